From an optimization exercise on the open Yosys and OpenROAD flow, aimed at small area; shortcuts taken in it are not production practice.
RTL that was checked went through simulation tests only; none was proved equivalent to the original.
Runs are listed by start time; runs that overlapped did not see each other's results, and the first one shown may already differ from the original design.
Some runs may be left out. An edit can pass the tests and still lose a function that they never use.
The RTL of runs 1, 3 and 5 was laid out without a check of its function.
Power figures rest on the tool's default switching activity, not on a simulated workload.

File: flow/design.v
module mult_gen_0(A, B, P);
input signed [32:0] A;
input signed [13:0] B;
output signed [53:0] P;
assign P = A * B;
endmodule
module mult_gen_1(A, B, P);
input signed [11:0] A;
input signed [13:0] B;
output signed [32:0] P;
assign P = A * B;
endmodule
`timescale 1ns / 1ps
module myidct_less_lut(clk, rst, start, dct_2d, idct_2d, rdy);
output [7:0] idct_2d; 
output rdy;
input clk, rst, start; 
input[11:0] dct_2d; 
wire[7:0] idct_2d; 
wire rdy;
integer i;
function signed [13:0] coef;
    input [2:0] k;
    input [2:0] n;
    begin
        case ({k, n})
            6'd0: coef = 14'd5793;
            6'd1: coef = 14'd5793;
            6'd2: coef = 14'd5793;
            6'd3: coef = 14'd5793;
            6'd4: coef = 14'd5793;
            6'd5: coef = 14'd5793;
            6'd6: coef = 14'd5793;
            6'd7: coef = 14'd5793;
            6'd8: coef = 14'd8035;
            6'd9: coef = 14'd6811;
            6'd10: coef = 14'd4551;
            6'd11: coef = 14'd1598;
            6'd12: coef = -14'd1598;
            6'd13: coef = -14'd4551;
            6'd14: coef = -14'd6811;
            6'd15: coef = -14'd8035;
            6'd16: coef = 14'd7568;
            6'd17: coef = 14'd3135;
            6'd18: coef = -14'd3135;
            6'd19: coef = -14'd7568;
            6'd20: coef = -14'd7568;
            6'd21: coef = -14'd3135;
            6'd22: coef = 14'd3135;
            6'd23: coef = 14'd7568;
            6'd24: coef = 14'd6811;
            6'd25: coef = -14'd1598;
            6'd26: coef = -14'd8035;
            6'd27: coef = -14'd4551;
            6'd28: coef = 14'd4551;
            6'd29: coef = 14'd8035;
            6'd30: coef = 14'd1598;
            6'd31: coef = -14'd6811;
            6'd32: coef = 14'd5793;
            6'd33: coef = -14'd5793;
            6'd34: coef = -14'd5793;
            6'd35: coef = 14'd5793;
            6'd36: coef = 14'd5793;
            6'd37: coef = -14'd5793;
            6'd38: coef = -14'd5793;
            6'd39: coef = 14'd5793;
            6'd40: coef = 14'd4551;
            6'd41: coef = -14'd8035;
            6'd42: coef = 14'd1598;
            6'd43: coef = 14'd6811;
            6'd44: coef = -14'd6811;
            6'd45: coef = -14'd1598;
            6'd46: coef = 14'd8035;
            6'd47: coef = -14'd4551;
            6'd48: coef = 14'd3135;
            6'd49: coef = -14'd7568;
            6'd50: coef = 14'd7568;
            6'd51: coef = -14'd3135;
            6'd52: coef = -14'd3135;
            6'd53: coef = 14'd7568;
            6'd54: coef = -14'd7568;
            6'd55: coef = 14'd3135;
            6'd56: coef = 14'd1598;
            6'd57: coef = -14'd4551;
            6'd58: coef = 14'd6811;
            6'd59: coef = -14'd8035;
            6'd60: coef = 14'd8035;
            6'd61: coef = -14'd6811;
            6'd62: coef = 14'd4551;
            6'd63: coef = -14'd1598;
            default: coef = 14'd0;
        endcase
    end
endfunction
reg [32:0] mem [0:63];
reg [32:0] dup_mem [0:63];
reg [5:0] mem_index;
reg [5:0] mem_index_2;
reg [5:0] mem_index_2_initial;
wire mem_rdy;
assign mem_rdy = (stage_1_cnt == 3'd0 & stage_1_cnt_valid == 1'b1) & (mem_index == 6'd56);
reg [2:0] stage_1_cnt;
reg [2:0] stage_1_cnt_i;
reg stage_1_cnt_valid; 
reg stage_1_i_valid; 
reg signed [11:0] dct_2d_signed;
reg signed [32:0] stage_1 [0:7];
reg signed [32:0] stage_1_i [0:7];
reg stage_1_rdy;
reg signed [32:0] stage_2_in;
reg signed [53:0] stage_2_i [0:7];
reg signed [53:0] stage_2 [0:7];
reg [2:0] stage_2_cnt;
reg [2:0] stage_2_cnt_i;
reg stage2_cnt_valid;
reg stage_2_rdy_i;
reg stage_2_rdy;
reg [53:0] output_buffer [0:7];
reg [53:0] output_i_0;
reg [25:0] output_i_1;
reg [25:0] output_i_2;
reg [7:0] output_i_3;
reg [8:0] output_i_4;
reg [7:0] output_final;
always @(posedge clk) begin
    if (rst) begin
        stage_1_cnt <= 3'd0;
        stage_1_cnt_valid <= 1'b0;
        stage_1_i_valid <= 1'b0;
        stage_1_cnt_i <= 3'd0;
    end
    else begin
        if (start) begin
            stage_1_cnt_i <= stage_1_cnt_i + 1;
            stage_1_i_valid <= 1'b1;
            if (stage_1_i_valid) begin
                stage_1_cnt <= stage_1_cnt + 1;
                stage_1_cnt_valid <= 1'b1;
            end
        end
    end
end
always @(*) begin
    if (rst) begin
        dct_2d_signed <= 0;
    end
    else begin
        dct_2d_signed <= dct_2d;
    end
end
reg signed [13:0] cin_0 [0:7];
wire signed [32:0] mult_out_0 [0:7];
always @(*) begin
   for (i = 0; i < 8; i = i + 1) begin
       cin_0[i] = coef(stage_1_cnt_i, i[2:0]);   
  end
end
mult_gen_1 mult_8(.P(mult_out_0[0]), .A(dct_2d_signed), .B(cin_0[0]));
mult_gen_1 mult_9(.P(mult_out_0[1]), .A(dct_2d_signed), .B(cin_0[1]));
mult_gen_1 mult_10(.P(mult_out_0[2]), .A(dct_2d_signed), .B(cin_0[2]));
mult_gen_1 mult_11(.P(mult_out_0[3]), .A(dct_2d_signed), .B(cin_0[3]));
mult_gen_1 mult_12(.P(mult_out_0[4]), .A(dct_2d_signed), .B(cin_0[4]));
mult_gen_1 mult_13(.P(mult_out_0[5]), .A(dct_2d_signed), .B(cin_0[5]));
mult_gen_1 mult_14(.P(mult_out_0[6]), .A(dct_2d_signed), .B(cin_0[6]));
mult_gen_1 mult_15(.P(mult_out_0[7]), .A(dct_2d_signed), .B(cin_0[7]));
always @(posedge clk) begin
   for (i = 0; i < 8; i = i + 1) begin
       if (rst) begin
            stage_1_i[i] <= 0;
        end
        else if (start) begin
            stage_1_i[i] <= mult_out_0[i];
        end
    end
end
always @(posedge clk) begin
   for (i = 0; i < 8; i = i + 1) begin
       if (rst) begin
            stage_1[i] <= 0;
        end
        else if (start && stage_1_i_valid) begin
            case(stage_1_cnt)
                0: stage_1[i] <= stage_1_i[i];
                1: stage_1[i] <= stage_1_i[i] + stage_1[i];
                2: stage_1[i] <= stage_1_i[i] + stage_1[i];
                3: stage_1[i] <= stage_1_i[i] + stage_1[i];
                4: stage_1[i] <= stage_1_i[i] + stage_1[i];
                5: stage_1[i] <= stage_1_i[i] + stage_1[i];
                6: stage_1[i] <= stage_1_i[i] + stage_1[i];
                7: stage_1[i] <= stage_1_i[i] + stage_1[i];
              endcase
        end
    end
end
always @(posedge clk) begin
    if (rst) begin
        mem_index <= 6'd0;
        stage_1_rdy <= 0;
    end
    else begin
        if (start) begin
            if (stage_1_cnt == 3'd0 && stage_1_cnt_valid == 1'b1) begin
                for (i = 0; i < 8; i = i + 1) begin
                    mem[mem_index + i] <= stage_1[i];
                end
                mem_index <= mem_index + 8;
                if (mem_rdy) begin
                    mem_index <= 6'd0;
                    stage_1_rdy <= 1'b1;
                end
              end
         end
    end
end
reg mem_rdy_d;
always @(posedge clk) begin
    if (rst) begin
        mem_rdy_d <= 1'b0;
    end else begin
        if (start) begin
            mem_rdy_d <= mem_rdy;
        end
    end
end
always @(posedge clk) begin
    if (start && mem_rdy_d) begin
        for (i = 0; i < 64; i = i + 1) begin
            dup_mem[i] <= mem[i];
        end
    end
end
always @(posedge clk) begin
    if (rst) begin
        stage_2_in <= 0;
        mem_index_2 <= 0;
        mem_index_2_initial <= 1;
    end else begin
        if (start && mem_rdy) begin
            stage_2_in <= mem[0];    
            mem_index_2 <= 8;
            mem_index_2_initial <= 1;
        end else begin
            if (start && stage_1_rdy) begin
                if (mem_index_2 == 8) begin
                    stage_2_in <= mem[mem_index_2];
                end else begin
                    stage_2_in <= dup_mem[mem_index_2];
                end
                if (mem_index_2[5:3] == 3'b111) begin
                    mem_index_2 <= mem_index_2_initial;
                    mem_index_2_initial <= mem_index_2_initial + 1;
                end else begin
                    mem_index_2 <= mem_index_2 + 8;
                end
            end
        end
    end
end
always @(posedge clk) begin
    if (rst) begin
        stage_2_cnt <= 3'd0;
        stage_2_rdy <= 1'b0;
        stage2_cnt_valid <= 1'b0;
        stage_2_rdy_i <= 1'b0;
        stage_2_cnt_i <= 3'd0;
    end
    else begin
        if (start && stage_1_rdy) begin
            stage_2_rdy_i <= 1'b1;
            stage_2_cnt_i <= stage_2_cnt_i + 1;
        end
        if (start && stage_2_rdy_i) begin
            stage_2_cnt <= stage_2_cnt + 1;
            stage2_cnt_valid <= 1'b1;
            if (stage_2_cnt == 3'd0 && stage2_cnt_valid == 1'b1) begin
                stage_2_rdy <= 1'b1;
            end
        end
    end
end
reg signed [13:0] cin [0:7];
wire signed [53:0] mult_out [0:7];
always @(*) begin
   for (i = 0; i < 8; i = i + 1) begin
       cin[i] = coef(stage_2_cnt_i, i[2:0]);   
  end
end
mult_gen_0 mult_0(.P(mult_out[0]), .A(stage_2_in), .B(cin[0]));
mult_gen_0 mult_1(.P(mult_out[1]), .A(stage_2_in), .B(cin[1]));
mult_gen_0 mult_2(.P(mult_out[2]), .A(stage_2_in), .B(cin[2]));
mult_gen_0 mult_3(.P(mult_out[3]), .A(stage_2_in), .B(cin[3]));
mult_gen_0 mult_4(.P(mult_out[4]), .A(stage_2_in), .B(cin[4]));
mult_gen_0 mult_5(.P(mult_out[5]), .A(stage_2_in), .B(cin[5]));
mult_gen_0 mult_6(.P(mult_out[6]), .A(stage_2_in), .B(cin[6]));
mult_gen_0 mult_7(.P(mult_out[7]), .A(stage_2_in), .B(cin[7]));
always @(posedge clk) begin
   for (i = 0; i < 8; i = i + 1) begin
       if (rst) begin
            stage_2_i[i] <= 0;
        end
        else if (start && stage_1_rdy) begin
            stage_2_i[i] <= mult_out[i];
        end
    end
end
always @(posedge clk) begin
   for (i = 0; i < 8; i = i + 1) begin
       if (rst) begin
            stage_2[i] <= 0;
        end
        else if (start && stage_2_rdy_i) begin
            case(stage_2_cnt)
                0: stage_2[i] <= stage_2_i[i];
                1: stage_2[i] <= stage_2_i[i] + stage_2[i];
                2: stage_2[i] <= stage_2_i[i] + stage_2[i];
                3: stage_2[i] <= stage_2_i[i] + stage_2[i];
                4: stage_2[i] <= stage_2_i[i] + stage_2[i];
                5: stage_2[i] <= stage_2_i[i] + stage_2[i];
                6: stage_2[i] <= stage_2_i[i] + stage_2[i];
                7: stage_2[i] <= stage_2_i[i] + stage_2[i];
              endcase
        end
    end
end
always @(posedge clk) begin
    for (i = 0; i < 8; i = i + 1) begin
        if (rst) begin
            output_buffer[i] <= 0;
        end
        else begin
            if (start && stage_2_cnt == 3'd0 && stage2_cnt_valid == 1'b1)  begin
                output_buffer[i] <= stage_2[i];
            end
        end
    end
end
always @(*) begin
    if (rst) begin
        output_final <= 0;
        output_i_0 <= 0;
        output_i_1 <= 0;
        output_i_2 <= 0;
        output_i_3 <= 0;
        output_i_4 <= 0;
    end
    else begin
        begin
            output_i_0 = output_buffer[stage_2_cnt-3'b1];
            output_i_1 = (output_i_0[53] == 1) ? ~((~output_i_0+1)>>28)+1 : output_i_0>>28;
            output_i_2 = (output_i_1[25] == 1) ? ~output_i_1+1 : output_i_1;
            output_i_3 = (|(output_i_2[25:7]) ? (output_i_1[25] == 1 ? -8'd128 : 8'd127) : output_i_1[7:0]);
            output_i_4 = {output_i_3[7], output_i_3} + 9'd128;
            output_final = output_i_4[7:0];
        end
    end
end
assign rdy = stage_2_rdy & start;
assign idct_2d =  output_final &  {8{rdy}};
endmodule
File: flow/constraint.sdc
create_clock -name core_clock -period 15.0 [get_ports {clk}]
set_input_delay 3.0000 -clock core_clock [delete_from_list [all_inputs] [get_ports {clk}]]
set_output_delay 3.0000 -clock core_clock [all_outputs]
set_load 0.01 [all_outputs]
File: flow/run.sh
#!/bin/bash
# synth_recipe.tcl (not shown) runs the flow's synth.tcl, then flattens the netlist and writes it again
# the make line also repeats each setting of config.mk as NAME=value (left out here)
make -C /OpenROAD-flow-scripts/flow DESIGN_CONFIG=/design/flow/config.mk WORK_HOME=/design/flow/orfs CLKGATE_MAP_FILE= SYNTH_SCRIPT=/design/flow/synth_recipe.tcl finish
File: flow/config.mk
export PLATFORM = sky130hd
export DESIGN_NAME = myidct_less_lut
export DESIGN_NICKNAME = myidct_less_lut
export VERILOG_FILES = /design/flow/design.v
export SDC_FILE = /design/flow/constraint.sdc
export NUM_CORES = 8
export LEC_CHECK = 0
export CAP_MARGIN = 20
export CORE_MARGIN = 2
export CORE_UTILIZATION = 28
export PLACE_DENSITY = 0.4
export SLEW_MARGIN = 20
==> results of run 1 <==
how the worst max path moves through the flow:
| stage | to | depth (start not counted) |
|---|---|---|
| floorplan | dup_mem[0][0]$_DFFE_PP_ | 5 |
| detailed placement | stage_2_i[2][45]$_SDFFE_PP0P_ | 36 |
| global route | idct_2d[1] | 26 |
| finish | idct_2d[1] | 26 |
| global placement | idct_2d[1] | 27 |
| CTS | idct_2d[1] | 26 |
where the power goes:
group	switching, mW	total [mW]	internal (mW)
combinational	7.15	10.9	3.78
clock	7.84	18.3	10.4
sequential	0.674	18.4	17.7
total	15.7	47.6	31.9
area by class of cell:
class	count	area share, %
multi-input combinational	28151	49.3
sequential	5962	34.0
tap	20158	5.31
antenna	100	0.0527
timing repair buffer	1126	1.95
inverter	5500	4.36
clock buffer	938	4.12
clock inverter	384	0.945
flip-flops by register name, summed over array words and instances, names as in the netlist, 3 cells and up:
name / cells
dup_mem: 2079
mem: 2112
mem_index: 3
mem_index_2: 6
mem_index_2_initial: 6
output_buffer: 432
stage_1: 264
stage_1_cnt: 3
stage_1_cnt_i: 3
stage_1_i: 204
stage_2: 432
stage_2_cnt: 3
stage_2_cnt_i: 3
stage_2_i: 372
stage_2_in: 33
through the flow:
stage	area (sq um)	instances	setup WS, ns
3_5_place_dp	450000	60896	2.18
5_1_grt	475000	62230	0.577
6_report	475000	62319	1.07
3_3_place_gp	450000	60882	1.16
2_1_floorplan	423000	42051	-3.26
4_1_cts	475000	62218	1.05
worst max-delay path: cells and delay by family (launching register included):
family                     cells  cell delay (ns)
buffers and inverters          4             1.22
muxes                          1             0.16
and+or+nand+nor               10             2.92
AOI/OAI and AO/OA              7             3.66
adders and majority gates      3             1.01
xor gates and xnor gates       1             0.17
DFF                            1             0.55
cells by family after synthesis:
family | share of synthesized area [%]
DFF | 38.1
xor gates and xnor gates | 2.17
muxes | 0.363
and+or+nand+nor | 13.6
buffers and inverters | 7.06
AOI/OAI and AO/OA | 11.1
adders and majority gates | 27.5
routing by layer:
layer	vias up	routed length, um	global-route usage (%)	share of wire [%]
met5	-	462	0	0.023
met4	64	94500	10.5	4.6
met3	2738	155000	4.14	7.6
met2	14158	925000	41.7	45
met1	171087	873000	36.2	43
li1	137919	-	-	-
cell usage in the layout, fill, tap and decap left out, drive strengths merged, types with 940 or more instances in the layout:
cell type     n
dfxtp      1771
fa         4536
nor2       2681
and2        971
nand2      6981
a21oi      2145
o21ai      1162
clkbuf      940
edfxtp     4191
ha         2061
inv        5521
a21o       1022
buf        1103
==> run summary, run 1 <==
- Status: complete, no violations
- Final nets: approximately 48000
- Fin util: 31.5%
- Post-synth top area share: about 30%
- Mean Syn Cell Area: around 10 sq um
- Routability congestion estimate: ~0.94
- Area of the multi-input gates: around 230000 sq um
- Starting Density: between 20% and 30%
- RSZ-0062 raised after global routing: false
- Die Area: ~1500000 sq um
- Post-detailed-route count of antenna-violating nets: 0
- Initial antenna violation count: around 220
- Peak supply drop: between 0.1 and 0.15 mV
- Count leader, synth: nand2_1
- DRT Pass-1 Iters: 7
- Fin crit period: around 14 ns
- Largest net degree at the start of global routing: ~170
- CP max stage cell: a211oi_1
- Hold Slack: ~0.32 ns
- Routed vias/inst: 5.23
- Max FO, Critical Path: 23
- R2r endpoint: stage_2_i[2][45]$_SDFFE_PP0P_
- Post-Syn Nets: 48663
- Clock tree buffer depth: 5
- I/O Pins: 24
- Pleak: about 210 nW
- Number of max-cap violations: 0
- Layout fillers: 155594
- Skew final: between 0.15 and 0.2 ns
- Crit Path Class: flop to output pin
- Synth Flop Type: edfxtp_1
- Setup Fix Bufs, Post-CTS: 0
- CP Launch Type: flop
- Pwr per Cell Area: about 100 nW/um^2
- Hold_buf cts: 0
- DR DRC count: 0
- Fmax: between 70 and 80 MHz
- Worst skew pair latency: between 1 and 1.5 ns
- DR iter-0 viols: just under 40000
- Sequential cell area fraction in the yosys report: roughly two fifths
- DR vias: ~330k
- Hold depth: 0
- Port buffer count: 23
- CTS sink count: between 5000 and 6000
- Slew HR: approximately an eighth
- Mapped Area: between 400000 and 500000 sq um
- Endpoints failing setup: 0
- Final hold violation count: 0
- Leading area contributor after synthesis: edfxtp_1
- Total Power: between 40 and 50 mW
- Launching point of the worst reg2reg path: stage_2_cnt_i[1]$_SDFFE_PP0P_
- Reg-to-reg slack, setup: 1.77 ns
- Worst-path clk slew: about 0.060 ns
- Post-synthesis cell count: ~42000
- First-pass GRT wire length: between 2000000 and 3000000 um
- Total track usage: a little over a quarter
- CTS tree: done
- Final Cycle Share: approximately 93%
- Routed WL: ~2000000 um
- Layout cells sized above 1: ~6.5%
- CORE AREA: between 1500000 and 2000000 sq um
- Commonest cells in the synthesized netlist: nand2_1, inv_1, fa_1
- Synth top area cells: edfxtp_1, fa_1, dfxtp_1
- Vias in the first global route: roughly 320k
- Number of synthesized flops with an enable pin: between 4000 and 5000
- Crit end category: output pin
- Critical path required time: between 10 and 15 ns
- CTS buffer count: about 730
- Worst-Margin Slew: about 1.3 ns
- Drt wl/cell: ~33 um
- Setup crit start: stage_2_cnt[0]$_SDFFE_PP0P_
- Hold Path Origin: mem[15][30]$_DFFE_PP_
- Worst reg-to-reg path cell count: 36
- Warnings from Yosys: 17
- Root Buffer: clkbuf_16
- Register area: about 160000 sq um
- Hold Path End: dup_mem[15][30]$_DFFE_PP_
- Worst hold path class: flop to flop
- Synth cell types: 96
- Die H: between 1000 and 1500 um
- Die width: around 1200 um
- # rows: about 450
- Post-CTS Resized: 0
- HPWL after DPL: 1490000 um
- TNS Setup: 0 ns
- #FFs+latches synth: about 6000
- Layout area overhead: 12.2%
- Slowest stage delay, CP: roughly 0.86 ns
- CTS H-tree lvls: 6
- Final slew viol count: 0
- Arr. time, crit path: 10.93 ns
- Synth async-reset ratio: 0%
- Gr ovfl total: 0
==> run 2, diff against run 1 <==
==> flow/design.v (replaced) <==
module idct_dot_col(sel, x0, x1, x2, x3, x4, x5, x6, x7, out);
input [2:0] sel;
input [27:0] x0, x1, x2, x3, x4, x5, x6, x7;
output [42:0] out;
wire s4 = (sel == 3'd1) | (sel == 3'd2) | (sel == 3'd5) | (sel == 3'd6);
wire [28:0] x4n = {29{s4}} ^ {x4[27], x4};
wire [28:0] sv = {x0[27], x0} + x4n + {28'd0, s4};
wire [28:0] sv_u = {~sv[28], sv[27:0]};
reg [27:0] m7568;
always @(*) begin
    case (sel)
        3'd0: m7568 = x2;
        3'd1: m7568 = ~x6;
        3'd2: m7568 = x6;
        3'd3: m7568 = ~x2;
        3'd4: m7568 = ~x2;
        3'd5: m7568 = x6;
        3'd6: m7568 = ~x6;
        3'd7: m7568 = x2;
        default: m7568 = 28'd0;
    endcase
end
wire [27:0] m7568_u = {~m7568[27], m7568[26:0]};
reg [27:0] m3135;
always @(*) begin
    case (sel)
        3'd0: m3135 = x6;
        3'd1: m3135 = x2;
        3'd2: m3135 = ~x2;
        3'd3: m3135 = ~x6;
        3'd4: m3135 = ~x6;
        3'd5: m3135 = ~x2;
        3'd6: m3135 = x2;
        3'd7: m3135 = x6;
        default: m3135 = 28'd0;
    endcase
end
wire [27:0] m3135_u = {~m3135[27], m3135[26:0]};
reg [27:0] m8035;
always @(*) begin
    case (sel)
        3'd0: m8035 = x1;
        3'd1: m8035 = ~x5;
        3'd2: m8035 = ~x3;
        3'd3: m8035 = ~x7;
        3'd4: m8035 = x7;
        3'd5: m8035 = x3;
        3'd6: m8035 = x5;
        3'd7: m8035 = ~x1;
        default: m8035 = 28'd0;
    endcase
end
wire [27:0] m8035_u = {~m8035[27], m8035[26:0]};
reg [27:0] m6811;
always @(*) begin
    case (sel)
        3'd0: m6811 = x3;
        3'd1: m6811 = x1;
        3'd2: m6811 = x7;
        3'd3: m6811 = x5;
        3'd4: m6811 = ~x5;
        3'd5: m6811 = ~x7;
        3'd6: m6811 = ~x1;
        3'd7: m6811 = ~x3;
        default: m6811 = 28'd0;
    endcase
end
wire [27:0] m6811_u = {~m6811[27], m6811[26:0]};
reg [27:0] m4551;
always @(*) begin
    case (sel)
        3'd0: m4551 = x5;
        3'd1: m4551 = ~x7;
        3'd2: m4551 = x1;
        3'd3: m4551 = ~x3;
        3'd4: m4551 = x3;
        3'd5: m4551 = ~x1;
        3'd6: m4551 = x7;
        3'd7: m4551 = ~x5;
        default: m4551 = 28'd0;
    endcase
end
wire [27:0] m4551_u = {~m4551[27], m4551[26:0]};
reg [27:0] m1598;
always @(*) begin
    case (sel)
        3'd0: m1598 = x7;
        3'd1: m1598 = ~x3;
        3'd2: m1598 = x5;
        3'd3: m1598 = x1;
        3'd4: m1598 = ~x1;
        3'd5: m1598 = ~x5;
        3'd6: m1598 = x3;
        3'd7: m1598 = ~x7;
        default: m1598 = 28'd0;
    endcase
end
wire [27:0] m1598_u = {~m1598[27], m1598[26:0]};
reg [42:0] kc;
always @(*) begin
    case (sel)
        3'd0: kc = 43'd415538092906;
        3'd1: kc = 43'd415538114658;
        3'd2: kc = 43'd415538104076;
        3'd3: kc = 43'd415538116195;
        3'd4: kc = 43'd415538112018;
        3'd5: kc = 43'd415538109001;
        3'd6: kc = 43'd415538107285;
        3'd7: kc = 43'd415538113901;
        default: kc = 43'd0;
    endcase
end
wire [42:0] pp0 = {14'd0, sv_u} << 0;
wire [42:0] pp1 = {14'd0, sv_u} << 5;
wire [42:0] pp2 = {14'd0, sv_u} << 7;
wire [42:0] pp3 = {14'd0, ~sv_u} << 9;
wire [42:0] pp4 = {14'd0, ~sv_u} << 11;
wire [42:0] pp5 = {14'd0, sv_u} << 13;
wire [42:0] pp6 = {15'd0, m7568_u} << 4;
wire [42:0] pp7 = {15'd0, ~m7568_u} << 7;
wire [42:0] pp8 = {15'd0, ~m7568_u} << 9;
wire [42:0] pp9 = {15'd0, m7568_u} << 13;
wire [42:0] pp10 = {15'd0, ~m3135_u} << 0;
wire [42:0] pp11 = {15'd0, m3135_u} << 6;
wire [42:0] pp12 = {15'd0, ~m3135_u} << 10;
wire [42:0] pp13 = {15'd0, m3135_u} << 12;
wire [42:0] pp14 = {15'd0, ~m8035_u} << 0;
wire [42:0] pp15 = {15'd0, m8035_u} << 2;
wire [42:0] pp16 = {15'd0, ~m8035_u} << 5;
wire [42:0] pp17 = {15'd0, ~m8035_u} << 7;
wire [42:0] pp18 = {15'd0, m8035_u} << 13;
wire [42:0] pp19 = {15'd0, ~m6811_u} << 0;
wire [42:0] pp20 = {15'd0, ~m6811_u} << 2;
wire [42:0] pp21 = {15'd0, m6811_u} << 5;
wire [42:0] pp22 = {15'd0, m6811_u} << 7;
wire [42:0] pp23 = {15'd0, m6811_u} << 9;
wire [42:0] pp24 = {15'd0, ~m6811_u} << 11;
wire [42:0] pp25 = {15'd0, m6811_u} << 13;
wire [42:0] pp26 = {15'd0, ~m4551_u} << 0;
wire [42:0] pp27 = {15'd0, m4551_u} << 3;
wire [42:0] pp28 = {15'd0, ~m4551_u} << 6;
wire [42:0] pp29 = {15'd0, m4551_u} << 9;
wire [42:0] pp30 = {15'd0, m4551_u} << 12;
wire [42:0] pp31 = {15'd0, ~m1598_u} << 1;
wire [42:0] pp32 = {15'd0, m1598_u} << 6;
wire [42:0] pp33 = {15'd0, ~m1598_u} << 9;
wire [42:0] pp34 = {15'd0, m1598_u} << 11;
assign out = pp0 + pp1 + pp2 + pp3 + pp4 + pp5 + pp6 + pp7 + pp8 + pp9 + pp10 + pp11 + pp12 + pp13 + pp14 + pp15 + pp16 + pp17 + pp18 + pp19 + pp20 + pp21 + pp22 + pp23 + pp24 + pp25 + pp26 + pp27 + pp28 + pp29 + pp30 + pp31 + pp32 + pp33 + pp34 + kc;
endmodule
module idct_dot_row(sel, x0, x1, x2, x3, x4, x5, x6, x7, out);
input [2:0] sel;
input [11:0] x0, x1, x2, x3, x4, x5, x6, x7;
output [27:0] out;
wire s4 = (sel == 3'd1) | (sel == 3'd2) | (sel == 3'd5) | (sel == 3'd6);
wire [12:0] x4n = {13{s4}} ^ {x4[11], x4};
wire [12:0] sv = {x0[11], x0} + x4n + {12'd0, s4};
wire [12:0] sv_u = {~sv[12], sv[11:0]};
reg [11:0] m7568;
always @(*) begin
    case (sel)
        3'd0: m7568 = x2;
        3'd1: m7568 = ~x6;
        3'd2: m7568 = x6;
        3'd3: m7568 = ~x2;
        3'd4: m7568 = ~x2;
        3'd5: m7568 = x6;
        3'd6: m7568 = ~x6;
        3'd7: m7568 = x2;
        default: m7568 = 12'd0;
    endcase
end
wire [11:0] m7568_u = {~m7568[11], m7568[10:0]};
reg [11:0] m3135;
always @(*) begin
    case (sel)
        3'd0: m3135 = x6;
        3'd1: m3135 = x2;
        3'd2: m3135 = ~x2;
        3'd3: m3135 = ~x6;
        3'd4: m3135 = ~x6;
        3'd5: m3135 = ~x2;
        3'd6: m3135 = x2;
        3'd7: m3135 = x6;
        default: m3135 = 12'd0;
    endcase
end
wire [11:0] m3135_u = {~m3135[11], m3135[10:0]};
reg [11:0] m8035;
always @(*) begin
    case (sel)
        3'd0: m8035 = x1;
        3'd1: m8035 = ~x5;
        3'd2: m8035 = ~x3;
        3'd3: m8035 = ~x7;
        3'd4: m8035 = x7;
        3'd5: m8035 = x3;
        3'd6: m8035 = x5;
        3'd7: m8035 = ~x1;
        default: m8035 = 12'd0;
    endcase
end
wire [11:0] m8035_u = {~m8035[11], m8035[10:0]};
reg [11:0] m6811;
always @(*) begin
    case (sel)
        3'd0: m6811 = x3;
        3'd1: m6811 = x1;
        3'd2: m6811 = x7;
        3'd3: m6811 = x5;
        3'd4: m6811 = ~x5;
        3'd5: m6811 = ~x7;
        3'd6: m6811 = ~x1;
        3'd7: m6811 = ~x3;
        default: m6811 = 12'd0;
    endcase
end
wire [11:0] m6811_u = {~m6811[11], m6811[10:0]};
reg [11:0] m4551;
always @(*) begin
    case (sel)
        3'd0: m4551 = x5;
        3'd1: m4551 = ~x7;
        3'd2: m4551 = x1;
        3'd3: m4551 = ~x3;
        3'd4: m4551 = x3;
        3'd5: m4551 = ~x1;
        3'd6: m4551 = x7;
        3'd7: m4551 = ~x5;
        default: m4551 = 12'd0;
    endcase
end
wire [11:0] m4551_u = {~m4551[11], m4551[10:0]};
reg [11:0] m1598;
always @(*) begin
    case (sel)
        3'd0: m1598 = x7;
        3'd1: m1598 = ~x3;
        3'd2: m1598 = x5;
        3'd3: m1598 = x1;
        3'd4: m1598 = ~x1;
        3'd5: m1598 = ~x5;
        3'd6: m1598 = x3;
        3'd7: m1598 = ~x7;
        default: m1598 = 12'd0;
    endcase
end
wire [11:0] m1598_u = {~m1598[11], m1598[10:0]};
reg [27:0] kc;
always @(*) begin
    case (sel)
        3'd0: kc = 28'd140565354;
        3'd1: kc = 28'd140587106;
        3'd2: kc = 28'd140576524;
        3'd3: kc = 28'd140588643;
        3'd4: kc = 28'd140584466;
        3'd5: kc = 28'd140581449;
        3'd6: kc = 28'd140579733;
        3'd7: kc = 28'd140586349;
        default: kc = 28'd0;
    endcase
end
wire [27:0] pp0 = {15'd0, sv_u} << 0;
wire [27:0] pp1 = {15'd0, sv_u} << 5;
wire [27:0] pp2 = {15'd0, sv_u} << 7;
wire [27:0] pp3 = {15'd0, ~sv_u} << 9;
wire [27:0] pp4 = {15'd0, ~sv_u} << 11;
wire [27:0] pp5 = {15'd0, sv_u} << 13;
wire [27:0] pp6 = {16'd0, m7568_u} << 4;
wire [27:0] pp7 = {16'd0, ~m7568_u} << 7;
wire [27:0] pp8 = {16'd0, ~m7568_u} << 9;
wire [27:0] pp9 = {16'd0, m7568_u} << 13;
wire [27:0] pp10 = {16'd0, ~m3135_u} << 0;
wire [27:0] pp11 = {16'd0, m3135_u} << 6;
wire [27:0] pp12 = {16'd0, ~m3135_u} << 10;
wire [27:0] pp13 = {16'd0, m3135_u} << 12;
wire [27:0] pp14 = {16'd0, ~m8035_u} << 0;
wire [27:0] pp15 = {16'd0, m8035_u} << 2;
wire [27:0] pp16 = {16'd0, ~m8035_u} << 5;
wire [27:0] pp17 = {16'd0, ~m8035_u} << 7;
wire [27:0] pp18 = {16'd0, m8035_u} << 13;
wire [27:0] pp19 = {16'd0, ~m6811_u} << 0;
wire [27:0] pp20 = {16'd0, ~m6811_u} << 2;
wire [27:0] pp21 = {16'd0, m6811_u} << 5;
wire [27:0] pp22 = {16'd0, m6811_u} << 7;
wire [27:0] pp23 = {16'd0, m6811_u} << 9;
wire [27:0] pp24 = {16'd0, ~m6811_u} << 11;
wire [27:0] pp25 = {16'd0, m6811_u} << 13;
wire [27:0] pp26 = {16'd0, ~m4551_u} << 0;
wire [27:0] pp27 = {16'd0, m4551_u} << 3;
wire [27:0] pp28 = {16'd0, ~m4551_u} << 6;
wire [27:0] pp29 = {16'd0, m4551_u} << 9;
wire [27:0] pp30 = {16'd0, m4551_u} << 12;
wire [27:0] pp31 = {16'd0, ~m1598_u} << 1;
wire [27:0] pp32 = {16'd0, m1598_u} << 6;
wire [27:0] pp33 = {16'd0, ~m1598_u} << 9;
wire [27:0] pp34 = {16'd0, m1598_u} << 11;
assign out = pp0 + pp1 + pp2 + pp3 + pp4 + pp5 + pp6 + pp7 + pp8 + pp9 + pp10 + pp11 + pp12 + pp13 + pp14 + pp15 + pp16 + pp17 + pp18 + pp19 + pp20 + pp21 + pp22 + pp23 + pp24 + pp25 + pp26 + pp27 + pp28 + pp29 + pp30 + pp31 + pp32 + pp33 + pp34 + kc;
endmodule
module myidct_less_lut(clk, rst, start, dct_2d, idct_2d, rdy);
output [7:0] idct_2d;
output rdy;
input clk, rst, start;
input [11:0] dct_2d;
integer n;
wire en = start & ~rst;
reg [5:0] pos;
reg wrapped;
reg rdy_q;
always @(posedge clk) begin
    if (rst) begin
        pos <= 6'd0;
        wrapped <= 1'b0;
        rdy_q <= 1'b0;
    end else if (start) begin
        pos <= pos + 6'd1;
        if (pos == 6'd63) wrapped <= 1'b1;
        if (wrapped && pos == 6'd11) rdy_q <= 1'b1;
    end
end
reg [11:0] xin [0:65];
always @(posedge clk) begin
    if (start) begin
        xin[0] <= dct_2d;
        for (n = 1; n < 66; n = n + 1) xin[n] <= xin[n-1];
    end
end
reg [11:0] xs [0:63];
always @(posedge clk) begin
    if (en && pos == 6'd2) begin
        for (n = 0; n < 64; n = n + 1) xs[n] <= xin[65-n];
    end
end
wire [5:0] t = pos - 6'd3;
wire [2:0] cj = t[5:3];
wire [2:0] cs = t[2:0];
wire [11:0] xr [0:7];
genvar g;
generate
    for (g = 0; g < 8; g = g + 1) begin : rowsel
        assign xr[g] = xs[{cs, g[2:0]}];
    end
endgenerate
wire [27:0] y;
idct_dot_row rowpass(.sel(cj), .x0(xr[0]), .x1(xr[1]), .x2(xr[2]), .x3(xr[3]),
                     .x4(xr[4]), .x5(xr[5]), .x6(xr[6]), .x7(xr[7]), .out(y));
reg signed [27:0] ysr [0:6];
reg signed [27:0] ycol [0:7];
always @(posedge clk) begin
    if (start) begin
        ysr[0] <= y;
        for (n = 1; n < 7; n = n + 1) ysr[n] <= ysr[n-1];
    end
    if (en && cs == 3'd7) begin
        ycol[7] <= y;
        for (n = 0; n < 7; n = n + 1) ycol[n] <= ysr[6-n];
    end
end
wire [42:0] z;
idct_dot_col colpass(.sel(cs), .x0(ycol[0]), .x1(ycol[1]), .x2(ycol[2]), .x3(ycol[3]),
                     .x4(ycol[4]), .x5(ycol[5]), .x6(ycol[6]), .x7(ycol[7]), .out(z));
wire zneg = z[42];
wire [14:0] zq = z[42:28];
wire zfrac = |z[27:0];
wire [14:0] zt = zq + {14'd0, zneg & zfrac};
wire [7:0] pix = (zt[14] ? (zt[14:7] != 8'hff) : (zt[14:7] != 8'h00)) ?
                 (zt[14] ? 8'h00 : 8'hff) : {~zt[7], zt[6:0]};
reg [7:0] pixel;
always @(posedge clk) begin
    if (start) pixel <= pix;
end
assign rdy = rdy_q & start;
assign idct_2d = (rdy & ~rst) ? pixel : 8'd0;
endmodule
==> run 2 against run 1 <==
Still clean on timing, DRC and antenna. Cell count shrank 77%. Hold slack gained 0.059 ns. First-iteration DRC count shrank 81%. Final area shrank 72%. Synthesized cell count shrank 79%. Critical path depth grew 26. Wire length shrank 81%. Critical endpoint is now pixel[3]$_DFFE_PP_. Largest cell class is now sequential cells.
==> run summary, run 2 <==
- Routability congestion estimate: 0.925 (-1.3%)
- Largest net degree at the start of global routing: 154 (-9.9%)
- Final nets: 10440 (-78%)
- Die Area: 423000 sq um (-72%)
- Arr. time, crit path: 14.89 ns (+3.96 ns)
- Mean Syn Cell Area: 13.4 sq um (+33%)
- Max reg flops: 792 (-63%)
- DR iter-0 viols: 7284 (-81%)
- TNS Setup: 0 ns (unchanged)
- Post-detailed-route count of antenna-violating nets: 0 (unchanged)
- Synth top area cells: edfxtp_1, fa_1, inv_1
- Total track usage: 18.1% (-8.3 points)
- Met2 Use GR: 30.0% (-12 points)
- Hold_buf cts: 0 (unchanged)
- Number of synthesized flops with an enable pin: 1988 (-53%)
- Sequential cell area fraction in the yosys report: 51.2% (+13 points)
- I/O Pins: 24 (unchanged)
- Max FO, Critical Path: 7 (-70%)
- Layout area overhead: 13.3%
- Top Registers: xin (792), xs (768), ycol (224)
- Routed WL: 390000 um (-81%)
- Endpoints failing setup: 0 (unchanged)
- Count leader, synth: edfxtp_1
- Worst skew pair latency: 0.95 ns (-0.30 ns)
- Root Buffer: clkbuf_16
- Commonest non-fill, non-tap cells in the layout: edfxtp_1, inv_1, fa_1
- Warnings from Yosys: 11 (-6)
- Die width: 650 um (-47%)
- GR Util met3: 1.85% (-2.3 points)
- #FFs+latches synth: 1996 (-67%)
- First-pass GRT wire length: 555000 um (-80%)
- Reg-to-reg slack, setup: 0.70 ns (-1.07 ns)
- Initial antenna violation count: 16 (-93%)
- Layout fillers: 41250 (-73%)
- Clock tree buffer depth: 4 (-1)
- CP max stage cell: fa_1
- Worst hold path class: flop to flop
- CTS H-tree lvls: 4 (-2)
- Critical path required time: 15.58 ns (+3.58 ns)
- CTS buffer count: 221 (-70%)
- Synth Flop Type: edfxtp_1
- Gr ovfl total: 0 (unchanged)
- Drt wl/cell: 26.8 um (-18%)
- CTS tree: done
- Setup ws final: 0.696 ns (-0.373 ns)
- Die H: 650 um (-47%)
- Post-synth top area share: 51.1% (+21 points)
- Worst-Margin Slew: 1.17 ns (-0.142 ns)
- Fin util: 31.8% (+0.32 points)
- Commonest cells in the synthesized netlist: edfxtp_1, inv_1, fa_1
- Skew final: 0.156 ns (-0.00637 ns)
- Routed vias/inst: 4.88 (-6.7%)
- CORE AREA: 416000 sq um (-72%)
- Fin crit period: 14.30 ns (+0.373 ns)
- Final Cycle Share: 95.4% (+2.5 points)
- Slowest stage delay, CP: 0.57 ns (-0.29 ns)
- Slew HR: 21.7% (+9.5 points)
- RSZ-0062 raised after global routing: false
- Hold Slack: 0.374 ns (+0.0587 ns)
- Layout cells sized above 1: 7.77% (+1.3 points)
- Setup slack at placement: -0.414 ns (-2.59 ns)
- M1 GR Usage: 25.2% (-11 points)
- Synth cell types: 101 (+5.2%)
- Final slew viol count: 0 (unchanged)
- Fmax: 69.9 MHz (-2.6%)
- Crit end category: flop
- Port buffer count: 23 (unchanged)
- HPWL after DPL: 296000 um (-80%)
- Most Crowded Layer GR: met2
- Post-synthesis cell count: 8709 (-79%)
- Synth async-reset ratio: 0% (unchanged)
- DRT Pass-1 Iters: 6 (-1)
- CP Launch Type: flop
- Final hold violation count: 0 (unchanged)
- Number of max-cap violations: 0 (unchanged)
- Mapped Area: 117000 sq um (-72%)
- DR DRC count: 0 (unchanged)
- Status: complete, no violations
- Starting Density: 28.1% (about the same)
- Biggest register: xin
- DR vias: 70846 (-78%)
- # rows: 237 (-47%)
- Most used cell, CP: fa_1
- Vias in the first global route: 74264 (-77%)
- Crit Path Class: flop to flop
- Post-Syn Nets: 10327 (-79%)
- Leading area contributor after synthesis: edfxtp_1
- CTS sink count: 1996 (-67%)
- Worst-path clk slew: 0.06 ns (about the same)
- Most common cell after layout, fill and taps aside: edfxtp_1
-- run 2: cell types whose count changed in the layout (fill, tap and decap cells not counted), sizes merged, moves of 965 or more --
cell,change
nor2,-2175
ha,-1735
edfxtp,-2203
nand2,-6549
fa,-3259
inv,-4138
a21o,-965
a21oi,-1788
dfxtp,-1763
-- run 2: area by class of cell --
type | count | area (sq um) | share of cell area (%)
diodes | 5 | 12.5 | 0.00945
flip-flops and latches | 1996 | 59900 | 45.2
inverters | 1378 | 5190 | 3.92
clock inverters | 146 | 1520 | 1.15
multi-input cells | 4954 | 50900 | 38.4
well taps | 5497 | 6880 | 5.19
repair buffers | 271 | 2410 | 1.82
clock buffers | 264 | 5710 | 4.31
-- run 2: logic make-up after synthesis --
family                   count (synthesis)  share of synthesized area [%]
adder cells (fa/ha/maj)               1607                           25.4
flip-flops                            1996                           51.2
AO/OA/AOI/OAI                         1683                           9.95
buffers and inverters                 1759                           5.67
multiplexers                           129                           1.11
XOR/XNOR                               219                           1.71
AND/OR/NAND/NOR                       1316                           4.97
-- run 2: through the flow --
step | area (sq um) | std cells
5_1_grt | 132000 | 14508
3_5_place_dp | 125000 | 14083
3_3_place_gp | 125000 | 14082
4_1_cts | 132000 | 14496
6_report | 132000 | 14511
2_1_floorplan | 117000 | 8709
-- run 2: worst paths after layout --
path / startpoint / end / cells after the start
min reg2reg: xin[26][7]$_DFFE_PP_ / xin[27][7]$_DFFE_PP_ / 0
max reg2reg: pos[1]$_SDFFE_PP0P_ / pixel[3]$_DFFE_PP_ / 52
min: xin[26][7]$_DFFE_PP_ / xin[27][7]$_DFFE_PP_ / 0
max: pos[1]$_SDFFE_PP0P_ / pixel[3]$_DFFE_PP_ / 52
-- run 2: worst max-delay path, delay by kind of cell, from the launching register on --
kind | cells | cell delay [ns]
buf+inv | 8 | 1.11
flops | 1 | 0.42
compound gates | 18 | 4.58
fa+ha+maj | 14 | 5.61
simple gates | 8 | 1.69
xor+xnor | 4 | 0.57
-- run 2: what timing repair did --
action                                  in CTS  in global routing
resized for setup                            2                 29
pin swaps                                    0                  3
setup buffers                                3                  7
endpoints found under the setup margin       7                  8
-- run 2: metal layers --
layer	share of wire, %	vias to the layer above
met5	0	-
met4	3.0	0
met3	4.4	505
met2	47	2225
met1	45	37387
li1	-	30729
Power of run 2 is left out: the tool's default activity adds up to more than one toggle a clock period on the data nets, which glitch-free logic cannot reach.
--- run 3: outline of the changes from run 2 ---
flow/design.v: 373 -> 3037 lines; modules unchanged: 1
  idct_dot_col: edited, 149 -> 2005 lines, shown in part
  idct_fa: new, 6 lines
  idct_ha: new, 6 lines
  idct_dot_row: edited, 149 -> 945 lines, not shown
==> module idct_dot_col, changes in run 3, first 71 of 1982 lines <==
@@ -6,6 +6,7 @@
 wire [28:0] x4n = {29{s4}} ^ {x4[27], x4};
 wire [28:0] sv = {x0[27], x0} + x4n + {28'd0, s4};
 wire [28:0] sv_u = {~sv[28], sv[27:0]};
+wire [28:0] sv_n = ~sv_u;
 reg [27:0] m7568;
 always @(*) begin
     case (sel)
@@ -21,6 +22,7 @@
     endcase
 end
 wire [27:0] m7568_u = {~m7568[27], m7568[26:0]};
+wire [27:0] m7568_n = ~m7568_u;
 reg [27:0] m3135;
 always @(*) begin
     case (sel)
@@ -36,6 +38,7 @@
     endcase
 end
 wire [27:0] m3135_u = {~m3135[27], m3135[26:0]};
+wire [27:0] m3135_n = ~m3135_u;
 reg [27:0] m8035;
 always @(*) begin
     case (sel)
@@ -51,6 +54,7 @@
     endcase
 end
 wire [27:0] m8035_u = {~m8035[27], m8035[26:0]};
+wire [27:0] m8035_n = ~m8035_u;
 reg [27:0] m6811;
 always @(*) begin
     case (sel)
@@ -66,6 +70,7 @@
     endcase
 end
 wire [27:0] m6811_u = {~m6811[27], m6811[26:0]};
+wire [27:0] m6811_n = ~m6811_u;
 reg [27:0] m4551;
 always @(*) begin
     case (sel)
@@ -81,6 +86,7 @@
     endcase
 end
 wire [27:0] m4551_u = {~m4551[27], m4551[26:0]};
+wire [27:0] m4551_n = ~m4551_u;
 reg [27:0] m1598;
 always @(*) begin
     case (sel)
@@ -96,6 +102,7 @@
     endcase
 end
 wire [27:0] m1598_u = {~m1598[27], m1598[26:0]};
+wire [27:0] m1598_n = ~m1598_u;
 reg [42:0] kc;
 always @(*) begin
     case (sel)
@@ -110,40 +117,1889 @@
         default: kc = 43'd0;
     endcase
 end
-wire [42:0] pp0 = {14'd0, sv_u} << 0;
-wire [42:0] pp1 = {14'd0, sv_u} << 5;
-wire [42:0] pp2 = {14'd0, sv_u} << 7;
-wire [42:0] pp3 = {14'd0, ~sv_u} << 9;
-wire [42:0] pp4 = {14'd0, ~sv_u} << 11;
-wire [42:0] pp5 = {14'd0, sv_u} << 13;
-wire [42:0] pp6 = {15'd0, m7568_u} << 4;
-wire [42:0] pp7 = {15'd0, ~m7568_u} << 7;
-wire [42:0] pp8 = {15'd0, ~m7568_u} << 9;
-wire [42:0] pp9 = {15'd0, m7568_u} << 13;
-wire [42:0] pp10 = {15'd0, ~m3135_u} << 0;
==> module idct_fa as of run 3 <==
module idct_fa(a, b, c, s, co);
input a, b, c;
output s, co;
assign s = a ^ b ^ c;
assign co = (a & b) | (a & c) | (b & c);
endmodule
==> module idct_ha as of run 3 <==
module idct_ha(a, b, s, co);
input a, b;
output s, co;
assign s = a ^ b;
assign co = a & b;
endmodule
--- a/flow/config.mk
+++ b/flow/config.mk
@@ -5,8 +5,11 @@
 export SDC_FILE = /design/flow/constraint.sdc
 export NUM_CORES = 8
 export LEC_CHECK = 0
+export ABC_AREA = 1
 export CAP_MARGIN = 20
 export CORE_MARGIN = 2
-export CORE_UTILIZATION = 28
-export PLACE_DENSITY = 0.4
+export CORE_UTILIZATION = 65
+export PLACE_DENSITY = 0.72
 export SLEW_MARGIN = 20
+export SYNTH_HIERARCHICAL = 1
+export SYNTH_MINIMUM_KEEP_SIZE = 0
==> run 3 against run 2 <==
Clock skew is 0.080 ns lower. Critical path depth is 5 lower. Wire length is 13% lower. Largest cell class unchanged. Synthesized area is 3.9% lower. Sequential cell count stayed put. Fmax is 8.3% higher. Hold slack better by 0.018 ns. Highest routed layer is now met5. Register-to-register slack better by 1.1 ns. Sequential share of layout area is 4.0 points higher. Still clean. Setup slack better by 1.1 ns.
==> run summary, run 3 <==
- Sequential cell area fraction in the yosys report: 53.3% (+2.1 points)
- #FFs+latches synth: 1996 (unchanged)
- Most used cell, CP: nand2_1
- CTS tree: done
- Mean Syn Cell Area: 13.3 sq um (-0.90%)
- Hold Slack: 0.392 ns (+0.0181 ns)
- Root Buffer: clkbuf_16
- Setup slack at placement: 1.30 ns (+1.71 ns)
- Post-Syn Nets: 9947 (-3.7%)
- CP Launch Type: flop
- Synth Flop Type: edfxtp_1
- Fmax: 75.7 MHz (+8.3%)
- Reg-to-reg slack, setup: 1.80 ns (+1.10 ns)
- Hold_buf cts: 0 (unchanged)
- CTS sink count: 1996 (unchanged)
- DP Cell Count: 10613 (-25%)
- Final hold violation count: 0 (unchanged)
- Non-Filler Instances: 10958 (-24%)
- Post-CTS Resized: 0 (-2)
- Biggest register: xin
- Die Area: 176000 sq um (-58%)
- Largest net degree at the start of global routing: 178 (+16%)
- Skew final: 0.0762 ns (-0.0795 ns)
- Synth top area cells: edfxtp_1, fa_1, nand2_1
- Mapped Area: 112000 sq um (-3.9%)
- HPWL after DPL: 253000 um (-15%)
- TNS Setup: 0 ns (unchanged)
- Synth cell types: 52 (-49%)
- Post-detailed-route count of antenna-violating nets: 0 (unchanged)
- Initial antenna violation count: 3 (-13)
- Crit Path Class: flop to flop
- Slew HR: 8.66% (-13 points)
- Endpoints failing setup: 0 (unchanged)
- CTS H-tree lvls: 4 (unchanged)
- Gr ovfl total: 0 (unchanged)
- Port buffer count: 23 (unchanged)
- Worst hold path class: flop to flop
- Layout area overhead: 8.32%
- Layout cells sized above 1: 5.71% (-2.1 points)
- Buf/Inv on CP: 5 (-3)
- Critical path required time: 15.60 ns (+0.02 ns)
- Status: complete, no violations
- Critical path's top delay family: adder cells
- Setup Fix Bufs, Post-CTS: 0 (-3)
- Final nets: 9993 (-4.3%)
- Routability congestion estimate: 1.09 (+18%)
- Max reg flops: 792 (unchanged)
- Vias in the first global route: 73019 (-1.7%)
- Drt wl/cell: 30.8 um (+15%)
- Die H: 420 um (-35%)
- Max FO, Critical Path: 19 (+12)
- CTS buffer count: 185 (-16%)
- CORE AREA: 172000 sq um (-59%)
- Worst skew pair latency: 0.86 ns (-0.09 ns)
- Commonest cells in the synthesized netlist: edfxtp_1, fa_1, nand2_1
- Routed WL: 338000 um (-13%)
- # rows: 152 (-36%)
- Total track usage: 39.0% (+21 points)
- Leading area contributor after synthesis: edfxtp_1
- Warnings from Yosys: 17 (+6)
- I/O Pins: 24 (unchanged)
- Arr. time, crit path: 13.81 ns (-1.08 ns)
- Synth async-reset ratio: 0% (unchanged)
- Slowest stage delay, CP: 0.83 ns (+0.26 ns)
- DR vias: 72332 (+2.1%)
- Fin crit period: 13.20 ns (-1.10 ns)
- CP max stage cell: xor2_1
- DR iter-0 viols: 10456 (+44%)
- Post-synth top area share: 53.1% (+2.1 points)
- Starting Density: 65.4% (+37 points)
- Most common cell after layout, fill and taps aside: edfxtp_1
- Final slew viol count: 0 (unchanged)
- Die width: 420 um (-35%)
- DRT Pass-1 Iters: 8 (+2)
- Routed vias/inst: 6.60 (+35%)
- Commonest non-fill, non-tap cells in the layout: edfxtp_1, fa_1, nand2_1
- Post-synthesis cell count: 8446 (-3.0%)
- Worst-Margin Slew: 1.36 ns (+0.189 ns)
- Antenna diodes: 0 (-5)
- Clock tree buffer depth: 3 (-1)
- Setup ws final: 1.80 ns (+1.10 ns)
- Top Registers: xin (792), xs (768), ycol (224)
- Worst-path clk slew: 0.06 ns (about the same)
- Final Cycle Share: 88.0% (-7.3 points)
- Number of synthesized flops with an enable pin: 1988 (unchanged)
- Crit end category: flop
- First-pass GRT wire length: 487000 um (-12%)
- RSZ-0062 raised after global routing: false
- DR DRC count: 0 (unchanged)
- Count leader, synth: edfxtp_1
- Number of max-cap violations: 0 (unchanged)
[run 3: cell types whose count changed after synthesis, sizes merged, moves of 82 or more]
| cell | before | now |
|---|---|---|
| ha | 326 | 178 |
| nand3 | 97 | 586 |
| o21ai | 370 | 197 |
| inv | 1375 | 914 |
| a222oi | 123 | 0 |
| o22ai | 86 | 375 |
| a22oi | 168 | 56 |
| nor2 | 506 | 346 |
| a21oi | 357 | 458 |
| nand2 | 432 | 1180 |
| xnor2 | 162 | 53 |
| o2111a | 6 | 88 |
| clkbuf | 297 | 168 |
| mux2i | 120 | 0 |
[run 3: path summary, 6_finish.rpt]
path	endpoint	from	cells after the start
setup / recovery	pixel[1]$_DFFE_PP_	pos[0]$_SDFFE_PP0P_	47
hold / removal	xin[55][11]$_DFFE_PP_	xin[54][11]$_DFFE_PP_	0
setup reg to reg	pixel[1]$_DFFE_PP_	pos[0]$_SDFFE_PP0P_	47
hold reg to reg	xin[55][11]$_DFFE_PP_	xin[54][11]$_DFFE_PP_	0
[run 3: Yosys stat by module, one instance, submodules excluded]
| module | area (sq um) | flops+latches | times used |
|---|---|---|---|
| myidct_less_lut | 66500 | 1996 | 1 |
| idct_dot_col | 12900 | 0 | 1 |
| idct_dot_row | 6310 | 0 | 1 |
| idct_fa | 20.0 | 0 | 1304 |
| idct_ha | 12.5 | 0 | 42 |
[run 3: stage by stage]
stage,util [%],instance area (sq um)
floorplan,-,112000
detailed placement,67.2,115000
CTS,70.8,122000
finish,70.9,122000
global route,70.9,122000
global placement,67.2,115000
[run 3: cell families after synthesis]
group	share of synthesized area, %
AOI/OAI and AO/OA	7.70
buffers and inverters	4.29
DFF	53.3
and+or+nand+nor	8.59
adders and majority gates	25.3
xor gates and xnor gates	0.857
[run 3: layout make-up]
class	count	area, sq um
multi-input combinational	5223	47900
sequential	1996	59900
clock inverter	127	1380
clock buffer	216	4780
timing repair buffer	168	1510
tap	2310	2890
fill	11210	50000
inverter	918	3450
[run 3: metal layers]
metal | part of all wire [%] | GRT usage [%] | vias up
met2 | 45 | 58.6 | 5250
met3 | 13 | 12.0 | 1067
met5 | 0.0027 | 0 | -
li1 | - | - | 29713
met4 | 5.4 | 17.5 | 2
met1 | 37 | 53.2 | 36300
Power of run 3 is left out for the same reason.
--- run 4: outline of the changes from run 3 ---
flow/design.v: 3037 -> 3263 lines; modules unchanged: 2
  idct_dot_col: edited, 2005 -> 2057 lines, shown in part
  idct_dot_row: edited, 945 -> 1066 lines, not shown
  myidct_less_lut: edited, 75 -> 128 lines
==> module idct_dot_col as of run 4, first 52 of 2057 lines <==
module idct_dot_col(ph, sa, pa, pb, o0, o1, o2, o3, pix);
input [2:0] ph;
input [28:0] sa;
input [27:0] pa, pb, o0, o1, o2, o3;
output [7:0] pix;
wire [28:0] sa_u = {~sa[28], sa[27:0]};
wire [28:0] sa_n = ~sa_u;
wire [27:0] pa_u = {~pa[27], pa[26:0]};
wire [27:0] pa_n = ~pa_u;
wire [27:0] pb_u = {~pb[27], pb[26:0]};
wire [27:0] pb_n = ~pb_u;
wire [27:0] o0_u = {~o0[27], o0[26:0]};
wire [27:0] o0_n = ~o0_u;
wire [27:0] o1_u = {~o1[27], o1[26:0]};
wire [27:0] o1_n = ~o1_u;
wire [27:0] o2_u = {~o2[27], o2[26:0]};
wire [27:0] o2_n = ~o2_u;
wire [27:0] o3_u = {~o3[27], o3[26:0]};
wire [27:0] o3_n = ~o3_u;
reg [42:0] kc;
always @(*) begin
    case (ph)
        3'd0: kc = 43'd415538092906;
        3'd1: kc = 43'd415538114658;
        3'd2: kc = 43'd415538116195;
        3'd3: kc = 43'd415538104076;
        3'd4: kc = 43'd415538113901;
        3'd5: kc = 43'd415538107285;
        3'd6: kc = 43'd415538112018;
        3'd7: kc = 43'd415538109001;
        default: kc = 43'd0;
    endcase
end
wire s1, c2;
idct_fa fs1 (.a(sa_u[11]), .b(sa_u[6]), .c(sa_u[4]), .s(s1), .co(c2));
wire s3, c4;
idct_fa fs3 (.a(sa_u[12]), .b(sa_u[7]), .c(sa_u[5]), .s(s3), .co(c4));
wire s5, c6;
idct_fa fs5 (.a(sa_n[3]), .b(sa_n[1]), .c(pa_u[8]), .s(s5), .co(c6));
wire s7, c8;
idct_ha hs7 (.a(pa_n[5]), .b(pa_n[3]), .s(s7), .co(c8));
wire s9, c10;
idct_fa fs9 (.a(sa_u[13]), .b(sa_u[8]), .c(sa_u[6]), .s(s9), .co(c10));
wire s11, c12;
idct_fa fs11 (.a(sa_n[4]), .b(sa_n[2]), .c(sa_u[0]), .s(s11), .co(c12));
wire s13, c14;
idct_fa fs13 (.a(pa_u[9]), .b(pa_n[6]), .c(pa_n[4]), .s(s13), .co(c14));
wire s15, c16;
idct_fa fs15 (.a(pa_u[0]), .b(pb_n[13]), .c(pb_u[7]), .s(s15), .co(c16));
wire s17, c18;
idct_fa fs17 (.a(pb_n[3]), .b(pb_u[1]), .c(o0_n[13]), .s(s17), .co(c18));
wire s19, c20;
==> module myidct_less_lut as of run 4 <==
module myidct_less_lut(clk, rst, start, dct_2d, idct_2d, rdy);
output [7:0] idct_2d;
output rdy;
input clk, rst, start;
input [11:0] dct_2d;
integer n;
wire en = start & ~rst;
reg [5:0] pos;
reg wrapped;
reg rdy_q;
always @(posedge clk) begin
    if (rst) begin
        pos <= 6'd0;
        wrapped <= 1'b0;
        rdy_q <= 1'b0;
    end else if (start) begin
        pos <= pos + 6'd1;
        if (pos == 6'd63) wrapped <= 1'b1;
        if (wrapped && pos == 6'd11) rdy_q <= 1'b1;
    end
end
wire [2:0] ph = pos[2:0];
reg [11:0] xin [0:62];
always @(posedge clk) begin
    if (start) begin
        xin[0] <= dct_2d;
        for (n = 1; n < 63; n = n + 1) xin[n] <= xin[n-1];
    end
end
reg [11:0] xs [0:63];
always @(posedge clk) begin
    if (en && pos == 6'd63) begin
        for (n = 0; n < 63; n = n + 1) xs[n] <= xin[62-n];
        xs[63] <= dct_2d;
    end
end
wire [11:0] xr [0:7];
genvar g;
generate
    for (g = 0; g < 8; g = g + 1) begin : rowsel
        assign xr[g] = xs[{ph, g[2:0]}];
    end
endgenerate
wire [27:0] y;
idct_dot_row rowpass(.sel(pos[5:3]), .x0(xr[0]), .x1(xr[1]), .x2(xr[2]), .x3(xr[3]),
                     .x4(xr[4]), .x5(xr[5]), .x6(xr[6]), .x7(xr[7]), .y(y));
reg [27:0] ysr [0:6];
always @(posedge clk) begin
    if (start) begin
        ysr[0] <= y;
        for (n = 1; n < 7; n = n + 1) ysr[n] <= ysr[n-1];
    end
end
wire [28:0] y0e = {ysr[6][27], ysr[6]};
wire [28:0] y4e = {ysr[2][27], ysr[2]};
wire [28:0] splus = y0e + y4e;
wire [28:0] sminus = y0e - y4e;
reg [28:0] sa, sb;
reg [27:0] pa, pb;
reg [27:0] o [0:3];
reg [3:0] fl;
always @(*) begin
    case (ph)
        3'd0: fl = 4'b1101;
        3'd1: fl = 4'b0010;
        3'd2: fl = 4'b0010;
        3'd3: fl = 4'b1101;
        3'd4: fl = 4'b1101;
        3'd5: fl = 4'b0010;
        3'd6: fl = 4'b0010;
        default: fl = 4'b0000;
    endcase
end
always @(posedge clk) begin
    if (start) begin
        if (ph == 3'd7) begin
            sa <= splus;
            sb <= sminus;
            pa <= ysr[4];
            pb <= ysr[0];
            o[0] <= ysr[5];
            o[1] <= ysr[3];
            o[2] <= ysr[1];
            o[3] <= y;
        end else begin
            sa <= sb;
            sb <= sa;
            pa <= ~pb;
            pb <= pa;
            o[0] <= o[2] ^ {28{fl[0]}};
            o[1] <= o[0] ^ {28{fl[1]}};
            o[2] <= o[3] ^ {28{fl[2]}};
            o[3] <= o[1] ^ {28{fl[3]}};
        end
    end
end
wire [7:0] pix;
idct_dot_col colpass(.ph(ph), .sa(sa), .pa(pa), .pb(pb), .o0(o[0]), .o1(o[1]),
                     .o2(o[2]), .o3(o[3]), .pix(pix));
reg [7:0] pbuf [0:3];
reg [1:0] ra;
always @(*) begin
    case (pos[3:0])
        4'd0: ra = 2'd0;
        4'd1: ra = 2'd1;
        4'd2: ra = 2'd2;
        4'd3: ra = 2'd3;
        4'd4: ra = 2'd0;
        4'd5: ra = 2'd1;
        4'd6: ra = 2'd3;
        4'd7: ra = 2'd2;
        4'd8: ra = 2'd3;
        4'd9: ra = 2'd2;
        4'd10: ra = 2'd1;
        4'd11: ra = 2'd0;
        4'd12: ra = 2'd3;
        4'd13: ra = 2'd2;
        4'd14: ra = 2'd0;
        4'd15: ra = 2'd1;
        default: ra = 2'd0;
    endcase
end
always @(posedge clk) begin
    if (start) pbuf[ra] <= pix;
end
assign rdy = rdy_q & start;
assign idct_2d = (rdy & ~rst) ? pbuf[ra] : 8'd0;
endmodule
--- a/flow/config.mk
+++ b/flow/config.mk
@@ -5,7 +5,6 @@
 export SDC_FILE = /design/flow/constraint.sdc
 export NUM_CORES = 8
 export LEC_CHECK = 0
-export ABC_AREA = 1
 export CAP_MARGIN = 20
 export CORE_MARGIN = 2
 export CORE_UTILIZATION = 65
==> run 4 against run 3 <==
The layout now fails its checks (negative setup slack). Global-route usage decreased by 2.5 points. Sequential share of layout area increased by 1.6 points. Utilization increased by 0.13 points. Via count decreased by 18%. Sequential cell count decreased by 8. Highest routed layer unchanged.
==> run summary, run 4 <==
- Port buffer count: 23 (unchanged)
- Max reg flops: 768 (-3.0%)
- Count leader, synth: edfxtp_1
- Area of the multi-input gates: 46300 sq um (-3.3%)
- Commonest cells in the synthesized netlist: edfxtp_1, fa_1, nand2_1
- Worst reg-to-reg path cell count: 46 (-2.1%)
- Status: complete, but fails checks
- Largest net degree at the start of global routing: 193 (+8.4%)
- Arr. time, crit path: 16.09 ns (+2.28 ns)
- HPWL after DPL: 226000 um (-11%)
- Critical path required time: 15.50 ns (-0.10 ns)
- CTS sink count: 1988 (-0.40%)
- #FFs+latches synth: 1988 (-0.40%)
- DP Cell Count: 8639 (-19%)
- Commonest non-fill, non-tap cells in the layout: edfxtp_1, fa_1, nand2_1
- Initial antenna violation count: 4 (+1)
- Routed vias/inst: 6.63 (+0.37%)
- Slew HR: 14.7% (+6.1 points)
- Endpoints failing setup: 6 (+6)
- Post-detailed-route count of antenna-violating nets: 0 (unchanged)
- Synth Flop Type: edfxtp_1
- Worst-Margin Slew: 1.27 ns (-0.0880 ns)
- Drt wl/cell: 33.9 um (+10%)
- DRT Pass-1 Iters: 7 (-1)
- DR DRC count: 0 (unchanged)
- Layout area overhead: 8.32% (about the same)
- Mapped Area: 108000 sq um (-3.5%)
- Root Buffer: clkbuf_16
- CORE AREA: 165000 sq um (-3.7%)
- CP Launch Type: flop
- Post-synthesis cell count: 6610 (-22%)
- Die width: 412 um (-1.8%)
- Crit Path Class: flop to flop
- Most common cell after layout, fill and taps aside: edfxtp_1
- Mean Syn Cell Area: 16.4 sq um (+23%)
- Worst-path clk slew: 0.06 ns (about the same)
- Final nets: 8224 (-18%)
- Number of synthesized flops with an enable pin: 1978 (-0.50%)
- Total track usage: 36.5% (-2.5 points)
- Fmax: 64.1 MHz (-15%)
- Post-Syn Nets: 8193 (-18%)
- DR vias: 59506 (-18%)
- Max FO, Critical Path: 4 (-15)
- CTS tree: done
- Setup ws final: -0.592 ns (-2.39 ns)
- Non-Filler Instances: 8982 (-18%)
- Top Registers: xs (768), xin (756), ysr (196)
- Gr ovfl total: 0 (unchanged)
- Hold_buf cts: 0 (unchanged)
- Clock tree buffer depth: 3 (unchanged)
- First-pass GRT wire length: 435000 um (-11%)
- Final Cycle Share: 104% (+16 points)
- CTS H-tree lvls: 4 (unchanged)
- Worst skew pair latency: 0.87 ns (about the same)
- CTS buffer count: 183 (-1.1%)
- Routability congestion estimate: 1.01 (-7.2%)
- I/O Pins: 24 (unchanged)
- Synth cell types: 90 (+73%)
- Fin crit period: 15.59 ns (+2.39 ns)
- Most used cell, CP: fa_2
- Layout fillers: 9925 (-11%)
- Register area: 59600 sq um (-0.41%)
- Starting Density: 65.6% (+0.12 points)
- Die H: 412 um (-1.8%)
- Biggest register: xs
- Worst hold path class: flop to flop
- Final slew viol count: 0 (unchanged)
- Hold depth: 0 (unchanged)
- Post-synth top area share: 54.8% (+1.7 points)
- Layout cells sized above 1: 11.8% (+6.1 points)
- RSZ-0062 raised after global routing: true
- Crit end category: flop
- Leading area contributor after synthesis: edfxtp_1
- Routed WL: 305000 um (-9.8%)
- Final hold violation count: 0 (unchanged)
- Vias in the first global route: 61937 (-15%)
- Sequential cell area fraction in the yosys report: 55.0% (+1.7 points)
- DR iter-0 viols: 8714 (-17%)
- Warnings from Yosys: 17 (unchanged)
- Synth async-reset ratio: 0% (unchanged)
- Layout Check Fails: negative setup slack
- Die Area: 170000 sq um (-3.5%)
- Skew final: 0.111 ns (+0.0351 ns)
- Slowest stage delay, CP: 0.58 ns (-0.25 ns)
- # rows: 149 (-2.0%)
- Synth top area cells: edfxtp_1, fa_1, mux2_2
- CP max stage cell: fa_2
- Number of max-cap violations: 0 (unchanged)
[run 4: cell types whose count changed after synthesis, sizes merged, moves of 88 or more]
cell / change
a21oi: -282
a222oi: +96
inv: -531
mux2: +239
nand2: -788
nand3: -558
o2111a: -88
o22ai: -372
[run 4: repair_timing]
| item | in CTS | in global routing |
|---|---|---|
| pin swaps | 0 | 1 |
| resized for setup | 9 | 2 |
| setup endpoints to repair | 6 | 8 |
| setup buffers | 4 | 2 |
[run 4: critical path: cells and delay by family (launching register included)]
kind	cells	cell delay, ns
DFF	1	0.38
xor gates and xnor gates	1	0.19
adders and majority gates	35	13.31
buffers and inverters	4	0.22
AOI/OAI and AO/OA	3	0.67
muxes	1	0.27
and+or+nand+nor	2	0.23
[run 4: per-layer routing]
metal | vias up | track usage [%] | wire length (um)
li1 | 23895 | - | -
met1 | 31420 | 48.8 | 114000
met2 | 3525 | 60.6 | 151000
met3 | 660 | 5.71 | 24500
met4 | 6 | 15.5 | 15400
met5 | - | 0 | 29
[run 4: cells by family (layout without fill, tap and decap cells)]
logic type                 after synthesis  count (layout)  share of synthesized area (%)
DFF                                   1988            1988                           55.0
adders and majority gates             1568            1568                           27.7
AOI/OAI and AO/OA                      939             939                           6.13
and+or+nand+nor                        910             910                           3.74
buffers and inverters                  699             878                           2.64
muxes                                  298             298                           3.15
xor gates and xnor gates               208             208                           1.68
other                                    0               4                              0
[run 4: final timing paths]
| check | startpoint | endpoint | slack, ns |
|---|---|---|---|
| hold / removal | xin[56][8]$_DFFE_PP_ | xin[57][8]$_DFFE_PP_ | 0.41 |
| setup reg to reg | pos[0]$_SDFFE_PP0P_ | o[3][26]$_DFFE_PP_ | -0.59 |
| hold reg to reg | xin[56][8]$_DFFE_PP_ | xin[57][8]$_DFFE_PP_ | 0.41 |
| setup / recovery | pos[0]$_SDFFE_PP0P_ | o[3][26]$_DFFE_PP_ | -0.59 |
[run 4: layout make-up]
type                       count  area share, %
multi-input combinational   3923           39.4
sequential                  1988           50.8
tap                         2189           2.33
timing repair buffer         162           1.17
clock inverter               114           1.03
inverter                     383           1.23
clock buffer                 219           4.02
antenna                        4        0.00852
[run 4: stage by stage]
stage	hold WS [ns]	setup WS (ns)	setup TNS, ns	area, sq um	utilization (%)
global placement	0.401	-0.396	-0.774	111000	67.4
CTS	0.396	-0.516	-1.64	117000	71.0
global route	0.411	-0.866	-3.89	117000	71.0
floorplan	0.400	-7.03	-5405.59	109000	-
finish	0.405	-0.592	-2.13	117000	71.0
detailed placement	0.406	-0.491	-1.30	111000	67.4
[run 4: modules after synthesis, one instance, submodules excluded]
module | times used | flops+latches
idct_ha | 45 | 0
idct_dot_col | 1 | 0
myidct_less_lut | 1 | 1988
idct_fa | 1382 | 0
idct_dot_row | 1 | 0
Power of run 4 is left out for the same reason.
==> run 5, diff against run 4 <==
--- a/flow/design.v
+++ b/flow/design.v
@@ -22,11 +22,11 @@
     case (ph)
         3'd0: kc = 43'd415538092906;
         3'd1: kc = 43'd415538114658;
-        3'd2: kc = 43'd415538116195;
+        3'd2: kc = 43'd415538112018;
         3'd3: kc = 43'd415538104076;
         3'd4: kc = 43'd415538113901;
         3'd5: kc = 43'd415538107285;
-        3'd6: kc = 43'd415538112018;
+        3'd6: kc = 43'd415538116195;
         3'd7: kc = 43'd415538109001;
         default: kc = 43'd0;
     endcase
@@ -3121,6 +3121,131 @@
 wire m944 = c876 ? s930 : s903;
 assign y = {m944, m943, m942, m941, m940, m939, m938, m937, m936, m935, m934, m933, m932, m931, s875, s873, s871, s869, s867, s865, s863, s861, s859, s857, s855, s853, s851, s849};
 endmodule
+module idct_addsub(a, b, sum, dif);
+input [27:0] a, b;
+output [28:0] sum, dif;
+wire [28:0] ae = {a[27], a};
+wire [28:0] be = {b[27], b};
+wire [28:0] bn = ~be;
+wire s1, c2;
+idct_ha hs1 (.a(ae[0]), .b(be[0]), .s(s1), .co(c2));
+wire s3, c4;
+idct_fa fs3 (.a(ae[1]), .b(be[1]), .c(c2), .s(s3), .co(c4));
+wire s5, c6;
+idct_fa fs5 (.a(ae[2]), .b(be[2]), .c(c4), .s(s5), .co(c6));
+wire s7, c8;
+idct_fa fs7 (.a(ae[3]), .b(be[3]), .c(c6), .s(s7), .co(c8));
+wire s9, c10;
+idct_fa fs9 (.a(ae[4]), .b(be[4]), .c(c8), .s(s9), .co(c10));
+wire s11, c12;
+idct_fa fs11 (.a(ae[5]), .b(be[5]), .c(c10), .s(s11), .co(c12));
+wire s13, c14;
+idct_fa fs13 (.a(ae[6]), .b(be[6]), .c(c12), .s(s13), .co(c14));
+wire s15, c16;
+idct_fa fs15 (.a(ae[7]), .b(be[7]), .c(c14), .s(s15), .co(c16));
+wire s17, c18;
+idct_fa fs17 (.a(ae[8]), .b(be[8]), .c(c16), .s(s17), .co(c18));
+wire s19, c20;
+idct_fa fs19 (.a(ae[9]), .b(be[9]), .c(c18), .s(s19), .co(c20));
+wire s21, c22;
+idct_fa fs21 (.a(ae[10]), .b(be[10]), .c(c20), .s(s21), .co(c22));
+wire s23, c24;
+idct_fa fs23 (.a(ae[11]), .b(be[11]), .c(c22), .s(s23), .co(c24));
+wire s25, c26;
+idct_fa fs25 (.a(ae[12]), .b(be[12]), .c(c24), .s(s25), .co(c26));
+wire s27, c28;
+idct_fa fs27 (.a(ae[13]), .b(be[13]), .c(c26), .s(s27), .co(c28));
+wire s29, c30;
+idct_fa fs29 (.a(ae[14]), .b(be[14]), .c(c28), .s(s29), .co(c30));
+wire s31, c32;
+idct_fa fs31 (.a(ae[15]), .b(be[15]), .c(c30), .s(s31), .co(c32));
+wire s33, c34;
+idct_fa fs33 (.a(ae[16]), .b(be[16]), .c(c32), .s(s33), .co(c34));
+wire s35, c36;
+idct_fa fs35 (.a(ae[17]), .b(be[17]), .c(c34), .s(s35), .co(c36));
+wire s37, c38;
+idct_fa fs37 (.a(ae[18]), .b(be[18]), .c(c36), .s(s37), .co(c38));
+wire s39, c40;
+idct_fa fs39 (.a(ae[19]), .b(be[19]), .c(c38), .s(s39), .co(c40));
+wire s41, c42;
+idct_fa fs41 (.a(ae[20]), .b(be[20]), .c(c40), .s(s41), .co(c42));
+wire s43, c44;
+idct_fa fs43 (.a(ae[21]), .b(be[21]), .c(c42), .s(s43), .co(c44));
+wire s45, c46;
+idct_fa fs45 (.a(ae[22]), .b(be[22]), .c(c44), .s(s45), .co(c46));
+wire s47, c48;
+idct_fa fs47 (.a(ae[23]), .b(be[23]), .c(c46), .s(s47), .co(c48));
+wire s49, c50;
+idct_fa fs49 (.a(ae[24]), .b(be[24]), .c(c48), .s(s49), .co(c50));
+wire s51, c52;
+idct_fa fs51 (.a(ae[25]), .b(be[25]), .c(c50), .s(s51), .co(c52));
+wire s53, c54;
+idct_fa fs53 (.a(ae[26]), .b(be[26]), .c(c52), .s(s53), .co(c54));
+wire s55, c56;
+idct_fa fs55 (.a(ae[27]), .b(be[27]), .c(c54), .s(s55), .co(c56));
+wire s57, c58;
+idct_fa fs57 (.a(ae[28]), .b(be[28]), .c(c56), .s(s57), .co(c58));
+wire s59 = ~(ae[0] ^ bn[0]);
+wire c60 = ae[0] | bn[0];
+wire s61, c62;
+idct_fa fs61 (.a(ae[1]), .b(bn[1]), .c(c60), .s(s61), .co(c62));
+wire s63, c64;
+idct_fa fs63 (.a(ae[2]), .b(bn[2]), .c(c62), .s(s63), .co(c64));
+wire s65, c66;
+idct_fa fs65 (.a(ae[3]), .b(bn[3]), .c(c64), .s(s65), .co(c66));
+wire s67, c68;
+idct_fa fs67 (.a(ae[4]), .b(bn[4]), .c(c66), .s(s67), .co(c68));
+wire s69, c70;
+idct_fa fs69 (.a(ae[5]), .b(bn[5]), .c(c68), .s(s69), .co(c70));
+wire s71, c72;
+idct_fa fs71 (.a(ae[6]), .b(bn[6]), .c(c70), .s(s71), .co(c72));
+wire s73, c74;
+idct_fa fs73 (.a(ae[7]), .b(bn[7]), .c(c72), .s(s73), .co(c74));
+wire s75, c76;
+idct_fa fs75 (.a(ae[8]), .b(bn[8]), .c(c74), .s(s75), .co(c76));
+wire s77, c78;
+idct_fa fs77 (.a(ae[9]), .b(bn[9]), .c(c76), .s(s77), .co(c78));
+wire s79, c80;
+idct_fa fs79 (.a(ae[10]), .b(bn[10]), .c(c78), .s(s79), .co(c80));
+wire s81, c82;
+idct_fa fs81 (.a(ae[11]), .b(bn[11]), .c(c80), .s(s81), .co(c82));
+wire s83, c84;
+idct_fa fs83 (.a(ae[12]), .b(bn[12]), .c(c82), .s(s83), .co(c84));
+wire s85, c86;
+idct_fa fs85 (.a(ae[13]), .b(bn[13]), .c(c84), .s(s85), .co(c86));
+wire s87, c88;
+idct_fa fs87 (.a(ae[14]), .b(bn[14]), .c(c86), .s(s87), .co(c88));
+wire s89, c90;
+idct_fa fs89 (.a(ae[15]), .b(bn[15]), .c(c88), .s(s89), .co(c90));
+wire s91, c92;
+idct_fa fs91 (.a(ae[16]), .b(bn[16]), .c(c90), .s(s91), .co(c92));
+wire s93, c94;
+idct_fa fs93 (.a(ae[17]), .b(bn[17]), .c(c92), .s(s93), .co(c94));
+wire s95, c96;
+idct_fa fs95 (.a(ae[18]), .b(bn[18]), .c(c94), .s(s95), .co(c96));
+wire s97, c98;
+idct_fa fs97 (.a(ae[19]), .b(bn[19]), .c(c96), .s(s97), .co(c98));
+wire s99, c100;
+idct_fa fs99 (.a(ae[20]), .b(bn[20]), .c(c98), .s(s99), .co(c100));
+wire s101, c102;
+idct_fa fs101 (.a(ae[21]), .b(bn[21]), .c(c100), .s(s101), .co(c102));
+wire s103, c104;
+idct_fa fs103 (.a(ae[22]), .b(bn[22]), .c(c102), .s(s103), .co(c104));
+wire s105, c106;
+idct_fa fs105 (.a(ae[23]), .b(bn[23]), .c(c104), .s(s105), .co(c106));
+wire s107, c108;
+idct_fa fs107 (.a(ae[24]), .b(bn[24]), .c(c106), .s(s107), .co(c108));
+wire s109, c110;
+idct_fa fs109 (.a(ae[25]), .b(bn[25]), .c(c108), .s(s109), .co(c110));
+wire s111, c112;
+idct_fa fs111 (.a(ae[26]), .b(bn[26]), .c(c110), .s(s111), .co(c112));
+wire s113, c114;
+idct_fa fs113 (.a(ae[27]), .b(bn[27]), .c(c112), .s(s113), .co(c114));
+wire s115, c116;
+idct_fa fs115 (.a(ae[28]), .b(bn[28]), .c(c114), .s(s115), .co(c116));
+assign sum = {s57, s55, s53, s51, s49, s47, s45, s43, s41, s39, s37, s35, s33, s31, s29, s27, s25, s23, s21, s19, s17, s15, s13, s11, s9, s7, s5, s3, s1};
+assign dif = {s115, s113, s111, s109, s107, s105, s103, s101, s99, s97, s95, s93, s91, s89, s87, s85, s83, s81, s79, s77, s75, s73, s71, s69, s67, s65, s63, s61, s59};
+endmodule
 module idct_fa(a, b, c, s, co);
 input a, b, c;
 output s, co;
@@ -3186,26 +3311,11 @@
         for (n = 1; n < 7; n = n + 1) ysr[n] <= ysr[n-1];
     end
 end
-wire [28:0] y0e = {ysr[6][27], ysr[6]};
-wire [28:0] y4e = {ysr[2][27], ysr[2]};
-wire [28:0] splus = y0e + y4e;
-wire [28:0] sminus = y0e - y4e;
+wire [28:0] splus, sminus;
+idct_addsub sadd(.a(ysr[6]), .b(ysr[2]), .sum(splus), .dif(sminus));
 reg [28:0] sa, sb;
 reg [27:0] pa, pb;
 reg [27:0] o [0:3];
-reg [3:0] fl;
-always @(*) begin
-    case (ph)
-        3'd0: fl = 4'b1101;
-        3'd1: fl = 4'b0010;
-        3'd2: fl = 4'b0010;
-        3'd3: fl = 4'b1101;
-        3'd4: fl = 4'b1101;
-        3'd5: fl = 4'b0010;
-        3'd6: fl = 4'b0010;
-        default: fl = 4'b0000;
-    endcase
-end
 always @(posedge clk) begin
     if (start) begin
         if (ph == 3'd7) begin
@@ -3222,10 +3332,10 @@
             sb <= sa;
             pa <= ~pb;
             pb <= pa;
-            o[0] <= o[2] ^ {28{fl[0]}};
-            o[1] <= o[0] ^ {28{fl[1]}};
-            o[2] <= o[3] ^ {28{fl[2]}};
-            o[3] <= o[1] ^ {28{fl[3]}};
+            o[0] <= ~o[2];
+            o[1] <= o[0];
+            o[2] <= ~o[3];
+            o[3] <= ~o[1];
         end
     end
 end
@@ -3235,24 +3345,40 @@
 reg [7:0] pbuf [0:3];
 reg [1:0] ra;
 always @(*) begin
-    case (pos[3:0])
-        4'd0: ra = 2'd0;
-        4'd1: ra = 2'd1;
-        4'd2: ra = 2'd2;
-        4'd3: ra = 2'd3;
-        4'd4: ra = 2'd0;
-        4'd5: ra = 2'd1;
-        4'd6: ra = 2'd3;
-        4'd7: ra = 2'd2;
-        4'd8: ra = 2'd3;
-        4'd9: ra = 2'd2;
-        4'd10: ra = 2'd1;
-        4'd11: ra = 2'd0;
-        4'd12: ra = 2'd3;
-        4'd13: ra = 2'd2;
-        4'd14: ra = 2'd0;
-        4'd15: ra = 2'd1;
-        default: ra = 2'd0;
+    case (pos[4:0])
+        5'd0: ra = 2'd0;
+        5'd1: ra = 2'd1;
+        5'd2: ra = 2'd2;
+        5'd3: ra = 2'd3;
+        5'd4: ra = 2'd0;
+        5'd5: ra = 2'd1;
+        5'd6: ra = 2'd3;
+        5'd7: ra = 2'd3;
+        5'd8: ra = 2'd2;
+        5'd9: ra = 2'd3;
+        5'd10: ra = 2'd1;
+        5'd11: ra = 2'd0;
+        5'd12: ra = 2'd2;
+        5'd13: ra = 2'd3;
+        5'd14: ra = 2'd0;
+        5'd15: ra = 2'd0;
+        5'd16: ra = 2'd1;
+        5'd17: ra = 2'd0;
+        5'd18: ra = 2'd3;
+        5'd19: ra = 2'd2;
+        5'd20: ra = 2'd1;
+        5'd21: ra = 2'd0;
+        5'd22: ra = 2'd2;
+        5'd23: ra = 2'd2;
+        5'd24: ra = 2'd3;
+        5'd25: ra = 2'd2;
+        5'd26: ra = 2'd0;
+        5'd27: ra = 2'd1;
+        5'd28: ra = 2'd3;
+        5'd29: ra = 2'd2;
+        5'd30: ra = 2'd1;
+        5'd31: ra = 2'd1;
+        default: ra = 0;
     endcase
 end
 always @(posedge clk) begin
--- a/flow/config.mk
+++ b/flow/config.mk
@@ -8,6 +8,7 @@
 export CAP_MARGIN = 20
 export CORE_MARGIN = 2
 export CORE_UTILIZATION = 65
+export CTS_BUF_LIST = sky130_fd_sc_hd__clkbuf_4 sky130_fd_sc_hd__clkbuf_8
 export PLACE_DENSITY = 0.72
 export SLEW_MARGIN = 20
 export SYNTH_HIERARCHICAL = 1
==> run 5 against run 4 <==
Still fails the layout checks on negative setup slack. Synthesized area down 2.3%. Setup slack better by 0.054 ns. Sequential share of layout area up 1.5 points. Synthesized cell count down 7.1%. Utilization down 0.66 points. Clock-buffer cell count up 185. Wire length down 8.1%. Clock skew down 0.0096 ns. Critical endpoint unchanged. Largest cell class unchanged.
==> run summary, run 5 <==
- Post-Syn Nets: 7726 (-5.7%)
- RSZ-0062 raised after global routing: true
- CTS buffer count: 318 (+74%)
- Most Crowded Layer GR: met2
- DRT Pass-1 Iters: 8 (+1)
- Commonest non-fill, non-tap cells in the layout: edfxtp_1, fa_1, inv_1
- Routed vias/inst: 6.47 (-2.3%)
- GR Util met3: 5.43% (-0.28 points)
- Worst-Margin Slew: 1.22 ns (-0.0549 ns)
- Met2 Use GR: 55.2% (-5.4 points)
- #FFs+latches synth: 1988 (unchanged)
- Worst reg-to-reg path cell count: 48 (+4.3%)
- DR vias: 56002 (-5.9%)
- CORE AREA: 162000 sq um (-1.9%)
- M1 GR Usage: 46.3% (-2.5 points)
- Arr. time, crit path: 16.21 ns (+0.12 ns)
- Final Cycle Share: 104% (-0.36 points)
- CTS H-tree lvls: 5 (+1)
- Die width: 408 um (-1.1%)
- Endpoints failing setup: 6 (unchanged)
- Final slew viol count: 0 (unchanged)
- HPWL after DPL: 214000 um (-5.2%)
- Skew final: 0.102 ns (-0.00963 ns)
- Root Buffer: clkbuf_8
- Most common cell after layout, fill and taps aside: edfxtp_1
- Die H: 408 um (-1.1%)
- Crit end category: flop
- Synth async-reset ratio: 0% (unchanged)
- # rows: 148 (-0.67%)
- Largest net degree at the start of global routing: 205 (+6.2%)
- Number of max-cap violations: 0 (unchanged)
- Post-detailed-route count of antenna-violating nets: 0 (unchanged)
- CP Launch Type: flop
- Synth cell types: 66 (-27%)
- Count leader, synth: edfxtp_1
- Non-Filler Instances: 8650 (-3.7%)
- R2r endpoint: o[3][26]$_DFFE_PP_
- Port buffer count: 23 (unchanged)
- Routability congestion estimate: 1.05 (+4.1%)
- Biggest register: xs
- Fin crit period: 15.54 ns (-0.0538 ns)
- Hold depth: 0 (unchanged)
- Top Registers: xs (768), xin (756), ysr (196)
- Setup ws final: -0.538 ns (+0.0538 ns)
- Commonest cells in the synthesized netlist: edfxtp_1, fa_1, inv_1
- Post-synthesis cell count: 6140 (-7.1%)
- Worst hold path class: flop to flop
- CTS tree: done
- Crit path to: o[3][26]$_DFFE_PP_
- Starting Density: 65.3% (-0.27 points)
- Max reg flops: 768 (unchanged)
- Layout Check Fails: negative setup slack
- Worst skew pair latency: 1.06 ns (+0.19 ns)
- Worst-path clk slew: 0.06 ns (about the same)
- TNS Setup: -1.70 ns (+0.427 ns)
- Setup crit start: pos[1]$_SDFFE_PP0P_
- Critical path required time: 15.68 ns (+0.18 ns)
- Post-synth top area share: 56.1% (+1.3 points)
- First-pass GRT wire length: 401000 um (-7.8%)
- CP max stage cell: fa_2
- Sequential cell area fraction in the yosys report: 56.3% (+1.3 points)
- Crit Path Class: flop to flop
- Gr ovfl total: 0 (unchanged)
- Leading area contributor after synthesis: edfxtp_1
- I/O Pins: 24 (unchanged)
- Synth top area cells: edfxtp_1, fa_1, ha_1
- Layout area overhead: 7.76%
- Mean Syn Cell Area: 17.2 sq um (+5.2%)
- Slew HR: 18.8% (+4.1 points)
- Mapped Area: 106000 sq um (-2.3%)
- Final hold violation count: 0 (unchanged)
- Vias in the first global route: 58590 (-5.4%)
- Routed WL: 280000 um (-8.1%)
- Fmax: 64.4 MHz (+0.35%)
- Final nets: 7850 (-4.5%)
- Launching point of the worst reg2reg path: pos[1]$_SDFFE_PP0P_
- Most used cell, CP: fa_2
- Warnings from Yosys: 17 (unchanged)
- Reg-to-reg slack, setup: -0.54 ns (+0.05 ns)
- Slowest stage delay, CP: 0.61 ns (+0.03 ns)
- Status: complete, but fails checks
- Initial antenna violation count: 6 (+2)
- Number of synthesized flops with an enable pin: 1978 (unchanged)
- Layout cells sized above 1: 13.5% (+1.7 points)
- Die Area: 166000 sq um (-2.3%)
- CTS sink count: 1988 (unchanged)
- Clock tree buffer depth: 4 (+1)
- DP Cell Count: 8114 (-6.1%)
- Max FO, Critical Path: 4 (unchanged)
- DR iter-0 viols: 7892 (-9.4%)
- Drt wl/cell: 32.4 um (-4.6%)
- Synth Flop Type: edfxtp_1
- Total track usage: 34.3% (-2.3 points)
- DR DRC count: 0 (unchanged)
-- run 5: changes by cell type in the layout (fill, tap and decap cells not counted), sizes merged, moves of 38 or more --
cell and delta:
clkbuf +185, nand2 -158, xor2 -118, mux2 -90, o21ai -90, a221oi +79
a41oi -78, a22oi +73, fa +54, a31oi +53, ha -51, o211ai +43
inv -39, nor2 -38
-- run 5: worst min-delay path by stage --
stage	startpoint	to	slack, ns
after global placement	xin[62][8]$_DFFE_PP_	xs[0][8]$_DFFE_PP_	0.40
after detailed placement	xin[62][8]$_DFFE_PP_	xs[0][8]$_DFFE_PP_	0.40
after global routing	ysr[0][23]$_DFFE_PP_	ysr[1][23]$_DFFE_PP_	0.40
after floorplan	xin[62][0]$_DFFE_PP_	xs[0][0]$_DFFE_PP_	0.40
final	ysr[0][23]$_DFFE_PP_	ysr[1][23]$_DFFE_PP_	0.38
after CTS	ysr[0][23]$_DFFE_PP_	ysr[1][23]$_DFFE_PP_	0.37
-- run 5: final cells by class --
class	instances	area (sq um)
well taps	2175	2720
fillers	10178	48100
multi-input cells	3446	43400
inverters	352	1330
repair buffers	158	1350
diodes	4	10.0
flip-flops and latches	1988	59600
clock inverters	123	686
clock buffers	404	5050
-- run 5: worst max-delay path, delay by kind of cell (launching register included) --
| family | cells | cell delay (ns) |
|---|---|---|
| flops | 1 | 0.37 |
| fa+ha+maj | 36 | 13.31 |
| simple gates | 2 | 0.17 |
| compound gates | 4 | 0.53 |
| buf+inv | 4 | 0.36 |
| xor+xnor | 1 | 0.18 |
| mux | 1 | 0.27 |
-- run 5: per-module statistics from Yosys (local to each module, per instance) --
| module | copies in the design | area, sq um |
|---|---|---|
| idct_dot_row | 1 | 5370 |
| idct_fa | 1438 | 20.0 |
| idct_dot_col | 1 | 3050 |
| myidct_less_lut | 1 | 67600 |
| idct_addsub | 1 | 561 |
| idct_ha | 46 | 12.5 |
-- run 5: cell families (layout without fill, tap and decap cells) --
group,count (synthesis),after routing,synth area share (%)
adder cells (fa/ha/maj),1571,1571,28.8
multiplexers,208,208,2.26
buffers and inverters,706,1037,3.05
other,0,4,0
AND/OR/NAND/NOR,671,671,2.87
XOR/XNOR,55,55,0.455
AO/OA/AOI/OAI,941,941,6.33
flip-flops,1988,1988,56.3
-- run 5: layer usage --
metal	share of wire (%)	vias up
met4	5.6	4
met5	0.010	-
li1	-	22639
met1	38	29585
met3	7.9	637
met2	49	3137
-- run 5: what timing repair did --
item	in CTS	in global routing
buffers inserted	4	0
gates resized for setup	11	2
pin swaps	5	0
endpoints found under the setup margin	6	8
hold buffers	0	0
-- run 5: through the flow --
stage               worst slack [ns]  hold slack (ns)  utilization [%]  instance area [sq um]
global route                  -0.916            0.403             70.3                 114000
finish                        -0.538            0.382             70.3                 114000
floorplan                      -7.02            0.400                -                 106000
CTS                           -0.477            0.375             70.3                 114000
detailed placement            -0.510            0.405             66.7                 108000
global placement              -0.434            0.403             66.7                 108000
Power of run 5 is left out for the same reason.
==> run 6: too many edits to list; what changed since run 5 <==
flow/design.v: 3389 -> 3495 lines; modules unchanged: 5
  idct_dot_row: edited, 1066 -> 1172 lines, shown in part
==> module idct_dot_row, changes in run 6, first 48 of 1603 lines <==
@@ -3,37 +3,11 @@
 input [11:0] x0, x1, x2, x3, x4, x5, x6, x7;
 output [27:0] y;
 wire s4 = (sel == 3'd1) | (sel == 3'd2) | (sel == 3'd5) | (sel == 3'd6);
-wire [12:0] x4n = {13{s4}} ^ {x4[11], x4};
-wire [12:0] x0e = {x0[11], x0};
-wire s1, c2;
-idct_fa fs1 (.a(x0e[0]), .b(x4n[0]), .c(s4), .s(s1), .co(c2));
-wire s3, c4;
-idct_fa fs3 (.a(x0e[1]), .b(x4n[1]), .c(c2), .s(s3), .co(c4));
-wire s5, c6;
-idct_fa fs5 (.a(x0e[2]), .b(x4n[2]), .c(c4), .s(s5), .co(c6));
-wire s7, c8;
-idct_fa fs7 (.a(x0e[3]), .b(x4n[3]), .c(c6), .s(s7), .co(c8));
-wire s9, c10;
-idct_fa fs9 (.a(x0e[4]), .b(x4n[4]), .c(c8), .s(s9), .co(c10));
-wire s11, c12;
-idct_fa fs11 (.a(x0e[5]), .b(x4n[5]), .c(c10), .s(s11), .co(c12));
-wire s13, c14;
-idct_fa fs13 (.a(x0e[6]), .b(x4n[6]), .c(c12), .s(s13), .co(c14));
-wire s15, c16;
-idct_fa fs15 (.a(x0e[7]), .b(x4n[7]), .c(c14), .s(s15), .co(c16));
-wire s17, c18;
-idct_fa fs17 (.a(x0e[8]), .b(x4n[8]), .c(c16), .s(s17), .co(c18));
-wire s19, c20;
-idct_fa fs19 (.a(x0e[9]), .b(x4n[9]), .c(c18), .s(s19), .co(c20));
-wire s21, c22;
-idct_fa fs21 (.a(x0e[10]), .b(x4n[10]), .c(c20), .s(s21), .co(c22));
-wire s23, c24;
-idct_fa fs23 (.a(x0e[11]), .b(x4n[11]), .c(c22), .s(s23), .co(c24));
-wire s25, c26;
-idct_fa fs25 (.a(x0e[12]), .b(x4n[12]), .c(c24), .s(s25), .co(c26));
-wire [12:0] sv = {s25, s23, s21, s19, s17, s15, s13, s11, s9, s7, s5, s3, s1};
-wire [12:0] sv_u = {~sv[12], sv[11:0]};
-wire [12:0] sv_n = ~sv_u;
+wire [11:0] x4s = {12{s4}} ^ x4;
+wire [11:0] x0_u = {~x0[11], x0[10:0]};
+wire [11:0] x0_n = ~x0_u;
+wire [11:0] x4s_u = {~x4s[11], x4s[10:0]};
+wire [11:0] x4s_n = ~x4s_u;
 reg [11:0] m7568;
 always @(*) begin
     case (sel)
@@ -133,934 +107,1066 @@
 reg [27:0] kc;
 always @(*) begin
     case (sel)
-        3'd0: kc = 28'd140565354;
--- a/flow/config.mk
+++ b/flow/config.mk
@@ -8,7 +8,6 @@
 export CAP_MARGIN = 20
 export CORE_MARGIN = 2
 export CORE_UTILIZATION = 65
-export CTS_BUF_LIST = sky130_fd_sc_hd__clkbuf_4 sky130_fd_sc_hd__clkbuf_8
 export PLACE_DENSITY = 0.72
 export SLEW_MARGIN = 20
 export SYNTH_HIERARCHICAL = 1
==> run 6 against run 5 <==
The run now finishes clean. Synthesized area up 0.90%. Via count up 1.2%. Fmax up 12%.
==> run summary, run 6 <==
- Max FO, Critical Path: 49 (+45)
- Hold_buf cts: 0 (unchanged)
- Worst-path clk slew: 0.06 ns (about the same)
- CTS H-tree lvls: 4 (-1)
- Die Area: 168000 sq um (+0.89%)
- Most common cell after layout, fill and taps aside: edfxtp_1
- Worst hold path class: flop to flop
- Biggest register: xs
- Worst-Margin Slew: 1.28 ns (+0.0572 ns)
- Vias in the first global route: 59768 (+2.0%)
- Mean Syn Cell Area: 17.4 sq um (+0.94%)
- CP max stage cell: o32ai_1
- Routed vias/inst: 6.69 (+3.4%)
- Drt wl/cell: 35.1 um (+8.5%)
- Commonest cells in the synthesized netlist: edfxtp_1, fa_1, inv_1
- Root Buffer: clkbuf_16
- Largest net degree at the start of global routing: 215 (+4.9%)
- CTS tree: done
- DR DRC count: 0 (unchanged)
- Post-Syn Nets: 7779 (+0.69%)
- Post-detailed-route count of antenna-violating nets: 0 (unchanged)
- First-pass GRT wire length: 426000 um (+6.1%)
- # rows: 148 (unchanged)
- Most used cell, CP: fa_1
- Synth async-reset ratio: 0% (unchanged)
- Number of synthesized flops with an enable pin: 1978 (unchanged)
- Warnings from Yosys: 17 (unchanged)
- Fin crit period: 13.87 ns (-1.67 ns)
- Number of max-cap violations: 0 (unchanged)
- Initial antenna violation count: 5 (-1)
- Final Cycle Share: 92.5% (-11 points)
- CTS sink count: 1988 (unchanged)
- Synth cell types: 79 (+20%)
- Commonest non-fill, non-tap cells in the layout: edfxtp_1, fa_1, inv_1
- Starting Density: 65.6% (+0.29 points)
- Top Registers: xs (768), xin (756), ysr (196)
- Post-synthesis cell count: 6138 (-0.033%)
- CTS buffer count: 186 (-42%)
- Slowest stage delay, CP: 0.94 ns (+0.33 ns)
- Synth Flop Type: edfxtp_1
- Slew HR: 15.0% (-3.8 points)
- Worst skew pair latency: 0.83 ns (-0.23 ns)
- Clock tree buffer depth: 3 (-1)
- Post-synth top area share: 55.6% (-0.50 points)
- Layout area overhead: 7.82% (about the same)
- Die H: 409 um (+0.45%)
- Crit end category: flop
- Max reg flops: 768 (unchanged)
- Routed WL: 297000 um (+6.2%)
- Gr ovfl total: 0 (unchanged)
- DR iter-0 viols: 8136 (+3.1%)
- Final slew viol count: 0 (unchanged)
- Mapped Area: 107000 sq um (+0.90%)
- Die width: 409 um (+0.45%)
- Final nets: 7767 (-1.1%)
- Endpoints failing setup: 0 (-6)
- Post-CTS Resized: 0 (-11)
- Leading area contributor after synthesis: edfxtp_1
- HPWL after DPL: 223000 um (+4.2%)
- Total track usage: 36.4% (+2.1 points)
- Area of placed instances: 109000 sq um (+0.82%)
- Count leader, synth: edfxtp_1
- DRT Pass-1 Iters: 9 (+1)
- DR vias: 56665 (+1.2%)
- Final hold violation count: 0 (unchanged)
- Routability congestion estimate: 1.05 (about the same)
- #FFs+latches synth: 1988 (unchanged)
- Layout cells sized above 1: 9.50% (-4.0 points)
- Setup Fix Bufs, Post-CTS: 0 (-4)
- CORE AREA: 163000 sq um (+0.46%)
- TNS Setup: 0 ns (+1.70 ns)
- Critical path required time: 15.49 ns (-0.19 ns)
- Fmax: 72.1 MHz (+12%)
- Sequential cell area fraction in the yosys report: 55.8% (-0.50 points)
- CP Launch Type: flop
- Status: complete, no violations
- Skew final: 0.0650 ns (-0.0367 ns)
- Synth top area cells: edfxtp_1, fa_1, ha_1
- I/O Pins: 24 (unchanged)
- Port buffer count: 23 (unchanged)
- Arr. time, crit path: 14.36 ns (-1.85 ns)
- RSZ-0062 raised after global routing: false
- Design Area, Final: 115000 sq um (+0.96%)
- Crit Path Class: flop to flop
## run 6: cell types whose count changed after synthesis, moves of 29 or more
| cell | previous run | this run |
|---|---|---|
| a21oi_1 | 156 | 103 |
| a31o_2 | 36 | 0 |
| mux2i_1 | 49 | 18 |
| a221oi_1 | 131 | 96 |
| fa_1 | 1438 | 1491 |
| o32ai_1 | 0 | 35 |
| nand2b_1 | 62 | 33 |
| nor2_1 | 226 | 179 |
| a31oi_1 | 117 | 86 |
## run 6: per-stage QoR
| stage | instances | utilization [%] | hold slack (ns) | setup WS [ns] |
|---|---|---|---|---|
| 2_1_floorplan | 6138 | - | 0.400 | -7.02 |
| 5_1_grt | 8462 | 70.7 | 0.406 | 0.716 |
| 6_report | 8464 | 70.7 | 0.405 | 1.13 |
| 4_1_cts | 8459 | 70.7 | 0.393 | 1.31 |
| 3_5_place_dp | 8113 | 67.0 | 0.405 | 1.38 |
| 3_3_place_gp | 8112 | 67.0 | 0.402 | 1.52 |
## run 6: layer usage
metal  track usage, %  share of wire [%]  vias to the layer above
met3             5.83                8.1                      715
met1             49.3                 37                    30061
met4             15.8                5.3                        4
li1                 -                  -                    22395
met5                0             0.0084                        -
met2             59.7                 49                     3490
## run 6: cell type report
cell class / count / area [sq um]
Tap cell: 2175 / 2720
Clock inverter: 128 / 1230
Inverter: 370 / 1390
Multi-Input combinational cell: 3429 / 44100
Timing Repair Buffer: 151 / 1350
Fill cell: 9909 / 47700
Sequential cell: 1988 / 59600
Antenna cell: 5 / 12.5
Clock buffer: 218 / 4800
## run 6: worst paths after layout
path / start / end / slack, ns / cells after the start
max: pos[1]$_SDFFE_PP0P_ / o[3][26]$_DFFE_PP_ / 1.13 / 34
min: ysr[4][20]$_DFFE_PP_ / ysr[5][20]$_DFFE_PP_ / 0.41 / 0
max reg2reg: pos[1]$_SDFFE_PP0P_ / o[3][26]$_DFFE_PP_ / 1.13 / 34
min reg2reg: ysr[4][20]$_DFFE_PP_ / ysr[5][20]$_DFFE_PP_ / 0.41 / 0
## run 6: worst max-delay path: cells and delay by family (launching register included)
kind	cells	cell delay, ns
AO/OA/AOI/OAI	5	2.41
adder cells (fa/ha/maj)	21	8.97
buffers and inverters	3	0.32
flip-flops	1	0.40
multiplexers	1	0.28
AND/OR/NAND/NOR	4	1.08
## run 6: modules after synthesis (local to each module, per instance)
module | copies in the design | area [sq um] | flops+latches | cells inside
idct_addsub | 1 | 561 | 0 | 89
idct_dot_row | 1 | 5260 | 0 | 805
idct_ha | 46 | 12.5 | 0 | 1
idct_fa | 1491 | 20.0 | 0 | 1
idct_dot_col | 1 | 3050 | 0 | 517
myidct_less_lut | 1 | 67600 | 1988 | 3190
## run 6: logic make-up after synthesis
family,after synthesis,share of synthesized area [%]
simple gates,603,2.52
xor+xnor,80,0.656
fa+ha+maj,1626,29.5
buf+inv,721,3.08
flops,1988,55.8
compound gates,958,6.69
mux,162,1.77
Power of run 6 is left out for the same reason.
==> run 7, diff against run 6 <==
--- a/flow/config.mk
+++ b/flow/config.mk
@@ -8,6 +8,8 @@
 export CAP_MARGIN = 20
 export CORE_MARGIN = 2
 export CORE_UTILIZATION = 65
+export CTS_CLUSTER_DIAMETER = 100
+export CTS_CLUSTER_SIZE = 32
 export PLACE_DENSITY = 0.72
 export SLEW_MARGIN = 20
 export SYNTH_HIERARCHICAL = 1
==> run 7 against run 6 <==
Utilization fell by 2.3 points. Cell count decreased by 2.9%. Fmax up 1.4%. Sequential share of layout area rose by 1.7 points. Sequential cell count did not move. Via count fell by 2.8%. Critical path depth shrank 2. Highest routed layer unchanged. Final area decreased by 3.2%. Non-clock buffer count unchanged. Critical path type unchanged. Hold slack gained 0.011 ns.
==> run summary, run 7 <==
- Most common cell after layout, fill and taps aside: edfxtp_1
- Vias in the first global route: 57785 (-3.3%)
- Worst path depth: 32 (-5.9%)
- CTS tree: done
- Root Buffer: clkbuf_16
- Worst reg-to-reg path cell count: 32 (-5.9%)
- Most used cell, CP: fa_1
- DR DRC count: 0 (unchanged)
- CP Launch Type: flop
- Met2 Use GR: 57.7% (-1.9 points)
- Worst-Margin Slew: 1.24 ns (-0.0398 ns)
- Max FO, Critical Path: 44 (-10%)
- Synth cell types: 79 (unchanged)
- Buf/Inv on CP: 2 (-1)
- Gr ovfl total: 0 (unchanged)
- Non-Filler Instances: 8222 (-2.9%)
- DR vias: 55063 (-2.8%)
- Synth top area cells: edfxtp_1, fa_1, ha_1
- Crit path to: o[3][26]$_DFFE_PP_
- Hold Slack: 0.416 ns (+0.0112 ns)
- Post-Synth Simple-Gate Area: 2.52% (unchanged)
- Post-synthesis mux area share: 1.77% (unchanged)
- Slew HR: 17.2% (+2.3 points)
- Total track usage: 35.1% (-1.3 points)
- Post-CTS Resized: 0 (unchanged)
- First-pass GRT wire length: 411000 um (-3.6%)
- Most Crowded Layer GR: met2
- Top Registers: xs (768), xin (756), ysr (196)
- Max reg flops: 768 (unchanged)
- Final nets: 7658 (-1.4%)
- DRT Pass-1 Iters: 9 (unchanged)
- Number of synthesized flops with an enable pin: 1978 (unchanged)
- Sequential cell area fraction in the yosys report: 55.8% (unchanged)
- Compound-Gate Fraction of Synth Area: 6.69% (unchanged)
- Arr. time, crit path: 14.13 ns (-0.23 ns)
- Initial antenna violation count: 7 (+2)
- CTS sink count: 1988 (unchanged)
- Largest net degree at the start of global routing: 215 (unchanged)
- #FFs+latches synth: 1988 (unchanged)
- CTS H-tree lvls: 3 (-1)
- Post-Syn Nets: 7779 (unchanged)
- Layout area overhead: 4.37%
- Count leader, synth: edfxtp_1
- Hold_buf cts: 0 (unchanged)
- Area of placed instances: 109000 sq um (unchanged)
- Critical path required time: 15.44 ns (-0.05 ns)
- Skew final: 0.0859 ns (+0.0209 ns)
- Launching point of the worst reg2reg path: pos[1]$_SDFFE_PP0P_
- Post-synth top area share: 55.6% (unchanged)
- Setup crit start: pos[1]$_SDFFE_PP0P_
- Design Area, Final: 112000 sq um (-3.2%)
- Die width: 409 um (unchanged)
- Worst hold path class: flop to flop
- RSZ-0062 raised after global routing: false
- Post-synthesis cell count: 6138 (unchanged)
- Final slew viol count: 0 (unchanged)
- Routability congestion estimate: 1.05 (unchanged)
- Register area: 59600 sq um (unchanged)
- DR iter-0 viols: 7412 (-8.9%)
- Slowest stage delay, CP: 0.74 ns (-0.20 ns)
- Crit end category: flop
- Hold Path Origin: ysr[5][7]$_DFFE_PP_
- Routed vias/inst: 6.70 (about the same)
- Routed WL: 287000 um (-3.4%)
- Fmax: 73.1 MHz (+1.4%)
- Starting Density: 65.6% (unchanged)
- Final Cycle Share: 91.2% (-1.3 points)
- Crit Path Class: flop to flop
- Setup slack at placement: 1.38 ns (unchanged)
- CORE AREA: 163000 sq um (unchanged)
- Layout fillers: 10495 (+5.9%)
- Post-detailed-route count of antenna-violating nets: 0 (unchanged)
- Final hold violation count: 0 (unchanged)
- Commonest cells in the synthesized netlist: edfxtp_1, fa_1, inv_1
- Setup ws final: 1.32 ns (+0.191 ns)
- Setup Fix Bufs, Post-CTS: 0 (unchanged)
- HPWL after DPL: 223000 um (unchanged)
- Die H: 409 um (unchanged)
- Mapped Area: 107000 sq um (unchanged)
- Largest family of logic cells by synthesized area: adder cells
- Fin crit period: 13.68 ns (-0.191 ns)
- Synth Flop Type: edfxtp_1
- R2r endpoint: o[3][26]$_DFFE_PP_
- Drt wl/cell: 34.9 um (-0.56%)
- GR Util met3: 4.73% (-1.1 points)
- # rows: 148 (unchanged)
- CTS buffer count: 77 (-59%)
- Area of the multi-input gates: 44100 sq um (unchanged)
- CP max stage cell: xor2_1
- Area share of fa/ha/maj cells after synthesis: 29.5% (unchanged)
- Synth Area in XOR/XNOR: 0.656% (unchanged)
- Worst-path clk slew: 0.12 ns (+0.06 ns)
- Die Area: 168000 sq um (unchanged)
- Clock tree buffer depth: 3 (unchanged)
- Critical path's top delay family: adder cells
- Synth async-reset ratio: 0% (unchanged)
- Mean Syn Cell Area: 17.4 sq um (unchanged)
- I/O Pins: 24 (unchanged)
- M1 GR Usage: 48.2% (-1.2 points)
- Reg-to-reg slack, setup: 1.32 ns (+0.19 ns)
- DP Cell Count: 8113 (unchanged)
- Port buffer count: 23 (unchanged)
- Biggest register: xs
- Commonest non-fill, non-tap cells in the layout: edfxtp_1, fa_1, inv_1
- Layout cells sized above 1: 6.99% (-2.5 points)
- Worst skew pair latency: 0.76 ns (-0.07 ns)
- Status: complete, no violations
- Endpoints failing setup: 0 (unchanged)
- Number of max-cap violations: 0 (unchanged)
- Warnings from Yosys: 17 (unchanged)
- Leading area contributor after synthesis: edfxtp_1
## run 7: cell counts after synthesis
No cell type changed its count.
## run 7: worst register-to-register path: cells and delay by family (launching register included)
kind / cells / cell delay [ns]
fa+ha+maj: 22 / 10.10
flops: 1 / 0.52
xor+xnor: 1 / 0.74
simple gates: 2 / 0.13
buf+inv: 2 / 0.85
compound gates: 4 / 0.83
mux: 1 / 0.28
## run 7: cells by family after synthesis
kind of cell,Yosys count
DFF,1988
buffers and inverters,721
AOI/OAI and AO/OA,958
adders and majority gates,1626
and+or+nand+nor,603
muxes,162
xor gates and xnor gates,80
## run 7: per-module statistics from Yosys (local to each module, per instance)
module	flip-flops and latches	cells inside	times used	cell area, sq um
idct_dot_col	0	517	1	3050
myidct_less_lut	1988	3190	1	67600
idct_dot_row	0	805	1	5260
idct_ha	0	1	46	12.5
idct_addsub	0	89	1	561
idct_fa	0	1	1491	20.0
## run 7: final cells by class
| class | instances | share of cell area [%] |
|---|---|---|
| clock buffers | 86 | 1.78 |
| clock inverters | 16 | 0.312 |
| repair buffers | 151 | 1.21 |
| diodes | 7 | 0.0157 |
| inverters | 370 | 1.25 |
| flip-flops and latches | 1988 | 53.5 |
| well taps | 2175 | 2.44 |
| multi-input cells | 3429 | 39.5 |
## run 7: layer usage
metal	routed length [um]	vias up
met2	142000	2978
met4	14700	2
met3	21800	573
li1	-	22024
met5	6	-
met1	109000	29486
## run 7: per-stage QoR
step	TNS (ns)	util (%)
2_1_floorplan	-5393.63	-
4_1_cts	0	68.4
3_3_place_gp	0	67.0
5_1_grt	0	68.4
6_report	0	68.4
3_5_place_dp	0	67.0
## run 7: worst min-delay path by stage
stage | slack (ns) | endpoint | depth (start not counted)
final | 0.42 | ysr[6][7]$_DFFE_PP_ | 0
after floorplan | 0.40 | xs[0][0]$_DFFE_PP_ | 0
after detailed placement | 0.40 | xs[0][7]$_DFFE_PP_ | 0
after global routing | 0.43 | ysr[6][7]$_DFFE_PP_ | 0
after global placement | 0.40 | xs[0][3]$_DFFE_PP_ | 0
after CTS | 0.41 | ysr[6][7]$_DFFE_PP_ | 0
Power of run 7 is left out for the same reason.
==> run 8, diff against run 7 <==
--- a/flow/config.mk
+++ b/flow/config.mk
@@ -9,7 +9,7 @@
 export CORE_MARGIN = 2
 export CORE_UTILIZATION = 65
 export CTS_CLUSTER_DIAMETER = 100
-export CTS_CLUSTER_SIZE = 32
+export CTS_CLUSTER_SIZE = 24
 export PLACE_DENSITY = 0.72
 export SLEW_MARGIN = 20
 export SYNTH_HIERARCHICAL = 1
==> run 8 against run 7 <==
Via count rose by 0.40%. Sequential share of layout area decreased by 0.19 points. Fmax shrank 0.59%. Critical endpoint unchanged. Final area is 0.36% higher. Sequential cell count did not move. Critical path depth up 3. Still clean on timing, DRC and antenna. Clock skew shrank 0.0038 ns. Global-route usage increased by 0.20 points.
==> run summary, run 8 <==
- CP max stage cell: o32ai_1
- Hold Slack: 0.404 ns (-0.0122 ns)
- Launching point of the worst reg2reg path: pos[1]$_SDFFE_PP0P_
- Routed WL: 288000 um (+0.30%)
- Root Buffer: clkbuf_16
- Mean Syn Cell Area: 17.4 sq um (unchanged)
- Final Cycle Share: 91.8% (+0.54 points)
- Commonest cells in the synthesized netlist: edfxtp_1, fa_1, inv_1
- Post-CTS Resized: 0 (unchanged)
- Critical path's top delay family: adder cells
- Final slew viol count: 0 (unchanged)
- CP Launch Type: flop
- Most common cell after layout, fill and taps aside: edfxtp_1
- Max reg flops: 768 (unchanged)
- Buf/Inv on CP: 3 (+1)
- Hold Path Origin: ysr[0][21]$_DFFE_PP_
- Status: complete, no violations
- Hold_buf cts: 0 (unchanged)
- I/O Pins: 24 (unchanged)
- Commonest non-fill, non-tap cells in the layout: edfxtp_1, fa_1, inv_1
- Layout area overhead: 4.74%
- Die H: 409 um (unchanged)
- Max layer used: met5
- DP Cell Count: 8113 (unchanged)
- Worst-path clk slew: 0.09 ns (-0.03 ns)
- Biggest register: xs
- Largest net degree at the start of global routing: 215 (unchanged)
- Wire length on met2: 142000 um (about the same)
- Worst hold path class: flop to flop
- Die Area: 168000 sq um (unchanged)
- Routed vias/inst: 6.71 (+0.16%)
- Fmax: 72.7 MHz (-0.59%)
- Post-Syn Nets: 7779 (unchanged)
- DRT Pass-1 Iters: 8 (-1)
- Number of max-cap violations: 0 (unchanged)
- Endpoints failing setup: 0 (unchanged)
- Sequential cell area fraction in the yosys report: 55.8% (unchanged)
- DR vias: 55284 (+0.40%)
- DR iter-0 viols: 7673 (+3.5%)
- Routability congestion estimate: 1.05 (unchanged)
- Synth cell types: 79 (unchanged)
- Starting Density: 65.6% (unchanged)
- RSZ-0062 raised after global routing: false
- Design Area, Final: 112000 sq um (+0.36%)
- Synth async-reset ratio: 0% (unchanged)
- HPWL after DPL: 223000 um (unchanged)
- CTS buffer count: 97 (+26%)
- Final hold violation count: 0 (unchanged)
- #FFs+latches synth: 1988 (unchanged)
- Post-synthesis cell count: 6138 (unchanged)
- Slowest stage delay, CP: 0.95 ns (+0.21 ns)
- Max FO, Critical Path: 46 (+4.5%)
- Drt wl/cell: 35.0 um (about the same)
- Worst skew pair latency: 0.78 ns (+0.02 ns)
- Layout cells sized above 1: 7.23% (+0.24 points)
- Port buffer count: 23 (unchanged)
- Reg-to-reg slack, setup: 1.24 ns (-0.08 ns)
- Worst-Margin Slew: 1.22 ns (-0.0199 ns)
- Synth top area cells: edfxtp_1, fa_1, ha_1
- Fin util: 68.7% (+0.24 points)
- Setup Fix Bufs, Post-CTS: 0 (unchanged)
- Total track usage: 35.3% (+0.20 points)
- Number of synthesized flops with an enable pin: 1978 (unchanged)
- CTS H-tree lvls: 3 (unchanged)
- Final nets: 7678 (+0.26%)
- CTS tree: done
- Vias in the first global route: 58071 (+0.49%)
- Area of placed instances: 109000 sq um (unchanged)
- Met3 routed WL: 22100 um (+1.1%)
- Post-synth top area share: 55.6% (unchanged)
- First-pass GRT wire length: 413000 um (+0.48%)
- Setup crit start: pos[1]$_SDFFE_PP0P_
- Gr ovfl total: 0 (unchanged)
- Non-Filler Instances: 8242 (+0.24%)
- Post-detailed-route count of antenna-violating nets: 0 (unchanged)
- Crit end category: flop
- Initial antenna violation count: 6 (-1)
- Crit Path Class: flop to flop
- Die width: 409 um (unchanged)
- Warnings from Yosys: 17 (unchanged)
- Leading area contributor after synthesis: edfxtp_1
- Count leader, synth: edfxtp_1
- Metal-1 WL: 109000 um (about the same)
- Mapped Area: 107000 sq um (unchanged)
- Fin crit period: 13.76 ns (+0.0806 ns)
- Critical path required time: 15.44 ns (about the same)
- Clock tree buffer depth: 3 (unchanged)
- DR DRC count: 0 (unchanged)
- CORE AREA: 163000 sq um (unchanged)
- Arr. time, crit path: 14.21 ns (+0.08 ns)
- Top Registers: xs (768), xin (756), ysr (196)
- # rows: 148 (unchanged)
- Skew final: 0.0821 ns (-0.00377 ns)
- Slew HR: 19.0% (+1.7 points)
- Synth Flop Type: edfxtp_1
- CTS sink count: 1988 (unchanged)
- Most used cell, CP: fa_1
==> run 8: cell counts after synthesis <==
Identical to the previous run, type by type.
==> run 8: path summary, 6_finish.rpt <==
path,endpoint,cells past startpoint
worst min register to register,ysr[1][21]$_DFFE_PP_,0
worst min-delay path,ysr[1][21]$_DFFE_PP_,0
worst max-delay path,o[3][26]$_DFFE_PP_,35
worst max register to register,o[3][26]$_DFFE_PP_,35
==> run 8: layer usage <==
| layer | up-vias | GRT usage (%) |
|---|---|---|
| li1 | 22089 | - |
| met1 | 29424 | 48.5 |
| met2 | 3118 | 57.9 |
| met3 | 651 | 4.51 |
| met4 | 2 | 15.4 |
| met5 | - | 0 |
==> run 8: Yosys stat by module, one instance, submodules excluded <==
module / cells inside / copies in the design
idct_addsub: 89 / 1
idct_dot_col: 517 / 1
idct_dot_row: 805 / 1
idct_fa: 1 / 1491
idct_ha: 1 / 46
myidct_less_lut: 3190 / 1
==> run 8: cell type report <==
| cell class | count | area [sq um] |
|---|---|---|
| Sequential cell | 1988 | 59600 |
| Clock inverter | 13 | 253 |
| Tap cell | 2175 | 2720 |
| Inverter | 370 | 1390 |
| Fill cell | 10438 | 51000 |
| Multi-Input combinational cell | 3429 | 44100 |
| Antenna cell | 5 | 12.5 |
| Clock buffer | 111 | 2480 |
| Timing Repair Buffer | 151 | 1350 |
==> run 8: logic make-up after synthesis <==
group | after synthesis | synth area share (%)
AO/OA/AOI/OAI | 958 | 6.69
XOR/XNOR | 80 | 0.656
adder cells (fa/ha/maj) | 1626 | 29.5
buffers and inverters | 721 | 3.08
flip-flops | 1988 | 55.8
multiplexers | 162 | 1.77
AND/OR/NAND/NOR | 603 | 2.52
==> run 8: stage by stage <==
step | setup TNS (ns) | setup slack [ns]
finish | 0 | 1.24
CTS | 0 | 1.38
floorplan | -5393.63 | -7.02
detailed placement | 0 | 1.38
global placement | 0 | 1.52
global route | 0 | 0.809
Power of run 8 is left out for the same reason.
==> run 9, diff against run 8 <==
==> flow/config.mk (replaced) <==
export PLATFORM = sky130hd
export DESIGN_NAME = myidct_less_lut
export DESIGN_NICKNAME = myidct_less_lut
export VERILOG_FILES = /design/flow/design.v
export SDC_FILE = /design/flow/constraint.sdc
export NUM_CORES = 8
export LEC_CHECK = 0
export CAP_MARGIN = 0
export CORE_MARGIN = 2
export CORE_UTILIZATION = 65
export CTS_CLUSTER_DIAMETER = 100
export CTS_CLUSTER_SIZE = 28
export PLACE_DENSITY = 0.72
export SLEW_MARGIN = 0
export SYNTH_HIERARCHICAL = 1
export SYNTH_MINIMUM_KEEP_SIZE = 0
==> run 9 against run 8 <==
Still clean. Register-to-register slack worse by 0.11 ns. Clock skew is 0.042 ns lower. Die area stayed put. Sequential share of layout area is 0.17 points higher. Sequential cell count stayed put. Final area is 0.33% lower. Critical path depth is 2 lower. Via count stayed put. Critical path type unchanged. Critical endpoint unchanged.
==> run summary, run 9 <==
- Routability congestion estimate: 1.05 (unchanged)
- CTS H-tree lvls: 3 (unchanged)
- DR vias: 55284 (unchanged)
- Area of placed instances: 109000 sq um (about the same)
- HPWL after DPL: 223000 um (about the same)
- Post-synthesis cell count: 6138 (unchanged)
- CP Launch Type: flop
- Layout fillers: 10534 (+0.92%)
- Vias in the first global route: 57783 (-0.50%)
- Port buffer count: 23 (unchanged)
- RSZ-0062 raised after global routing: false
- Worst-path clk slew: 0.10 ns (about the same)
- Number of max-cap violations: 0 (unchanged)
- Synth top area cells: edfxtp_1, fa_1, ha_1
- Largest family of logic cells by synthesized area: adder cells
- Hold_buf cts: 0 (unchanged)
- Worst skew pair latency: 0.76 ns (-0.02 ns)
- Final nets: 7664 (-0.18%)
- Fmax: 72.1 MHz (-0.82%)
- Mapped Area: 107000 sq um (unchanged)
- Biggest register: xs
- Die width: 409 um (unchanged)
- Final Cycle Share: 92.5% (+0.76 points)
- CORE AREA: 163000 sq um (unchanged)
- Starting Density: 65.6% (unchanged)
- Drt wl/cell: 35.0 um (about the same)
- Most Crowded Layer GR: met2
- Worst hold path class: flop to flop
- First-pass GRT wire length: 410000 um (-0.54%)
- Design Area, Final: 112000 sq um (-0.33%)
- Leading area contributor after synthesis: edfxtp_1
- Status: complete, no violations
- Fin crit period: 13.88 ns (+0.114 ns)
- Met2 Use GR: 57.3% (-0.58 points)
- Slowest stage delay, CP: 1.06 ns (+0.11 ns)
- Endpoints failing setup: 0 (unchanged)
- Synth Flop Type: edfxtp_1
- Layout area overhead: 4.40%
- Commonest cells in the synthesized netlist: edfxtp_1, fa_1, inv_1
- Post-Synth Simple-Gate Area: 2.52% (unchanged)
- Post-detailed-route count of antenna-violating nets: 0 (unchanged)
- Compound-Gate Fraction of Synth Area: 6.69% (unchanged)
- Routed vias/inst: 6.72 (+0.17%)
- Warnings from Yosys: 17 (unchanged)
- Layout cells sized above 1: 7.00% (-0.23 points)
- Max FO, Critical Path: 35 (-24%)
- Clock tree buffer depth: 3 (unchanged)
- Skew final: 0.0397 ns (-0.0424 ns)
- Largest net degree at the start of global routing: 215 (unchanged)
- Arr. time, crit path: 14.34 ns (+0.13 ns)
- GR Util met3: 5.02% (+0.51 points)
- M1 GR Usage: 48.0% (-0.55 points)
- Final slew viol count: 0 (unchanged)
- #FFs+latches synth: 1988 (unchanged)
- Die Area: 168000 sq um (unchanged)
- Root Buffer: clkbuf_16
- Post-CTS Resized: 0 (unchanged)
- Synth async-reset ratio: 0% (unchanged)
- Commonest non-fill, non-tap cells in the layout: edfxtp_1, fa_1, inv_1
- Gr ovfl total: 0 (unchanged)
- Setup Fix Bufs, Post-CTS: 0 (unchanged)
- Count leader, synth: edfxtp_1
- Most used cell, CP: fa_1
- I/O Pins: 24 (unchanged)
- Post-Syn Nets: 7779 (unchanged)
- CTS buffer count: 84 (-13%)
- Final hold violation count: 0 (unchanged)
- Die H: 409 um (unchanged)
- Total track usage: 35.1% (-0.18 points)
- CTS tree: done
- DRT Pass-1 Iters: 10 (+2)
- DR iter-0 viols: 7589 (-1.1%)
- Synth cell types: 79 (unchanged)
- CP max stage cell: a41oi_1
- Initial antenna violation count: 3 (-3)
- Number of synthesized flops with an enable pin: 1978 (unchanged)
- Top Registers: xs (768), xin (756), ysr (196)
- Routed WL: 288000 um (about the same)
- Critical path required time: 15.46 ns (+0.02 ns)
- Crit end category: flop
- DR DRC count: 0 (unchanged)
- Post-synthesis mux area share: 1.77% (unchanged)
- Mean Syn Cell Area: 17.4 sq um (unchanged)
- Post-synth top area share: 55.6% (unchanged)
- Sequential cell area fraction in the yosys report: 55.8% (unchanged)
- Max reg flops: 768 (unchanged)
- CTS sink count: 1988 (unchanged)
- # rows: 148 (unchanged)
- Slew HR: 15.9% (-3.1 points)
- Synth Area in XOR/XNOR: 0.656% (unchanged)
- Crit Path Class: flop to flop
- Area share of fa/ha/maj cells after synthesis: 29.5% (unchanged)
- Worst-Margin Slew: 1.26 ns (+0.0466 ns)
- Most common cell after layout, fill and taps aside: edfxtp_1
-- run 9: cells by family (layout without fill, tap and decap cells) --
| logic type | after synthesis | count (layout) |
|---|---|---|
| DFF | 1988 | 1988 |
| adders and majority gates | 1626 | 1626 |
| and+or+nand+nor | 603 | 603 |
| muxes | 162 | 162 |
| buffers and inverters | 721 | 629 |
| other | 0 | 7 |
| xor gates and xnor gates | 80 | 80 |
| AOI/OAI and AO/OA | 958 | 958 |
-- run 9: final timing paths --
check | startpoint | endpoint | slack [ns] | cells after the start
setup / recovery | pos[1]$_SDFFE_PP0P_ | o[3][26]$_DFFE_PP_ | 1.12 | 33
hold / removal | xin[62][6]$_DFFE_PP_ | xs[0][6]$_DFFE_PP_ | 0.42 | 0
setup reg to reg | pos[1]$_SDFFE_PP0P_ | o[3][26]$_DFFE_PP_ | 1.12 | 33
hold reg to reg | xin[62][6]$_DFFE_PP_ | xs[0][6]$_DFFE_PP_ | 0.42 | 0
-- run 9: per-layer routing --
| metal | share of wire [%] | routed length (um) | vias to the layer above |
|---|---|---|---|
| li1 | - | - | 22038 |
| met2 | 49 | 141000 | 3056 |
| met1 | 38 | 109000 | 29547 |
| met4 | 5.4 | 15500 | 2 |
| met3 | 7.7 | 22100 | 641 |
| met5 | 0.0038 | 11 | - |
-- run 9: per-module statistics from Yosys (local to each module, per instance) --
module	flops+latches	cell area, sq um	times used
myidct_less_lut	1988	67600	1
idct_dot_row	0	5260	1
idct_dot_col	0	3050	1
idct_addsub	0	561	1
idct_fa	0	20.0	1491
idct_ha	0	12.5	46
-- run 9: through the flow --
stage / setup TNS [ns] / worst slack [ns] / hold slack [ns] / utilization, % / instances
2_1_floorplan: -5393.63 / -7.02 / 0.400 / - / 6138
3_3_place_gp: 0 / 1.52 / 0.402 / 67.0 / 8112
3_5_place_dp: 0 / 1.31 / 0.405 / 67.0 / 8112
4_1_cts: 0 / 1.34 / 0.420 / 68.4 / 8221
5_1_grt: 0 / 0.823 / 0.416 / 68.4 / 8226
6_report: 0 / 1.12 / 0.424 / 68.5 / 8228
-- run 9: worst max-delay path, delay by kind of cell (launching register included) --
kind | cells | cell delay (ns)
AO/OA/AOI/OAI | 3 | 2.14
adder cells (fa/ha/maj) | 21 | 8.96
buffers and inverters | 3 | 0.30
flip-flops | 1 | 0.53
multiplexers | 2 | 0.52
AND/OR/NAND/NOR | 4 | 1.07
-- run 9: area by class of cell --
class | count | area (sq um) | share of cell area (%)
Antenna cell | 7 | 17.5 | 0.0157
Multi-Input combinational cell | 3429 | 44100 | 39.5
Timing Repair Buffer | 150 | 1340 | 1.20
Sequential cell | 1988 | 59600 | 53.4
Clock inverter | 14 | 248 | 0.222
Inverter | 370 | 1390 | 1.25
Clock buffer | 95 | 2140 | 1.92
Tap cell | 2175 | 2720 | 2.44
Power of run 9 is left out for the same reason.
==> run 10, diff against run 9 <==
--- a/flow/design.v
+++ b/flow/design.v
@@ -3386,25 +3386,25 @@
     end
 end
 wire [2:0] ph = pos[2:0];
-reg [11:0] xin [0:62];
+reg [11:0] xin [0:55];
 always @(posedge clk) begin
-    if (start) begin
+    if (start && pos[5:3] != 3'd7) begin
         xin[0] <= dct_2d;
-        for (n = 1; n < 63; n = n + 1) xin[n] <= xin[n-1];
+        for (n = 1; n < 56; n = n + 1) xin[n] <= xin[n-1];
     end
 end
 reg [11:0] xs [0:63];
 always @(posedge clk) begin
-    if (en && pos == 6'd63) begin
-        for (n = 0; n < 63; n = n + 1) xs[n] <= xin[62-n];
-        xs[63] <= dct_2d;
+    if (start && pos == 6'd63) begin
+        for (n = 0; n < 56; n = n + 1) xs[n] <= xin[55-n];
     end
+    if (start && pos[5:3] == 3'd7) xs[{3'd7, pos[2:0]}] <= dct_2d;
 end
 wire [11:0] xr [0:7];
 genvar g;
 generate
     for (g = 0; g < 8; g = g + 1) begin : rowsel
-        assign xr[g] = xs[{ph, g[2:0]}];
+        assign xr[g] = xs[{ph - 3'd1, g[2:0]}];
     end
 endgenerate
 wire [27:0] y;
@@ -3418,7 +3418,7 @@
     end
 end
 wire [28:0] splus, sminus;
-idct_addsub sadd(.a(ysr[6]), .b(ysr[2]), .sum(splus), .dif(sminus));
+idct_addsub sadd(.a(ysr[5]), .b(ysr[1]), .sum(splus), .dif(sminus));
 reg [28:0] sa, sb;
 reg [27:0] pa, pb;
 reg [27:0] o [0:3];
@@ -3427,12 +3427,12 @@
         if (ph == 3'd7) begin
             sa <= splus;
             sb <= sminus;
-            pa <= ysr[4];
-            pb <= ysr[0];
-            o[0] <= ysr[5];
-            o[1] <= ysr[3];
-            o[2] <= ysr[1];
-            o[3] <= y;
+            pa <= ysr[3];
+            pb <= y;
+            o[0] <= ysr[4];
+            o[1] <= ysr[2];
+            o[2] <= ysr[0];
+            o[3] <= ysr[6];
         end else begin
             sa <= sb;
             sb <= sa;
==> run 10 against run 9 <==
Fmax increased by 1.4%. Critical path depth fell by 1. Utilization is 0.27 points lower. Non-clock buffer count decreased by 45. Sequential share of layout area decreased by 1.2 points. Setup slack improved by 0.19 ns. Critical path type unchanged. Highest routed layer unchanged. Cell count decreased by 6.8%.
==> run summary, run 10 <==
- DP Cell Count: 7565 (-6.7%)
- Number of synthesized flops with an enable pin: 1894 (-4.2%)
- Post-synthesis cell count: 5565 (-9.3%)
- Die Area: 164000 sq um (-2.0%)
- Final hold violation count: 0 (unchanged)
- CTS H-tree lvls: 3 (unchanged)
- Worst skew pair latency: 0.74 ns (-0.02 ns)
- Mean Syn Cell Area: 18.8 sq um (+8.0%)
- Fin util: 68.2% (-0.27 points)
- Clock tree buffer depth: 3 (unchanged)
- CTS buffer count: 80 (-4.8%)
- Post-synth top area share: 54.3% (-1.3 points)
- Buf/Inv on CP: 4 (+1)
- CP Launch Type: flop
- Antenna diodes: 0 (-7)
- Slew HR: 19.8% (+3.9 points)
- Layout area overhead: 4.36% (about the same)
- Commonest cells in the synthesized netlist: edfxtp_1, fa_1, inv_1
- Worst hold path class: flop to flop
- Endpoints failing setup: 0 (unchanged)
- DR DRC count: 0 (unchanged)
- TNS Setup: 0 ns (unchanged)
- Non-Filler Instances: 7672 (-6.8%)
- Critical path's top delay family: adder cells
- Starting Density: 65.3% (-0.23 points)
- Status: complete, no violations
- Die H: 405 um (-1.0%)
- Drt wl/cell: 36.0 um (+3.0%)
- Critical path required time: 15.47 ns (about the same)
- Routed vias/inst: 6.60 (-1.8%)
- First-pass GRT wire length: 391000 um (-4.7%)
- Fmax: 73.1 MHz (+1.4%)
- Warnings from Yosys: 15 (-2)
- Commonest non-fill, non-tap cells in the layout: edfxtp_1, fa_1, inv_1
- CTS sink count: 1904 (-4.2%)
- Synth cell types: 59 (-25%)
- Synth Flop Type: edfxtp_1
- Hold_buf cts: 0 (unchanged)
- Max reg flops: 768 (unchanged)
- Total track usage: 34.8% (-0.33 points)
- Biggest register: xs
- Final slew viol count: 0 (unchanged)
- HPWL after DPL: 212000 um (-5.0%)
- CTS tree: done
- Mapped Area: 105000 sq um (-2.0%)
- Post-detailed-route count of antenna-violating nets: 0 (unchanged)
- Most common cell after layout, fill and taps aside: edfxtp_1
- Setup ws final: 1.31 ns (+0.189 ns)
- # rows: 147 (-0.68%)
- Sequential cell area fraction in the yosys report: 54.5% (-1.2 points)
- CORE AREA: 160000 sq um (-1.7%)
- Synth async-reset ratio: 0% (unchanged)
- Gr ovfl total: 0 (unchanged)
- Metal-1 WL: 104000 um (-4.8%)
- DR vias: 50639 (-8.4%)
- Largest net degree at the start of global routing: 189 (-12%)
- Port buffer count: 23 (unchanged)
- Leading area contributor after synthesis: edfxtp_1
- Met3 routed WL: 20200 um (-8.8%)
- Initial antenna violation count: 3 (unchanged)
- Hold depth: 0 (unchanged)
- Worst-path clk slew: 0.10 ns (about the same)
- Top Registers: xs (768), xin (672), ysr (196)
- Slowest stage delay, CP: 0.83 ns (-0.23 ns)
- Post-CTS Resized: 0 (unchanged)
- Wire length on met2: 138000 um (-2.6%)
- CP max stage cell: a22oi_1
- Crit Path Class: flop to flop
- Routed WL: 276000 um (-4.0%)
- Final Cycle Share: 91.3% (-1.3 points)
- Die width: 405 um (-1.0%)
- Worst path depth: 32 (-3.0%)
- DR iter-0 viols: 6711 (-12%)
- Setup Fix Bufs, Post-CTS: 0 (unchanged)
- Max layer used: met5
- I/O Pins: 24 (unchanged)
- Root Buffer: clkbuf_16
- Layout fillers: 10008 (-5.0%)
- Routability congestion estimate: 1.03 (-2.6%)
- Layout cells sized above 1: 11.7% (+4.7 points)
- Crit end category: flop
- Worst-Margin Slew: 1.20 ns (-0.0587 ns)
- Fin crit period: 13.69 ns (-0.189 ns)
- Number of max-cap violations: 0 (unchanged)
- Synth top area cells: edfxtp_1, fa_1, mux4_2
- Count leader, synth: edfxtp_1
- Max FO, Critical Path: 36 (+2.9%)
- DRT Pass-1 Iters: 9 (-1)
- Arr. time, crit path: 14.16 ns (-0.18 ns)
- #FFs+latches synth: 1904 (-4.2%)
- Setup slack at placement: 1.37 ns (+0.0523 ns)
- Final nets: 7125 (-7.0%)
- RSZ-0062 raised after global routing: false
- Skew final: 0.0429 ns (+0.00314 ns)
- Worst reg-to-reg path cell count: 32 (-3.0%)
- Most used cell, CP: fa_1
- Vias in the first global route: 53797 (-6.9%)
- Post-Syn Nets: 7203 (-7.4%)
==> run 10: cell types whose count changed after synthesis, sizes merged, moves of 37 or more <==
cell    change
mux2       +90
a21oi      -73
o21ai      -41
a222oi     -73
a221oi     -95
clkbuf     -37
buf        -49
edfxtp     -84
mux4      +192
a31oi      -85
nor2      -144
a22o       +43
==> run 10: logic make-up after synthesis <==
logic type / share of synthesized area [%]
DFF: 54.5
adders and majority gates: 30.1
buffers and inverters: 2.89
AOI/OAI and AO/OA: 3.26
muxes: 6.88
and+or+nand+nor: 1.66
xor gates and xnor gates: 0.678
==> run 10: path summary, 6_finish.rpt <==
| path | from | endpoint | slack, ns |
|---|---|---|---|
| worst max register to register | pos[0]$_SDFFE_PP0P_ | pb[26]$_DFFE_PP_ | 1.31 |
| worst max-delay path | pos[0]$_SDFFE_PP0P_ | pb[26]$_DFFE_PP_ | 1.31 |
| worst min register to register | xin[55][4]$_DFFE_PP_ | xs[0][4]$_DFFE_PP_ | 0.43 |
| worst min-delay path | xin[55][4]$_DFFE_PP_ | xs[0][4]$_DFFE_PP_ | 0.43 |
==> run 10: metal layers <==
layer	GRT usage, %	up-vias
met2	57.5	2721
met1	47.2	27481
met3	4.76	601
li1	-	19832
met5	0	-
met4	15.2	4
==> run 10: worst register-to-register path, delay by kind of cell, from the launching register on <==
family | cells | cell delay, ns
AO/OA/AOI/OAI | 3 | 1.39
adder cells (fa/ha/maj) | 21 | 9.23
multiplexers | 4 | 1.26
flip-flops | 1 | 0.72
buffers and inverters | 4 | 0.87
==> run 10: final cells by class <==
cell class	instances	area, sq um	area share [%]
Timing Repair Buffer	105	951	0.871
Clock buffer	94	2080	1.90
Inverter	400	1500	1.37
Multi-Input combinational cell	2996	44700	40.9
Tap cell	2160	2700	2.47
Clock inverter	13	239	0.219
Sequential cell	1904	57100	52.3
==> run 10: per-stage QoR <==
stage	area, sq um	hold WS [ns]
3_5_place_dp	107000	0.405
3_3_place_gp	107000	0.401
6_report	109000	0.428
2_1_floorplan	105000	0.400
5_1_grt	109000	0.432
4_1_cts	109000	0.423
==> run 10: Yosys stat by module (local to each module, per instance) <==
| module | flip-flops and latches | copies in the design | cells | area [sq um] |
|---|---|---|---|---|
| myidct_less_lut | 1904 | 1 | 2718 | 66000 |
| idct_ha | 0 | 46 | 1 | 12.5 |
| idct_dot_row | 0 | 1 | 704 | 4650 |
| idct_addsub | 0 | 1 | 89 | 561 |
| idct_fa | 0 | 1491 | 1 | 20.0 |
| idct_dot_col | 0 | 1 | 517 | 3050 |
Power of run 10 is left out for the same reason.
==> run 11, diff against run 10 <==
--- a/flow/config.mk
+++ b/flow/config.mk
@@ -7,10 +7,10 @@
 export LEC_CHECK = 0
 export CAP_MARGIN = 0
 export CORE_MARGIN = 2
-export CORE_UTILIZATION = 65
+export CORE_UTILIZATION = 55
 export CTS_CLUSTER_DIAMETER = 100
 export CTS_CLUSTER_SIZE = 28
-export PLACE_DENSITY = 0.72
+export PLACE_DENSITY = 0.62
 export SLEW_MARGIN = 0
 export SYNTH_HIERARCHICAL = 1
 export SYNTH_MINIMUM_KEEP_SIZE = 0
==> run 11 against run 10 <==
Final area up 0.52%. Fmax rose by 1.4%. Die area increased by 18%. Still clean on timing, DRC and antenna. Synthesized cell count stayed put. First-iteration DRC count shrank 17%. Largest cell class unchanged. Highest routed layer is now met4.
==> run summary, run 11 <==
- Status: complete, no violations
- CP max stage cell: a221oi_1
- Fmax: 74.1 MHz (+1.4%)
- Most common cell after layout, fill and taps aside: edfxtp_1
- Largest family of logic cells by synthesized area: adder cells
- Layout area overhead: 4.91%
- Commonest non-fill, non-tap cells in the layout: edfxtp_1, fa_1, inv_1
- CP Launch Type: flop
- DR iter-0 viols: 5594 (-17%)
- Final slew viol count: 0 (unchanged)
- Final nets: 7130 (+0.070%)
- Starting Density: 55.2% (-10 points)
- Worst-Margin Slew: 1.14 ns (-0.0628 ns)
- CORE AREA: 190000 sq um (+18%)
- First-pass GRT wire length: 391000 um (about the same)
- DR DRC count: 0 (unchanged)
- CTS tree: done
- Initial antenna violation count: 2 (-1)
- Routability congestion estimate: 1.01 (-1.4%)
- Fin crit period: 13.50 ns (-0.186 ns)
- #FFs+latches synth: 1904 (unchanged)
- Hold_buf cts: 0 (unchanged)
- Synth top area cells: edfxtp_1, fa_1, mux4_2
- Skew final: 0.0615 ns (+0.0186 ns)
- DRT Pass-1 Iters: 8 (-1)
- Sequential cell area fraction in the yosys report: 54.5% (unchanged)
- Gr ovfl total: 0 (unchanged)
- Final hold violation count: 0 (unchanged)
- Area of the multi-input gates: 44700 sq um (about the same)
- Layout cells sized above 1: 11.8% (+0.050 points)
- Vias in the first global route: 52937 (-1.6%)
- Slowest stage delay, CP: 0.95 ns (+0.12 ns)
- Crit end category: flop
- Post-Synth Simple-Gate Area: 1.66% (unchanged)
- GR Util met3: 3.28% (-1.5 points)
- Mapped Area: 105000 sq um (unchanged)
- Die Area: 194000 sq um (+18%)
- Leading area contributor after synthesis: edfxtp_1
- Die H: 440 um (+8.6%)
- Count leader, synth: edfxtp_1
- Worst-path clk slew: 0.11 ns (about the same)
- Port buffer count: 23 (unchanged)
- Endpoints failing setup: 0 (unchanged)
- Routed WL: 276000 um (about the same)
- Drt wl/cell: 34.4 um (-4.4%)
- CTS buffer count: 81 (+1.3%)
- Slew HR: 24.0% (+4.2 points)
- Clock tree buffer depth: 3 (unchanged)
- Post-detailed-route count of antenna-violating nets: 0 (unchanged)
- CTS H-tree lvls: 3 (unchanged)
- Most used cell, CP: fa_1
- Commonest cells in the synthesized netlist: edfxtp_1, fa_1, inv_1
- Worst hold path class: flop to flop
- DR vias: 49248 (-2.7%)
- Crit Path Class: flop to flop
- Warnings from Yosys: 15 (unchanged)
- Mean Syn Cell Area: 18.8 sq um (unchanged)
- Total track usage: 29.2% (-5.6 points)
- Biggest register: xs
- Fin util: 57.9% (-10 points)
- Setup Fix Bufs, Post-CTS: 0 (unchanged)
- Worst skew pair latency: 0.74 ns (about the same)
- Post-synthesis mux area share: 6.88% (unchanged)
- Layout fillers: 14028 (+40%)
- Max FO, Critical Path: 34 (-5.6%)
- RSZ-0062 raised after global routing: false
- Post-synth top area share: 54.3% (unchanged)
- Antenna diodes: 0 (unchanged)
- Root Buffer: clkbuf_16
- # rows: 160 (+8.8%)
- Synth async-reset ratio: 0% (unchanged)
- I/O Pins: 24 (unchanged)
- Top Registers: xs (768), xin (672), ysr (196)
- Post-Syn Nets: 7203 (unchanged)
- Buf/Inv on CP: 3 (-1)
- Die width: 440 um (+8.6%)
- Max reg flops: 768 (unchanged)
- Met2 Use GR: 48.2% (-9.3 points)
- Synth Area in XOR/XNOR: 0.678% (unchanged)
- Largest net degree at the start of global routing: 179 (-5.3%)
- Post-CTS Resized: 0 (unchanged)
- Area share of fa/ha/maj cells after synthesis: 30.1% (unchanged)
- Synth Flop Type: edfxtp_1
- Number of max-cap violations: 0 (unchanged)
- M1 GR Usage: 40.5% (-6.7 points)
- CTS sink count: 1904 (unchanged)
- Most Crowded Layer GR: met2
- Synth cell types: 59 (unchanged)
- HPWL after DPL: 218000 um (+3.1%)
- TNS Setup: 0 ns (unchanged)
- Compound-Gate Fraction of Synth Area: 3.26% (unchanged)
- Critical path required time: 15.48 ns (about the same)
- Final Cycle Share: 90.0% (-1.2 points)
- Arr. time, crit path: 13.98 ns (-0.18 ns)
- Number of synthesized flops with an enable pin: 1894 (unchanged)
- Critical path's top delay family: adder cells
- Routed vias/inst: 6.14 (-7.0%)
- Register area: 57100 sq um (unchanged)
- Post-synthesis cell count: 5565 (unchanged)
## run 11: layout make-up
cell class	instances	area share (%)
Sequential cell	1904	52.0
Tap cell	2511	2.86
Clock buffer	92	1.88
Multi-Input combinational cell	2996	40.7
Clock inverter	13	0.243
Inverter	400	1.37
Timing Repair Buffer	109	0.962
## run 11: logic make-up after synthesis
kind of cell | count (synthesis)
AOI/OAI and AO/OA | 467
xor gates and xnor gates | 81
adders and majority gates | 1623
buffers and inverters | 665
DFF | 1904
muxes | 441
and+or+nand+nor | 384
## run 11: per-module statistics from Yosys, one instance, submodules excluded
module,times used,cells
idct_ha,46,1
myidct_less_lut,1,2718
idct_dot_col,1,517
idct_addsub,1,89
idct_fa,1491,1
idct_dot_row,1,704
## run 11: through the flow
stage	setup slack (ns)	area, sq um	std cells	hold slack [ns]
floorplan	1.01	105000	5565	0.400
global placement	1.64	107000	7920	0.401
detailed placement	1.53	107000	7920	0.405
CTS	1.48	110000	8025	0.406
global route	1.22	110000	8025	0.434
finish	1.50	110000	8025	0.424
## run 11: worst paths after layout
kind	from	endpoint	slack, ns	cells past startpoint
worst max-delay path	pos[0]$_SDFFE_PP0P_	pb[26]$_DFFE_PP_	1.50	30
worst min-delay path	xin[10][2]$_DFFE_PP_	xs[45][2]$_DFFE_PP_	0.42	0
worst max register to register	pos[0]$_SDFFE_PP0P_	pb[26]$_DFFE_PP_	1.50	30
worst min register to register	xin[10][2]$_DFFE_PP_	xs[45][2]$_DFFE_PP_	0.42	0
## run 11: metal layers
layer  wire length, um  part of all wire, %
met5                 0                    0
met4             12200                  4.4
met3             13300                  4.8
met2            136000                   49
met1            115000                   41
Power of run 11 is left out for the same reason.
## Run 12: large edit since run 11, in outline
flow/design.v: 3495 -> 3516 lines; modules unchanged: 2
  myidct_less_lut: edited, 129 -> 3504 lines, shown in part
  removed: idct_dot_col, idct_dot_row, idct_addsub
==> module myidct_less_lut, changes in run 12, first 51 of 3500 lines <==
@@ -34,16 +34,1222 @@
     end
     if (start && pos[5:3] == 3'd7) xs[{3'd7, pos[2:0]}] <= dct_2d;
 end
-wire [11:0] xr [0:7];
-genvar g;
+wire [7:0] rsel;
+assign rsel[7] = (ph == 3'd0);
+genvar g, h;
 generate
-    for (g = 0; g < 8; g = g + 1) begin : rowsel
-        assign xr[g] = xs[{ph - 3'd1, g[2:0]}];
+    for (h = 0; h < 7; h = h + 1) begin : rdec
+        assign rsel[h] = (ph == h + 1);
     end
 endgenerate
-wire [27:0] y;
-idct_dot_row rowpass(.sel(pos[5:3]), .x0(xr[0]), .x1(xr[1]), .x2(xr[2]), .x3(xr[3]),
-                     .x4(xr[4]), .x5(xr[5]), .x6(xr[6]), .x7(xr[7]), .y(y));
+reg [11:0] xr [0:7];
+always @(*) begin
+    for (n = 0; n < 8; n = n + 1)
+        xr[n] = (xs[n] & {12{rsel[0]}}) | (xs[8+n] & {12{rsel[1]}}) |
+                (xs[16+n] & {12{rsel[2]}}) | (xs[24+n] & {12{rsel[3]}}) |
+                (xs[32+n] & {12{rsel[4]}}) | (xs[40+n] & {12{rsel[5]}}) |
+                (xs[48+n] & {12{rsel[6]}}) | (xs[56+n] & {12{rsel[7]}});
+end
+wire [2:0] r_sel;
+wire [11:0] r_x0, r_x1, r_x2, r_x3, r_x4, r_x5, r_x6, r_x7;
+wire [27:0] r_y;
+wire r_s4 = (r_sel == 3'd1) | (r_sel == 3'd2) | (r_sel == 3'd5) | (r_sel == 3'd6);
+wire [11:0] r_x4s = {12{r_s4}} ^ r_x4;
+wire [11:0] r_x0_u = {~r_x0[11], r_x0[10:0]};
+wire [11:0] r_x0_n = ~r_x0_u;
+wire [11:0] r_x4s_u = {~r_x4s[11], r_x4s[10:0]};
+wire [11:0] r_x4s_n = ~r_x4s_u;
+reg [11:0] r_m7568;
+always @(*) begin
+    case (r_sel)
+        3'd0: r_m7568 = r_x2;
+        3'd1: r_m7568 = ~r_x6;
+        3'd2: r_m7568 = r_x6;
+        3'd3: r_m7568 = ~r_x2;
+        3'd4: r_m7568 = ~r_x2;
+        3'd5: r_m7568 = r_x6;
+        3'd6: r_m7568 = ~r_x6;
+        3'd7: r_m7568 = r_x2;
+        default: r_m7568 = 12'd0;
+    endcase
+end
+wire [11:0] r_m7568_u = {~r_m7568[11], r_m7568[10:0]};
--- a/flow/config.mk
+++ b/flow/config.mk
@@ -7,10 +7,10 @@
 export LEC_CHECK = 0
 export CAP_MARGIN = 0
 export CORE_MARGIN = 2
-export CORE_UTILIZATION = 55
+export CORE_UTILIZATION = 65
 export CTS_CLUSTER_DIAMETER = 100
 export CTS_CLUSTER_SIZE = 28
-export PLACE_DENSITY = 0.62
+export PLACE_DENSITY = 0.72
 export SLEW_MARGIN = 0
 export SYNTH_HIERARCHICAL = 1
 export SYNTH_MINIMUM_KEEP_SIZE = 0
==> run 12 against run 11 <==
Still clean. Via count rose by 9.7%. Utilization increased by 11 points. Clock-buffer cell count fell by 8. First-iteration DRC count up 57%. Register-to-register slack lost 0.31 ns.
==> run summary, run 12 <==
- Count leader, synth: edfxtp_1
- Post-CTS Resized: 0 (unchanged)
- Largest family of logic cells by synthesized area: adder cells
- Final hold violation count: 0 (unchanged)
- R2r endpoint: pb[26]$_DFFE_PP_
- Final slew viol count: 0 (unchanged)
- CORE AREA: 156000 sq um (-18%)
- Starting Density: 65.5% (+10 points)
- Critical path's top delay family: adder cells
- Biggest register: xs
- Compound-Gate Fraction of Synth Area: 6.92% (+3.7 points)
- Most common cell after layout, fill and taps aside: edfxtp_1
- Setup Fix Bufs, Post-CTS: 0 (unchanged)
- RSZ-0062 raised after global routing: false
- Launching point of the worst reg2reg path: pos[1]$_SDFFE_PP0P_
- Die width: 401 um (-8.9%)
- Commonest non-fill, non-tap cells in the layout: edfxtp_1, fa_1, nand2_1
- Commonest cells in the synthesized netlist: edfxtp_1, fa_1, nand2_1
- Max FO, Critical Path: 45 (+32%)
- Number of synthesized flops with an enable pin: 1894 (unchanged)
- Warnings from Yosys: 11 (-4)
- Worst skew pair latency: 0.76 ns (+0.02 ns)
- Leading area contributor after synthesis: edfxtp_1
- # rows: 145 (-9.4%)
- Reg-to-reg slack, setup: 1.19 ns (-0.31 ns)
- Final Cycle Share: 92.1% (+2.0 points)
- Routed WL: 288000 um (+4.0%)
- Post-Syn Nets: 7431 (+3.2%)
- Root Buffer: clkbuf_16
- Layout cells sized above 1: 5.85% (-5.9 points)
- Post-synth top area share: 55.5% (+1.2 points)
- Gr ovfl total: 0 (unchanged)
- Die Area: 161000 sq um (-17%)
- Routed vias/inst: 6.86 (+12%)
- Crit end category: flop
- DR vias: 54043 (+9.7%)
- Port buffer count: 23 (unchanged)
- Initial antenna violation count: 8 (+6)
- #FFs+latches synth: 1902 (-0.11%)
- Vias in the first global route: 56196 (+6.2%)
- Total track usage: 36.5% (+7.3 points)
- Post-Synth Simple-Gate Area: 2.29% (+0.63 points)
- Endpoints failing setup: 0 (unchanged)
- Synth top area cells: edfxtp_1, fa_1, a222oi_1
- Max reg flops: 768 (unchanged)
- Clock tree buffer depth: 3 (unchanged)
- Synth Flop Type: edfxtp_1
- Most used cell, CP: fa_1
- Drt wl/cell: 36.5 um (+6.0%)
- Slowest stage delay, CP: 1.02 ns (+0.07 ns)
- DR DRC count: 0 (unchanged)
- First-pass GRT wire length: 408000 um (+4.4%)
- Routability congestion estimate: 1.05 (+3.5%)
- TNS Setup: 0 ns (unchanged)
- DRT Pass-1 Iters: 9 (+1)
- Slew HR: 14.4% (-9.5 points)
- Setup crit start: pos[1]$_SDFFE_PP0P_
- Top Registers: xs (768), xin (672), ysr (196)
- DR iter-0 viols: 8765 (+57%)
- Arr. time, crit path: 14.26 ns (+0.28 ns)
- Area share of fa/ha/maj cells after synthesis: 30.6% (+0.55 points)
- Fin crit period: 13.81 ns (+0.307 ns)
- Fmax: 72.4 MHz (-2.2%)
- Mean Syn Cell Area: 17.7 sq um (-6.1%)
- Status: complete, no violations
- Post-synthesis mux area share: 1.59% (-5.3 points)
- Worst path depth: 34 (+13%)
- Sequential cell area fraction in the yosys report: 55.7% (+1.1 points)
- CTS H-tree lvls: 3 (unchanged)
- Synth cell types: 71 (+20%)
- CTS buffer count: 81 (unchanged)
- Mapped Area: 102000 sq um (-2.1%)
- Synth Area in XOR/XNOR: 0.675% (-0.0026 points)
- Die H: 401 um (-8.9%)
- Final nets: 7430 (+4.2%)
- Worst-path clk slew: 0.11 ns (about the same)
- Hold Slack: 0.426 ns (+0.00133 ns)
- Layout area overhead: 5.42%
- Post-detailed-route count of antenna-violating nets: 0 (unchanged)
- CP Launch Type: flop
- Synth async-reset ratio: 0% (unchanged)
- HPWL after DPL: 223000 um (+2.0%)
- Crit path to: pb[26]$_DFFE_PP_
- I/O Pins: 24 (unchanged)
- Crit Path Class: flop to flop
- CP max stage cell: a222oi_1
- CTS sink count: 1902 (-0.11%)
- CTS tree: done
- Worst reg-to-reg path cell count: 34 (+13%)
- Buf/Inv on CP: 4 (+1)
- Skew final: 0.0452 ns (-0.0163 ns)
- Number of max-cap violations: 0 (unchanged)
- Hold_buf cts: 0 (unchanged)
- Largest net degree at the start of global routing: 196 (+9.5%)
- Post-synthesis cell count: 5801 (+4.2%)
- Worst-Margin Slew: 1.28 ns (+0.143 ns)
- Worst hold path class: flop to flop
- Critical path required time: 15.45 ns (-0.03 ns)
run 12: cell count changes after synthesis, sizes merged, moves of 91 or more:
cell,before,now
mux4,200,9
a222oi,23,198
mux2,226,53
nand2,221,361
buf,193,74
o21ai,133,248
clkbuf,72,163
run 12: per-layer routing:
metal / vias to the layer above / part of all wire (%) / GRT usage [%]
met3: 576 / 9.0 / 5.79
met5: - / 0.016 / 0
li1: 21224 / - / -
met1: 28760 / 38 / 51.6
met2: 3477 / 48 / 57.4
met4: 6 / 5.4 / 16.3
run 12: how the worst min path moves through the flow:
| stage | slack (ns) | endpoint | start | cells past startpoint |
|---|---|---|---|---|
| global placement | 0.40 | xs[0][6]$_DFFE_PP_ | xin[55][6]$_DFFE_PP_ | 0 |
| finish | 0.43 | xs[19][3]$_DFFE_PP_ | xin[36][3]$_DFFE_PP_ | 0 |
| CTS | 0.43 | xs[0][3]$_DFFE_PP_ | xin[55][3]$_DFFE_PP_ | 0 |
| global route | 0.43 | xs[0][0]$_DFFE_PP_ | xin[55][0]$_DFFE_PP_ | 0 |
| floorplan | 0.40 | xs[0][0]$_DFFE_PP_ | xin[55][0]$_DFFE_PP_ | 0 |
| detailed placement | 0.41 | xs[0][9]$_DFFE_PP_ | xin[55][9]$_DFFE_PP_ | 0 |
run 12: Yosys stat by module (local to each module, per instance):
module           flops+latches  cells inside  times used  cell area, sq um
idct_fa                      0             1        1491              20.0
myidct_less_lut           1902          4264           1             72100
idct_ha                      0             1          46              12.5
run 12: metrics by stage:
step                area (sq um)  utilization (%)  std cells  worst slack, ns
detailed placement        106000             67.6       7775             1.40
CTS                       108000             69.1       7874             1.36
global placement          106000             67.6       7775             1.55
finish                    108000             69.1       7875             1.19
floorplan                 102000                -       5801             1.03
global route              108000             69.1       7874            0.663
run 12: final cells by class:
class	instances	area [sq um]
inverter	353	1330
multi-input combinational	3309	43300
timing repair buffer	153	1390
clock inverter	15	320
tap	2058	2570
clock buffer	84	2040
fill	9856	48400
sequential	1902	57000
antenna	1	2.50
run 12: cells by family after synthesis:
| kind of cell | Yosys count |
|---|---|
| simple gates | 556 |
| buf+inv | 590 |
| compound gates | 914 |
| mux | 145 |
| flops | 1902 |
| xor+xnor | 79 |
| fa+ha+maj | 1615 |
Power of run 12 is left out for the same reason.
==> run 13, diff against run 12 <==
--- a/flow/config.mk
+++ b/flow/config.mk
@@ -8,8 +8,8 @@
 export CAP_MARGIN = 0
 export CORE_MARGIN = 2
 export CORE_UTILIZATION = 65
-export CTS_CLUSTER_DIAMETER = 100
-export CTS_CLUSTER_SIZE = 28
+export CTS_CLUSTER_DIAMETER = 70
+export CTS_CLUSTER_SIZE = 30
 export PLACE_DENSITY = 0.72
 export SLEW_MARGIN = 0
 export SYNTH_HIERARCHICAL = 1
==> run 13 against run 12 <==
Critical endpoint unchanged. Still clean. Fmax decreased by 0.45%. Synthesized cell count stayed put. Synthesized area unchanged. Hold slack worse by 0.00087 ns. Die area stayed put. Utilization up 0.35 points. Final area is 0.51% higher. Cell count up 0.53%. Via count barely moved. First-iteration DRC count fell by 1.4%.
==> run summary, run 13 <==
- Status: complete, no violations
- Worst-path clk slew: 0.10 ns (about the same)
- DR iter-0 viols: 8640 (-1.4%)
- Count leader, synth: edfxtp_1
- Post-Syn Nets: 7431 (unchanged)
- Slew HR: 15.7% (+1.3 points)
- Mapped Area: 102000 sq um (unchanged)
- Synth Area in XOR/XNOR: 0.675% (unchanged)
- #FFs+latches synth: 1902 (unchanged)
- Biggest register: xs
- Die width: 401 um (unchanged)
- Skew final: 0.0516 ns (+0.00641 ns)
- Design Area, Final: 109000 sq um (+0.51%)
- Endpoints failing setup: 0 (unchanged)
- CTS buffer count: 87 (+7.4%)
- Critical path required time: 15.46 ns (about the same)
- Final nets: 7436 (+0.081%)
- Total track usage: 36.5% (+0.037 points)
- Hold_buf cts: 0 (unchanged)
- Most common cell after layout, fill and taps aside: edfxtp_1
- Area share of fa/ha/maj cells after synthesis: 30.6% (unchanged)
- Post-Synth Simple-Gate Area: 2.29% (unchanged)
- Vias in the first global route: 56197 (+0.0018%)
- CORE AREA: 156000 sq um (unchanged)
- # rows: 145 (unchanged)
- DR vias: 54035 (-0.015%)
- Fin crit period: 13.87 ns (+0.0625 ns)
- DRT Pass-1 Iters: 10 (+1)
- Worst hold path class: flop to flop
- Synth Flop Type: edfxtp_1
- Worst-Margin Slew: 1.25 ns (-0.0303 ns)
- TNS Setup: 0 ns (unchanged)
- Synth cell types: 71 (unchanged)
- RSZ-0062 raised after global routing: false
- Layout fillers: 9781 (-0.76%)
- Die Area: 161000 sq um (unchanged)
- Largest family of logic cells by synthesized area: adder cells
- Number of synthesized flops with an enable pin: 1894 (unchanged)
- Max reg flops: 768 (unchanged)
- Routed WL: 287000 um (about the same)
- Compound-Gate Fraction of Synth Area: 6.92% (unchanged)
- Layout area overhead: 5.95%
- Setup slack at placement: 1.40 ns (unchanged)
- Port buffer count: 23 (unchanged)
- Synth top area cells: edfxtp_1, fa_1, a222oi_1
- Buf/Inv on CP: 4 (unchanged)
- Initial antenna violation count: 6 (-2)
- CTS sink count: 1902 (unchanged)
- Top Registers: xs (768), xin (672), ysr (196)
- Slowest stage delay, CP: 1.01 ns (about the same)
- Number of max-cap violations: 0 (unchanged)
- Worst skew pair latency: 0.77 ns (about the same)
- CP max stage cell: a222oi_1
- Fmax: 72.1 MHz (-0.45%)
- CP Launch Type: flop
- Synth async-reset ratio: 0% (unchanged)
- First-pass GRT wire length: 408000 um (about the same)
- Setup ws final: 1.13 ns (-0.0625 ns)
- DR DRC count: 0 (unchanged)
- Crit Path Class: flop to flop
- Max FO, Critical Path: 45 (unchanged)
- I/O Pins: 24 (unchanged)
- CTS tree: done
- Most used cell, CP: fa_1
- Crit end category: flop
- Root Buffer: clkbuf_16
- Layout cells sized above 1: 6.42% (+0.58 points)
- Routability congestion estimate: 1.05 (unchanged)
- Post-synth top area share: 55.5% (unchanged)
- Post-detailed-route count of antenna-violating nets: 0 (unchanged)
- Post-CTS Resized: 0 (unchanged)
- Clock tree buffer depth: 3 (unchanged)
- Commonest cells in the synthesized netlist: edfxtp_1, fa_1, nand2_1
- Critical path's top delay family: adder cells
- Warnings from Yosys: 11 (unchanged)
- CTS H-tree lvls: 3 (unchanged)
- Drt wl/cell: 36.3 um (-0.59%)
- Area of placed instances: 106000 sq um (unchanged)
- Leading area contributor after synthesis: edfxtp_1
- Sequential cell area fraction in the yosys report: 55.7% (unchanged)
- Routed vias/inst: 6.83 (-0.55%)
- Arr. time, crit path: 14.33 ns (+0.07 ns)
- Final hold violation count: 0 (unchanged)
- Commonest non-fill, non-tap cells in the layout: edfxtp_1, fa_1, nand2_1
- Fin util: 69.4% (+0.35 points)
- Mean Syn Cell Area: 17.7 sq um (unchanged)
- Starting Density: 65.5% (unchanged)
- Final Cycle Share: 92.5% (+0.42 points)
- Die H: 401 um (unchanged)
- Gr ovfl total: 0 (unchanged)
- Post-synthesis cell count: 5801 (unchanged)
- Post-synthesis mux area share: 1.59% (unchanged)
- Largest net degree at the start of global routing: 196 (unchanged)
- Setup Fix Bufs, Post-CTS: 0 (unchanged)
- HPWL after DPL: 223000 um (unchanged)
- Final slew viol count: 0 (unchanged)
## run 13: worst paths after layout
path,startpoint,end,slack (ns),cells after the start
hold / removal,xin[55][7]$_DFFE_PP_,xs[0][7]$_DFFE_PP_,0.42,0
setup reg to reg,pos[1]$_SDFFE_PP0P_,pb[26]$_DFFE_PP_,1.13,34
hold reg to reg,xin[55][7]$_DFFE_PP_,xs[0][7]$_DFFE_PP_,0.42,0
setup / recovery,pos[1]$_SDFFE_PP0P_,pb[26]$_DFFE_PP_,1.13,34
## run 13: layout make-up
class	count	area (sq um)	share of cell area, %
Sequential cell	1902	57000	52.5
Timing Repair Buffer	153	1390	1.28
Inverter	353	1330	1.23
Clock inverter	48	708	0.652
Clock buffer	90	2190	2.02
Antenna cell	4	10.0	0.00922
Multi-Input combinational cell	3309	43300	39.9
Tap cell	2058	2570	2.37
## run 13: worst register-to-register path, delay by kind of cell (launching register included)
family,cells,cell delay (ns)
and+or+nand+nor,2,0.19
muxes,1,0.30
adders and majority gates,21,8.80
AOI/OAI and AO/OA,6,2.90
DFF,1,0.69
buffers and inverters,4,0.76
## run 13: Yosys stat by module (local to each module, per instance)
module,copies in the design,cells inside,cell area (sq um),flip-flops and latches
myidct_less_lut,1,4264,72100,1902
idct_fa,1491,1,20.0,0
idct_ha,46,1,12.5,0
## run 13: metal layers
| layer | vias to the layer above | global-route usage (%) | share of wire [%] |
|---|---|---|---|
| met3 | 583 | 6.29 | 9.1 |
| met2 | 3451 | 57.4 | 48 |
| met5 | - | 0 | 0.0080 |
| li1 | 21303 | - | - |
| met1 | 28694 | 51.3 | 38 |
| met4 | 4 | 16.4 | 5.4 |
## run 13: kinds of logic (layout without fill, tap and decap cells)
| family | after synthesis | count (layout) |
|---|---|---|
| compound gates | 914 | 914 |
| xor+xnor | 79 | 79 |
| fa+ha+maj | 1615 | 1615 |
| buf+inv | 590 | 644 |
| flops | 1902 | 1902 |
| mux | 145 | 145 |
| other cells | 0 | 4 |
| simple gates | 556 | 556 |
## run 13: stage by stage
stage / cells / hold WS (ns)
5_1_grt: 7913 / 0.434
3_5_place_dp: 7775 / 0.405
4_1_cts: 7913 / 0.429
6_report: 7917 / 0.425
2_1_floorplan: 5801 / 0.400
3_3_place_gp: 7775 / 0.401
Power of run 13 is left out for the same reason.
==> run 14, diff against run 13 <==
--- a/flow/config.mk
+++ b/flow/config.mk
@@ -8,8 +8,9 @@
 export CAP_MARGIN = 0
 export CORE_MARGIN = 2
 export CORE_UTILIZATION = 65
-export CTS_CLUSTER_DIAMETER = 70
-export CTS_CLUSTER_SIZE = 30
+export CTS_BUF_LIST = sky130_fd_sc_hd__clkbuf_8
+export CTS_CLUSTER_DIAMETER = 60
+export CTS_CLUSTER_SIZE = 16
 export PLACE_DENSITY = 0.72
 export SLEW_MARGIN = 0
 export SYNTH_HIERARCHICAL = 1
==> run 14 against run 13 <==
Sequential share of layout area increased by 0.16 points. Final area fell by 0.30%. Critical path depth did not move. First-iteration DRC count down 1.1%. Clock-buffer cell count is 57 higher. Fmax is 0.69% higher. Global-route usage shrank 0.21 points. Via count is 0.13% lower. Still clean on timing, DRC and antenna.
==> run summary, run 14 <==
- Worst-Margin Slew: 1.28 ns (+0.0278 ns)
- Die Area: 161000 sq um (unchanged)
- Routability congestion estimate: 1.05 (unchanged)
- Status: complete, no violations
- Synth cell types: 71 (unchanged)
- DR iter-0 viols: 8542 (-1.1%)
- Count leader, synth: edfxtp_1
- Crit end category: flop
- Die width: 401 um (unchanged)
- Post-synthesis cell count: 5801 (unchanged)
- Post-detailed-route count of antenna-violating nets: 0 (unchanged)
- Largest family of logic cells by synthesized area: adder cells
- TNS Setup: 0 ns (unchanged)
- Final nets: 7496 (+0.81%)
- Mapped Area: 102000 sq um (unchanged)
- Post-Synth Simple-Gate Area: 2.29% (unchanged)
- Commonest non-fill, non-tap cells in the layout: edfxtp_1, fa_1, nand2_1
- First-pass GRT wire length: 406000 um (-0.58%)
- Setup Fix Bufs, Post-CTS: 0 (unchanged)
- CTS sink count: 1902 (unchanged)
- Die H: 401 um (unchanged)
- Max reg flops: 768 (unchanged)
- Clock tree buffer depth: 3 (unchanged)
- Slew HR: 14.6% (-1.2 points)
- Skew final: 0.0747 ns (+0.0231 ns)
- Biggest register: xs
- Gr ovfl total: 0 (unchanged)
- Total track usage: 36.3% (-0.21 points)
- RSZ-0062 raised after global routing: false
- CTS H-tree lvls: 4 (+1)
- Fin crit period: 13.78 ns (-0.0946 ns)
- Leading area contributor after synthesis: edfxtp_1
- #FFs+latches synth: 1902 (unchanged)
- Most used cell, CP: fa_1
- Largest net degree at the start of global routing: 196 (unchanged)
- Area share of fa/ha/maj cells after synthesis: 30.6% (unchanged)
- Post-Syn Nets: 7431 (unchanged)
- Synth Flop Type: edfxtp_1
- Worst-path clk slew: 0.10 ns (about the same)
- Sequential cell area fraction in the yosys report: 55.7% (unchanged)
- Port buffer count: 23 (unchanged)
- Layout cells sized above 1: 7.18% (+0.76 points)
- Final slew viol count: 0 (unchanged)
- DR DRC count: 0 (unchanged)
- CTS tree: done
- Max FO, Critical Path: 45 (unchanged)
- Arr. time, crit path: 14.37 ns (+0.04 ns)
- Critical path required time: 15.59 ns (+0.13 ns)
- Starting Density: 65.5% (unchanged)
- Final Cycle Share: 91.8% (-0.63 points)
- Number of synthesized flops with an enable pin: 1894 (unchanged)
- Worst hold path class: flop to flop
- Layout area overhead: 5.63%
- Synth Area in XOR/XNOR: 0.675% (unchanged)
- Fmax: 72.6 MHz (+0.69%)
- DRT Pass-1 Iters: 10 (unchanged)
- CP Launch Type: flop
- Slowest stage delay, CP: 1.01 ns (about the same)
- Met3 routed WL: 26100 um (-0.63%)
- I/O Pins: 24 (unchanged)
- Synth top area cells: edfxtp_1, fa_1, a222oi_1
- CTS buffer count: 147 (+69%)
- # rows: 145 (unchanged)
- Mean Syn Cell Area: 17.7 sq um (unchanged)
- Hold_buf cts: 0 (unchanged)
- HPWL after DPL: 223000 um (unchanged)
- Vias in the first global route: 56494 (+0.53%)
- Initial antenna violation count: 7 (+1)
- Compound-Gate Fraction of Synth Area: 6.92% (unchanged)
- Commonest cells in the synthesized netlist: edfxtp_1, fa_1, nand2_1
- Worst skew pair latency: 0.95 ns (+0.18 ns)
- Root Buffer: clkbuf_8
- Most common cell after layout, fill and taps aside: edfxtp_1
- Max layer used: met5
- Crit Path Class: flop to flop
- CORE AREA: 156000 sq um (unchanged)
- Wire length on met2: 135000 um (-1.4%)
- Post-synth top area share: 55.5% (unchanged)
- Post-synthesis mux area share: 1.59% (unchanged)
- Final hold violation count: 0 (unchanged)
- CP max stage cell: a222oi_1
- Drt wl/cell: 35.9 um (-1.2%)
- Routed WL: 286000 um (-0.65%)
- Endpoints failing setup: 0 (unchanged)
- Routed vias/inst: 6.78 (-0.72%)
- Top Registers: xs (768), xin (672), ysr (196)
- DR vias: 53963 (-0.13%)
- Warnings from Yosys: 11 (unchanged)
- Synth async-reset ratio: 0% (unchanged)
- Metal-1 WL: 109000 um (about the same)
- Number of max-cap violations: 0 (unchanged)
- Post-CTS Resized: 0 (unchanged)
## run 14: cell count changes in the layout (fill, tap and decap cells not counted), moves of 2 or more
cell        delta
clkbuf_8     +147
clkbuf_16     -87
inv_12         +8
inv_6          -7
inv_16         -6
clkinv_4       -5
clkinv_8       +5
inv_1          +5
clkinv_16      -4
clkbuf_1       -3
clkinv_2       -2
clkinvlp_4     -2
diode_2        -2
inv_8          +2
## run 14: layout make-up
| class | instances | area, sq um |
|---|---|---|
| Timing Repair Buffer | 153 | 1390 |
| Multi-Input combinational cell | 3309 | 43300 |
| Tap cell | 2058 | 2570 |
| Inverter | 353 | 1330 |
| Clock buffer | 147 | 2020 |
| Sequential cell | 1902 | 57000 |
| Clock inverter | 40 | 557 |
| Fill cell | 9860 | 48100 |
| Antenna cell | 2 | 5.00 |
## run 14: critical path: cells and delay by family (launching register included)
family	cells	cell delay, ns
fa+ha+maj	21	8.77
simple gates	2	0.18
buf+inv	4	0.72
flops	1	0.67
mux	1	0.30
compound gates	6	2.71
## run 14: logic make-up after synthesis
logic type | count (synthesis)
adder cells (fa/ha/maj) | 1615
AO/OA/AOI/OAI | 914
flip-flops | 1902
AND/OR/NAND/NOR | 556
XOR/XNOR | 79
buffers and inverters | 590
multiplexers | 145
## run 14: per-module statistics from Yosys (local to each module, per instance)
module / copies in the design / flops+latches
myidct_less_lut: 1 / 1902
idct_fa: 1491 / 0
idct_ha: 46 / 0
## run 14: final timing paths
| check | startpoint | end | slack, ns | cells after the start |
|---|---|---|---|---|
| max | pos[1]$_SDFFE_PP0P_ | pb[26]$_DFFE_PP_ | 1.22 | 34 |
| min | xin[0][0]$_DFFE_PP_ | xin[1][0]$_DFFE_PP_ | 0.40 | 0 |
| max reg2reg | pos[1]$_SDFFE_PP0P_ | pb[26]$_DFFE_PP_ | 1.22 | 34 |
| min reg2reg | xin[0][0]$_DFFE_PP_ | xin[1][0]$_DFFE_PP_ | 0.40 | 0 |
## run 14: per-stage QoR
stage / hold WS (ns) / util [%] / instances / worst slack (ns) / area [sq um]
4_1_cts: 0.392 / 69.2 / 7962 / 1.34 / 108000
5_1_grt: 0.410 / 69.2 / 7963 / 0.672 / 108000
3_3_place_gp: 0.401 / 67.6 / 7775 / 1.55 / 106000
6_report: 0.397 / 69.2 / 7964 / 1.22 / 108000
3_5_place_dp: 0.405 / 67.6 / 7775 / 1.40 / 106000
2_1_floorplan: 0.400 / - / 5801 / 1.03 / 102000
## run 14: metal layers
metal,global-route usage [%],vias to the layer above
met5,0,-
met4,16.5,2
met3,6.20,635
met2,56.5,3395
met1,51.5,28547
li1,-,21384
Power of run 14 is left out for the same reason.
==> run 15, diff against run 14 <==
--- a/flow/config.mk
+++ b/flow/config.mk
@@ -8,9 +8,9 @@
 export CAP_MARGIN = 0
 export CORE_MARGIN = 2
 export CORE_UTILIZATION = 65
-export CTS_BUF_LIST = sky130_fd_sc_hd__clkbuf_8
-export CTS_CLUSTER_DIAMETER = 60
-export CTS_CLUSTER_SIZE = 16
+export CTS_BUF_LIST = sky130_fd_sc_hd__clkbuf_8 sky130_fd_sc_hd__clkbuf_16
+export CTS_CLUSTER_DIAMETER = 80
+export CTS_CLUSTER_SIZE = 20
 export PLACE_DENSITY = 0.72
 export SLEW_MARGIN = 0
 export SYNTH_HIERARCHICAL = 1
==> run 15 against run 14 <==
Cell count is 0.67% lower. Synthesized area stayed put. Global-route usage is 0.55 points higher. Final area is 0.55% higher. Critical path type unchanged. Critical endpoint unchanged. Largest cell class unchanged. Highest routed layer unchanged.
==> run summary, run 15 <==
- Status: complete, no violations
- Max FO, Critical Path: 45 (unchanged)
- Leading area contributor after synthesis: edfxtp_1
- Biggest register: xs
- DRT Pass-1 Iters: 9 (-1)
- Hold_buf cts: 0 (unchanged)
- Post-CTS Resized: 0 (unchanged)
- # rows: 145 (unchanged)
- Sequential cell area fraction in the yosys report: 55.7% (unchanged)
- Most Crowded Layer GR: met2
- Routed WL: 290000 um (+1.5%)
- Arr. time, crit path: 14.31 ns (-0.06 ns)
- Slew HR: 14.4% (-0.23 points)
- Largest family of logic cells by synthesized area: adder cells
- Warnings from Yosys: 11 (unchanged)
- Synth Flop Type: edfxtp_1
- Post-Synth Simple-Gate Area: 2.29% (unchanged)
- RSZ-0062 raised after global routing: false
- Synth async-reset ratio: 0% (unchanged)
- Top Registers: xs (768), xin (672), ysr (196)
- Critical path required time: 15.45 ns (-0.14 ns)
- DR DRC count: 0 (unchanged)
- Endpoints failing setup: 0 (unchanged)
- Worst-path clk slew: 0.08 ns (-0.02 ns)
- Final Cycle Share: 92.4% (+0.53 points)
- CTS sink count: 1902 (unchanged)
- Fin crit period: 13.86 ns (+0.0799 ns)
- CTS buffer count: 111 (-24%)
- DR iter-0 viols: 9278 (+8.6%)
- Met2 Use GR: 58.0% (+1.4 points)
- Post-detailed-route count of antenna-violating nets: 0 (unchanged)
- M1 GR Usage: 51.8% (+0.28 points)
- Crit Path Class: flop to flop
- Clock tree buffer depth: 3 (unchanged)
- Slowest stage delay, CP: 1.02 ns (about the same)
- Die Area: 161000 sq um (unchanged)
- Worst-Margin Slew: 1.28 ns (+0.00348 ns)
- Fmax: 72.2 MHz (-0.58%)
- Layout cells sized above 1: 6.39% (-0.79 points)
- Routed vias/inst: 6.90 (+1.8%)
- Vias in the first global route: 56624 (+0.23%)
- Most used cell, CP: fa_1
- Post-synth top area share: 55.5% (unchanged)
- Number of synthesized flops with an enable pin: 1894 (unchanged)
- Commonest cells in the synthesized netlist: edfxtp_1, fa_1, nand2_1
- Most common cell after layout, fill and taps aside: edfxtp_1
- Number of max-cap violations: 0 (unchanged)
- Largest net degree at the start of global routing: 196 (unchanged)
- CTS H-tree lvls: 3 (-1)
- CTS tree: done
- Worst hold path class: flop to flop
- Synth Area in XOR/XNOR: 0.675% (unchanged)
- Mean Syn Cell Area: 17.7 sq um (unchanged)
- Fin util: 69.6% (+0.38 points)
- Mapped Area: 102000 sq um (unchanged)
- CORE AREA: 156000 sq um (unchanged)
- GR Util met3: 6.02% (-0.18 points)
- Post-synthesis cell count: 5801 (unchanged)
- Root Buffer: clkbuf_16
- Synth top area cells: edfxtp_1, fa_1, a222oi_1
- Initial antenna violation count: 7 (unchanged)
- Worst skew pair latency: 0.80 ns (-0.15 ns)
- #FFs+latches synth: 1902 (unchanged)
- Max reg flops: 768 (unchanged)
- Skew final: 0.0718 ns (-0.00283 ns)
- Compound-Gate Fraction of Synth Area: 6.92% (unchanged)
- Count leader, synth: edfxtp_1
- Crit end category: flop
- CP max stage cell: a222oi_1
- Drt wl/cell: 36.7 um (+2.2%)
- Final hold violation count: 0 (unchanged)
- Commonest non-fill, non-tap cells in the layout: edfxtp_1, fa_1, nand2_1
- Final slew viol count: 0 (unchanged)
- Layout area overhead: 6.21%
- HPWL after DPL: 223000 um (unchanged)
- Die width: 401 um (unchanged)
- Post-synthesis mux area share: 1.59% (unchanged)
- Starting Density: 65.5% (unchanged)
- DR vias: 54586 (+1.2%)
- Area share of fa/ha/maj cells after synthesis: 30.6% (unchanged)
- Routability congestion estimate: 1.05 (unchanged)
- TNS Setup: 0 ns (unchanged)
- Gr ovfl total: 0 (unchanged)
- Die H: 401 um (unchanged)
- Total track usage: 36.9% (+0.55 points)
- First-pass GRT wire length: 412000 um (+1.5%)
- Synth cell types: 71 (unchanged)
- Final nets: 7460 (-0.48%)
- I/O Pins: 24 (unchanged)
- CP Launch Type: flop
- Port buffer count: 23 (unchanged)
- Setup Fix Bufs, Post-CTS: 0 (unchanged)
- Post-Syn Nets: 7431 (unchanged)
==> run 15: cell counts after synthesis <==
No cell type changed its count.
==> run 15: routing by layer <==
layer	wire length (um)	part of all wire, %	vias to the layer above
met5	50	0.017	-
met4	16200	5.6	8
met3	27300	9.4	631
met2	138000	48	3720
met1	108000	37	28913
li1	-	-	21314
==> run 15: worst paths after layout <==
path,startpoint,endpoint,slack (ns),cells past startpoint
hold reg to reg,xin[0][0]$_DFFE_PP_,xin[1][0]$_DFFE_PP_,0.41,0
hold / removal,xin[0][0]$_DFFE_PP_,xin[1][0]$_DFFE_PP_,0.41,0
setup reg to reg,pos[1]$_SDFFE_PP0P_,pb[26]$_DFFE_PP_,1.14,34
setup / recovery,pos[1]$_SDFFE_PP0P_,pb[26]$_DFFE_PP_,1.14,34
==> run 15: final cells by class <==
class | instances | area, sq um
multi-input cells | 3309 | 43300
fillers | 9727 | 47500
flip-flops and latches | 1902 | 57000
clock buffers | 111 | 2780
well taps | 2058 | 2570
repair buffers | 153 | 1390
diodes | 2 | 5.00
clock inverters | 23 | 393
inverters | 353 | 1330
==> run 15: stage by stage <==
stage | instances | hold slack, ns | worst slack [ns] | instance area [sq um]
6_report | 7911 | 0.412 | 1.14 | 109000
4_1_cts | 7909 | 0.408 | 1.37 | 109000
3_5_place_dp | 7775 | 0.405 | 1.40 | 106000
3_3_place_gp | 7775 | 0.401 | 1.55 | 106000
2_1_floorplan | 5801 | 0.400 | 1.03 | 102000
5_1_grt | 7909 | 0.412 | 0.643 | 109000
==> run 15: kinds of logic after synthesis <==
logic type / count (synthesis)
muxes: 145
AOI/OAI and AO/OA: 914
DFF: 1902
and+or+nand+nor: 556
buffers and inverters: 590
adders and majority gates: 1615
xor gates and xnor gates: 79
==> run 15: critical path, delay by kind of cell, from the launching register on <==
kind                     cells  cell delay [ns]
buffers and inverters        4             0.72
AO/OA/AOI/OAI                6             2.82
adder cells (fa/ha/maj)     21             8.79
AND/OR/NAND/NOR              2             0.18
flip-flops                   1             0.67
multiplexers                 1             0.30
==> run 15: Yosys stat by module (local to each module, per instance) <==
module           copies in the design  cells inside  area (sq um)
idct_fa                          1491             1          20.0
idct_ha                            46             1          12.5
myidct_less_lut                     1          4264         72100
Power of run 15 is left out for the same reason.
==> run 16, diff against run 15 <==
--- a/flow/config.mk
+++ b/flow/config.mk
@@ -8,10 +8,9 @@
 export CAP_MARGIN = 0
 export CORE_MARGIN = 2
 export CORE_UTILIZATION = 65
-export CTS_BUF_LIST = sky130_fd_sc_hd__clkbuf_8 sky130_fd_sc_hd__clkbuf_16
-export CTS_CLUSTER_DIAMETER = 80
-export CTS_CLUSTER_SIZE = 20
-export PLACE_DENSITY = 0.72
+export CTS_CLUSTER_DIAMETER = 100
+export CTS_CLUSTER_SIZE = 28
+export PLACE_DENSITY = 0.65
 export SLEW_MARGIN = 0
 export SYNTH_HIERARCHICAL = 1
 export SYNTH_MINIMUM_KEEP_SIZE = 0
==> run 16 against run 15 <==
Highest routed layer unchanged. Setup slack better by 0.022 ns. Sequential share of layout area up 0.38 points. Clock skew down 0.0054 ns. Non-clock buffer count down 4. Final area down 0.72%. Utilization down 0.50 points. Synthesized cell count unchanged. Sequential cell count unchanged. Still clean on timing, DRC and antenna. Clock-buffer cell count down 25. Register-to-register slack better by 0.02 ns. Critical path depth down 3.
==> run summary, run 16 <==
- Status: complete, no violations
- CP Launch Type: flop
- Commonest cells in the synthesized netlist: edfxtp_1, fa_1, nand2_1
- Arr. time, crit path: 14.28 ns (-0.03 ns)
- CORE AREA: 156000 sq um (unchanged)
- First-pass GRT wire length: 401000 um (-2.7%)
- Hold_buf cts: 0 (unchanged)
- Crit Path Class: flop to flop
- Post-synthesis cell count: 5801 (unchanged)
- Mean Syn Cell Area: 17.7 sq um (unchanged)
- Largest net degree at the start of global routing: 241 (+23%)
- Post-CTS Resized: 0 (unchanged)
- DR iter-0 viols: 7953 (-14%)
- RSZ-0062 raised after global routing: false
- Routability congestion estimate: 1.05 (+0.64%)
- Most common cell after layout, fill and taps aside: edfxtp_1
- Biggest register: xs
- Final hold violation count: 0 (unchanged)
- Layout area overhead: 5.45%
- Drt wl/cell: 35.8 um (-2.4%)
- Clock tree buffer depth: 3 (unchanged)
- Final nets: 7426 (-0.46%)
- Synth top area cells: edfxtp_1, fa_1, a222oi_1
- CTS sink count: 1902 (unchanged)
- Count leader, synth: edfxtp_1
- Crit end category: flop
- CTS H-tree lvls: 3 (unchanged)
- Number of synthesized flops with an enable pin: 1894 (unchanged)
- I/O Pins: 24 (unchanged)
- Hold Path Origin: xin[55][9]$_DFFE_PP_
- Starting Density: 65.5% (unchanged)
- Post-Syn Nets: 7431 (unchanged)
- R2r endpoint: pb[26]$_DFFE_PP_
- Layout cells sized above 1: 5.76% (-0.63 points)
- Number of max-cap violations: 0 (unchanged)
- Slowest stage delay, CP: 0.91 ns (-0.11 ns)
- CP max stage cell: a21boi_0
- Routed vias/inst: 6.81 (-1.3%)
- Worst-path clk slew: 0.12 ns (+0.04 ns)
- Die Area: 161000 sq um (unchanged)
- Warnings from Yosys: 11 (unchanged)
- Die H: 401 um (unchanged)
- Buf/Inv on CP: 1 (-3)
- Post-synth top area share: 55.5% (unchanged)
- Synth async-reset ratio: 0% (unchanged)
- Synth cell types: 71 (unchanged)
- Total track usage: 35.7% (-1.1 points)
- Port buffer count: 23 (unchanged)
- Setup Fix Bufs, Post-CTS: 0 (unchanged)
- Worst reg-to-reg path cell count: 31 (-8.8%)
- Routed WL: 282000 um (-2.9%)
- #FFs+latches synth: 1902 (unchanged)
- Mapped Area: 102000 sq um (unchanged)
- Leading area contributor after synthesis: edfxtp_1
- Slew HR: 6.30% (-8.1 points)
- Critical path required time: 15.44 ns (about the same)
- Most used cell, CP: fa_1
- DP Cell Count: 7771 (-0.051%)
- Worst-Margin Slew: 1.41 ns (+0.121 ns)
- CTS tree: done
- Critical path's top delay family: adder cells
- Post-detailed-route count of antenna-violating nets: 0 (unchanged)
- Endpoints failing setup: 0 (unchanged)
- Commonest non-fill, non-tap cells in the layout: edfxtp_1, fa_1, nand2_1
- CTS buffer count: 81 (-27%)
- Initial antenna violation count: 5 (-2)
- Worst skew pair latency: 0.78 ns (-0.02 ns)
- Skew final: 0.0664 ns (-0.00540 ns)
- Setup ws final: 1.17 ns (+0.0223 ns)
- Root Buffer: clkbuf_16
- Vias in the first global route: 55541 (-1.9%)
- Launching point of the worst reg2reg path: pos[1]$_SDFFE_PP0P_
- Reg-to-reg slack, setup: 1.17 ns (+0.02 ns)
- # rows: 145 (unchanged)
- Max reg flops: 768 (unchanged)
- Hold Path End: xs[0][9]$_DFFE_PP_
- Worst hold path class: flop to flop
- Setup slack at placement: 1.23 ns (-0.172 ns)
- DR DRC count: 0 (unchanged)
- Hold depth: 0 (unchanged)
- Final Cycle Share: 92.2% (-0.15 points)
- DRT Pass-1 Iters: 10 (+1)
- Non-Filler Instances: 7875 (-0.46%)
- Die width: 401 um (unchanged)
- Max FO, Critical Path: 47 (+4.4%)
- HPWL after DPL: 218000 um (-2.1%)
- Fin crit period: 13.83 ns (-0.0222 ns)
- TNS Setup: 0 ns (unchanged)
- Top Registers: xs (768), xin (672), ysr (196)
- Gr ovfl total: 0 (unchanged)
- DR vias: 53638 (-1.7%)
- Fmax: 72.3 MHz (+0.16%)
- Final slew viol count: 0 (unchanged)
- Synth Flop Type: edfxtp_1
- Sequential cell area fraction in the yosys report: 55.7% (unchanged)
[run 16: worst max path at each step]
stage / startpoint / to / slack [ns] / cells past startpoint
3_3_place_gp: pos[1]$_SDFFE_PP0P_ / pb[26]$_DFFE_PP_ / 1.37 / 33
6_report: pos[1]$_SDFFE_PP0P_ / pb[26]$_DFFE_PP_ / 1.17 / 31
5_1_grt: pos[1]$_SDFFE_PP0P_ / pb[26]$_DFFE_PP_ / 0.73 / 31
2_1_floorplan: start / xs[0][0]$_DFFE_PP_ / 1.03 / 3
4_1_cts: pos[1]$_SDFFE_PP0P_ / pb[26]$_DFFE_PP_ / 1.17 / 31
3_5_place_dp: pos[1]$_SDFFE_PP0P_ / pb[26]$_DFFE_PP_ / 1.23 / 31
[run 16: routing by layer]
metal | up-vias | track usage [%] | part of all wire (%)
met5 | - | 0 | 0.0075
li1 | 21238 | - | -
met4 | 4 | 15.9 | 5.3
met1 | 28645 | 50.6 | 38
met2 | 3195 | 56.9 | 48
met3 | 556 | 4.84 | 8.2
[run 16: logic make-up after synthesis]
logic type	count (synthesis)	share of synthesized area (%)
simple gates	556	2.29
compound gates	914	6.92
mux	145	1.59
xor+xnor	79	0.675
fa+ha+maj	1615	30.6
flops	1902	55.7
buf+inv	590	2.22
[run 16: stage by stage]
step                utilization [%]  hold WS (ns)  instance area, sq um
global route                   69.1         0.427                108000
floorplan                         -         0.400                102000
CTS                            69.1         0.422                108000
finish                         69.1         0.425                108000
global placement               67.6         0.401                106000
detailed placement             67.6         0.405                106000
[run 16: cell type report]
type / instances / area (sq um)
sequential: 1902 / 57000
fill: 9938 / 48300
multi-input combinational: 3309 / 43400
tap: 2058 / 2570
clock buffer: 86 / 2050
timing repair buffer: 149 / 1370
inverter: 353 / 1330
clock inverter: 15 / 328
antenna: 3 / 7.51
[run 16: worst register-to-register path, delay by kind of cell, from the launching register on]
| kind | cells | cell delay, ns |
|---|---|---|
| DFF | 1 | 0.72 |
| muxes | 1 | 0.29 |
| AOI/OAI and AO/OA | 5 | 2.20 |
| adders and majority gates | 21 | 8.99 |
| and+or+nand+nor | 3 | 1.03 |
| buffers and inverters | 1 | 0.31 |
[run 16: modules after synthesis (local to each module, per instance)]
module           times used  cells inside  cell area, sq um
idct_fa                1491             1              20.0
myidct_less_lut           1          4264             72100
idct_ha                  46             1              12.5
Power of run 16 is left out for the same reason.
==> run 17, diff against run 16 <==
--- a/flow/config.mk
+++ b/flow/config.mk
@@ -10,7 +10,7 @@
 export CORE_UTILIZATION = 65
 export CTS_CLUSTER_DIAMETER = 100
 export CTS_CLUSTER_SIZE = 28
-export PLACE_DENSITY = 0.65
+export PLACE_DENSITY = 0.8
 export SLEW_MARGIN = 0
 export SYNTH_HIERARCHICAL = 1
 export SYNTH_MINIMUM_KEEP_SIZE = 0
==> run 17 against run 16 <==
Sequential share of layout area hardly changed. Global-route usage increased by 1.4 points. Critical path depth is 3 higher. Utilization hardly changed. First-iteration DRC count increased by 16%. Register-to-register slack got worse by 0.03 ns. Final area hardly changed. Sequential cell count stayed put. Largest cell class unchanged. Highest routed layer is now met4.
==> run summary, run 17 <==
- Status: complete, no violations
- Synth cell types: 71 (unchanged)
- CP max stage cell: a222oi_1
- Critical path required time: 15.44 ns (about the same)
- Crit Path Class: flop to flop
- Post-detailed-route count of antenna-violating nets: 0 (unchanged)
- # rows: 145 (unchanged)
- Post-synth top area share: 55.5% (unchanged)
- Max FO, Critical Path: 53 (+13%)
- Routability congestion estimate: 1.08 (+2.3%)
- Post-Syn Nets: 7431 (unchanged)
- Total track usage: 37.2% (+1.4 points)
- DRT Pass-1 Iters: 14 (+4)
- Worst-Margin Slew: 1.41 ns (+0.000825 ns)
- Setup Fix Bufs, Post-CTS: 0 (unchanged)
- Mapped Area: 102000 sq um (unchanged)
- Worst reg-to-reg path cell count: 34 (+9.7%)
- Synth top area cells: edfxtp_1, fa_1, a222oi_1
- Skew final: 0.0696 ns (+0.00316 ns)
- Critical path's top delay family: adder cells
- Drt wl/cell: 37.3 um (+4.3%)
- Worst-path clk slew: 0.11 ns (about the same)
- Worst skew pair latency: 0.77 ns (about the same)
- Hold depth: 0 (unchanged)
- Slowest stage delay, CP: 1.03 ns (+0.12 ns)
- Starting Density: 65.5% (unchanged)
- Worst hold path class: flop to flop
- Arr. time, crit path: 14.31 ns (+0.03 ns)
- Port buffer count: 23 (unchanged)
- Most common cell after layout, fill and taps aside: edfxtp_1
- Final hold violation count: 0 (unchanged)
- Initial antenna violation count: 4 (-1)
- Final slew viol count: 0 (unchanged)
- Top Registers: xs (768), xin (672), ysr (196)
- DR iter-0 viols: 9186 (+16%)
- Number of synthesized flops with an enable pin: 1894 (unchanged)
- Largest net degree at the start of global routing: 233 (-3.3%)
- Hold Path End: xs[0][1]$_DFFE_PP_
- Die Area: 161000 sq um (unchanged)
- CTS tree: done
- Hold_buf cts: 0 (unchanged)
- Routed WL: 294000 um (+4.4%)
- Final nets: 7434 (+0.11%)
- R2r endpoint: pb[26]$_DFFE_PP_
- Sequential cell area fraction in the yosys report: 55.7% (unchanged)
- Mean Syn Cell Area: 17.7 sq um (unchanged)
- Post-synthesis cell count: 5801 (unchanged)
- Post-CTS Resized: 0 (unchanged)
- Clock tree buffer depth: 3 (unchanged)
- Root Buffer: clkbuf_16
- Die H: 401 um (unchanged)
- First-pass GRT wire length: 416000 um (+3.7%)
- CTS sink count: 1902 (unchanged)
- CTS buffer count: 80 (-1.2%)
- Crit end category: flop
- Commonest non-fill, non-tap cells in the layout: edfxtp_1, fa_1, nand2_1
- Vias in the first global route: 57055 (+2.7%)
- Buf/Inv on CP: 4 (+3)
- Count leader, synth: edfxtp_1
- Most used cell, CP: fa_1
- Gr ovfl total: 0 (unchanged)
- Warnings from Yosys: 11 (unchanged)
- RSZ-0062 raised after global routing: false
- Worst path depth: 34 (+9.7%)
- CTS H-tree lvls: 3 (unchanged)
- Layout area overhead: 5.39% (about the same)
- CP Launch Type: flop
- Fin crit period: 13.87 ns (+0.0348 ns)
- Number of max-cap violations: 0 (unchanged)
- Synth async-reset ratio: 0% (unchanged)
- DR vias: 54935 (+2.4%)
- Max reg flops: 768 (unchanged)
- #FFs+latches synth: 1902 (unchanged)
- Commonest cells in the synthesized netlist: edfxtp_1, fa_1, nand2_1
- Final Cycle Share: 92.5% (+0.23 points)
- Routed vias/inst: 6.97 (+2.3%)
- DR DRC count: 0 (unchanged)
- Reg-to-reg slack, setup: 1.13 ns (-0.03 ns)
- Fmax: 72.1 MHz (-0.25%)
- Hold Path Origin: xin[55][1]$_DFFE_PP_
- Endpoints failing setup: 0 (unchanged)
- Slew HR: 5.25% (-1.0 points)
- Die width: 401 um (unchanged)
- HPWL after DPL: 226000 um (+3.7%)
- I/O Pins: 24 (unchanged)
- Synth Flop Type: edfxtp_1
- TNS Setup: 0 ns (unchanged)
- Layout cells sized above 1: 5.92% (+0.16 points)
- Biggest register: xs
- Leading area contributor after synthesis: edfxtp_1
- CORE AREA: 156000 sq um (unchanged)
- Launching point of the worst reg2reg path: pos[1]$_SDFFE_PP0P_
[run 17: worst max-delay path by stage]
stage	to	startpoint	slack, ns
finish	pb[26]$_DFFE_PP_	pos[1]$_SDFFE_PP0P_	1.13
global route	pb[26]$_DFFE_PP_	pos[1]$_SDFFE_PP0P_	0.82
CTS	pb[26]$_DFFE_PP_	pos[1]$_SDFFE_PP0P_	1.26
detailed placement	pb[26]$_DFFE_PP_	pos[1]$_SDFFE_PP0P_	1.44
global placement	pb[26]$_DFFE_PP_	pos[1]$_SDFFE_PP0P_	1.60
floorplan	xs[0][0]$_DFFE_PP_	start	1.03
[run 17: metal layers]
metal / part of all wire [%] / GRT usage (%) / vias up / wire length, um
met3: 9.3 / 5.16 / 664 / 27300
met2: 48 / 60.1 / 3980 / 142000
li1: - / - / 21241 / -
met5: 0 / 0 / - / 0
met4: 5.3 / 16.2 / 0 / 15600
met1: 37 / 51.8 / 29050 / 109000
[run 17: cell families after synthesis]
kind of cell / count (synthesis) / synth area share, %
flip-flops: 1902 / 55.7
adder cells (fa/ha/maj): 1615 / 30.6
AO/OA/AOI/OAI: 914 / 6.92
buffers and inverters: 590 / 2.22
AND/OR/NAND/NOR: 556 / 2.29
multiplexers: 145 / 1.59
XOR/XNOR: 79 / 0.675
[run 17: final cells by class]
type,instances,area (sq um)
Sequential cell,1902,57000
Clock inverter,17,338
Inverter,353,1330
Antenna cell,4,10.0
Tap cell,2058,2570
Fill cell,9807,48400
Timing Repair Buffer,158,1360
Multi-Input combinational cell,3309,43300
Clock buffer,84,2020
[run 17: per-stage QoR]
step	area, sq um	util, %	worst slack [ns]	hold slack, ns	cells
after floorplan	102000	-	1.03	0.400	5801
after global placement	106000	67.5	1.60	0.401	7780
after detailed placement	106000	67.5	1.44	0.405	7780
after CTS	108000	69.1	1.26	0.429	7881
after global routing	108000	69.1	0.823	0.431	7882
final	108000	69.1	1.13	0.430	7885
[run 17: per-module statistics from Yosys, one instance, submodules excluded]
module | cells | flip-flops and latches
idct_fa | 1 | 0
myidct_less_lut | 4264 | 1902
idct_ha | 1 | 0
Power of run 17 is left out for the same reason.

==> re-timing with driven ports <==
How much do the figures lean on ideal ports? The routed layouts below were timed once more, with nothing changed but the port constraints. Step 1 sets driving cells, clkbuf_16 on the clock port and buf_2 on the other inputs (assumed; they add their load-dependent delay and slew). Step 2, shift: input delay + t, output delay - t, t = (earliest + latest rising clock arrival at the registers) / 2. This alone moves slack from input paths to output paths. a / b / c = ideal / step 1 / step 2; a / b = the first two.
run	t (ns)	setup slack, ns	hold slack, ns	worst register clock-pin slew, ns	pins driven straight from the clock port
run 1	1.336	1.068 / 0.901 / 1.775	0.315 / 0.315 / 0.315	0.08 / 0.08	1
run 2	0.970	0.696 / 0.696 / 0.696	0.374 / 0.374 / 0.374	0.07 / 0.07	1
run 3	0.912	1.796 / 1.796 / 1.796	0.392 / 0.392 / 0.392	0.07 / 0.07	1
run 4	0.906	-0.592 / -0.592 / -0.592	0.405 / 0.405 / 0.405	0.08 / 0.08	1
run 5	1.085	-0.538 / -0.538 / -0.538	0.382 / 0.382 / 0.382	0.07 / 0.07	1
run 6	0.891	1.127 / 1.127 / 1.127	0.405 / 0.405 / 0.405	0.08 / 0.08	1
run 7	0.812	1.318 / 1.318 / 1.318	0.416 / 0.416 / 0.416	0.12 / 0.12	1
run 8	0.830	1.237 / 1.237 / 1.237	0.404 / 0.404 / 0.404	0.10 / 0.10	1
run 9	0.819	1.123 / 1.123 / 1.123	0.424 / 0.424 / 0.424	0.11 / 0.11	1
run 10	0.795	1.312 / 1.312 / 1.312	0.428 / 0.428 / 0.428	0.11 / 0.11	1
run 11	0.798	1.498 / 1.498 / 1.498	0.424 / 0.424 / 0.424	0.11 / 0.11	1
run 12	0.823	1.191 / 1.191 / 1.191	0.426 / 0.426 / 0.426	0.12 / 0.12	1
run 13	0.831	1.129 / 1.129 / 1.129	0.425 / 0.425 / 0.425	0.11 / 0.11	1
run 14	0.988	1.223 / 1.223 / 1.223	0.397 / 0.397 / 0.397	0.10 / 0.10	1
run 15	0.847	1.143 / 1.143 / 1.143	0.412 / 0.412 / 0.412	0.10 / 0.10	1
run 16	0.831	1.166 / 1.166 / 1.166	0.425 / 0.425 / 0.425	0.12 / 0.12	1
run 17	0.826	1.131 / 1.131 / 1.131	0.430 / 0.430 / 0.430	0.12 / 0.12	1
